From an optimization exercise on the open Yosys and OpenROAD flow, aimed at small area; shortcuts taken in it are not production practice.
RTL that was checked went through simulation tests only; none was proved equivalent to the original.
Order is by start time. A run may have started before the one above it ended, and the first run may already hold edits.
Some runs may be left out. An edit can pass the tests and still lose a function that they never use.
The RTL of runs 3 and 13 was laid out without a check of its function.
No activity file was given, so power comes from the tool's default toggle rates.

$ cat flow/run.sh
#!/bin/bash
# synth_recipe.tcl (not shown) runs the flow's synth.tcl, then flattens the netlist and writes it again
# the make line also repeats each setting of config.mk as NAME=value (left out here)
make -C /OpenROAD-flow-scripts/flow DESIGN_CONFIG=/design/flow/config.mk WORK_HOME=/design/flow/orfs CLKGATE_MAP_FILE= SYNTH_SCRIPT=/design/flow/synth_recipe.tcl finish
$ cat flow/config.mk
export PLATFORM = sky130hd
export DESIGN_NAME = morse_top
export DESIGN_NICKNAME = morse_top
export VERILOG_FILES = /design/flow/design.v
export SDC_FILE = /design/flow/constraint.sdc
export NUM_CORES = 4
export LEC_CHECK = 0
export CAP_MARGIN = 20
export CORE_MARGIN = 2
export CORE_UTILIZATION = 40
export SLEW_MARGIN = 20
$ cat flow/constraint.sdc
create_clock -name core_clock -period 20.0 [get_ports {clk}]
set_input_delay 4.0000 -clock core_clock [delete_from_list [all_inputs] [get_ports {clk}]]
set_output_delay 4.0000 -clock core_clock [all_outputs]
set_load 0.01 [all_outputs]
$ cat flow/design.v
`timescale 1ns / 1ps
module decoder(
input check,
input rst,       
input en,        
input long_key,  
input short_key,  
input send,  
input back_space, 
input reset, 
output reg[14:0] Y_led,  
output reg error_out_of_length,  
output reg error_character,    
output reg [3:0]cnt_character, 
output reg error_decode,          
output reg [39:0] characters_code, 
output reg [23:0] cnt_character_code 
);
reg [5:0] cnt_code;
reg [2:0] codes_length; 
reg [5:0] index; 
reg decode_complete;
reg [15:0] y_pad;   
reg[3:0] reg_long_key;
reg[3:0] reg_short_key;
reg[3:0] reg_back_space;
reg[3:0] reg_send;
reg[3:0] reg_reset;
always@(posedge check)
if(rst)
begin
    Y_led = 0;
    error_out_of_length = 0;
    error_character = 0;
    cnt_character = 0;
    error_decode = 0;
    characters_code = 0;
    cnt_character_code = 0;
    cnt_code = 0;
    codes_length = 0;
    index = 0;
    decode_complete = 0;
    y_pad = 0;
    reg_long_key = 0;
    reg_short_key = 0;
    reg_back_space = 0;
    reg_send = 0;
    reg_reset = 0;
end
else if(en)
begin  
    if(error_decode)
        error_decode = 0;
    if(long_key) 
    begin
        if(reg_long_key[3] != 1)
        reg_long_key = reg_long_key + 1;   
    end
    if(short_key)
    begin
        if(reg_short_key[3] != 1)
        reg_short_key = reg_short_key + 1;
    end
    if(back_space)
    begin
        if(reg_back_space[3] != 1)
        reg_back_space = reg_back_space + 1;
    end
    if(send)
    begin
        if(reg_send[3] != 1)
        reg_send = reg_send + 1;
    end
    if(reset)
    begin
        if(reg_reset[3] != 1)
        reg_reset = reg_reset + 1;
    end
    if(reg_long_key[3])
    begin
        if(cnt_code <= 13)
        begin
            Y_led[cnt_code] = 1;                       
            Y_led[cnt_code + 1] = 1;
            cnt_code = cnt_code + 3;
            if(cnt_code > 14)
            begin
                cnt_code = 15;
            end            
        end
        else
        cnt_code = 15;
        reg_long_key = 0;
        reg_short_key = 0;
        reg_back_space = 0;
        reg_send = 0;
    end
    else if(reg_short_key[3])
    begin
        if(cnt_code <= 14)
        begin
            Y_led[cnt_code] = 1;    
            cnt_code = cnt_code + 2;
            if(cnt_code > 14)
            cnt_code = 15;
        end
        reg_long_key = 0;
        reg_short_key = 0;
        reg_back_space = 0;
        reg_send = 0;
        reg_reset = 0;
    end
    else if(reg_back_space[3])
    begin             
        if(cnt_code == 15)
        begin
            error_out_of_length = 0;
            if(Y_led[14] && Y_led[13]) 
            begin
                Y_led[14] = 0;
                Y_led[13] = 0;
                cnt_code = 13;
            end
            else if(Y_led[14] && ~Y_led[13])  
            begin
                Y_led[14] = 0;
                cnt_code = 14;
            end
            else if(~Y_led[14] && Y_led[13] && Y_led[12]) 
            begin
                Y_led[13] = 0;
                Y_led[12] = 0;
                cnt_code = 12;
            end
            else if(~Y_led[14] && Y_led[13] && ~Y_led[12]) 
            begin
                Y_led[13] = 0;
                cnt_code = 13;
            end
            else if(~Y_led[14] && ~Y_led[13] && Y_led[12] && ~Y_led[11]) 
            begin
                Y_led[12] = 0;
                cnt_code = 12;
            end
            else if(~Y_led[14] && ~Y_led[13] && Y_led[12] && Y_led[11]) 
            begin
                Y_led[12] = 0;
                Y_led[11] = 0;
                cnt_code = 11;
            end
        end
        else if(cnt_code > 2)
        begin   
            cnt_code = cnt_code - 2; 
            Y_led[cnt_code] = 0;                  
            if(Y_led[cnt_code - 1] == 1)
            begin
                Y_led[cnt_code - 1] = 0;
                cnt_code = cnt_code - 1;
            end
        end
        else
        begin
        Y_led = 0;
        cnt_code = 0;
        end
        reg_long_key = 0;
        reg_short_key = 0;
        reg_back_space = 0;
        reg_send = 0;  
        reg_reset = 0;          
    end
    else if(reg_send[3])
    begin
        codes_length = 0;
        index = 0;
        decode_complete = 1;
        y_pad = {1'b0, Y_led};
        if(cnt_character <= 7)                              
        begin                        
            repeat(6) 
            begin
            if(index <= 14)
            begin
                if(y_pad[index] && y_pad[index + 1])  
                begin
                    if(codes_length < 5)  
                    begin
                        codes_length = codes_length + 1;
                        characters_code[5 * (cnt_character + 1) - codes_length] = 1;  
                    end
                    else
                    decode_complete = 0;
                    index = index + 3; 
                end
                else if(y_pad[index] && ~y_pad[index+1])  
                begin
                    if(codes_length < 5)  
                    begin
                        codes_length = codes_length + 1;
                        characters_code[5 * (cnt_character + 1) - codes_length] = 0;   
                    end
                    else
                    decode_complete = 0;
                    index = index + 2;
                end
                else   
                    index = index + 1;
            end
            end
            case(codes_length)
                4:
                begin
                    case({characters_code[5 * (cnt_character + 1) - 1], characters_code[5 * (cnt_character + 1) - 2], characters_code[5 * (cnt_character + 1) - 3], characters_code[5 * (cnt_character + 1) - 4]})
                        4'b0011: 
                        begin
                        codes_length = 0;
                        decode_complete = 0;
                        end
                        4'b0101: 
                        begin
                        codes_length = 0;
                        decode_complete = 0;
                        end
                        4'b1110: 
                        begin
                        codes_length = 0;
                        decode_complete = 0;
                        end
                        4'b1111:
                        begin
                        codes_length = 0;
                        decode_complete = 0; 
                        end
                        default: codes_length = codes_length;
                    endcase
                end
                5:               
                begin
                    case({characters_code[5 * (cnt_character + 1) - 1], characters_code[5 * (cnt_character + 1) - 2], characters_code[5 * (cnt_character + 1) - 3], characters_code[5 * (cnt_character + 1) - 4], characters_code[5 * (cnt_character + 1) - 5]}) 
                        5'b01111: codes_length = codes_length;
                        5'b00111: codes_length = codes_length;
                        5'b00011: codes_length = codes_length;
                        5'b00001: codes_length = codes_length;
                        5'b00000: codes_length = codes_length;
                        5'b10000: codes_length = codes_length;
                        5'b11000: codes_length = codes_length;
                        5'b11100: codes_length = codes_length;
                        5'b11110: codes_length = codes_length;
                        5'b11111: codes_length = codes_length;
                        default:
                        begin
                            codes_length = 0; 
                            decode_complete = 0;
                        end
                    endcase
                end
                default: 
                begin
                codes_length = codes_length;
                end
            endcase
            if(decode_complete && codes_length != 0)
            begin
                cnt_character = cnt_character + 1;
                error_decode = 0;
            end
            else   
            begin
                codes_length = 0;
                error_decode = 1; 
            end
            case(codes_length)
                1: begin cnt_character_code[3 * cnt_character - 3] = 1'b0; cnt_character_code[3 * cnt_character - 2] = 1'b0; cnt_character_code[3 * cnt_character - 1] = 1'b1; end
                2: begin cnt_character_code[3 * cnt_character - 3] = 1'b0; cnt_character_code[3 * cnt_character - 2] = 1'b1; cnt_character_code[3 * cnt_character - 1] = 1'b0; end
                3: begin cnt_character_code[3 * cnt_character - 3] = 1'b0; cnt_character_code[3 * cnt_character - 2] = 1'b1; cnt_character_code[3 * cnt_character - 1] = 1'b1; end
                4: begin cnt_character_code[3 * cnt_character - 3] = 1'b1; cnt_character_code[3 * cnt_character - 2] = 1'b0; cnt_character_code[3 * cnt_character - 1] = 1'b0; end
                5: begin cnt_character_code[3 * cnt_character - 3] = 1'b1; cnt_character_code[3 * cnt_character - 2] = 1'b0; cnt_character_code[3 * cnt_character - 1] = 1'b1; end 
                default: 
                begin
                characters_code[5 * (cnt_character + 1) - 1] = 1'b0; characters_code[5 * (cnt_character + 1) - 2] = 1'b0;
                characters_code[5 * (cnt_character + 1) - 3] = 1'b0; characters_code[5 * (cnt_character + 1) - 4] = 1'b0; characters_code[5 * (cnt_character + 1) - 5] = 1'b0;
                end
            endcase            
            index = 0;
            codes_length = 0;
            if(cnt_character == 8)
            error_character = 1; 
        end
        else
        error_character = 1;
        Y_led = 0;
        cnt_code = 0;
        error_out_of_length = 0;
        reg_long_key = 0;
        reg_short_key = 0;
        reg_back_space = 0;
        reg_send = 0;
        reg_reset = 0;
    end
    else if(reg_reset[3])
    begin
        cnt_code = 0;
        Y_led = 0;
        error_out_of_length = 0;
        error_character = 0;
        characters_code = 0;
        cnt_character_code = 0;
        cnt_character = 0;
        reg_long_key = 0;
        reg_short_key = 0;
        reg_back_space = 0;
        reg_send = 0;
        reg_reset = 0;
    end
    else
        Y_led = Y_led; 
    if(cnt_code >= 15)
    begin
    cnt_code = 15;
    error_out_of_length = 1;
    end   
end
endmodule
`timescale 1ns / 1ps
module seg_tube(
    input switch,   
    input mode_selection,    
    input clk,  
    input rst,  
    output [7:0] DIG,  
    input [39:0] characters_code,
    input [23:0] cnt_character_code,
    input [3:0] cnt_characters,
    input [63:0] store,
    output [7:0] Y   
  );  
    wire [4:0] character_1;   wire [2:0] length_1;
    wire [4:0] character_2;   wire [2:0] length_2;
    wire [4:0] character_3;   wire [2:0] length_3;
    wire [4:0] character_4;   wire [2:0] length_4;
    wire [4:0] character_5;   wire [2:0] length_5;
    wire [4:0] character_6;   wire [2:0] length_6;
    wire [4:0] character_7;   wire [2:0] length_7;
    wire [4:0] character_8;   wire [2:0] length_8;
    assign character_1 = {characters_code[4],characters_code[3],characters_code[2],characters_code[1],characters_code[0]};
    assign character_2 = {characters_code[9],characters_code[8],characters_code[7],characters_code[6],characters_code[5]};
    assign character_3 = {characters_code[14],characters_code[13],characters_code[12],characters_code[11],characters_code[10]};
    assign character_4 = {characters_code[19],characters_code[18],characters_code[17],characters_code[16],characters_code[15]};
    assign character_5 = {characters_code[24],characters_code[23],characters_code[22],characters_code[21],characters_code[20]};
    assign character_6 = {characters_code[29],characters_code[28],characters_code[27],characters_code[26],characters_code[25]};
    assign character_7 = {characters_code[34],characters_code[33],characters_code[32],characters_code[31],characters_code[30]};
    assign character_8 = {characters_code[39],characters_code[38],characters_code[37],characters_code[36],characters_code[35]};
    assign length_1 = {cnt_character_code[0],cnt_character_code[1],cnt_character_code[2]};
    assign length_2 = {cnt_character_code[3],cnt_character_code[4],cnt_character_code[5]};
    assign length_3 = {cnt_character_code[6],cnt_character_code[7],cnt_character_code[8]};
    assign length_4 = {cnt_character_code[9],cnt_character_code[10],cnt_character_code[11]};
    assign length_5 = {cnt_character_code[12],cnt_character_code[13],cnt_character_code[14]};
    assign length_6 = {cnt_character_code[15],cnt_character_code[16],cnt_character_code[17]};
    assign length_7 = {cnt_character_code[18],cnt_character_code[19],cnt_character_code[20]};
    assign length_8 = {cnt_character_code[21],cnt_character_code[22],cnt_character_code[23]};
    reg [31:0] mode_cnt;
    reg [2:0] scan_cnt;
    parameter period = 200000;  
    reg [6:0] Y_r;
    reg [7:0] DIG_r;
    reg [4:0] mode;
    assign Y = {1'b1,(~Y_r[6:0])};  
    assign DIG = ~DIG_r;
    always@(posedge clk)  
    if(rst)
    begin
            scan_cnt <= 0;
            mode_cnt <= 0;
            mode <= 0;
    end
    else
    begin
            scan_cnt <= scan_cnt + 1;
            if(scan_cnt == 7) scan_cnt <= 0;
            if(!mode_selection)
            begin
                if(mode_cnt == (1200 >> 1) - 1)   
                begin
                    if(mode == 23)
                    begin
                        mode <= 0;
                    end
                    else
                    mode <= mode + 1;
                    mode_cnt <= 0;
                end
                else
                mode_cnt <= mode_cnt + 1;
          end
            else
            begin
                mode_cnt <= 0;
                mode <= 0;
            end
    end 
    always@(*)   
    begin
    case(switch)
    0:
    begin
        case (scan_cnt)
            0: DIG_r = 8'b1000_0000;
            1: DIG_r = 8'b0100_0000;
            2: DIG_r = 8'b0010_0000;
            3: DIG_r = 8'b0001_0000;
            4: DIG_r = 8'b0000_1000;
            5: DIG_r = 8'b0000_0100; 
            6: DIG_r = 8'b0000_0010;
            7: DIG_r = 8'b0000_0001;
            default:DIG_r = 8'b0000_0000;
        endcase
    end
    1:
    begin
       case(scan_cnt) 
            0: DIG_r = 8'b0000_0001;
            1: DIG_r = 8'b0000_0010;
            2: DIG_r = 8'b0000_0100;
            3: DIG_r = 8'b0000_1000;
            4: DIG_r = 8'b0001_0000;
            5: DIG_r = 8'b0010_0000;
            6: DIG_r = 8'b0100_0000;
            7: DIG_r = 8'b1000_0000;
            default:DIG_r = 8'b0000_0000;
        endcase   
    end
    endcase
    end
    always@(*)   
    begin
        case(switch)
        0:   
        begin
          case(mode_selection)
            0:   
            begin
                case(mode)
                        0:    
                        begin
                            case(scan_cnt)
                                0: Y_r = 7'b1101_101;  
                                1: Y_r = 7'b0111_110;  
                                2: Y_r = 7'b1101_101;  
                                3: Y_r = 7'b0000_111;  
                                4: Y_r = 7'b1111_001;  
                                5: Y_r = 7'b0111_001;  
                                6: Y_r = 7'b1110_110;  
                                7: Y_r = 7'b0000_000;
                            endcase
                        end
                        1:    
                        begin
                            case(scan_cnt)
                                0: Y_r = 7'b1101_101;  
                                1: Y_r = 7'b0111_110;  
                                2: Y_r = 7'b1101_101;  
                                3: Y_r = 7'b0000_111;  
                                4: Y_r = 7'b1111_001;  
                                5: Y_r = 7'b0111_001;  
                                6: Y_r = 7'b1110_110;  
                                7: Y_r = 7'b0000_000;
                            endcase
                        end            
                        2:    
                        begin
                            case(scan_cnt)
                                0: Y_r = 7'b0111_001;  
                                1: Y_r = 7'b1101_101;  
                                2: Y_r = 7'b1011_011;  
                                3: Y_r = 7'b0111_111;  
                                4: Y_r = 7'b0100_111;  
                                5: Y_r = 7'b0000_000;
                                6: Y_r = 7'b0000_000;
                                7: Y_r = 7'b0000_000;
                            endcase
                        end 
                        3:    
                        begin
                            case(scan_cnt)
                                0: Y_r = 7'b0111_001;  
                                1: Y_r = 7'b1101_101;  
                                2: Y_r = 7'b1011_011;  
                                3: Y_r = 7'b0111_111;  
                                4: Y_r = 7'b0100_111;  
                                5: Y_r = 7'b0000_000;
                                6: Y_r = 7'b0000_000;
                                7: Y_r = 7'b0000_000;
                            endcase
                        end           
                        4:   
                        begin
                            case(scan_cnt)
                            0: Y_r = 7'b0000_110;  
                            1: Y_r = 7'b1011_011;  
                            2: Y_r = 7'b0111_111;  
                            3: Y_r = 7'b0000_110;  
                            4: Y_r = 7'b1011_011;  
                            5: Y_r = 7'b1101_111;  
                            6: Y_r = 7'b0111_111;  
                            7: Y_r = 7'b1011_011;  
                        endcase            
                        end
                        5:   
                        begin
                            case(scan_cnt)
                            0: Y_r = 7'b0000_110;  
                            1: Y_r = 7'b1011_011;  
                            2: Y_r = 7'b0111_111;  
                            3: Y_r = 7'b0000_110;  
                            4: Y_r = 7'b1011_011;  
                            5: Y_r = 7'b1101_111;  
                            6: Y_r = 7'b0111_111;  
                            7: Y_r = 7'b1011_011;  
                        endcase            
                        end            
                        6:   
                        begin
                            case(scan_cnt)
                            0: Y_r = 7'b0000_110;  
                            1: Y_r = 7'b1011_011;  
                            2: Y_r = 7'b0111_111;  
                            3: Y_r = 7'b0000_110;  
                            4: Y_r = 7'b1011_011;  
                            5: Y_r = 7'b0100_111;  
                            6: Y_r = 7'b0000_110;  
                            7: Y_r = 7'b1101_111;  
                        endcase            
                        end
                        7:   
                        begin
                            case(scan_cnt)
                            0: Y_r = 7'b0000_110;  
                            1: Y_r = 7'b1011_011;  
                            2: Y_r = 7'b0111_111;  
                            3: Y_r = 7'b0000_110;  
                            4: Y_r = 7'b1011_011;  
                            5: Y_r = 7'b0100_111;  
                            6: Y_r = 7'b0000_110;  
                            7: Y_r = 7'b1101_111;  
                        endcase            
                        end            
                        8:   
                        begin
                           case(scan_cnt)
                           0: Y_r = 7'b0000_110;  
                           1: Y_r = 7'b1011_011;  
                           2: Y_r = 7'b0111_111;  
                           3: Y_r = 7'b0000_110;  
                           4: Y_r = 7'b0111_111;  
                           5: Y_r = 7'b1001_111;  
                           6: Y_r = 7'b1001_111;  
                           7: Y_r = 7'b1111_101;  
                        endcase  
                        end
                        9:   
                        begin
                           case(scan_cnt)
                           0: Y_r = 7'b0000_110;  
                           1: Y_r = 7'b1011_011;  
                           2: Y_r = 7'b0111_111;  
                           3: Y_r = 7'b0000_110;  
                           4: Y_r = 7'b0111_111;  
                           5: Y_r = 7'b1001_111;  
                           6: Y_r = 7'b1001_111;  
                           7: Y_r = 7'b1111_101;  
                        endcase  
                        end            
                        10:
                        begin
                            case(scan_cnt)
                                7: Y_r = 7'b1110_110;  
                                default: Y_r = 7'b0000_000;
                            endcase
                        end
                        11:
                        begin
                            case(scan_cnt)
                                6: Y_r = 7'b1110_110;  
                                7: Y_r = 7'b1111_001;  
                                default: Y_r = 7'b0000_000;
                            endcase
                        end
                        12:
                        begin
                            case(scan_cnt)
                                5: Y_r = 7'b1110_110;  
                                6: Y_r = 7'b1111_001;  
                                7: Y_r = 7'b0111_000;  
                                default: Y_r = 7'b0000_000;
                            endcase
                        end
                        13:
                        begin
                            case(scan_cnt)
                                4: Y_r = 7'b1110_110;  
                                5: Y_r = 7'b1111_001;  
                                6: Y_r = 7'b0111_000;  
                                7: Y_r = 7'b0111_000;  
                                default: Y_r = 7'b0000_000;
                            endcase
                        end        
                        14:
                        begin
                            case(scan_cnt)
                                3: Y_r = 7'b1110_110;  
                                4: Y_r = 7'b1111_001;  
                                5: Y_r = 7'b0111_000;  
                                6: Y_r = 7'b0111_000;  
                                7: Y_r = 7'b0111_111;  
                                default: Y_r = 7'b0000_000;
                            endcase
                        end  
                        15:
                        begin
                           case(scan_cnt) 
                            2: Y_r = 7'b1110_110;  
                            3: Y_r = 7'b1111_001;  
                            4: Y_r = 7'b0111_000;  
                            5: Y_r = 7'b0111_000;  
                            6: Y_r = 7'b0111_111;  
                            default: Y_r = 7'b0000_000;
                        endcase                
                        end
                        16:
                        begin
                           case(scan_cnt) 
                            1: Y_r = 7'b1110_110;  
                            2: Y_r = 7'b1111_001;  
                            3: Y_r = 7'b0111_000;  
                            4: Y_r = 7'b0111_000;  
                            5: Y_r = 7'b0111_111;  
                            default: Y_r = 7'b0000_000;
                        endcase
                        end                                                         
                        17:   
                        begin
                           case(scan_cnt)
                           0: Y_r = 7'b1110_110;  
                           1: Y_r = 7'b1111_001;  
                           2: Y_r = 7'b0111_000;  
                           3: Y_r = 7'b0111_000;  
                           4: Y_r = 7'b0111_111;  
                           default: Y_r = 7'b0000_000;
                        endcase  
                        end
                        18:  
                        begin
                           case(scan_cnt)
                           0: Y_r = 7'b1111_001;  
                           1: Y_r = 7'b0111_000;  
                           2: Y_r = 7'b0111_000;  
                           3: Y_r = 7'b0111_111;  
                           default: Y_r = 7'b0000_000;
                        endcase  
                        end 
                        19:
                        begin
                            case(scan_cnt)
                            0: Y_r = 7'b0111_000;  
                            1: Y_r = 7'b0111_000;  
                            2: Y_r = 7'b0111_111;  
                            default: Y_r = 7'b0000_000;
                        endcase
                        end
                        20:
                         begin
                            case(scan_cnt)
                            0: Y_r = 7'b0111_000;  
                            1: Y_r = 7'b0111_111;  
                            default: Y_r = 7'b0000_000;
                        endcase   
                        end
                        21:
                         begin
                            case(scan_cnt)
                            0: Y_r = 7'b0111_111;  
                            default: Y_r = 7'b0000_000;
                        endcase   
                        end
                        default: Y_r = 7'b0000_000;                             
                  endcase
            end
            1:   
            begin
                if(scan_cnt + 1 > cnt_characters)
                begin
                    Y_r = 7'b0000_000;  
                end
                else
                begin
                    case(scan_cnt)
                       0: 
                       begin
                       case(length_1)
                            3'b001: 
                            begin
                                casex(character_1)
                                    5'b0xxxx: Y_r = 7'b1111_001;  
                                    5'b1xxxx: Y_r = 7'b1111_000;  
                                endcase
                            end
                            3'b010: 
                            begin
                                casex(character_1)
                                    5'b00xxx: Y_r = 7'b0001_111;  
                                    5'b01xxx: Y_r = 7'b1110_111;  
                                    5'b10xxx: Y_r = 7'b1010_100;  
                                    5'b11xxx: Y_r = 7'b0110_111;  
                                endcase
                            end
                            3'b011: 
                            begin
                                casex(character_1)
                                    5'b000xx: Y_r = 7'b1001_001;   
                                    5'b001xx: Y_r = 7'b0111_110;   
                                    5'b010xx: Y_r = 7'b0110_001;   
                                    5'b011xx: Y_r = 7'b1111_110;   
                                    5'b100xx: Y_r = 7'b1011_110;   
                                    5'b101xx: Y_r = 7'b1110_101;   
                                    5'b110xx: Y_r = 7'b0111_101;   
                                    5'b111xx: Y_r = 7'b1011_100;   
                                endcase
                            end
                            3'b100: 
                            begin
                                casex(character_1)
                                    5'b0000x: Y_r = 7'b1110_110;  
                                    5'b0001x: Y_r = 7'b0011_100;  
                                    5'b0010x: Y_r = 7'b1110_001;  
                                    5'b0100x: Y_r = 7'b0111_000;  
                                    5'b0110x: Y_r = 7'b1110_011;  
                                    5'b0111x: Y_r = 7'b0001_110;  
                                    5'b1000x: Y_r = 7'b1111_100;  
                                    5'b1001x: Y_r = 7'b1100_100;  
                                    5'b1010x: Y_r = 7'b0111_001;  
                                    5'b1011x: Y_r = 7'b1101_110;  
                                    5'b1100x: Y_r = 7'b1011_010;  
                                    5'b1101x: Y_r = 7'b1100_111;  
                                    default:  Y_r = 7'b0000_000; 
                                endcase
                            end
                            3'b101:
                            begin
                                casex(character_1)      
                                    5'b01111: Y_r = 7'b0000_110;  
                                    5'b00111: Y_r = 7'b1011_011;  
                                    5'b00011: Y_r = 7'b1001_111;  
                                    5'b00001: Y_r = 7'b1100_110;  
                                    5'b00000: Y_r = 7'b1101_101;  
                                    5'b10000: Y_r = 7'b1111_101;  
                                    5'b11000: Y_r = 7'b0100_111;  
                                    5'b11100: Y_r = 7'b1111_111;  
                                    5'b11110: Y_r = 7'b1101_111;  
                                    5'b11111: Y_r = 7'b0111_111;  
                                    default:  Y_r = 7'b0000_000; 
                                endcase
                            end
                            default: Y_r = 7'b0000_000;
                       endcase
                       end
                       1: 
                       begin
                          case(length_2)
                               3'b001: 
                               begin
                                   casex(character_2)
                                       5'b0xxxx: Y_r = 7'b1111_001;  
                                       5'b1xxxx: Y_r = 7'b1111_000;  
                                   endcase
                               end
                               3'b010: 
                               begin
                                   casex(character_2)
                                       5'b00xxx: Y_r = 7'b0001_111;  
                                       5'b01xxx: Y_r = 7'b1110_111;  
                                       5'b10xxx: Y_r = 7'b1010_100;  
                                       5'b11xxx: Y_r = 7'b0110_111;  
                                   endcase
                               end
                               3'b011: 
                               begin
                                   casex(character_2)
                                       5'b000xx: Y_r = 7'b1001_001;   
                                       5'b001xx: Y_r = 7'b0111_110;   
                                       5'b010xx: Y_r = 7'b0110_001;   
                                       5'b011xx: Y_r = 7'b1111_110;   
                                       5'b100xx: Y_r = 7'b1011_110;   
                                       5'b101xx: Y_r = 7'b1110_101;   
                                       5'b110xx: Y_r = 7'b0111_101;   
                                       5'b111xx: Y_r = 7'b1011_100;   
                                   endcase
                               end
                               3'b100: 
                               begin
                                   casex(character_2)
                                       5'b0000x: Y_r = 7'b1110_110;  
                                       5'b0001x: Y_r = 7'b0011_100;  
                                       5'b0010x: Y_r = 7'b1110_001;  
                                       5'b0100x: Y_r = 7'b0111_000;  
                                       5'b0110x: Y_r = 7'b1110_011;  
                                       5'b0111x: Y_r = 7'b0001_110;  
                                       5'b1000x: Y_r = 7'b1111_100;  
                                       5'b1001x: Y_r = 7'b1100_100;  
                                       5'b1010x: Y_r = 7'b0111_001;  
                                       5'b1011x: Y_r = 7'b1101_110;  
                                       5'b1100x: Y_r = 7'b1011_010;  
                                       5'b1101x: Y_r = 7'b1100_111;  
                                       default:  Y_r = 7'b0000_000; 
                                   endcase
                               end
                               3'b101:
                               begin
                                   casex(character_2)      
                                       5'b01111: Y_r = 7'b0000_110;  
                                       5'b00111: Y_r = 7'b1011_011;  
                                       5'b00011: Y_r = 7'b1001_111;  
                                       5'b00001: Y_r = 7'b1100_110;  
                                       5'b00000: Y_r = 7'b1101_101;  
                                       5'b10000: Y_r = 7'b1111_101;  
                                       5'b11000: Y_r = 7'b0100_111;  
                                       5'b11100: Y_r = 7'b1111_111;  
                                       5'b11110: Y_r = 7'b1101_111;  
                                       5'b11111: Y_r = 7'b0111_111;  
                                       default:  Y_r = 7'b0000_000; 
                                   endcase
                               end
                               default: Y_r = 7'b0000_000;
                          endcase
                        end
                       2: 
                       begin
                          case(length_3)
                               3'b001: 
                               begin
                                   casex(character_3)
                                        5'b0xxxx: Y_r = 7'b1111_001;  
                                        5'b1xxxx: Y_r = 7'b1111_000;  
                                   endcase
                               end
                               3'b010: 
                               begin
                                   casex(character_3)
                                       5'b00xxx: Y_r = 7'b0001_111;  
                                       5'b01xxx: Y_r = 7'b1110_111;  
                                       5'b10xxx: Y_r = 7'b1010_100;  
                                       5'b11xxx: Y_r = 7'b0110_111;  
                                   endcase
                               end
                               3'b011: 
                               begin
                                   casex(character_3)
                                       5'b000xx: Y_r = 7'b1001_001;   
                                       5'b001xx: Y_r = 7'b0111_110;   
                                       5'b010xx: Y_r = 7'b0110_001;   
                                       5'b011xx: Y_r = 7'b1111_110;   
                                       5'b100xx: Y_r = 7'b1011_110;   
                                       5'b101xx: Y_r = 7'b1110_101;   
                                       5'b110xx: Y_r = 7'b0111_101;   
                                       5'b111xx: Y_r = 7'b1011_100;   
                                   endcase
                               end
                               3'b100: 
                               begin
                                   casex(character_3)
                                       5'b0000x: Y_r = 7'b1110_110;  
                                       5'b0001x: Y_r = 7'b0011_100;  
                                       5'b0010x: Y_r = 7'b1110_001;  
                                       5'b0100x: Y_r = 7'b0111_000;  
                                       5'b0110x: Y_r = 7'b1110_011;  
                                       5'b0111x: Y_r = 7'b0001_110;  
                                       5'b1000x: Y_r = 7'b1111_100;  
                                       5'b1001x: Y_r = 7'b1100_100;  
                                       5'b1010x: Y_r = 7'b0111_001;  
                                       5'b1011x: Y_r = 7'b1101_110;  
                                       5'b1100x: Y_r = 7'b1011_010;  
                                       5'b1101x: Y_r = 7'b1100_111;  
                                       default:  Y_r = 7'b0000_000; 
                                   endcase
                               end
                               3'b101:
                               begin
                                   casex(character_3)      
                                       5'b01111: Y_r = 7'b0000_110;  
                                       5'b00111: Y_r = 7'b1011_011;  
                                       5'b00011: Y_r = 7'b1001_111;  
                                       5'b00001: Y_r = 7'b1100_110;  
                                       5'b00000: Y_r = 7'b1101_101;  
                                       5'b10000: Y_r = 7'b1111_101;  
                                       5'b11000: Y_r = 7'b0100_111;  
                                       5'b11100: Y_r = 7'b1111_111;  
                                       5'b11110: Y_r = 7'b1101_111;  
                                       5'b11111: Y_r = 7'b0111_111;  
                                       default:  Y_r = 7'b0000_000; 
                                   endcase
                               end
                               default: Y_r = 7'b0000_000;
                          endcase
                       end                
                       3: 
                       begin
                          case(length_4)
                               3'b001: 
                               begin
                                   casex(character_4)
                                        5'b0xxxx: Y_r = 7'b1111_001;  
                                        5'b1xxxx: Y_r = 7'b1111_000;  
                                   endcase
                               end
                               3'b010: 
                               begin
                                   casex(character_4)
                                       5'b00xxx: Y_r = 7'b0001_111;  
                                       5'b01xxx: Y_r = 7'b1110_111;  
                                       5'b10xxx: Y_r = 7'b1010_100;  
                                       5'b11xxx: Y_r = 7'b0110_111;  
                                   endcase
                               end
                               3'b011: 
                               begin
                                   casex(character_4)
                                       5'b000xx: Y_r = 7'b1001_001;   
                                       5'b001xx: Y_r = 7'b0111_110;   
                                       5'b010xx: Y_r = 7'b0110_001;   
                                       5'b011xx: Y_r = 7'b1111_110;   
                                       5'b100xx: Y_r = 7'b1011_110;   
                                       5'b101xx: Y_r = 7'b1110_101;   
                                       5'b110xx: Y_r = 7'b0111_101;   
                                       5'b111xx: Y_r = 7'b1011_100;   
                                   endcase
                               end
                               3'b100: 
                               begin
                                   casex(character_4)
                                       5'b0000x: Y_r = 7'b1110_110;  
                                       5'b0001x: Y_r = 7'b0011_100;  
                                       5'b0010x: Y_r = 7'b1110_001;  
                                       5'b0100x: Y_r = 7'b0111_000;  
                                       5'b0110x: Y_r = 7'b1110_011;  
                                       5'b0111x: Y_r = 7'b0001_110;  
                                       5'b1000x: Y_r = 7'b1111_100;  
                                       5'b1001x: Y_r = 7'b1100_100;  
                                       5'b1010x: Y_r = 7'b0111_001;  
                                       5'b1011x: Y_r = 7'b1101_110;  
                                       5'b1100x: Y_r = 7'b1011_010;  
                                       5'b1101x: Y_r = 7'b1100_111;  
                                       default:  Y_r = 7'b0000_000; 
                                   endcase
                               end
                               3'b101:
                               begin
                                   casex(character_4)      
                                       5'b01111: Y_r = 7'b0000_110;  
                                       5'b00111: Y_r = 7'b1011_011;  
                                       5'b00011: Y_r = 7'b1001_111;  
                                       5'b00001: Y_r = 7'b1100_110;  
                                       5'b00000: Y_r = 7'b1101_101;  
                                       5'b10000: Y_r = 7'b1111_101;  
                                       5'b11000: Y_r = 7'b0100_111;  
                                       5'b11100: Y_r = 7'b1111_111;  
                                       5'b11110: Y_r = 7'b1101_111;  
                                       5'b11111: Y_r = 7'b0111_111;  
                                       default:  Y_r = 7'b0000_000; 
                                   endcase
                               end
                               default: Y_r = 7'b0000_000;
                          endcase
                       end               
                       4: 
                       begin
                          case(length_5)
                               3'b001: 
                               begin
                                   casex(character_5)
                                        5'b0xxxx: Y_r = 7'b1111_001;  
                                        5'b1xxxx: Y_r = 7'b1111_000;  
                                   endcase
                               end
                               3'b010: 
                               begin
                                   casex(character_5)
                                       5'b00xxx: Y_r = 7'b0001_111;  
                                       5'b01xxx: Y_r = 7'b1110_111;  
                                       5'b10xxx: Y_r = 7'b1010_100;  
                                       5'b11xxx: Y_r = 7'b0110_111;  
                                   endcase
                               end
                               3'b011: 
                               begin
                                   casex(character_5)
                                       5'b000xx: Y_r = 7'b1001_001;   
                                       5'b001xx: Y_r = 7'b0111_110;   
                                       5'b010xx: Y_r = 7'b0110_001;   
                                       5'b011xx: Y_r = 7'b1111_110;   
                                       5'b100xx: Y_r = 7'b1011_110;   
                                       5'b101xx: Y_r = 7'b1110_101;   
                                       5'b110xx: Y_r = 7'b0111_101;   
                                       5'b111xx: Y_r = 7'b1011_100;   
                                   endcase
                               end
                               3'b100: 
                               begin
                                   casex(character_5)
                                       5'b0000x: Y_r = 7'b1110_110;  
                                       5'b0001x: Y_r = 7'b0011_100;  
                                       5'b0010x: Y_r = 7'b1110_001;  
                                       5'b0100x: Y_r = 7'b0111_000;  
                                       5'b0110x: Y_r = 7'b1110_011;  
                                       5'b0111x: Y_r = 7'b0001_110;  
                                       5'b1000x: Y_r = 7'b1111_100;  
                                       5'b1001x: Y_r = 7'b1100_100;  
                                       5'b1010x: Y_r = 7'b0111_001;  
                                       5'b1011x: Y_r = 7'b1101_110;  
                                       5'b1100x: Y_r = 7'b1011_010;  
                                       5'b1101x: Y_r = 7'b1100_111;  
                                       default:  Y_r = 7'b0000_000; 
                                   endcase
                               end
                               3'b101:
                               begin
                                   casex(character_5)      
                                       5'b01111: Y_r = 7'b0000_110;  
                                       5'b00111: Y_r = 7'b1011_011;  
                                       5'b00011: Y_r = 7'b1001_111;  
                                       5'b00001: Y_r = 7'b1100_110;  
                                       5'b00000: Y_r = 7'b1101_101;  
                                       5'b10000: Y_r = 7'b1111_101;  
                                       5'b11000: Y_r = 7'b0100_111;  
                                       5'b11100: Y_r = 7'b1111_111;  
                                       5'b11110: Y_r = 7'b1101_111;  
                                       5'b11111: Y_r = 7'b0111_111;  
                                       default:  Y_r = 7'b0000_000; 
                                   endcase
                               end
                               default: Y_r = 7'b0000_000;
                          endcase
                       end               
                       5: 
                       begin
                          case(length_6)
                               3'b001: 
                               begin
                                   casex(character_6)
                                        5'b0xxxx: Y_r = 7'b1111_001;  
                                        5'b1xxxx: Y_r = 7'b1111_000;  
                                   endcase
                               end
                               3'b010: 
                               begin
                                   casex(character_6)
                                       5'b00xxx: Y_r = 7'b0001_111;  
                                       5'b01xxx: Y_r = 7'b1110_111;  
                                       5'b10xxx: Y_r = 7'b1010_100;  
                                       5'b11xxx: Y_r = 7'b0110_111;  
                                   endcase
                               end
                               3'b011: 
                               begin
                                   casex(character_6)
                                       5'b000xx: Y_r = 7'b1001_001;   
                                       5'b001xx: Y_r = 7'b0111_110;   
                                       5'b010xx: Y_r = 7'b0110_001;   
                                       5'b011xx: Y_r = 7'b1111_110;   
                                       5'b100xx: Y_r = 7'b1011_110;   
                                       5'b101xx: Y_r = 7'b1110_101;   
                                       5'b110xx: Y_r = 7'b0111_101;   
                                       5'b111xx: Y_r = 7'b1011_100;   
                                   endcase
                               end
                               3'b100: 
                               begin
                                   casex(character_6)
                                       5'b0000x: Y_r = 7'b1110_110;  
                                       5'b0001x: Y_r = 7'b0011_100;  
                                       5'b0010x: Y_r = 7'b1110_001;  
                                       5'b0100x: Y_r = 7'b0111_000;  
                                       5'b0110x: Y_r = 7'b1110_011;  
                                       5'b0111x: Y_r = 7'b0001_110;  
                                       5'b1000x: Y_r = 7'b1111_100;  
                                       5'b1001x: Y_r = 7'b1100_100;  
                                       5'b1010x: Y_r = 7'b0111_001;  
                                       5'b1011x: Y_r = 7'b1101_110;  
                                       5'b1100x: Y_r = 7'b1011_010;  
                                       5'b1101x: Y_r = 7'b1100_111;  
                                       default:  Y_r = 7'b0000_000; 
                                   endcase
                               end
                               3'b101:
                               begin
                                   casex(character_6)      
                                       5'b01111: Y_r = 7'b0000_110;  
                                       5'b00111: Y_r = 7'b1011_011;  
                                       5'b00011: Y_r = 7'b1001_111;  
                                       5'b00001: Y_r = 7'b1100_110;  
                                       5'b00000: Y_r = 7'b1101_101;  
                                       5'b10000: Y_r = 7'b1111_101;  
                                       5'b11000: Y_r = 7'b0100_111;  
                                       5'b11100: Y_r = 7'b1111_111;  
                                       5'b11110: Y_r = 7'b1101_111;  
                                       5'b11111: Y_r = 7'b0111_111;  
                                       default:  Y_r = 7'b0000_000; 
                                   endcase
                               end
                               default: Y_r = 7'b0000_000;
                          endcase
                       end 
                       6: 
                       begin
                          case(length_7)
                               3'b001: 
                               begin
                                   casex(character_7)
                                        5'b0xxxx: Y_r = 7'b1111_001;  
                                        5'b1xxxx: Y_r = 7'b1111_000;  
                                   endcase
                               end
                               3'b010: 
                               begin
                                   casex(character_7)
                                       5'b00xxx: Y_r = 7'b0001_111;  
                                       5'b01xxx: Y_r = 7'b1110_111;  
                                       5'b10xxx: Y_r = 7'b1010_100;  
                                       5'b11xxx: Y_r = 7'b0110_111;  
                                   endcase
                               end
                               3'b011: 
                               begin
                                   casex(character_7)
                                       5'b000xx: Y_r = 7'b1001_001;   
                                       5'b001xx: Y_r = 7'b0111_110;   
                                       5'b010xx: Y_r = 7'b0110_001;   
                                       5'b011xx: Y_r = 7'b1111_110;   
                                       5'b100xx: Y_r = 7'b1011_110;   
                                       5'b101xx: Y_r = 7'b1110_101;   
                                       5'b110xx: Y_r = 7'b0111_101;   
                                       5'b111xx: Y_r = 7'b1011_100;   
                                   endcase
                               end
                               3'b100: 
                               begin
                                   casex(character_7)
                                       5'b0000x: Y_r = 7'b1110_110;  
                                       5'b0001x: Y_r = 7'b0011_100;  
                                       5'b0010x: Y_r = 7'b1110_001;  
                                       5'b0100x: Y_r = 7'b0111_000;  
                                       5'b0110x: Y_r = 7'b1110_011;  
                                       5'b0111x: Y_r = 7'b0001_110;  
                                       5'b1000x: Y_r = 7'b1111_100;  
                                       5'b1001x: Y_r = 7'b1100_100;  
                                       5'b1010x: Y_r = 7'b0111_001;  
                                       5'b1011x: Y_r = 7'b1101_110;  
                                       5'b1100x: Y_r = 7'b1011_010;  
                                       5'b1101x: Y_r = 7'b1100_111;  
                                       default:  Y_r = 7'b0000_000; 
                                   endcase
                               end
                               3'b101:
                               begin
                                   casex(character_7)      
                                       5'b01111: Y_r = 7'b0000_110;  
                                       5'b00111: Y_r = 7'b1011_011;  
                                       5'b00011: Y_r = 7'b1001_111;  
                                       5'b00001: Y_r = 7'b1100_110;  
                                       5'b00000: Y_r = 7'b1101_101;  
                                       5'b10000: Y_r = 7'b1111_101;  
                                       5'b11000: Y_r = 7'b0100_111;  
                                       5'b11100: Y_r = 7'b1111_111;  
                                       5'b11110: Y_r = 7'b1101_111;  
                                       5'b11111: Y_r = 7'b0111_111;  
                                       default:  Y_r = 7'b0000_000; 
                                   endcase
                               end
                               default: Y_r = 7'b0000_000;
                          endcase
                       end
                       7: 
                       begin
                          case(length_8)
                               3'b001: 
                               begin
                                   casex(character_8)
                                        5'b0xxxx: Y_r = 7'b1111_001;  
                                        5'b1xxxx: Y_r = 7'b1111_000;  
                                   endcase
                               end
                               3'b010: 
                               begin
                                   casex(character_8)
                                       5'b00xxx: Y_r = 7'b0001_111;  
                                       5'b01xxx: Y_r = 7'b1110_111;  
                                       5'b10xxx: Y_r = 7'b1010_100;  
                                       5'b11xxx: Y_r = 7'b0110_111;  
                                   endcase
                               end
                               3'b011: 
                               begin
                                   casex(character_8)
                                       5'b000xx: Y_r = 7'b1001_001;   
                                       5'b001xx: Y_r = 7'b0111_110;   
                                       5'b010xx: Y_r = 7'b0110_001;   
                                       5'b011xx: Y_r = 7'b1111_110;   
                                       5'b100xx: Y_r = 7'b1011_110;   
                                       5'b101xx: Y_r = 7'b1110_101;   
                                       5'b110xx: Y_r = 7'b0111_101;   
                                       5'b111xx: Y_r = 7'b1011_100;   
                                   endcase
                               end
                               3'b100: 
                               begin
                                   casex(character_8)
                                       5'b0000x: Y_r = 7'b1110_110;  
                                       5'b0001x: Y_r = 7'b0011_100;  
                                       5'b0010x: Y_r = 7'b1110_001;  
                                       5'b0100x: Y_r = 7'b0111_000;  
                                       5'b0110x: Y_r = 7'b1110_011;  
                                       5'b0111x: Y_r = 7'b0001_110;  
                                       5'b1000x: Y_r = 7'b1111_100;  
                                       5'b1001x: Y_r = 7'b1100_100;  
                                       5'b1010x: Y_r = 7'b0111_001;  
                                       5'b1011x: Y_r = 7'b1101_110;  
                                       5'b1100x: Y_r = 7'b1011_010;  
                                       5'b1101x: Y_r = 7'b1100_111;  
                                       default:  Y_r = 7'b0000_000; 
                                   endcase
                               end
                               3'b101:
                               begin
                                   casex(character_8)      
                                       5'b01111: Y_r = 7'b0000_110;  
                                       5'b00111: Y_r = 7'b1011_011;  
                                       5'b00011: Y_r = 7'b1001_111;  
                                       5'b00001: Y_r = 7'b1100_110;  
                                       5'b00000: Y_r = 7'b1101_101;  
                                       5'b10000: Y_r = 7'b1111_101;  
                                       5'b11000: Y_r = 7'b0100_111;  
                                       5'b11100: Y_r = 7'b1111_111;  
                                       5'b11110: Y_r = 7'b1101_111;  
                                       5'b11111: Y_r = 7'b0111_111;  
                                       default:  Y_r = 7'b0000_000; 
                                   endcase
                               end
                               default: Y_r = 7'b0000_000;
                          endcase
                       end               
                       default: Y_r = 7'b0000_000;                             
                    endcase
                    end
                end 
            endcase 
          end  
        1:   
        begin
             case(DIG_r)
               8'b10000000:
                   begin
                   Y_r[0] = ~store[0];
                   Y_r[1] = ~store[1];
                   Y_r[2] = ~store[2];
                   Y_r[3] = ~store[3];
                   Y_r[4] = ~store[4];
                   Y_r[5] = ~store[5];
                   Y_r[6] = ~store[6];
                   end
               8'b01000000:
                   begin
                   Y_r[0] = ~store[8];
                   Y_r[1] = ~store[9];
                   Y_r[2] = ~store[10];
                   Y_r[3] = ~store[11];
                   Y_r[4] = ~store[12];
                   Y_r[5] = ~store[13];
                   Y_r[6] = ~store[14];
                   end
               8'b00100000:
                   begin
                   Y_r[0] = ~store[16];
                   Y_r[1] = ~store[17];
                   Y_r[2] = ~store[18];
                   Y_r[3] = ~store[19];
                   Y_r[4] = ~store[20];
                   Y_r[5] = ~store[21];
                   Y_r[6] = ~store[22];
                   end
               8'b00010000:
                   begin
                   Y_r[0] = ~store[24];
                   Y_r[1] = ~store[25];
                   Y_r[2] = ~store[26];
                   Y_r[3] = ~store[27];
                   Y_r[4] = ~store[28];
                   Y_r[5] = ~store[29];
                   Y_r[6] = ~store[30];
                   end
               8'b00001000:
                   begin
                   Y_r[0] = ~store[32];
                   Y_r[1] = ~store[33];
                   Y_r[2] = ~store[34];
                   Y_r[3] = ~store[35];
                   Y_r[4] = ~store[36];
                   Y_r[5] = ~store[37];
                   Y_r[6] = ~store[38];
                   end
               8'b00000100:
                   begin
                   Y_r[0] = ~store[40];
                   Y_r[1] = ~store[41];
                   Y_r[2] = ~store[42];
                   Y_r[3] = ~store[43];
                   Y_r[4] = ~store[44];
                   Y_r[5] = ~store[45];
                   Y_r[6] = ~store[46];
                   end
               8'b00000010:
                   begin
                   Y_r[0] = ~store[48];
                   Y_r[1] = ~store[49];
                   Y_r[2] = ~store[50];
                   Y_r[3] = ~store[51];
                   Y_r[4] = ~store[52];
                   Y_r[5] = ~store[53];
                   Y_r[6] = ~store[54];
                   end
               8'b00000001:
                   begin
                   Y_r[0] = ~store[56];
                   Y_r[1] = ~store[57];
                   Y_r[2] = ~store[58];
                   Y_r[3] = ~store[59];
                   Y_r[4] = ~store[60];
                   Y_r[5] = ~store[61];
                   Y_r[6] = ~store[62];
                   end
               default: Y_r = 7'b0000000;
           endcase
        end
        endcase
    end
endmodule
`timescale 1ns / 1ps
module morse_top(
    input clk,                  
    input rst,                  
    input enable,               
    input EN,                   
    input [63:0] store,         
    input long_key,             
    input short_key,            
    input send_decoder,         
    input back_space_decoder,   
    input reset,                
    output [14:0] Y_led,
    output error_out_of_length,
    output error_character,
    output error_decode,
    output [7:0] seg_bit_selection,
    output [7:0] seg_selection
);
wire [3:0] cnt_character;
wire [39:0] characters_code;
wire [23:0] cnt_character_code;
decoder u_decoder(
    clk,
    rst,
    enable,
    long_key,
    short_key,
    send_decoder,
    back_space_decoder,
    reset,
    Y_led,
    error_out_of_length,
    error_character,
    cnt_character,
    error_decode,
    characters_code,
    cnt_character_code
);
seg_tube u_seg_tube(
    EN,
    enable,
    clk,
    rst,
    seg_bit_selection,
    characters_code,
    cnt_character_code,
    cnt_character,
    store,
    seg_selection
);
endmodule
==> results of run 1 <==
-- cells in the final DEF (no fill, tap or decap), types with 153 or more instances in the layout --
cell     netlist  final
nor2_1       690    684
nand2_1      634    631
a21oi_1      402    401
o21ai_0      305    304
ha_1         262    260
nand3_1      245    245
dfxtp_1      241    235
nor3_1       226    223
inv_1        217    215
buf_4         13    213
mux2i_1      154    153
-- power breakdown --
| part | internal (W) | switching, W |
|---|---|---|
| combinational | 0.0000461 | 0.0000715 |
| clock | 0.000391 | 0.000259 |
| sequential | 0.000490 | 0.00000690 |
-- layer usage --
layer  vias up  track usage [%]  routed length, um
met5         -                0                  0
met4         0             14.7               9020
met3       494             7.23              20400
met2      2698             51.0              76800
met1     22695             47.7              79000
li1      21993                -                  -
-- through the flow --
stage	utilization, %	cells
after floorplan	-	5885
after global placement	43.1	7086
after detailed placement	43.1	7086
after CTS	44.3	7144
after global routing	44.7	7155
final	44.7	7156
-- cell families (layout without fill, tap and decap cells) --
| group | Yosys count | in the layout |
|---|---|---|
| AND/OR/NAND/NOR | 2486 | 2486 |
| multiplexers | 231 | 231 |
| flip-flops | 241 | 241 |
| XOR/XNOR | 234 | 234 |
| buffers and inverters | 619 | 602 |
| adder cells (fa/ha/maj) | 270 | 270 |
| other | 1 | 2 |
| AO/OA/AOI/OAI | 1803 | 1803 |
-- path summary, 6_finish.rpt --
check / from / endpoint / slack [ps]
min reg2reg: u_seg_tube.mode_cnt[0]$_SDFF_PP0_ / u_seg_tube.mode_cnt[0]$_SDFF_PP0_ / 450
max reg2reg: u_decoder.Y_led[1]$_SDFFE_PP0P_ / register / 960
max: u_decoder.Y_led[1]$_SDFFE_PP0P_ / register / 960
min: u_seg_tube.mode_cnt[0]$_SDFF_PP0_ / u_seg_tube.mode_cnt[0]$_SDFF_PP0_ / 450
-- critical path: cells and delay by family (launching register included) --
kind / cells / cell delay (ps)
multiplexers: 4 / 900
adder cells (fa/ha/maj): 8 / 2500
AND/OR/NAND/NOR: 26 / 6290
XOR/XNOR: 5 / 1120
flip-flops: 1 / 490
buffers and inverters: 15 / 2530
AO/OA/AOI/OAI: 19 / 4930
-- layout make-up --
type	count	area [um2]	share of cell area (%)
diodes	1	2.50	0.00568
multi-input cells	5025	33000	74.8
clock inverters	22	349	0.792
well taps	1287	1610	3.65
inverters	232	873	1.98
clock buffers	36	825	1.87
flip-flops and latches	241	4840	11.0
repair buffers	312	2600	5.91
-- what timing repair did --
item	4_1_cts	5_1_grt
endpoints found under the hold margin	0	0
setup endpoints to repair	0	104
hold buffers	0	0
resized for setup	0	50
setup buffers	0	9
==> results.ini, run 1 <==
[clock_tree]
cts_buffer_depth=3
clk_latency_ps=660
clk_pin_slew_ps=70
cts-buffers-inserted=31
htreeDepth=1
clock_sinks=241
root_buffer=clkbuf_16
cts_tree=done

[synthesis]
synth_fa_ha_area_share_pct=8.61
netlist_top_cells_count=690 x nor2_1, 634 x nand2_1, 402 x a21oi_1
postSynth.asyncResetShare_pct=0
synth_seq_area_share_pct=12.1
synth_top_family_by_area=compound AO/OA/AOI/OAI gates
synth-main-ff-cell=dfxtp_1
ys_warn_count=2
synth_compound_area_share_pct=31.2
synthesis.nets=6228
synth-edff-count=0
synth_seq_cells=241
synth_top_cells_by_area=dfxtp_1 12%, ha_1 8.2%, nor2_1 6.5%, nand2_1 6.0%, a21oi_1 5.0%
ys_types=135
avgSynthCellArea_um2=6.79
synthXorXnorAreaFrac_pct=5.23
synth_top_area_cell=dfxtp_1
syn-cell-area_mm2=0.0399
muxShareOfSynthArea_pct=6.50
yosysMostFrequentCell=nor2_1
synth_top_area_share_pct=12.1
synthCells=5885
synth-simple-area-share_pct=30.2

[detailed_routing]
routedWlPerCell_um=25.9
drc_errors=0
antenna_left=0
drt-initial-drc-count=6490
routed_wl_mm=185
vias=47880
dr.pass1.iters=9
viasPerCell=6.69

[critical_path]
worstPathRequired_ps=20440
slowest_stage=o31ai_2
cp-start-kind=register
end_kind=register
cp.arrival_ps=19480
reg2regPathDepth=77
slowest_delay_ps=620
crit_top_cell=buf_4
worstPathMaxFanout=27
worstSetupPathType=reg2reg

[sta]
setup_viol=0
tightest_slew_ps=1140
final.setup.worst_slack_ps=959
hold_slack_ps=446
fin_setup_tns_ps=0
finClkSkew_ps=60.7
max_freq_mhz=52.5
fin_crit_ps=19040
post-route-period-util_pct=95.2
finalMaxSlewViolations=0
timing.slew.headroom_pct=23.7
hold_violations=0

[status]
status=complete, no violations

[cells_and_area]
final_nets=6186
fillCellCount=10313
area_growth_pct=10.4
finish.instance_area_mm2=0.0441
drive_gt1_share_pct=9.03

[place]
gp_congestion=1.07
post-place-ws_ps=289
post_dp_cell_area_mm2=0.0426
portBuffers=97
dpl.hpwl_mm=143

[worst_hold_path]
hp-class=reg2reg
holdPathStages=1

[power_and_ir_drop]
p_leak_nw=15.6
ir_drop_mv=0.0729
power_density_mw_per_mm2=28.7
totalPowerFinal_w=0.00127

[floorplanning]
die_h_um=320
fp.coreArea_mm2=0.0987
die-area_mm2=0.102
start_util_pct=40.5
rows=115
ios=107
fp.dieW_um=320

[global_route]
grt_overflow_total=0
track_usage_pct=34.4
antenna_found_initial=3
grt_pass1_vias=43487
grt_max_degree=54
grt_pass1_wl_mm=275

[flow_run]
maxCapViolCount=0

==> inputs of run 2 (changes only) <==
==> flow/design.v (replaced) <==
`timescale 1ns / 1ps
module decoder(
    input clk,
    input rst,           
    input en,            
    input long_key,
    input short_key,
    input send,
    input back_space,
    input reset,
    input wr,            
    output reg [14:0] Y_led,
    output error_out_of_length,
    output error_character,
    output reg error_decode,
    output reg [3:0] cnt_character,
    output reg [5:0] code,
    output reg pend
);
reg [3:0] cnt_code;
reg [1:0] extra;
reg [2:0] k_long, k_short, k_back, k_send;
reg [3:0] k_reset;
assign error_out_of_length = &cnt_code;
assign error_character = cnt_character[3];
wire h_long  = long_key & (&k_long);
wire h_short = short_key & (&k_short);
wire h_back  = back_space & (&k_back);
wire h_send  = send & (&k_send);
wire h_reset = k_reset[3] | (reset & (&k_reset[2:0]));
wire a_long  = h_long;
wire a_short = ~h_long & h_short;
wire a_back  = ~h_long & ~h_short & h_back;
wire a_send  = ~h_long & ~h_short & ~h_back & h_send;
wire a_reset = ~h_long & ~h_short & ~h_back & ~h_send & h_reset;
wire a_any   = h_long | h_short | h_back | h_send | h_reset;
localparam [63:0] CODE_OK = 64'hd101808b3fd7fffc;
wire code_ok = CODE_OK[code];
wire send_ok = ~cnt_character[3] & (cnt_code != 4'd0) & (extra == 2'd0) & code_ok;
reg [14:0] y_n;
reg [3:0] c_n;
reg push, pop, clr;
integer i;
always @(*) begin
    y_n = Y_led;
    c_n = cnt_code;
    push = 1'b0;
    pop = 1'b0;
    clr = 1'b0;
    if (a_long) begin
        if (cnt_code <= 4'd13) begin
            for (i = 0; i < 15; i = i + 1)
                if (i == cnt_code || i == cnt_code + 1) y_n[i] = 1'b1;
            c_n = (cnt_code >= 4'd12) ? 4'd15 : cnt_code + 4'd3;
            push = 1'b1;
        end else
            c_n = 4'd15;
    end else if (a_short) begin
        if (cnt_code <= 4'd14) begin
            for (i = 0; i < 15; i = i + 1)
                if (i == cnt_code) y_n[i] = 1'b1;
            c_n = (cnt_code >= 4'd13) ? 4'd15 : cnt_code + 4'd2;
            push = 1'b1;
        end
    end else if (a_back) begin
        if (cnt_code == 4'd15) begin
            pop = 1'b1;
            if (Y_led[14] && Y_led[13]) begin
                y_n[14] = 1'b0; y_n[13] = 1'b0; c_n = 4'd13;
            end else if (Y_led[14]) begin
                y_n[14] = 1'b0; c_n = 4'd14;
            end else if (Y_led[13] && Y_led[12]) begin
                y_n[13] = 1'b0; y_n[12] = 1'b0; c_n = 4'd12;
            end else if (Y_led[13]) begin
                y_n[13] = 1'b0; c_n = 4'd13;
            end else if (Y_led[12] && !Y_led[11]) begin
                y_n[12] = 1'b0; c_n = 4'd12;
            end else if (Y_led[12]) begin
                y_n[12] = 1'b0; y_n[11] = 1'b0; c_n = 4'd11;
            end
        end else if (cnt_code > 4'd2) begin
            pop = 1'b1;
            for (i = 0; i < 15; i = i + 1)
                if (i + 2 == cnt_code || i + 3 == cnt_code) y_n[i] = 1'b0;
            c_n = Y_led[cnt_code - 4'd3] ? cnt_code - 4'd3 : cnt_code - 4'd2;
        end else begin
            y_n = 15'd0;
            c_n = 4'd0;
            clr = 1'b1;
        end
    end else if (a_send || a_reset) begin
        y_n = 15'd0;
        c_n = 4'd0;
        clr = ~(a_send & send_ok);
    end
end
always @(posedge clk)
if (rst) begin
    Y_led <= 15'd0;
    cnt_code <= 4'd0;
    cnt_character <= 4'd0;
    error_decode <= 1'b0;
    code <= 6'd1;
    extra <= 2'd0;
    pend <= 1'b0;
    k_long <= 3'd0;
    k_short <= 3'd0;
    k_back <= 3'd0;
    k_send <= 3'd0;
    k_reset <= 4'd0;
end else begin
    if (wr) begin
        pend <= 1'b0;
        code <= 6'd1;
    end
    if (en) begin
        error_decode <= 1'b0;
        Y_led <= y_n;
        cnt_code <= c_n;
        k_long  <= a_any ? 3'd0 : k_long + long_key;
        k_short <= a_any ? 3'd0 : k_short + short_key;
        k_back  <= a_any ? 3'd0 : k_back + back_space;
        k_send  <= a_any ? 3'd0 : k_send + send;
        k_reset <= (a_any & ~a_long) ? 4'd0 : k_reset + (reset & ~k_reset[3]);
        if (clr) begin
            code <= 6'd1;
            extra <= 2'd0;
        end else if (push) begin
            if (pend)
                code <= {5'b00001, a_long};
            else if (code[5] || extra != 2'd0)
                extra <= extra + 2'd1;
            else
                code <= {code[4:0], a_long};
        end else if (pop) begin
            if (extra != 2'd0)
                extra <= extra - 2'd1;
            else
                code <= {1'b0, code[5:1]};
        end
        if (a_send) begin
            if (send_ok) begin
                cnt_character <= cnt_character + 4'd1;
                pend <= 1'b1;
            end else if (!cnt_character[3])
                error_decode <= 1'b1;
        end
        if (a_reset) begin
            cnt_character <= 4'd0;
            pend <= 1'b0;
        end
    end
end
endmodule
`timescale 1ns / 1ps
module seg_tube(
    input switch,               
    input mode_selection,       
    input clk,
    input rst,                  
    output [7:0] DIG,           
    input [5:0] code,           
    input pend,
    input [3:0] cnt_characters,
    input [63:0] store,
    output wr,                  
    output [7:0] Y              
);
reg [2:0] scan_cnt;
reg [4:0] mode;
reg [9:0] mode_cnt;
reg [47:0] ring;
wire [3:0] last = cnt_characters - 4'd1;
assign wr = pend & (scan_cnt == last[2:0]);
wire [5:0] cur = wr ? code : ring[5:0];
always @(posedge clk)
    ring <= {cur, ring[47:6]};
always @(posedge clk)
if (rst) begin
    scan_cnt <= 3'd0;
    mode_cnt <= 10'd0;
    mode <= 5'd0;
end else begin
    scan_cnt <= scan_cnt + 3'd1;
    if (mode_selection) begin
        mode_cnt <= 10'd0;
        mode <= 5'd0;
    end else if (mode_cnt == 10'd599) begin
        mode_cnt <= 10'd0;
        mode <= (mode == 5'd23) ? 5'd0 : mode + 5'd1;
    end else
        mode_cnt <= mode_cnt + 10'd1;
end
localparam [63:0] CH0 = 64'hd1010089244465b4;
localparam [63:0] CH1 = 64'hd100808a38c11ab0;
localparam [63:0] CH2 = 64'hd101800b2b83faf0;
localparam [63:0] CH3 = 64'hd00100891d92db1c;
localparam [63:0] CH4 = 64'h900100801557feec;
localparam [63:0] CH5 = 64'hd10100032f556eac;
localparam [63:0] CH6 = 64'h5001008b3b45b96c;
wire [6:0] ch = {CH6[cur], CH5[cur], CH4[cur], CH3[cur], CH2[cur], CH1[cur], CH0[cur]};
localparam [255:0] WEL0 = 256'h10204091224489020408000f6f6b6b6f6f61f1f3d3d;
localparam [255:0] WEL1 = 256'h102040811224488102040807f7fffffffff1c1c4a4a;
localparam [255:0] WEL2 = 256'h10204081122448810204080fdfdeded6d6d1a1a4f4f;
localparam [255:0] WEL3 = 256'h103070f1e3c78f0e0c08000f6f69696f6f60f0f3737;
localparam [255:0] WEL4 = 256'h103070f1f3e7cf8f0e0c08096961616d6d60d0d7272;
localparam [255:0] WEL5 = 256'h103070f1f3e7cf8f0e0c0809494a4a464641b1b7777;
localparam [255:0] WEL6 = 256'h103060c183060c080e2e29292b2b206065555;
wire [7:0] ws = {mode, scan_cnt};
wire [6:0] wel = {WEL6[ws], WEL5[ws], WEL4[ws], WEL3[ws], WEL2[ws], WEL1[ws], WEL0[ws]};
wire show = {1'b0, scan_cnt} < cnt_characters;
wire [2:0] byte_sel = ~scan_cnt;
reg [6:0] seg;
always @(*)
    if (switch)
        seg = store[{byte_sel, 3'b000} +: 7];
    else if (mode_selection)
        seg = show ? ~ch : 7'b111_1111;
    else
        seg = ~wel;
assign Y = {1'b1, seg};
assign DIG = switch ? ~(8'b0000_0001 << scan_cnt) : ~(8'b1000_0000 >> scan_cnt);
endmodule
`timescale 1ns / 1ps
module morse_top(
    input clk,                  
    input rst,                  
    input enable,               
    input EN,                   
    input [63:0] store,         
    input long_key,             
    input short_key,            
    input send_decoder,         
    input back_space_decoder,   
    input reset,                
    output [14:0] Y_led,
    output error_out_of_length,
    output error_character,
    output error_decode,
    output [7:0] seg_bit_selection,
    output [7:0] seg_selection
);
wire [3:0] cnt_character;
wire [5:0] code;
wire pend, wr;
decoder u_decoder(
    .clk(clk),
    .rst(rst),
    .en(enable),
    .long_key(long_key),
    .short_key(short_key),
    .send(send_decoder),
    .back_space(back_space_decoder),
    .reset(reset),
    .wr(wr),
    .Y_led(Y_led),
    .error_out_of_length(error_out_of_length),
    .error_character(error_character),
    .error_decode(error_decode),
    .cnt_character(cnt_character),
    .code(code),
    .pend(pend)
);
seg_tube u_seg_tube(
    .switch(EN),
    .mode_selection(enable),
    .clk(clk),
    .rst(rst),
    .DIG(seg_bit_selection),
    .code(code),
    .pend(pend),
    .cnt_characters(cnt_character),
    .store(store),
    .wr(wr),
    .Y(seg_selection)
);
endmodule
--- a/flow/config.mk
+++ b/flow/config.mk
@@ -5,6 +5,7 @@
 export SDC_FILE = /design/flow/constraint.sdc
 export NUM_CORES = 4
 export LEC_CHECK = 0
+export ABC_AREA = 1
 export CAP_MARGIN = 20
 export CORE_MARGIN = 2
 export CORE_UTILIZATION = 40
==> run 2 against run 1 <==
Maximum frequency is 76% higher. Setup slack better by 8200 ps. Count of clock-buffer cells in the layout shrank 19. Clock power decreased by 53%. Combinational power is 38% lower. Cell count decreased by 78%. First-iteration DRC count down 85%. Critical path type is now in2out. Largest cell class unchanged.
==> results.ini, run 2 <==
[synthesis]
avgSynthCellArea_um2=6.53  ; was 6.79 um2
ys_warn_count=2  ; unchanged
synth_top_family_by_area=simple AND/OR/NAND/NOR gates  ; was compound AO/OA/AOI/OAI gates
synthCells=1218  ; was 5,885
synth_top_cells_by_area=dfxtp_1 29%, nand2_1 13%, ha_1 7.7%, nor2_1 6.5%, o21ai_0 6.0%  ; was dfxtp_1 12%, ha_1 8.2%, nor2_1 6.5%, nand2_1 6.0%, a21oi_1 5.0%
synth-main-ff-cell=dfxtp_1  ; unchanged
postSynth.asyncResetShare_pct=0  ; unchanged
synthesis.nets=1340  ; was 6,228
synthXorXnorAreaFrac_pct=0.660  ; was 5.23%
synth_seq_area_share_pct=28.9  ; was 12.1%
synth_top_area_share_pct=28.9  ; was 12.1%
netlist_top_cells_count=271 x nand2_1, 137 x nor2_1, 115 x dfxtp_1  ; was 690 x nor2_1, 634 x nand2_1, 402 x a21oi_1
ys_types=53  ; was 135
synth_fa_ha_area_share_pct=7.70  ; was 8.61%
synth-edff-count=0  ; unchanged
yosysMostFrequentCell=nand2_1  ; was nor2_1
syn-cell-area_mm2=0.00796  ; was 0.0399 mm2
synth_top_area_cell=dfxtp_1  ; unchanged
synth-simple-area-share_pct=32.2  ; was 30.2%
synth_compound_area_share_pct=21.2  ; was 31.2%
synth_seq_cells=115  ; was 241
muxShareOfSynthArea_pct=0.377  ; was 6.50%

[floorplanning]
ios=107  ; unchanged
die-area_mm2=0.0210  ; was 0.102 mm2
die_h_um=145  ; was 320 um
start_util_pct=40.9  ; was 40.5%
rows=51  ; was 115
fp.coreArea_mm2=0.0195  ; was 0.0987 mm2
fp.dieW_um=145  ; was 320 um

[sta]
fin_crit_ps=10810  ; was 19,040 ps
finalMaxSlewViolations=0  ; unchanged
finClkSkew_ps=6.68  ; was 60.7 ps
post-route-period-util_pct=54.1  ; was 95.2%
timing.slew.headroom_pct=29.3  ; was 23.7%
hold_violations=0  ; unchanged
fin_setup_tns_ps=0  ; unchanged
tightest_slew_ps=1060  ; was 1140 ps
rsz0062_at_grt=no
max_freq_mhz=92.5  ; was 52.5 MHz
setup_viol=0  ; unchanged
hold_slack_ps=324  ; was 446 ps

[power_and_ir_drop]
power.internal_w=0.000451  ; was 0.000927 W
power_frac_seq_pct=38.3  ; was 39.3%
power_density_mw_per_mm2=63.2  ; was 28.7 mW/mm2
p_sw_share_pct=26.2  ; was 26.7%
p_sw_w=0.000160  ; was 0.000338 W
power_frac_comb_pct=11.9  ; was 9.3%
p_leak_nw=4.15  ; was 15.6 nW
clock_power_share_pct=49.8  ; was 51.4%
ir_drop_mv=0.0564  ; was 0.0729 mV

[detailed_routing]
drc_errors=0  ; unchanged
dr.pass1.iters=6  ; was 9
antenna_left=0  ; unchanged
viasPerCell=5.38  ; was 6.69
drt-initial-drc-count=990  ; was 6,490
routed_wl_mm=24.2  ; was 185 mm
vias=8458  ; was 47,880
routedWlPerCell_um=15.4  ; was 25.9 um

[critical_path]
reg2regPathDepth=10  ; was 77
worstReg2RegStart=u_decoder.k_long[1]$_SDFFE_PP0P_  ; was u_decoder.Y_led[1]$_SDFFE_PP0P_
critPathBufInv=4  ; was 15
end_kind=primary output  ; was register
slowest_stage=clkdlybuf4s50_1  ; was o31ai_2
rr_endpoint=u_decoder.Y_led[9]$_SDFFE_PP0P_
ff2ff_setup_slack_ps=17140  ; was 960 ps
path_cells=clkdlybuf4s50_1 -> clkinv_1 -> nor2_1 -> inv_1 -> a21oi_1 -> nand2_1 -> nand2_1 -> nand2_1 -> clkdlybuf4s50_1
crit_top_cell=nand2_1  ; was buf_4
cp-start-kind=primary input  ; was register
worstSetupPathType=in2out  ; was reg2reg
crit_family=buffers and inverters  ; was simple AND/OR/NAND/NOR gates
slowest_delay_ps=970  ; was 620 ps
worstPathMaxFanout=19  ; was 27
worstPathRequired_ps=16000  ; was 20,440 ps
cp.arrival_ps=6810  ; was 19,480 ps

[cells_and_area]
top_register=u_seg_tube.ring
area_growth_pct=21.6  ; was 10.4%
final_common_cell=nand2_1  ; was nor2_1
final_nets=1415  ; was 6,186
n_antenna_cell=0  ; was 1
drive_gt1_share_pct=5.67  ; was 9.03%
largest_register_ffs=48
layout_common_cells=271 x nand2_1, 136 x nor2_1, 115 x dfxtp_1  ; was 684 x nor2_1, 631 x nand2_1, 401 x a21oi_1
top_regs=u_seg_tube.ring (48), u_decoder.Y_led (15), u_seg_tube.mode_cnt (10)
fillCellCount=1972  ; was 10,313

[clock_tree]
htreeDepth=4  ; was 1
clock_sinks=115  ; was 241
root_buffer=clkbuf_16  ; unchanged
cts_tree=done  ; unchanged
cts_resized=0  ; unchanged
post_cts_buffers=0  ; unchanged
holdBufCountCts=0  ; unchanged
cts-buffers-inserted=17  ; was 31
clk_latency_ps=410  ; was 660 ps
cts_buffer_depth=2  ; was 3
clk_pin_slew_ps=60  ; was 70 ps

[place]
dpl.hpwl_mm=17.6  ; was 143 mm
gp_congestion=0.928  ; was 1.07
portBuffers=97  ; unchanged

[flow_run]
maxCapViolCount=0  ; unchanged

[global_route]
grt_pass1_vias=7324  ; was 43,487
grt_overflow_total=0  ; unchanged
grt_max_degree=45  ; was 54
grt_pass1_wl_mm=38.6  ; was 275 mm
track_usage_pct=22.2  ; was 34.4%
antenna_found_initial=0  ; was 3

[worst_hold_path]
min_to=u_seg_tube.ring[24]$_DFF_P_  ; was u_seg_tube.mode_cnt[0]$_SDFF_PP0_
hp-class=reg2reg  ; unchanged
holdPathStages=0  ; was 1
hp-start=u_seg_tube.ring[30]$_DFF_P_  ; was u_seg_tube.mode_cnt[0]$_SDFF_PP0_

[status]
status=complete, no violations  ; unchanged

run 2: cell count changes in the layout (fill, tap and decap cells not counted), sizes merged, moves of 208 or more:
| cell | before | now |
|---|---|---|
| nor2 | 693 | 142 |
| nand2 | 634 | 284 |
| a21oi | 406 | 88 |
| o21ai | 337 | 102 |
| ha | 262 | 49 |
| buf | 215 | 7 |
run 2: power groups by stage:
stage | logic, W | registers (W) | clock network, W
detailed placement | 0.0000722 | 0.000239 | 0
CTS | 0.0000727 | 0.000234 | 0.000311
floorplan | 0.0000402 | 0.000238 | 0
global route | 0.0000805 | 0.000234 | 0.000321
finish | 0.0000729 | 0.000234 | 0.000305
global placement | 0.0000725 | 0.000239 | 0
run 2: worst max path at each step:
stage | from | end | slack (ps) | depth (start not counted)
final | enable | seg_selection[4] | 9190 | 9
after global routing | enable | seg_selection[4] | 8920 | 9
after CTS | enable | seg_selection[4] | 9200 | 9
after detailed placement | enable | seg_selection[4] | 9190 | 9
after global placement | enable | seg_selection[4] | 9250 | 9
after floorplan | enable | seg_selection[4] | 11010 | 8
run 2: kinds of logic after synthesis:
family | Yosys count
and+or+nand+nor | 588
xor gates and xnor gates | 6
AOI/OAI and AO/OA | 282
other | 1
adders and majority gates | 49
muxes | 3
buffers and inverters | 174
DFF | 115
run 2: worst register-to-register path: cells and delay by family (launching register included):
kind	cells	cell delay [ps]
AOI/OAI and AO/OA	2	270
buffers and inverters	2	680
DFF	1	370
and+or+nand+nor	6	1460
run 2: metrics by stage:
stage | util (%) | instances | cell area [um2] | power, W | setup slack (ps)
2_1_floorplan | - | 1218 | 7960 | 0.000278 | 11010
3_3_place_gp | 46.6 | 1539 | 9080 | 0.000311 | 9250
3_5_place_dp | 46.6 | 1539 | 9080 | 0.000311 | 9190
4_1_cts | 49.7 | 1571 | 9680 | 0.000617 | 9200
5_1_grt | 49.7 | 1571 | 9680 | 0.000636 | 8920
6_report | 49.7 | 1571 | 9680 | 0.000611 | 9190
run 2: per-layer routing:
metal  part of all wire (%)  track usage (%)  vias to the layer above
li1                       -                -                     4301
met4                    1.3             5.98                        0
met3                    6.2             3.43                       28
met2                     45             34.2                      299
met1                     48             32.2                     3830
met5                      0                0                        -
run 2: layout make-up:
type,instances,area [um2],share of cell area [%]
clock buffers,17,425,4.40
multi-input cells,929,4950,51.2
repair buffers,104,1020,10.6
inverters,126,473,4.89
clock inverters,15,173,1.78
flip-flops and latches,115,2300,23.8
well taps,265,332,3.43
==> inputs of run 3 (changes only) <==
--- a/flow/design.v
+++ b/flow/design.v
@@ -10,18 +10,17 @@
     input reset,
     input wr,            
     output reg [14:0] Y_led,
-    output error_out_of_length,
+    output reg error_out_of_length,
     output error_character,
     output reg error_decode,
     output reg [3:0] cnt_character,
     output reg [5:0] code,
     output reg pend
 );
-reg [3:0] cnt_code;
 reg [1:0] extra;
 reg [2:0] k_long, k_short, k_back, k_send;
 reg [3:0] k_reset;
-assign error_out_of_length = &cnt_code;
+wire full = error_out_of_length;
 assign error_character = cnt_character[3];
 wire h_long  = long_key & (&k_long);
 wire h_short = short_key & (&k_short);
@@ -34,70 +33,46 @@
 wire a_send  = ~h_long & ~h_short & ~h_back & h_send;
 wire a_reset = ~h_long & ~h_short & ~h_back & ~h_send & h_reset;
 wire a_any   = h_long | h_short | h_back | h_send | h_reset;
+wire [15:0] z;
+assign z[15] = 1'b1;
+genvar g;
+generate
+    for (g = 0; g < 15; g = g + 1) begin : g_z
+        assign z[g] = z[g + 1] & ~Y_led[g];
+    end
+endgenerate
+wire [14:0] at;
+assign at[0] = z[0];
+assign at[1] = 1'b0;
+generate
+    for (g = 2; g < 15; g = g + 1) begin : g_at
+        assign at[g] = Y_led[g - 2] & z[g - 1];
+    end
+endgenerate
+wire [16:0] last;
+assign last[13:0] = {14{~full}} & at[13:0];
+assign last[14] = full ? (~Y_led[14] & ~Y_led[13]) : at[14];
+assign last[15] = full & ~Y_led[14] & Y_led[13];
+assign last[16] = full & Y_led[14];
+wire empty = ~full & z[0];
 localparam [63:0] CODE_OK = 64'hd101808b3fd7fffc;
 wire code_ok = CODE_OK[code];
-wire send_ok = ~cnt_character[3] & (cnt_code != 4'd0) & (extra == 2'd0) & code_ok;
+wire send_ok = ~cnt_character[3] & ~empty & (extra == 2'd0) & code_ok;
+wire push_long  = a_long & ~full & ~at[14];
+wire push_short = a_short & ~full;
+wire push = push_long | push_short;
+wire pop  = a_back & ~empty;
 reg [14:0] y_n;
-reg [3:0] c_n;
-reg push, pop, clr;
 integer i;
-always @(*) begin
-    y_n = Y_led;
-    c_n = cnt_code;
-    push = 1'b0;
-    pop = 1'b0;
-    clr = 1'b0;
-    if (a_long) begin
-        if (cnt_code <= 4'd13) begin
-            for (i = 0; i < 15; i = i + 1)
-                if (i == cnt_code || i == cnt_code + 1) y_n[i] = 1'b1;
-            c_n = (cnt_code >= 4'd12) ? 4'd15 : cnt_code + 4'd3;
-            push = 1'b1;
-        end else
-            c_n = 4'd15;
-    end else if (a_short) begin
-        if (cnt_code <= 4'd14) begin
-            for (i = 0; i < 15; i = i + 1)
-                if (i == cnt_code) y_n[i] = 1'b1;
-            c_n = (cnt_code >= 4'd13) ? 4'd15 : cnt_code + 4'd2;
-            push = 1'b1;
-        end
-    end else if (a_back) begin
-        if (cnt_code == 4'd15) begin
-            pop = 1'b1;
-            if (Y_led[14] && Y_led[13]) begin
-                y_n[14] = 1'b0; y_n[13] = 1'b0; c_n = 4'd13;
-            end else if (Y_led[14]) begin
-                y_n[14] = 1'b0; c_n = 4'd14;
-            end else if (Y_led[13] && Y_led[12]) begin
-                y_n[13] = 1'b0; y_n[12] = 1'b0; c_n = 4'd12;
-            end else if (Y_led[13]) begin
-                y_n[13] = 1'b0; c_n = 4'd13;
-            end else if (Y_led[12] && !Y_led[11]) begin
-                y_n[12] = 1'b0; c_n = 4'd12;
-            end else if (Y_led[12]) begin
-                y_n[12] = 1'b0; y_n[11] = 1'b0; c_n = 4'd11;
-            end
-        end else if (cnt_code > 4'd2) begin
-            pop = 1'b1;
-            for (i = 0; i < 15; i = i + 1)
-                if (i + 2 == cnt_code || i + 3 == cnt_code) y_n[i] = 1'b0;
-            c_n = Y_led[cnt_code - 4'd3] ? cnt_code - 4'd3 : cnt_code - 4'd2;
-        end else begin
-            y_n = 15'd0;
-            c_n = 4'd0;
-            clr = 1'b1;
-        end
-    end else if (a_send || a_reset) begin
-        y_n = 15'd0;
-        c_n = 4'd0;
-        clr = ~(a_send & send_ok);
-    end
-end
+always @(*)
+    for (i = 0; i < 15; i = i + 1)
+        y_n[i] = (Y_led[i] & ~(a_send | a_reset) & ~(a_back & (last[i + 2] | last[i + 3])))
+               | (push_long & (at[i] | (i > 0 ? at[i - 1] : 1'b0)))
+               | (push_short & at[i]);
 always @(posedge clk)
 if (rst) begin
     Y_led <= 15'd0;
-    cnt_code <= 4'd0;
+    error_out_of_length <= 1'b0;
     cnt_character <= 4'd0;
     error_decode <= 1'b0;
     code <= 6'd1;
@@ -116,13 +91,18 @@
     if (en) begin
         error_decode <= 1'b0;
         Y_led <= y_n;
-        cnt_code <= c_n;
+        if (a_long)
+            error_out_of_length <= full | at[12] | at[13] | at[14];
+        else if (a_short)
+            error_out_of_length <= full | at[13] | at[14];
+        else if (a_any)
+            error_out_of_length <= 1'b0;
         k_long  <= a_any ? 3'd0 : k_long + long_key;
         k_short <= a_any ? 3'd0 : k_short + short_key;
         k_back  <= a_any ? 3'd0 : k_back + back_space;
         k_send  <= a_any ? 3'd0 : k_send + send;
         k_reset <= (a_any & ~a_long) ? 4'd0 : k_reset + (reset & ~k_reset[3]);
-        if (clr) begin
+        if (a_reset || (a_send && !send_ok)) begin
             code <= 6'd1;
             extra <= 2'd0;
         end else if (push) begin
==> flow/flow/run.sh (new file) <==
#!/bin/bash
# The standard layout, with smaller port buffers and a leaner clock tree:
# every port still gets its own buffer (buf_1 instead of clkdlybuf4s50_1),
# and CTS builds from small clock buffers without dummy loads.
set -euo pipefail
cat >> config.mk <<'EOC'
export BUFFER_PORTS_ARGS = -buffer_cell sky130_fd_sc_hd__buf_1
export CTS_ARGS = -sink_clustering_enable -repair_clock_nets -dont_use_dummy_load -buf_list {sky130_fd_sc_hd__clkbuf_2 sky130_fd_sc_hd__clkbuf_4 sky130_fd_sc_hd__clkbuf_8}
EOC
bash standard.sh finish > make_finish.log 2>&1
==> flow/standard.sh (new file) <==
#!/bin/bash
# synth_recipe.tcl (not shown) runs the flow's synth.tcl, then flattens the netlist and writes it again
# the make line also repeats each setting of config.mk as NAME=value (left out here)
make -C /OpenROAD-flow-scripts/flow DESIGN_CONFIG=/design/flow/config.mk WORK_HOME=/design/flow/orfs CLKGATE_MAP_FILE= SYNTH_SCRIPT=/design/flow/synth_recipe.tcl "${@:-finish}"
--- a/flow/config.mk
+++ b/flow/config.mk
@@ -10,3 +10,5 @@
 export CORE_MARGIN = 2
 export CORE_UTILIZATION = 40
 export SLEW_MARGIN = 20
+export BUFFER_PORTS_ARGS = -buffer_cell sky130_fd_sc_hd__buf_1
+export CTS_ARGS = -sink_clustering_enable -repair_clock_nets -dont_use_dummy_load -buf_list {sky130_fd_sc_hd__clkbuf_2 sky130_fd_sc_hd__clkbuf_4 sky130_fd_sc_hd__clkbuf_8}
removed: flow/run.sh
==> run 3 against run 2 <==
Clock power shrank 64%. Total power shrank 33%. Largest power group is now sequential cells. Sequential share of layout area grew 5.5 points. Final area shrank 21%. Still clean. Maximum frequency grew 6.1%. Combinational power shrank 2%. Global-route usage shrank 0.47 points. Sequential power shrank 2%. Clock skew grew 40 ps.
==> results.ini, run 3 <==
[status]
status=complete, no violations  ; unchanged

[cells_and_area]
fillCellCount=1854  ; was 1,972
top_register=u_seg_tube.ring  ; unchanged
area_growth_pct=9.28  ; was 21.6%
largest_register_ffs=48  ; unchanged
top_regs=u_seg_tube.ring (48), u_decoder.Y_led (15), u_seg_tube.mode_cnt (10)  ; unchanged
final_nets=1226  ; was 1,415
drive_gt1_share_pct=3.78  ; was 5.67%
finish.instance_area_mm2=0.00766  ; was 0.00968 mm2
n_antenna_cell=0  ; unchanged
final_util_pct=44.4  ; was 49.7%
final_common_cell=nand2_1  ; unchanged
layout_common_cells=192 x nand2_1, 134 x nor2_1, 118 x o21ai_0  ; was 271 x nand2_1, 136 x nor2_1, 115 x dfxtp_1

[global_route]
grt_pass1_vias=6704  ; was 7,324
grt_max_degree=43  ; was 45
grt_overflow_total=0  ; unchanged
grt_pass1_wl_mm=32.2  ; was 38.6 mm
track_usage_pct=21.7  ; was 22.2%
antenna_found_initial=0  ; unchanged

[floorplanning]
rows=48  ; was 51
start_util_pct=40.7  ; was 40.9%
ios=107  ; unchanged
fp.coreArea_mm2=0.0172  ; was 0.0195 mm2
die_h_um=136  ; was 145 um
fp.dieW_um=136  ; was 145 um
die-area_mm2=0.0186  ; was 0.0210 mm2

[worst_hold_path]
min_to=u_seg_tube.ring[14]$_DFF_P_  ; was u_seg_tube.ring[24]$_DFF_P_
hp-start=u_seg_tube.ring[20]$_DFF_P_  ; was u_seg_tube.ring[30]$_DFF_P_
holdPathStages=0  ; unchanged
hp-class=reg2reg  ; unchanged

[sta]
timing.slew.headroom_pct=44.3  ; was 29.3%
post-route-period-util_pct=51.0  ; was 54.1%
tightest_slew_ps=834  ; was 1060 ps
finClkSkew_ps=47.1  ; was 6.68 ps
hold_slack_ps=320  ; was 324 ps
fin_crit_ps=10190  ; was 10,810 ps
setup_viol=0  ; unchanged
rsz0062_at_grt=no  ; unchanged
finalMaxSlewViolations=0  ; unchanged
hold_violations=0  ; unchanged
fin_setup_tns_ps=0  ; unchanged
max_freq_mhz=98.1  ; was 92.5 MHz

[clock_tree]
clock_sinks=112  ; was 115
cts-buffers-inserted=9  ; was 17
cts_tree=done  ; unchanged
post_cts_buffers=0  ; unchanged
clk_pin_slew_ps=120  ; was 60 ps
root_buffer=clkbuf_8  ; was clkbuf_16
clk_latency_ps=400  ; was 410 ps
cts_resized=0  ; unchanged
cts_buffer_depth=2  ; unchanged
htreeDepth=3  ; was 4
holdBufCountCts=0  ; unchanged

[detailed_routing]
routed_wl_mm=19.8  ; was 24.2 mm
dr.pass1.iters=5  ; was 6
drt-initial-drc-count=564  ; was 990
viasPerCell=5.46  ; was 5.38
antenna_left=0  ; unchanged
routedWlPerCell_um=14.8  ; was 15.4 um
vias=7306  ; was 8,458
drc_errors=0  ; unchanged

[synthesis]
synth_top_area_cell=dfxtp_1  ; unchanged
synth_seq_area_share_pct=32.0  ; was 28.9%
ys_types=52  ; was 53
synthCells=1039  ; was 1,218
synth_top_cells_by_area=dfxtp_1 32%, nand2_1 10%, o21ai_0 8.4%, nor2_1 7.2%, ha_1 7.0%  ; was dfxtp_1 29%, nand2_1 13%, ha_1 7.7%, nor2_1 6.5%, o21ai_0 6.0%
avgSynthCellArea_um2=6.75  ; was 6.53 um2
synth_seq_cells=112  ; was 115
synth-main-ff-cell=dfxtp_1  ; unchanged
syn-cell-area_mm2=0.00701  ; was 0.00796 mm2
postSynth.asyncResetShare_pct=0  ; unchanged
yosysMostFrequentCell=nand2_1  ; unchanged
synth-edff-count=0  ; unchanged
ys_warn_count=3  ; was 2
synthesis.nets=1151  ; was 1,340
synth_top_area_share_pct=32.0  ; was 28.9%
netlist_top_cells_count=192 x nand2_1, 134 x nor2_1, 118 x o21ai_0  ; was 271 x nand2_1, 137 x nor2_1, 115 x dfxtp_1

[critical_path]
rr_endpoint=u_decoder.extra[1]$_SDFFE_PP0P_  ; was u_decoder.Y_led[9]$_SDFFE_PP0P_
slowest_stage=a21oi_1  ; was clkdlybuf4s50_1
ff2ff_setup_slack_ps=17380  ; was 17,140 ps
slowest_delay_ps=660  ; was 970 ps
worstPathMaxFanout=31  ; was 19
startpoint=enable  ; unchanged
worstReg2RegStart=u_decoder.k_long[1]$_SDFFE_PP0P_  ; unchanged
cp-start-kind=primary input  ; unchanged
cp.arrival_ps=6190  ; was 6810 ps
reg2regPathDepth=15  ; was 10
end_kind=primary output  ; unchanged
worstPathRequired_ps=16000  ; about the same
worstSetupPathType=in2out  ; unchanged
path_cells=buf_1 -> buf_4 -> clkinv_1 -> a21oi_1 -> nand3_1 -> nand3_1 -> nand2_1 -> buf_1  ; was clkdlybuf4s50_1 -> clkinv_1 -> nor2_1 -> inv_1 -> a21oi_1 -> nand2_1 -> nand2_1 -> nand2_1 -> clkdlybuf4s50_1

[place]
post_dp_cell_area_mm2=0.00754  ; was 0.00908 mm2
dpl.hpwl_mm=14.4  ; was 17.6 mm
portBuffers=97  ; unchanged
gp_congestion=0.943  ; was 0.928

[power_and_ir_drop]
p_leak_nw=3.20  ; was 4.15 nW
totalPowerFinal_w=0.000410  ; was 0.000611 W
ir_drop_mv=0.0279  ; was 0.0564 mV
power_density_mw_per_mm2=53.5  ; was 63.2 mW/mm2

[flow_run]
maxCapViolCount=0  ; unchanged

-- run 3: cell count changes after synthesis, moves of 8 or more --
cell	delta
nand2_2	-11
ha_1	-10
nand3_1	-26
inv_1	-8
buf_2	-9
o22ai_1	+8
nand4_1	-12
nand2_1	-79
nor3_1	-8
o21ai_0	+23
o211ai_1	+8
a21oi_1	-32
a22oi_1	-10
-- run 3: logic make-up (layout without fill, tap and decap cells) --
family / after synthesis / in the layout / share of synthesized area [%]
and+or+nand+nor: 446 / 446 / 27.1
AOI/OAI and AO/OA: 280 / 280 / 24.4
other: 1 / 1 / 0.0535
DFF: 112 / 112 / 32.0
adders and majority gates: 39 / 39 / 6.96
buffers and inverters: 155 / 228 / 8.71
xor gates and xnor gates: 6 / 6 / 0.750
-- run 3: per-layer routing --
| metal | vias up | share of wire [%] | track usage, % |
|---|---|---|---|
| met1 | 3283 | 46 | 28.0 |
| met4 | 0 | 2.6 | 8.33 |
| li1 | 3697 | - | - |
| met2 | 280 | 45 | 35.6 |
| met5 | - | 0 | 0 |
| met3 | 46 | 6.4 | 4.29 |
-- run 3: through the flow --
stage	setup slack (ps)	instances
after CTS	9830	1337
after floorplan	11210	1039
after global routing	9550	1337
after global placement	9860	1328
final	9810	1337
after detailed placement	9840	1328
-- run 3: worst max path at each step --
| stage | end | slack [ps] |
|---|---|---|
| 2_1_floorplan | seg_selection[1] | 11210 |
| 3_3_place_gp | seg_selection[1] | 9860 |
| 3_5_place_dp | seg_selection[1] | 9840 |
| 4_1_cts | seg_selection[1] | 9830 |
| 5_1_grt | seg_selection[1] | 9550 |
| 6_report | seg_selection[1] | 9810 |
-- run 3: power by group --
| part | leakage (nW) | internal (W) | switching [W] |
|---|---|---|---|
| logic | 2.23 | 0.0000245 | 0.0000471 |
| clock network | 0.0647 | 0.0000406 | 0.0000689 |
| registers | 0.906 | 0.000226 | 0.00000276 |
-- run 3: worst max-delay path, delay by kind of cell --
kind            cells  cell delay [ps]
buf+inv             4             1150
simple gates        3              360
compound gates      1              660
-- run 3: layout make-up --
| type | instances | area, um2 | share of cell area [%] |
|---|---|---|---|
| timing repair buffer | 106 | 432 | 5.64 |
| sequential | 112 | 2240 | 29.3 |
| inverter | 113 | 424 | 5.54 |
| multi-input combinational | 772 | 4160 | 54.3 |
| tap | 225 | 282 | 3.68 |
| clock buffer | 9 | 124 | 1.62 |
==> inputs of run 4 (changes only) <==
--- a/flow/design.v
+++ b/flow/design.v
@@ -147,7 +147,7 @@
     output [7:0] Y              
 );
 reg [2:0] scan_cnt;
-reg [4:0] mode;
+reg [4:0] frame;
 reg [9:0] mode_cnt;
 reg [47:0] ring;
 wire [3:0] last = cnt_characters - 4'd1;
@@ -155,51 +155,80 @@
 wire [5:0] cur = wr ? code : ring[5:0];
 always @(posedge clk)
     ring <= {cur, ring[47:6]};
+wire frame_end = ~mode_cnt[0] & mode_cnt[1] & mode_cnt[3] & ~mode_cnt[4] &
+                 mode_cnt[5] & mode_cnt[6] & ~mode_cnt[7] & ~mode_cnt[9];
 always @(posedge clk)
 if (rst) begin
     scan_cnt <= 3'd0;
     mode_cnt <= 10'd0;
-    mode <= 5'd0;
+    frame <= 5'd16;
 end else begin
     scan_cnt <= scan_cnt + 3'd1;
     if (mode_selection) begin
         mode_cnt <= 10'd0;
-        mode <= 5'd0;
-    end else if (mode_cnt == 10'd599) begin
+        frame <= 5'd16;
+    end else if (frame_end) begin
         mode_cnt <= 10'd0;
-        mode <= (mode == 5'd23) ? 5'd0 : mode + 5'd1;
+        frame <= (frame == 5'd7) ? 5'd16 : frame + 5'd1;
     end else
-        mode_cnt <= mode_cnt + 10'd1;
+        mode_cnt <= {mode_cnt[8:0], ~(mode_cnt[9] ^ mode_cnt[6])};
 end
-localparam [63:0] CH0 = 64'hd1010089244465b4;
-localparam [63:0] CH1 = 64'hd100808a38c11ab0;
-localparam [63:0] CH2 = 64'hd101800b2b83faf0;
-localparam [63:0] CH3 = 64'hd00100891d92db1c;
-localparam [63:0] CH4 = 64'h900100801557feec;
-localparam [63:0] CH5 = 64'hd10100032f556eac;
-localparam [63:0] CH6 = 64'h5001008b3b45b96c;
-wire [6:0] ch = {CH6[cur], CH5[cur], CH4[cur], CH3[cur], CH2[cur], CH1[cur], CH0[cur]};
-localparam [255:0] WEL0 = 256'h10204091224489020408000f6f6b6b6f6f61f1f3d3d;
-localparam [255:0] WEL1 = 256'h102040811224488102040807f7fffffffff1c1c4a4a;
-localparam [255:0] WEL2 = 256'h10204081122448810204080fdfdeded6d6d1a1a4f4f;
-localparam [255:0] WEL3 = 256'h103070f1e3c78f0e0c08000f6f69696f6f60f0f3737;
-localparam [255:0] WEL4 = 256'h103070f1f3e7cf8f0e0c08096961616d6d60d0d7272;
-localparam [255:0] WEL5 = 256'h103070f1f3e7cf8f0e0c0809494a4a464641b1b7777;
-localparam [255:0] WEL6 = 256'h103060c183060c080e2e29292b2b206065555;
-wire [7:0] ws = {mode, scan_cnt};
-wire [6:0] wel = {WEL6[ws], WEL5[ws], WEL4[ws], WEL3[ws], WEL2[ws], WEL1[ws], WEL0[ws]};
+wire [6:0] ch;
+assign ch[0] = (cur[0] & cur[2] & ~cur[3] & ~cur[4]) | (~cur[0] & ~cur[2] & ~cur[4]) | (cur[0] & ~cur[1] & cur[2]) | (~cur[0] & cur[1] & cur[3]) | (~cur[0] & cur[1] & cur[4]) | (cur[4] & cur[5]) | (cur[1] & ~cur[2] & cur[5]) | (~cur[0] & ~cur[1] & ~cur[3] & ~cur[4]);
+assign ch[1] = (cur[0] & cur[2] & ~cur[3]) | (~cur[0] & ~cur[1] & ~cur[2] & ~cur[3] & ~cur[5]) | (cur[1] & cur[2] & cur[4]) | (cur[3] & cur[5]) | (cur[0] & cur[5]) | (cur[2] & cur[3] & cur[4]) | (cur[0] & cur[1] & ~cur[2] & cur[3]) | (~cur[0] & ~cur[1] & cur[2] & ~cur[4]) | (cur[0] & ~cur[1] & ~cur[2] & ~cur[4]);
+assign ch[2] = (cur[0] & cur[3]) | (~cur[2] & cur[5]) | (~cur[1] & ~cur[2] & cur[4]) | (cur[2] & ~cur[4] & ~cur[5]) | (cur[4] & cur[5]) | (cur[0] & cur[4]);
+assign ch[3] = (~cur[0] & ~cur[1] & cur[2]) | (cur[1] & cur[3] & cur[4]) | (cur[0] & cur[1] & ~cur[2]) | (cur[0] & ~cur[3] & cur[4]) | (~cur[0] & ~cur[3] & cur[5]) | (~cur[0] & ~cur[1] & cur[3] & ~cur[5]) | (cur[1] & cur[2] & cur[3] & ~cur[5]) | (cur[2] & ~cur[3] & cur[5]) | (cur[1] & ~cur[2] & ~cur[3] & ~cur[4]) | (cur[0] & ~cur[2] & cur[3] & ~cur[4]);
+assign ch[4] = (~cur[0] & cur[4] & ~cur[5]) | (cur[1] & ~cur[4] & ~cur[5]) | (cur[0] & ~cur[4] & ~cur[5]) | (~cur[2] & ~cur[3] & cur[4]) | (~cur[0] & ~cur[1] & cur[2] & cur[3]) | (cur[2] & ~cur[3] & cur[5]) | (cur[0] & cur[4] & cur[5]);
+assign ch[5] = (cur[0] & ~cur[3] & ~cur[4] & ~cur[5]) | (~cur[0] & cur[1] & cur[3]) | (~cur[1] & cur[5]) | (cur[0] & cur[3] & cur[4]) | (~cur[0] & ~cur[3] & cur[4]) | (cur[1] & ~cur[2] & ~cur[5]) | (cur[0] & ~cur[1] & cur[3]) | (~cur[0] & ~cur[2] & cur[4]);
+assign ch[6] = ~((cur[0] & cur[1] & cur[2] & ~cur[3] & ~cur[5]) | (~cur[2] & cur[3] & cur[5]) | (~cur[0] & cur[1] & cur[3] & ~cur[5]) | (cur[0] & cur[3] & cur[5]) | (~cur[0] & ~cur[1] & cur[2] & ~cur[3]) | (cur[0] & ~cur[3] & cur[4]) | (cur[0] & ~cur[1] & ~cur[2] & ~cur[4] & ~cur[5]));
+wire [3:0] g_static, g_scroll;
+assign g_static[0] = ~((~scan_cnt[0] & frame[1] & ~frame[2]) | (scan_cnt[1] & scan_cnt[2] & frame[3]) | (scan_cnt[0] & scan_cnt[1] & scan_cnt[2] & ~frame[1]) | (scan_cnt[0] & scan_cnt[2] & ~frame[2]) | (~scan_cnt[0] & ~scan_cnt[1] & scan_cnt[2] & ~frame[3]) | (scan_cnt[0] & ~scan_cnt[1] & ~scan_cnt[2] & ~frame[1]) | (scan_cnt[0] & ~scan_cnt[1] & frame[1] & frame[2]));
+assign g_static[1] = (scan_cnt[2] & frame[3]) | (scan_cnt[0] & frame[1] & ~frame[2]) | (scan_cnt[1] & scan_cnt[2] & frame[1] & ~frame[2]) | (~scan_cnt[0] & scan_cnt[1] & ~frame[1] & frame[2]) | (~scan_cnt[0] & scan_cnt[1] & ~scan_cnt[2] & frame[2]) | (~scan_cnt[0] & scan_cnt[1] & ~scan_cnt[2] & ~frame[1]) | (scan_cnt[0] & scan_cnt[1] & ~frame[2] & ~frame[3]) | (~scan_cnt[0] & ~scan_cnt[1] & ~frame[1] & ~frame[2] & ~frame[3]);
+assign g_static[2] = ~((scan_cnt[0] & scan_cnt[1] & ~scan_cnt[2] & ~frame[1] & ~frame[2] & ~frame[3]) | (scan_cnt[0] & ~scan_cnt[1] & scan_cnt[2] & ~frame[1]) | (scan_cnt[1] & scan_cnt[2] & frame[3]) | (~scan_cnt[0] & ~scan_cnt[1] & frame[1] & ~frame[2]) | (scan_cnt[0] & scan_cnt[2] & frame[1] & frame[2]));
+assign g_static[3] = ~((~scan_cnt[1] & scan_cnt[2] & ~frame[1] & ~frame[2] & ~frame[3]) | (~scan_cnt[0] & ~scan_cnt[2] & frame[1]) | (~scan_cnt[2] & frame[3]) | (scan_cnt[0] & scan_cnt[1] & frame[3]) | (scan_cnt[1] & ~scan_cnt[2] & frame[1]) | (~scan_cnt[2] & frame[2]) | (scan_cnt[1] & ~frame[1] & frame[2]) | (~scan_cnt[0] & frame[2]) | (~scan_cnt[0] & ~scan_cnt[1] & frame[3]));
+wire [4:0] k = frame + {2'b00, scan_cnt};
+assign g_scroll[0] = ~((~k[0] & ~k[2]) | (k[1] & k[2]) | (k[3]) | (k[4]));
+assign g_scroll[1] = (~k[0]) | (k[1]) | (k[2]) | (k[3]) | (k[4]);
+assign g_scroll[2] = (k[3]) | (k[4]) | (k[0] & ~k[1]) | (~k[0] & ~k[2]) | (k[1] & k[2]);
+assign g_scroll[3] = (~k[1] & ~k[2]) | (k[1] & k[2]) | (k[3]) | (k[4]);
+wire still = frame[4] & (frame[3:1] < 3'd5);
+wire [3:0] glyph = still ? g_static : g_scroll;
+wire [6:0] wel;
+assign wel[0] = (~glyph[0] & ~glyph[3]) | (~glyph[2] & glyph[3]) | (glyph[0] & glyph[1] & glyph[2]);
+assign wel[1] = (~glyph[1] & glyph[2]) | (glyph[0] & glyph[2] & ~glyph[3]) | (~glyph[2] & glyph[3]);
+assign wel[2] = (~glyph[0] & glyph[1] & ~glyph[2]) | (glyph[0] & glyph[2]) | (~glyph[1] & glyph[3]) | (~glyph[2] & glyph[3]);
+assign wel[3] = ~((~glyph[0] & ~glyph[1] & ~glyph[2] & glyph[3]) | (glyph[0] & ~glyph[1] & glyph[2]) | (glyph[0] & glyph[1] & ~glyph[2] & glyph[3]) | (~glyph[0] & glyph[1] & glyph[2] & glyph[3]));
+assign wel[4] = (glyph[1] & ~glyph[3]) | (~glyph[1] & glyph[2] & glyph[3]) | (~glyph[0] & ~glyph[3]);
+assign wel[5] = (glyph[1] & ~glyph[3]) | (~glyph[1] & glyph[3]) | (~glyph[2] & ~glyph[3]) | (glyph[0] & glyph[2] & glyph[3]);
+assign wel[6] = ~((glyph[0] & ~glyph[3]) | (glyph[0] & glyph[1] & ~glyph[2]) | (~glyph[0] & glyph[2] & glyph[3]) | (~glyph[0] & ~glyph[1] & ~glyph[2]));
+wire [7:0] sel = 8'b1000_0000 >> scan_cnt;
+wire [6:0] st_seg;
+genvar i, j;
+generate
+    for (i = 0; i < 7; i = i + 1) begin : g_store
+        wire [7:0] t;
+        for (j = 0; j < 8; j = j + 1) begin : g_byte
+            assign t[j] = sel[j] & store[8 * j + i];
+        end
+        assign st_seg[i] = |t;
+    end
+endgenerate
 wire show = {1'b0, scan_cnt} < cnt_characters;
-wire [2:0] byte_sel = ~scan_cnt;
 reg [6:0] seg;
 always @(*)
     if (switch)
-        seg = store[{byte_sel, 3'b000} +: 7];
+        seg = st_seg;
     else if (mode_selection)
         seg = show ? ~ch : 7'b111_1111;
     else
         seg = ~wel;
 assign Y = {1'b1, seg};
-assign DIG = switch ? ~(8'b0000_0001 << scan_cnt) : ~(8'b1000_0000 >> scan_cnt);
+genvar d;
+generate
+    for (d = 0; d < 8; d = d + 1) begin : g_dig
+        assign DIG[d] = ~(switch ? sel[7 - d] : sel[d]);
+    end
+endgenerate
 endmodule
 `timescale 1ns / 1ps
 module morse_top(
==> flow/flow/run.sh (replaced) <==
#!/bin/bash
# The standard layout (standard.sh, unchanged synthesis), with smaller port
# buffers and a leaner clock tree: every port still gets its own buffer
# (buf_1 instead of clkdlybuf4s50_1), and CTS builds the tree from small
# clock buffers in small clusters, without dummy loads.
# make's full output goes to make_finish.log; each ORFS step also keeps its
# own log under orfs/logs/.
set -euo pipefail
cat >> config.mk <<'EOC'
export BUFFER_PORTS_ARGS = -buffer_cell sky130_fd_sc_hd__buf_1
export CTS_ARGS = -sink_clustering_enable -repair_clock_nets -dont_use_dummy_load -sink_clustering_size 12 -sink_clustering_max_diameter 60 -buf_list {sky130_fd_sc_hd__clkbuf_4 sky130_fd_sc_hd__clkbuf_8 sky130_fd_sc_hd__clkbuf_16}
EOC
bash standard.sh finish > make_finish.log 2>&1
==> flow/config.mk (replaced) <==
export PLATFORM = sky130hd
export DESIGN_NAME = morse_top
export DESIGN_NICKNAME = morse_top
export VERILOG_FILES = /design/flow/design.v
export SDC_FILE = /design/flow/constraint.sdc
export NUM_CORES = 4
export LEC_CHECK = 0
export ABC_AREA = 1
export CAP_MARGIN = 20
export CORE_MARGIN = 2
export CORE_UTILIZATION = 55
export SLEW_MARGIN = 20
export BUFFER_PORTS_ARGS = -buffer_cell sky130_fd_sc_hd__buf_1
export CTS_ARGS = -sink_clustering_enable -repair_clock_nets -dont_use_dummy_load -sink_clustering_size 12 -sink_clustering_max_diameter 60 -buf_list {sky130_fd_sc_hd__clkbuf_4 sky130_fd_sc_hd__clkbuf_8 sky130_fd_sc_hd__clkbuf_16}
==> run 4 against run 3 <==
Still clean on timing, DRC and antenna. Non-clock buffer count down 7. Sequential share of layout area grew 3.9 points. Final area fell by 12%. Count of clock-buffer cells in the layout is the same. Critical endpoint is now seg_selection[6]. Largest power group unchanged.
==> results.ini, run 4 <==
[synthesis]
synth_top_area_share_pct=36.3  ; was 32.0%
synth-main-ff-cell=dfxtp_1  ; unchanged
synth_compound_area_share_pct=21.6  ; was 24.4%
synth_top_family_by_area=simple AND/OR/NAND/NOR gates  ; unchanged
synth-simple-area-share_pct=26.2  ; was 27.1%
avgSynthCellArea_um2=7.25  ; was 6.75 um2
synthesis.nets=956  ; was 1,151
netlist_top_cells_count=157 x nand2_1, 112 x dfxtp_1, 103 x inv_1  ; was 192 x nand2_1, 134 x nor2_1, 118 x o21ai_0
synthCells=853  ; was 1,039
synth_top_cells_by_area=dfxtp_1 36%, nand2_1 9.5%, inv_1 6.3%, ha_1 5.9%, o21ai_0 5.3%  ; was dfxtp_1 32%, nand2_1 10%, o21ai_0 8.4%, nor2_1 7.2%, ha_1 7.0%
synth_top_area_cell=dfxtp_1  ; unchanged
syn-cell-area_mm2=0.00618  ; was 0.00701 mm2
postSynth.asyncResetShare_pct=0  ; unchanged
synth-edff-count=0  ; unchanged
ys_types=56  ; was 52
muxShareOfSynthArea_pct=0  ; unchanged
ys_warn_count=3  ; unchanged
synth_seq_area_share_pct=36.3  ; was 32.0%
synthXorXnorAreaFrac_pct=1.11  ; was 0.750%
yosysMostFrequentCell=nand2_1  ; unchanged
synth_seq_cells=112  ; unchanged
synth_fa_ha_area_share_pct=6.19  ; was 6.96%

[power_and_ir_drop]
p_sw_w=0.000109  ; was 0.000119 W
p_leak_nw=2.86  ; was 3.20 nW
p_sw_share_pct=27.5  ; was 29.0%
power_frac_seq_pct=58.2  ; was 55.8%
power_density_mw_per_mm2=58.5  ; was 53.5 mW/mm2
ir_drop_mv=0.0610  ; was 0.0279 mV
power.internal_w=0.000287  ; was 0.000291 W
power_frac_comb_pct=14.5  ; was 17.5%
clock_power_share_pct=27.4  ; was 26.7%

[clock_tree]
post_cts_buffers=0  ; unchanged
clk_latency_ps=390  ; was 400 ps
cts_resized=0  ; unchanged
cts_tree=done  ; unchanged
root_buffer=clkbuf_8  ; unchanged
htreeDepth=3  ; unchanged
clock_sinks=112  ; unchanged
holdBufCountCts=0  ; unchanged
clk_pin_slew_ps=100  ; was 120 ps
cts_buffer_depth=2  ; unchanged
cts-buffers-inserted=9  ; unchanged

[detailed_routing]
dr.max_layer_used=met4  ; unchanged
dr_wl_met2_mm=7.86  ; was 8.96 mm
routedWlPerCell_um=15.0  ; was 14.8 um
dr_wl_met3_mm=1.05  ; was 1.26 mm
drt-initial-drc-count=555  ; was 564
wl_met1_mm=6.90  ; was 9.09 mm
antenna_left=0  ; unchanged
vias=6166  ; was 7,306
viasPerCell=5.71  ; was 5.46
dr.pass1.iters=6  ; was 5
drc_errors=0  ; unchanged
routed_wl_mm=16.2  ; was 19.8 mm

[sta]
rsz0062_at_grt=no  ; unchanged
tightest_slew_ps=1020  ; was 834 ps
max_freq_mhz=103  ; was 98.1 MHz
finClkSkew_ps=32.5  ; was 47.1 ps
setup_viol=0  ; unchanged
finalMaxSlewViolations=0  ; unchanged
timing.slew.headroom_pct=31.7  ; was 44.3%
fin_crit_ps=9680  ; was 10,190 ps
fin_setup_tns_ps=0  ; unchanged
post-route-period-util_pct=48.4  ; was 51.0%
hold_violations=0  ; unchanged

[cells_and_area]
drive_gt1_share_pct=4.79  ; was 3.78%
layout_common_cells=157 x nand2_1, 112 x dfxtp_1, 103 x inv_1  ; was 192 x nand2_1, 134 x nor2_1, 118 x o21ai_0
final_common_cell=nand2_1  ; unchanged
finish.instance_area_mm2=0.00677  ; was 0.00766 mm2
n_antenna_cell=0  ; unchanged
top_register=u_seg_tube.ring  ; unchanged
largest_register_ffs=48  ; unchanged
area_growth_pct=9.39  ; was 9.28%
final_nets=1044  ; was 1,226
fillCellCount=1032  ; was 1,854
top_regs=u_seg_tube.ring (48), u_decoder.Y_led (15), u_seg_tube.mode_cnt (10)  ; unchanged
multi_input_area_mm2=0.00341  ; was 0.00416 mm2
regArea_mm2=0.00224  ; unchanged
layout.cells.non_filler=1079  ; was 1,337

[critical_path]
startpoint=enable  ; unchanged
ff2ff_setup_slack_ps=17440  ; was 17,380 ps
worstPathRequired_ps=16000  ; about the same
worstSetupPathType=in2out  ; unchanged
cp.arrival_ps=5680  ; was 6190 ps
end_kind=primary output  ; unchanged
cp-start-kind=primary input  ; unchanged
cp-endpoint=seg_selection[6]  ; was seg_selection[1]
rr_endpoint=u_decoder.Y_led[6]$_SDFFE_PP0P_  ; was u_decoder.extra[1]$_SDFFE_PP0P_
worstPathMaxFanout=33  ; was 31
worstReg2RegStart=u_decoder.k_long[1]$_SDFFE_PP0P_  ; unchanged
reg2regPathDepth=10  ; was 15

[global_route]
grt_max_degree=34  ; was 43
antenna_found_initial=0  ; unchanged
track_usage_pct=26.8  ; was 21.7%
grt_overflow_total=0  ; unchanged
grt_pass1_wl_mm=25.6  ; was 32.2 mm
grt_pass1_vias=5541  ; was 6,704

[place]
portBuffers=97  ; unchanged
post_dp_cell_area_mm2=0.00664  ; was 0.00754 mm2
dpl.hpwl_mm=12.0  ; was 14.4 mm
gp_congestion=0.926  ; was 0.943
placedCellCount=1070  ; was 1,328

[floorplanning]
start_util_pct=56.8  ; was 40.7%
ios=107  ; unchanged
die-area_mm2=0.0121  ; was 0.0186 mm2
rows=38  ; was 48
fp.coreArea_mm2=0.0109  ; was 0.0172 mm2
fp.dieW_um=110  ; was 136 um
die_h_um=110  ; was 136 um

[worst_hold_path]
hp-class=reg2reg  ; unchanged

[status]
status=complete, no violations  ; unchanged

[flow_run]
maxCapViolCount=0  ; unchanged

run 4: cell types whose count changed after synthesis, moves of 8 or more:
cell,before,now
o21ai_0,118,66
nand2_1,192,157
a221oi_1,0,8
a22o_1,1,9
a21oi_1,56,45
clkbuf_1,31,16
ha_1,39,29
nand3_1,60,41
o221ai_1,10,1
nor2_1,134,84
run 4: kinds of logic (layout without fill, tap and decap cells):
kind of cell	Yosys count	count (layout)
and+or+nand+nor	361	361
AOI/OAI and AO/OA	205	205
buffers and inverters	137	223
adders and majority gates	30	30
xor gates and xnor gates	7	7
DFF	112	112
other	1	1
run 4: layout make-up:
class | count | share of cell area (%)
clock buffer | 9 | 1.83
inverter | 115 | 6.45
sequential | 112 | 33.1
tap | 140 | 2.59
multi-input combinational | 604 | 50.4
timing repair buffer | 99 | 5.60
run 4: stage by stage:
step           hold slack (ps)  utilization, %  setup slack [ps]  power (W)
6_report                   333            62.1             10320   0.000396
4_1_cts                    336            62.1             10330   0.000397
2_1_floorplan              310               -             11010   0.000272
3_3_place_gp               310            61.0             10370   0.000289
5_1_grt                    342            62.1             10180   0.000414
3_5_place_dp               312            61.0             10350   0.000291
run 4: power groups by stage:
stage	clock network, W	logic, W	registers, W
floorplan	0	0.0000379	0.000234
global placement	0	0.0000545	0.000235
detailed placement	0	0.0000563	0.000235
CTS	0.000110	0.0000566	0.000230
global route	0.000119	0.0000637	0.000231
finish	0.000108	0.0000573	0.000230
run 4: metal layers:
layer / global-route usage [%] / vias up
li1: - / 3089
met1: 33.2 / 2803
met2: 46.5 / 249
met3: 4.17 / 25
met4: 10.5 / 0
met5: 0 / -
run 4: worst max-delay path: stages:
cell and delay [ps]:
buf_1 70, buf_4 320, inv_1 360, nor2_1 380, nand4_1 150, nand2_1 100
o21ai_1 120, buf_1 170
run 4: worst min path at each step:
stage                             endpoint  slack (ps)                   startpoint  depth (start not counted)
5_1_grt        u_seg_tube.ring[37]$_DFF_P_         340  u_seg_tube.ring[43]$_DFF_P_                          0
3_5_place_dp   u_seg_tube.ring[16]$_DFF_P_         310  u_seg_tube.ring[22]$_DFF_P_                          0
4_1_cts         u_seg_tube.ring[1]$_DFF_P_         340   u_seg_tube.ring[7]$_DFF_P_                          0
2_1_floorplan   u_seg_tube.ring[0]$_DFF_P_         310   u_seg_tube.ring[6]$_DFF_P_                          0
3_3_place_gp   u_seg_tube.ring[18]$_DFF_P_         310  u_seg_tube.ring[24]$_DFF_P_                          0
6_report       u_seg_tube.ring[24]$_DFF_P_         330  u_seg_tube.ring[30]$_DFF_P_                          0
==> inputs of run 5 (changes only) <==
--- a/flow/design.v
+++ b/flow/design.v
@@ -22,17 +22,18 @@
 reg [3:0] k_reset;
 wire full = error_out_of_length;
 assign error_character = cnt_character[3];
+wire run = en & ~rst;
 wire h_long  = long_key & (&k_long);
 wire h_short = short_key & (&k_short);
 wire h_back  = back_space & (&k_back);
 wire h_send  = send & (&k_send);
 wire h_reset = k_reset[3] | (reset & (&k_reset[2:0]));
-wire a_long  = h_long;
-wire a_short = ~h_long & h_short;
-wire a_back  = ~h_long & ~h_short & h_back;
-wire a_send  = ~h_long & ~h_short & ~h_back & h_send;
-wire a_reset = ~h_long & ~h_short & ~h_back & ~h_send & h_reset;
-wire a_any   = h_long | h_short | h_back | h_send | h_reset;
+wire a_long  = run & h_long;
+wire a_short = run & ~h_long & h_short;
+wire a_back  = run & ~h_long & ~h_short & h_back;
+wire a_send  = run & ~h_long & ~h_short & ~h_back & h_send;
+wire a_reset = run & ~h_long & ~h_short & ~h_back & ~h_send & h_reset;
+wire a_any   = run & (h_long | h_short | h_back | h_send | h_reset);
 wire [15:0] z;
 assign z[15] = 1'b1;
 genvar g;
@@ -58,78 +59,63 @@
 localparam [63:0] CODE_OK = 64'hd101808b3fd7fffc;
 wire code_ok = CODE_OK[code];
 wire send_ok = ~cnt_character[3] & ~empty & (extra == 2'd0) & code_ok;
+wire sent = a_send & send_ok;            
+wire wipe = rst | a_reset | (a_send & ~send_ok);   
 wire push_long  = a_long & ~full & ~at[14];
 wire push_short = a_short & ~full;
 wire push = push_long | push_short;
 wire pop  = a_back & ~empty;
+wire clear = rst | a_send | a_reset;     
 reg [14:0] y_n;
 integer i;
 always @(*)
     for (i = 0; i < 15; i = i + 1)
-        y_n[i] = (Y_led[i] & ~(a_send | a_reset) & ~(a_back & (last[i + 2] | last[i + 3])))
+        y_n[i] = (Y_led[i] & ~clear & ~(a_back & (last[i + 2] | last[i + 3])))
                | (push_long & (at[i] | (i > 0 ? at[i - 1] : 1'b0)))
                | (push_short & at[i]);
-always @(posedge clk)
-if (rst) begin
-    Y_led <= 15'd0;
-    error_out_of_length <= 1'b0;
-    cnt_character <= 4'd0;
-    error_decode <= 1'b0;
-    code <= 6'd1;
-    extra <= 2'd0;
-    pend <= 1'b0;
-    k_long <= 3'd0;
-    k_short <= 3'd0;
-    k_back <= 3'd0;
-    k_send <= 3'd0;
-    k_reset <= 4'd0;
-end else begin
-    if (wr) begin
-        pend <= 1'b0;
-        code <= 6'd1;
-    end
-    if (en) begin
-        error_decode <= 1'b0;
-        Y_led <= y_n;
-        if (a_long)
-            error_out_of_length <= full | at[12] | at[13] | at[14];
-        else if (a_short)
-            error_out_of_length <= full | at[13] | at[14];
-        else if (a_any)
-            error_out_of_length <= 1'b0;
-        k_long  <= a_any ? 3'd0 : k_long + long_key;
-        k_short <= a_any ? 3'd0 : k_short + short_key;
-        k_back  <= a_any ? 3'd0 : k_back + back_space;
-        k_send  <= a_any ? 3'd0 : k_send + send;
-        k_reset <= (a_any & ~a_long) ? 4'd0 : k_reset + (reset & ~k_reset[3]);
-        if (a_reset || (a_send && !send_ok)) begin
-            code <= 6'd1;
-            extra <= 2'd0;
-        end else if (push) begin
-            if (pend)
-                code <= {5'b00001, a_long};
-            else if (code[5] || extra != 2'd0)
-                extra <= extra + 2'd1;
-            else
-                code <= {code[4:0], a_long};
-        end else if (pop) begin
-            if (extra != 2'd0)
-                extra <= extra - 2'd1;
-            else
-                code <= {1'b0, code[5:1]};
-        end
-        if (a_send) begin
-            if (send_ok) begin
-                cnt_character <= cnt_character + 4'd1;
-                pend <= 1'b1;
-            end else if (!cnt_character[3])
-                error_decode <= 1'b1;
-        end
-        if (a_reset) begin
-            cnt_character <= 4'd0;
-            pend <= 1'b0;
-        end
-    end
+wire full_n = (a_long & (full | at[12] | at[13] | at[14]))
+            | (a_short & (full | at[13] | at[14]))
+            | (full & ~rst & ~a_any);
+wire more = code[5] | (extra != 2'd0);   
+reg [5:0] code_n;
+reg [1:0] extra_n;
+always @(*) begin
+    code_n = code;
+    extra_n = extra;
+    if (wipe) begin
+        code_n = 6'd1;
+        extra_n = 2'd0;
+    end else if (push) begin
+        if (pend)
+            code_n = {5'b00001, a_long};
+        else if (more)
+            extra_n = extra + 2'd1;
+        else
+            code_n = {code[4:0], a_long};
+    end else if (pop) begin
+        if (extra != 2'd0)
+            extra_n = extra - 2'd1;
+        else
+            code_n = {1'b0, code[5:1]};
+    end else if (wr)
+        code_n = 6'd1;
+end
+wire k_clr  = rst | a_any;
+wire kr_clr = rst | (a_any & ~a_long);
+wire ke = en;
+always @(posedge clk) begin
+    Y_led <= y_n;
+    error_out_of_length <= full_n;
+    code <= code_n;
+    extra <= extra_n;
+    pend <= ~rst & ~a_reset & (sent | (pend & ~wr));
+    cnt_character <= {4{~rst & ~a_reset}} & (cnt_character + {3'd0, sent});
+    error_decode <= ~rst & (en ? (a_send & ~send_ok & ~cnt_character[3]) : error_decode);
+    k_long  <= {3{~k_clr}} & (k_long + {2'd0, long_key & ke});
+    k_short <= {3{~k_clr}} & (k_short + {2'd0, short_key & ke});
+    k_back  <= {3{~k_clr}} & (k_back + {2'd0, back_space & ke});
+    k_send  <= {3{~k_clr}} & (k_send + {2'd0, send & ke});
+    k_reset <= {4{~kr_clr}} & (k_reset + {3'd0, reset & ke & ~k_reset[3]});
 end
 endmodule
 `timescale 1ns / 1ps
==> run 5 against run 4 <==
Sequential cell count did not move. Non-clock buffer count decreased by 2. Worst hold slack got worse by 11 ps. Count of clock-buffer cells in the layout unchanged. Clock skew barely moved. Global-route usage decreased by 1.3 points. Critical path depth down 1. Largest cell class unchanged.
==> results.ini, run 5 <==
[detailed_routing]
vias=5754  ; was 6,166
dr.max_layer_used=met4  ; unchanged
dr_wl_met3_mm=1.15  ; was 1.05 mm
wl_met1_mm=6.72  ; was 6.90 mm
routed_wl_mm=14.7  ; was 16.2 mm
viasPerCell=5.53  ; was 5.71
antenna_left=0  ; unchanged
routedWlPerCell_um=14.1  ; was 15.0 um
drc_errors=0  ; unchanged
dr.pass1.iters=5  ; was 6
dr_wl_met2_mm=6.58  ; was 7.86 mm
drt-initial-drc-count=424  ; was 555

[synthesis]
synth_top_area_share_pct=38.1  ; was 36.3%
synth_top_cells_by_area=dfxtp_1 38%, nand2_1 11%, inv_1 7.5%, nor2_1 6.5%, ha_1 6.4%  ; was dfxtp_1 36%, nand2_1 9.5%, inv_1 6.3%, ha_1 5.9%, o21ai_0 5.3%
muxShareOfSynthArea_pct=0  ; unchanged
postSynth.asyncResetShare_pct=0  ; unchanged
synthXorXnorAreaFrac_pct=2.64  ; was 1.11%
synthCells=816  ; was 853
synth_top_family_by_area=simple AND/OR/NAND/NOR gates  ; unchanged
yosysMostFrequentCell=nand2_1  ; unchanged
synth-edff-count=0  ; unchanged
synth_seq_cells=112  ; unchanged
ys_types=49  ; was 56
synth_seq_area_share_pct=38.1  ; was 36.3%
synth_top_area_cell=dfxtp_1  ; unchanged
synth_compound_area_share_pct=15.5  ; was 21.6%
synth-simple-area-share_pct=27.8  ; was 26.2%
syn-cell-area_mm2=0.00589  ; was 0.00618 mm2
netlist_top_cells_count=173 x nand2_1, 117 x inv_1, 112 x dfxtp_1  ; was 157 x nand2_1, 112 x dfxtp_1, 103 x inv_1
ys_warn_count=3  ; unchanged
synthesis.nets=920  ; was 956
avgSynthCellArea_um2=7.21  ; was 7.25 um2
synth_fa_ha_area_share_pct=6.72  ; was 6.19%
synth-main-ff-cell=dfxtp_1  ; unchanged

[global_route]
antenna_found_initial=0  ; unchanged
grt_pass1_wl_mm=23.7  ; was 25.6 mm
grt_pass1_vias=5227  ; was 5,541
track_usage_pct=25.5  ; was 26.8%
grt_overflow_total=0  ; unchanged
grt_max_degree=22  ; was 34

[cells_and_area]
area_growth_pct=9.95  ; was 9.39%
final_nets=1011  ; was 1,044
fillCellCount=982  ; was 1,032
top_register=u_seg_tube.ring  ; unchanged
finish.instance_area_mm2=0.00647  ; was 0.00677 mm2
largest_register_ffs=48  ; unchanged
top_regs=u_seg_tube.ring (48), u_decoder.Y_led (15), u_seg_tube.mode_cnt (10)  ; unchanged
multi_input_area_mm2=0.00311  ; was 0.00341 mm2
drive_gt1_share_pct=4.31  ; was 4.79%
layout_common_cells=173 x nand2_1, 117 x inv_1, 112 x dfxtp_1  ; was 157 x nand2_1, 112 x dfxtp_1, 103 x inv_1
regArea_mm2=0.00224  ; unchanged
final_common_cell=nand2_1  ; unchanged
n_antenna_cell=0  ; unchanged

[sta]
rsz0062_at_grt=no  ; unchanged
fin_crit_ps=9490  ; was 9680 ps
timing.slew.headroom_pct=31.7  ; about the same
fin_setup_tns_ps=0  ; unchanged
post-route-period-util_pct=47.5  ; was 48.4%
setup_viol=0  ; unchanged
finClkSkew_ps=32.3  ; was 32.5 ps
finalMaxSlewViolations=0  ; unchanged
tightest_slew_ps=1020  ; about the same
hold_violations=0  ; unchanged
max_freq_mhz=105  ; was 103 MHz

[clock_tree]
cts-buffers-inserted=9  ; unchanged
clock_sinks=112  ; unchanged
post_cts_buffers=0  ; unchanged
clk_pin_slew_ps=90  ; was 100 ps
root_buffer=clkbuf_8  ; unchanged
cts_tree=done  ; unchanged
cts_resized=0  ; unchanged
htreeDepth=3  ; unchanged
clk_latency_ps=370  ; was 390 ps
cts_buffer_depth=2  ; unchanged
holdBufCountCts=0  ; unchanged

[critical_path]
ff2ff_setup_slack_ps=17320  ; was 17,440 ps
cp.arrival_ps=5490  ; was 5680 ps
reg2regPathDepth=16  ; was 10
worstPathRequired_ps=16000  ; about the same
end_kind=primary output  ; unchanged
startpoint=enable  ; unchanged
worstReg2RegStart=u_decoder.Y_led[14]$_DFF_P_  ; was u_decoder.k_long[1]$_SDFFE_PP0P_
worstPathMaxFanout=9  ; was 33
cp-start-kind=primary input  ; unchanged
worstSetupPathType=in2out  ; unchanged
rr_endpoint=u_decoder.cnt_character[2]$_DFF_P_  ; was u_decoder.Y_led[6]$_SDFFE_PP0P_

[worst_hold_path]
min_to=u_seg_tube.ring[9]$_DFF_P_  ; was u_seg_tube.ring[24]$_DFF_P_
hp-start=u_seg_tube.ring[15]$_DFF_P_  ; was u_seg_tube.ring[30]$_DFF_P_
hp-class=reg2reg  ; unchanged
holdPathStages=0  ; unchanged

[floorplanning]
rows=37  ; was 38
ios=107  ; unchanged
start_util_pct=56.8  ; about the same
fp.coreArea_mm2=0.0104  ; was 0.0109 mm2
die_h_um=107  ; was 110 um
fp.dieW_um=107  ; was 110 um
die-area_mm2=0.0115  ; was 0.0121 mm2

[place]
gp_congestion=0.915  ; was 0.926
portBuffers=97  ; unchanged
post_dp_cell_area_mm2=0.00634  ; was 0.00664 mm2
dpl.hpwl_mm=11.2  ; was 12.0 mm

[power_and_ir_drop]
totalPowerFinal_w=0.000385  ; was 0.000396 W
p_leak_nw=2.94  ; was 2.86 nW
power_density_mw_per_mm2=59.6  ; was 58.5 mW/mm2
ir_drop_mv=0.0606  ; was 0.0610 mV

[status]
status=complete, no violations  ; unchanged

[flow_run]
maxCapViolCount=0  ; unchanged

-- run 5: power breakdown --
part / switching, W / internal (W) / leakage, nW / total [W]
registers: 0.00000336 / 0.000226 / 0.905 / 0.000230
clock network: 0.0000654 / 0.0000407 / 0.0647 / 0.000106
logic: 0.0000316 / 0.0000180 / 1.97 / 0.0000496
-- run 5: worst max path at each step --
| stage | to | slack (ps) | cells after the start |
|---|---|---|---|
| floorplan | seg_bit_selection[0] | 11180 | 4 |
| global placement | seg_selection[4] | 10500 | 7 |
| detailed placement | seg_selection[4] | 10470 | 7 |
| CTS | seg_selection[4] | 10470 | 7 |
| global route | seg_selection[4] | 10220 | 7 |
| finish | seg_selection[4] | 10510 | 7 |
-- run 5: cell type report --
cell class              count  area share [%]
clock buffers               9            1.91
inverters                 123            7.13
multi-input cells         564            48.0
flip-flops and latches    112            34.6
well taps                 136            2.63
repair buffers             97            5.63
-- run 5: routing by layer --
layer / global-route usage, % / vias up
li1: - / 2862
met1: 33.8 / 2631
met2: 43.0 / 244
met3: 4.48 / 17
met4: 6.41 / 0
met5: 0 / -
-- run 5: kinds of logic after synthesis --
| family | Yosys count |
|---|---|
| other | 1 |
| AND/OR/NAND/NOR | 379 |
| flip-flops | 112 |
| buffers and inverters | 140 |
| adder cells (fa/ha/maj) | 31 |
| AO/OA/AOI/OAI | 137 |
| XOR/XNOR | 16 |
-- run 5: critical path, cell delays in order --
cell	delay [ps]
buf_1	410
inv_2	170
nor2_1	330
o21ai_0	240
nand2_1	110
o21ai_0	80
buf_1	150
-- run 5: through the flow --
stage | instances | hold slack, ps | utilization, % | setup WS (ps)
6_report | 1041 | 323 | 62.4 | 10510
5_1_grt | 1041 | 322 | 62.4 | 10220
4_1_cts | 1041 | 318 | 62.3 | 10470
3_5_place_dp | 1032 | 312 | 61.1 | 10470
3_3_place_gp | 1032 | 310 | 61.1 | 10500
2_1_floorplan | 816 | 310 | - | 11180
==> inputs of run 6 (changes only) <==
==> flow/flow/run.sh (replaced) <==
#!/bin/bash
# Layout flow: the standard flow (standard.sh), with three changes.
#  1. After the standard synthesis, its logic (everything but the flip-flops,
#     which keep their cells and names) is optimised again by ABC with a
#     stronger script (flow/abc.script) and mapped onto the same library;
#     the netlist then goes through the rest of the standard flow.
#  2. Every port still gets its own buffer, a buf_1 instead of clkdlybuf4s50_1.
#  3. CTS builds the tree from small clock buffers in small clusters,
#     without dummy loads.
# Each tool's full output goes to a log here: make_synth.log, resynth.log,
# make_finish.log (ORFS also keeps each step's log under orfs/logs/).
set -euo pipefail
cat >> config.mk <<'EOC'
export BUFFER_PORTS_ARGS = -buffer_cell sky130_fd_sc_hd__buf_1
export CTS_ARGS = -sink_clustering_enable -repair_clock_nets -dont_use_dummy_load -sink_clustering_size 12 -sink_clustering_max_diameter 60 -buf_list {sky130_fd_sc_hd__clkbuf_4 sky130_fd_sc_hd__clkbuf_8 sky130_fd_sc_hd__clkbuf_16}
EOC
bash standard.sh synth > make_synth.log 2>&1

RES=orfs/results/${FLOW_PLATFORM}/morse_top/base
LIB=${FLOW_HOME}/platforms/${FLOW_PLATFORM}/lib/sky130_fd_sc_hd__tt_025C_1v80.lib
YOSYS=yosys
if [[ -x ${FLOW_HOME}/../tools/install/yosys/bin/yosys ]]; then
  YOSYS=${FLOW_HOME}/../tools/install/yosys/bin/yosys
fi
DONT_USE=""
for c in $(sed -n 's/^export DONT_USE_CELLS += *//p; /^ *sky130_fd_sc_hd__/p' ${FLOW_HOME}/platforms/${FLOW_PLATFORM}/config.mk | tr -d '\\'); do
  DONT_USE="$DONT_USE -dont_use $c"
done
cp ${RES}/1_2_yosys.v standard_1_2_yosys.v
${YOSYS} -l resynth.log -p "
read_liberty -ignore_miss_func ${LIB}
blackbox sky130_fd_sc_hd__dfxtp_1
read_verilog standard_1_2_yosys.v
hierarchy -top ${FLOW_TOP}
flatten
opt -purge
techmap
opt -fast -purge
abc -script flow/abc.script -liberty ${LIB} ${DONT_USE}
setundef -zero
splitnets
opt_clean -purge
hilomap -singleton -hicell sky130_fd_sc_hd__conb_1 HI -locell sky130_fd_sc_hd__conb_1 LO
insbuf -buf sky130_fd_sc_hd__buf_4 A X
write_verilog -noattr -nohex -nodec resynth_1_2_yosys.v
tee -o resynth_stat.txt stat -liberty ${LIB}
" > /dev/null
cp resynth_1_2_yosys.v ${RES}/1_2_yosys.v
rm -f ${RES}/1_synth.odb ${RES}/1_synth.sdc
bash standard.sh finish > make_finish.log 2>&1
==> flow/flow/abc.script (new file) <==
strash
&get -n
&deepsyn -T 120
&put
&get -n
&dch -f
&nf -R 1000
&put
topo
dnsize -c
==> run 6 against run 5 <==
Largest power group unchanged. Highest routed layer unchanged. Final area fell by 16%. Still clean on timing, DRC and antenna. Cell count fell by 24%. Core utilization rose by 0.49 points. Area after synthesis fell by 16%. Sequential power barely moved. First-iteration DRC count fell by 23%.
==> results.ini, run 6 <==
[floorplanning]
die_h_um=98.6  ; was 107 um
ios=107  ; unchanged
fp.coreArea_mm2=0.00868  ; was 0.0104 mm2
rows=34  ; was 37
fp.dieW_um=98.6  ; was 107 um
start_util_pct=56.7  ; was 56.8%
die-area_mm2=0.00972  ; was 0.0115 mm2

[sta]
fin_setup_tns_ps=0  ; unchanged
final.setup.worst_slack_ps=10140  ; was 10,510 ps
finClkSkew_ps=51.0  ; was 32.3 ps
hold_violations=0  ; unchanged
max_freq_mhz=101  ; was 105 MHz
tightest_slew_ps=946  ; was 1020 ps
finalMaxSlewViolations=0  ; unchanged
timing.slew.headroom_pct=36.4  ; was 31.7%
setup_viol=0  ; unchanged
fin_crit_ps=9860  ; was 9490 ps
post-route-period-util_pct=49.3  ; was 47.5%
rsz0062_at_grt=no  ; unchanged

[clock_tree]
clock_sinks=112  ; unchanged
holdBufCountCts=0  ; unchanged
cts_tree=done  ; unchanged
clk_latency_ps=370  ; about the same
cts_buffer_depth=2  ; unchanged
cts_resized=0  ; unchanged
post_cts_buffers=0  ; unchanged
root_buffer=clkbuf_8  ; unchanged
clk_pin_slew_ps=90  ; about the same
cts-buffers-inserted=9  ; unchanged
htreeDepth=3  ; unchanged

[status]
status=complete, no violations  ; unchanged

[power_and_ir_drop]
power_density_mw_per_mm2=67.8  ; was 59.6 mW/mm2
p_leak_nw=1.93  ; was 2.94 nW
ir_drop_mv=0.0345  ; was 0.0606 mV

[cells_and_area]
fillCellCount=774  ; was 982
top_register=u_seg_tube.ring  ; unchanged
drive_gt1_share_pct=2.21  ; was 4.31%
area_growth_pct=10.9  ; was 9.95%
final_common_cell=dfxtp_1  ; was nand2_1
final_util_pct=62.9  ; was 62.4%
largest_register_ffs=48  ; unchanged
n_antenna_cell=0  ; unchanged
layout.cells.non_filler=787  ; was 1,041
final_nets=754  ; was 1,011
top_regs=u_seg_tube.ring (48), u_decoder.Y_led (15), u_seg_tube.mode_cnt (10)  ; unchanged
layout_common_cells=112 x dfxtp_1, 97 x buf_1, 71 x nor2_1  ; was 173 x nand2_1, 117 x inv_1, 112 x dfxtp_1

[critical_path]
worstPathRequired_ps=16000  ; about the same
worstSetupPathType=in2out  ; unchanged
worstPathMaxFanout=9  ; unchanged
cp.arrival_ps=5860  ; was 5490 ps
end_kind=primary output  ; unchanged
path_cells=buf_1 -> clkinv_1 -> nor2_1 -> nand3_1 -> a21oi_1 -> a21oi_1 -> a31oi_1 -> nor4_1 -> buf_1  ; was buf_1 -> inv_2 -> nor2_1 -> o21ai_0 -> nand2_1 -> o21ai_0 -> buf_1
slowest_delay_ps=570  ; was 410 ps
slowest_stage=nor2_1  ; was buf_1
cp-start-kind=primary input  ; unchanged

[detailed_routing]
viasPerCell=5.99  ; was 5.53
dr.pass1.iters=5  ; unchanged
drc_errors=0  ; unchanged
routedWlPerCell_um=14.7  ; was 14.1 um
drt-initial-drc-count=326  ; was 424
routed_wl_mm=11.5  ; was 14.7 mm
vias=4713  ; was 5,754
antenna_left=0  ; unchanged

[flow_run]
maxCapViolCount=0  ; unchanged

[synthesis]
syn-cell-area_mm2=0.00492  ; was 0.00589 mm2
synthCells=585  ; was 816
avgSynthCellArea_um2=8.41  ; was 7.21 um2
ys_warn_count=3  ; unchanged
synthesis.nets=658  ; was 920

[global_route]
track_usage_pct=23.5  ; was 25.5%
grt_overflow_total=0  ; unchanged
grt_pass1_wl_mm=19.4  ; was 23.7 mm
grt_max_degree=26  ; was 22
antenna_found_initial=0  ; unchanged
grt_pass1_vias=4408  ; was 5,227

[place]
gp_congestion=0.897  ; was 0.915
placedCellCount=778  ; was 1,032
dpl.hpwl_mm=8.38  ; was 11.2 mm
portBuffers=97  ; unchanged
post-place-ws_ps=10100  ; was 10,470 ps

[worst_hold_path]
hp-class=reg2reg  ; unchanged

[run 6: routing by layer]
layer	share of wire, %	routed length (um)	vias up	track usage (%)
met3	5.7	654	19	3.83
met4	1.3	150	0	8.11
met5	0	0	-	0
met1	46	5320	2150	31.1
li1	-	-	2353	-
met2	47	5410	191	39.4
[run 6: cell type report]
class,instances,area [um2],area share [%]
repair buffers,101,394,7.22
multi-input cells,437,2490,45.6
clock buffers,9,124,2.27
well taps,108,135,2.48
flip-flops and latches,112,2240,41.1
inverters,20,75.1,1.38
[run 6: final timing paths]
path | endpoint | from | cells past startpoint | slack, ps
setup / recovery | seg_selection[0] | EN | 9 | 10140
hold reg to reg | u_seg_tube.ring[35]$_DFF_P_ | u_seg_tube.ring[41]$_DFF_P_ | 0 | 300
hold / removal | u_seg_tube.ring[35]$_DFF_P_ | u_seg_tube.ring[41]$_DFF_P_ | 0 | 300
setup reg to reg | u_decoder.code[1]$_SDFFE_PP0P_ | u_decoder.error_out_of_length$_DFF_P_ | 10 | 16530
[run 6: metrics by stage]
| step | hold slack (ps) | total power, W | cell area (um2) |
|---|---|---|---|
| 6_report | 297 | 0.000370 | 5460 |
| 5_1_grt | 303 | 0.000386 | 5460 |
| 4_1_cts | 303 | 0.000374 | 5450 |
| 3_5_place_dp | 312 | 0.000271 | 5330 |
| 3_3_place_gp | 311 | 0.000270 | 5330 |
| 2_1_floorplan | 310 | 0.000256 | 4920 |
[run 6: worst max-delay path, delay by kind of cell]
| kind | cells | cell delay, ps |
|---|---|---|
| buffers and inverters | 3 | 580 |
| AO/OA/AOI/OAI | 3 | 420 |
| AND/OR/NAND/NOR | 3 | 840 |
[run 6: report_power, final]
| part | switching (W) | leakage, nW | internal (W) |
|---|---|---|---|
| clock | 0.0000633 | 0.0647 | 0.0000406 |
| sequential | 0.00000240 | 0.904 | 0.000225 |
| combinational | 0.0000239 | 0.957 | 0.0000153 |
==> inputs of run 7 (changes only) <==
--- a/flow/flow/run.sh
+++ b/flow/flow/run.sh
@@ -12,7 +12,7 @@
 set -euo pipefail
 cat >> config.mk <<'EOC'
 export BUFFER_PORTS_ARGS = -buffer_cell sky130_fd_sc_hd__buf_1
-export CTS_ARGS = -sink_clustering_enable -repair_clock_nets -dont_use_dummy_load -sink_clustering_size 12 -sink_clustering_max_diameter 60 -buf_list {sky130_fd_sc_hd__clkbuf_4 sky130_fd_sc_hd__clkbuf_8 sky130_fd_sc_hd__clkbuf_16}
+export CTS_ARGS = -sink_clustering_enable -repair_clock_nets -dont_use_dummy_load -sink_clustering_size 8 -sink_clustering_max_diameter 30 -buf_list {sky130_fd_sc_hd__clkbuf_4 sky130_fd_sc_hd__clkbuf_8}
 EOC
 bash standard.sh synth > make_synth.log 2>&1
 
==> flow/config.mk (replaced) <==
export PLATFORM = sky130hd
export DESIGN_NAME = morse_top
export DESIGN_NICKNAME = morse_top
export VERILOG_FILES = /design/flow/design.v
export SDC_FILE = /design/flow/constraint.sdc
export NUM_CORES = 4
export LEC_CHECK = 0
export ABC_AREA = 1
export CAP_MARGIN = 20
export CORE_MARGIN = 2
export CORE_UTILIZATION = 55
export SLEW_MARGIN = 20
export BUFFER_PORTS_ARGS = -buffer_cell sky130_fd_sc_hd__buf_1
export CTS_ARGS = -sink_clustering_enable -repair_clock_nets -dont_use_dummy_load -sink_clustering_size 8 -sink_clustering_max_diameter 30 -buf_list {sky130_fd_sc_hd__clkbuf_4 sky130_fd_sc_hd__clkbuf_8}
==> run 7 against run 6 <==
Die area unchanged. Still clean. Synthesized cell count did not move. First-iteration DRC count did not move. Routed wire length is the same. Setup slack unchanged. Core utilization unchanged. Critical path type unchanged.
==> results.ini, run 7 <==
[cells_and_area]
top_register=u_seg_tube.ring  ; unchanged
layout_common_cells=112 x dfxtp_1, 97 x buf_1, 71 x nor2_1  ; unchanged
multi_input_area_mm2=0.00249  ; unchanged
top_regs=u_seg_tube.ring (48), u_decoder.Y_led (15), u_seg_tube.mode_cnt (10)  ; unchanged
final_common_cell=dfxtp_1  ; unchanged
finish.instance_area_mm2=0.00546  ; unchanged
n_antenna_cell=0  ; unchanged
final_nets=754  ; unchanged
fillCellCount=774  ; unchanged
regArea_mm2=0.00224  ; unchanged
area_growth_pct=10.9  ; unchanged
layout.cells.non_filler=787  ; unchanged
drive_gt1_share_pct=2.21  ; unchanged
largest_register_ffs=48  ; unchanged

[floorplanning]
ios=107  ; unchanged
die_h_um=98.6  ; unchanged
die-area_mm2=0.00972  ; unchanged
rows=34  ; unchanged
fp.coreArea_mm2=0.00868  ; unchanged
fp.dieW_um=98.6  ; unchanged
start_util_pct=56.7  ; unchanged

[clock_tree]
cts_resized=0  ; unchanged
clock_sinks=112  ; unchanged
htreeDepth=3  ; unchanged
clk_latency_ps=370  ; about the same
cts_tree=done  ; unchanged
clk_pin_slew_ps=90  ; about the same
holdBufCountCts=0  ; unchanged
cts_buffer_depth=2  ; unchanged
cts-buffers-inserted=9  ; unchanged
root_buffer=clkbuf_8  ; unchanged
post_cts_buffers=0  ; unchanged

[power_and_ir_drop]
p_leak_nw=1.93  ; unchanged
ir_drop_mv=0.0345  ; unchanged
totalPowerFinal_w=0.000370  ; unchanged
power_density_mw_per_mm2=67.8  ; unchanged

[sta]
hold_slack_ps=297  ; unchanged
tightest_slew_ps=946  ; unchanged
post-route-period-util_pct=49.3  ; unchanged
rsz0062_at_grt=no  ; unchanged
finClkSkew_ps=51.0  ; unchanged
setup_viol=0  ; unchanged
max_freq_mhz=101  ; unchanged
fin_setup_tns_ps=0  ; unchanged
fin_crit_ps=9860  ; unchanged
timing.slew.headroom_pct=36.4  ; unchanged
hold_violations=0  ; unchanged
finalMaxSlewViolations=0  ; unchanged

[synthesis]
synthesis.nets=658  ; unchanged
synthCells=585  ; unchanged
ys_warn_count=3  ; unchanged
syn-cell-area_mm2=0.00492  ; unchanged
avgSynthCellArea_um2=8.41  ; unchanged

[global_route]
grt_pass1_vias=4408  ; unchanged
track_usage_pct=23.5  ; unchanged
grt_pass1_wl_mm=19.4  ; unchanged
antenna_found_initial=0  ; unchanged
grt_overflow_total=0  ; unchanged
grt_max_degree=26  ; unchanged

[worst_hold_path]
hp-start=u_seg_tube.ring[41]$_DFF_P_  ; unchanged
min_to=u_seg_tube.ring[35]$_DFF_P_  ; unchanged
holdPathStages=0  ; unchanged
hp-class=reg2reg  ; unchanged

[critical_path]
crit_family=simple AND/OR/NAND/NOR gates  ; unchanged
rr_endpoint=u_decoder.code[1]$_SDFFE_PP0P_  ; unchanged
cp.depth=9  ; unchanged
ff2ff_setup_slack_ps=16530  ; about the same
path_cells=buf_1 -> clkinv_1 -> nor2_1 -> nand3_1 -> a21oi_1 -> a21oi_1 -> a31oi_1 -> nor4_1 -> buf_1  ; unchanged
critPathBufInv=3  ; unchanged
slowest_stage=nor2_1  ; unchanged
worstSetupPathType=in2out  ; unchanged
cp.arrival_ps=5860  ; about the same
end_kind=primary output  ; unchanged
reg2regPathDepth=10  ; unchanged
worstPathMaxFanout=9  ; unchanged
worstReg2RegStart=u_decoder.error_out_of_length$_DFF_P_  ; unchanged
slowest_delay_ps=570  ; about the same
worstPathRequired_ps=16000  ; about the same
cp-start-kind=primary input  ; unchanged

[detailed_routing]
drc_errors=0  ; unchanged
dr.pass1.iters=5  ; unchanged
routed_wl_mm=11.5  ; unchanged
vias=4713  ; unchanged
antenna_left=0  ; unchanged
drt-initial-drc-count=326  ; unchanged
routedWlPerCell_um=14.7  ; unchanged
viasPerCell=5.99  ; unchanged

[place]
gp_congestion=0.897  ; unchanged
placedCellCount=778  ; unchanged
dpl.hpwl_mm=8.38  ; unchanged
portBuffers=97  ; unchanged
post_dp_cell_area_mm2=0.00533  ; unchanged

[flow_run]
maxCapViolCount=0  ; unchanged

[status]
status=complete, no violations  ; unchanged

[run 7: report_power, final]
group          total [W]  internal (W)  switching [W]  leakage [nW]
sequential      0.000227      0.000225     0.00000240         0.904
combinational  0.0000391     0.0000153      0.0000239         0.957
clock           0.000104     0.0000406      0.0000633        0.0647
total           0.000370      0.000281      0.0000896          1.93
[run 7: per-layer routing]
metal  track usage [%]  vias up  routed length, um
li1                  -     2353                  -
met5                 0        -                  0
met4              8.11        0                150
met1              31.1     2150               5320
met3              3.83       19                654
met2              39.4      191               5410
[run 7: worst max-delay path by stage]
stage	startpoint	to	slack, ps
2_1_floorplan	EN	seg_selection[2]	10990
3_3_place_gp	EN	seg_selection[3]	10170
3_5_place_dp	EN	seg_selection[0]	10100
4_1_cts	EN	seg_selection[0]	10100
5_1_grt	EN	seg_selection[3]	9880
6_report	EN	seg_selection[0]	10140
[run 7: stage by stage]
step                      util, %  worst slack (ps)
after floorplan                 -             10990
after global placement       61.4             10170
after global routing         62.9              9880
after CTS                    62.8             10100
final                        62.9             10140
after detailed placement     61.4             10100
[run 7: worst reg2reg max path, delay by kind of cell, from the launching register on]
family	cells	cell delay (ps)
AND/OR/NAND/NOR	7	2580
flip-flops	1	360
AO/OA/AOI/OAI	3	430
[run 7: final cells by class]
| cell class | instances | share of cell area (%) |
|---|---|---|
| multi-input cells | 437 | 45.6 |
| flip-flops and latches | 112 | 41.1 |
| repair buffers | 101 | 7.22 |
| well taps | 108 | 2.48 |
| clock buffers | 9 | 2.27 |
| inverters | 20 | 1.38 |
==> inputs of run 8 (changes only) <==
--- a/flow/flow/run.sh
+++ b/flow/flow/run.sh
@@ -12,7 +12,7 @@
 set -euo pipefail
 cat >> config.mk <<'EOC'
 export BUFFER_PORTS_ARGS = -buffer_cell sky130_fd_sc_hd__buf_1
-export CTS_ARGS = -sink_clustering_enable -repair_clock_nets -dont_use_dummy_load -sink_clustering_size 8 -sink_clustering_max_diameter 30 -buf_list {sky130_fd_sc_hd__clkbuf_4 sky130_fd_sc_hd__clkbuf_8}
+export CTS_ARGS = -sink_clustering_enable -repair_clock_nets -dont_use_dummy_load -sink_buffer_max_cap_derate 0.6 -buf_list {sky130_fd_sc_hd__clkbuf_8}
 EOC
 bash standard.sh synth > make_synth.log 2>&1
 
--- a/flow/config.mk
+++ b/flow/config.mk
@@ -11,4 +11,4 @@
 export CORE_UTILIZATION = 55
 export SLEW_MARGIN = 20
 export BUFFER_PORTS_ARGS = -buffer_cell sky130_fd_sc_hd__buf_1
-export CTS_ARGS = -sink_clustering_enable -repair_clock_nets -dont_use_dummy_load -sink_clustering_size 8 -sink_clustering_max_diameter 30 -buf_list {sky130_fd_sc_hd__clkbuf_4 sky130_fd_sc_hd__clkbuf_8}
+export CTS_ARGS = -sink_clustering_enable -repair_clock_nets -dont_use_dummy_load -sink_buffer_max_cap_derate 0.6 -buf_list {sky130_fd_sc_hd__clkbuf_8}
==> run 8 against run 7 <==
Count of clock-buffer cells in the layout unchanged. Total power unchanged. Clock power about the same. Global-route usage unchanged. First-iteration DRC count unchanged. Critical endpoint unchanged.
==> results.ini, run 8 <==
[status]
status=complete, no violations  ; unchanged

[critical_path]
worstSetupPathType=in2out  ; unchanged
ff2ff_setup_slack_ps=16530  ; about the same
reg2regPathDepth=10  ; unchanged
startpoint=EN  ; unchanged
cp-start-kind=primary input  ; unchanged
worstPathRequired_ps=16000  ; about the same
slowest_delay_ps=570  ; about the same
cp-endpoint=seg_selection[0]  ; unchanged
worstPathMaxFanout=9  ; unchanged
path_cells=buf_1 -> clkinv_1 -> nor2_1 -> nand3_1 -> a21oi_1 -> a21oi_1 -> a31oi_1 -> nor4_1 -> buf_1  ; unchanged
critPathBufInv=3  ; unchanged
rr_endpoint=u_decoder.code[1]$_SDFFE_PP0P_  ; unchanged
crit_family=simple AND/OR/NAND/NOR gates  ; unchanged
end_kind=primary output  ; unchanged
worstReg2RegStart=u_decoder.error_out_of_length$_DFF_P_  ; unchanged
cp.arrival_ps=5860  ; about the same
slowest_stage=nor2_1  ; unchanged
cp.depth=9  ; unchanged

[place]
post_dp_cell_area_mm2=0.00533  ; unchanged
gp_congestion=0.897  ; unchanged
dpl.hpwl_mm=8.38  ; unchanged
portBuffers=97  ; unchanged

[sta]
setup_viol=0  ; unchanged
fin_setup_tns_ps=0  ; unchanged
finalMaxSlewViolations=0  ; unchanged
fin_crit_ps=9860  ; unchanged
timing.slew.headroom_pct=36.4  ; unchanged
hold_violations=0  ; unchanged
finClkSkew_ps=51.0  ; unchanged
tightest_slew_ps=946  ; unchanged
hold_slack_ps=297  ; unchanged
max_freq_mhz=101  ; unchanged
post-route-period-util_pct=49.3  ; unchanged
rsz0062_at_grt=no  ; unchanged

[clock_tree]
cts_resized=0  ; unchanged
cts_tree=done  ; unchanged
cts-buffers-inserted=9  ; unchanged
htreeDepth=3  ; unchanged
cts_buffer_depth=2  ; unchanged
clk_latency_ps=370  ; about the same
clock_sinks=112  ; unchanged
post_cts_buffers=0  ; unchanged
clk_pin_slew_ps=90  ; about the same
root_buffer=clkbuf_8  ; unchanged
holdBufCountCts=0  ; unchanged

[cells_and_area]
final_util_pct=62.9  ; unchanged
final_nets=754  ; unchanged
top_register=u_seg_tube.ring  ; unchanged
drive_gt1_share_pct=2.21  ; unchanged
n_antenna_cell=0  ; unchanged
area_growth_pct=10.9  ; unchanged
layout_common_cells=112 x dfxtp_1, 97 x buf_1, 71 x nor2_1  ; unchanged
finish.instance_area_mm2=0.00546  ; unchanged
largest_register_ffs=48  ; unchanged
final_common_cell=dfxtp_1  ; unchanged
top_regs=u_seg_tube.ring (48), u_decoder.Y_led (15), u_seg_tube.mode_cnt (10)  ; unchanged

[synthesis]
ys_warn_count=3  ; unchanged
synthesis.nets=658  ; unchanged
avgSynthCellArea_um2=8.41  ; unchanged
synthCells=585  ; unchanged
syn-cell-area_mm2=0.00492  ; unchanged

[floorplanning]
die-area_mm2=0.00972  ; unchanged
start_util_pct=56.7  ; unchanged
die_h_um=98.6  ; unchanged
rows=34  ; unchanged
ios=107  ; unchanged
fp.dieW_um=98.6  ; unchanged
fp.coreArea_mm2=0.00868  ; unchanged

[global_route]
grt_pass1_vias=4408  ; unchanged
grt_max_degree=26  ; unchanged
antenna_found_initial=0  ; unchanged
grt_pass1_wl_mm=19.4  ; unchanged
grt_overflow_total=0  ; unchanged
track_usage_pct=23.5  ; unchanged

[detailed_routing]
antenna_left=0  ; unchanged
routedWlPerCell_um=14.7  ; unchanged
vias=4713  ; unchanged
dr.pass1.iters=5  ; unchanged
viasPerCell=5.99  ; unchanged
routed_wl_mm=11.5  ; unchanged
drc_errors=0  ; unchanged
drt-initial-drc-count=326  ; unchanged

[power_and_ir_drop]
p_leak_nw=1.93  ; unchanged
ir_drop_mv=0.0345  ; unchanged
power_density_mw_per_mm2=67.8  ; unchanged

[flow_run]
maxCapViolCount=0  ; unchanged

[worst_hold_path]
holdPathStages=0  ; unchanged
hp-class=reg2reg  ; unchanged

[run 8: how the worst min path moves through the flow]
stage	startpoint	end	slack (ps)
final	u_seg_tube.ring[41]$_DFF_P_	u_seg_tube.ring[35]$_DFF_P_	300
after CTS	u_seg_tube.ring[41]$_DFF_P_	u_seg_tube.ring[35]$_DFF_P_	300
after global routing	u_seg_tube.ring[41]$_DFF_P_	u_seg_tube.ring[35]$_DFF_P_	300
after global placement	u_seg_tube.ring[43]$_DFF_P_	u_seg_tube.ring[37]$_DFF_P_	310
after floorplan	u_seg_tube.ring[6]$_DFF_P_	u_seg_tube.ring[0]$_DFF_P_	310
after detailed placement	u_seg_tube.ring[26]$_DFF_P_	u_seg_tube.ring[20]$_DFF_P_	310
[run 8: where the power goes]
| part | leakage (nW) | internal, W | switching (W) |
|---|---|---|---|
| clock network | 0.0647 | 0.0000406 | 0.0000633 |
| registers | 0.904 | 0.000225 | 0.00000240 |
| logic | 0.957 | 0.0000153 | 0.0000239 |
[run 8: area by class of cell]
| type | instances | area, um2 |
|---|---|---|
| Multi-Input combinational cell | 437 | 2490 |
| Tap cell | 108 | 135 |
| Fill cell | 774 | 3220 |
| Timing Repair Buffer | 101 | 394 |
| Clock buffer | 9 | 124 |
| Sequential cell | 112 | 2240 |
| Inverter | 20 | 75.1 |
[run 8: routing by layer]
layer	GRT usage, %	share of wire (%)	up-vias
met4	8.11	1.3	0
met5	0	0	-
met2	39.4	47	191
met1	31.1	46	2150
met3	3.83	5.7	19
li1	-	-	2353
[run 8: metrics by stage]
stage               power [W]  setup slack [ps]  cells
floorplan            0.000256             10990    585
global placement     0.000270             10170    778
detailed placement   0.000271             10100    778
CTS                  0.000374             10100    787
global route         0.000386              9880    787
finish               0.000370             10140    787
==> inputs of run 9 (changes only) <==
==> flow/flow/run.sh (replaced) <==
#!/bin/bash
# Layout flow: the standard flow (standard.sh), with three changes.
#  1. After the standard synthesis, its logic (everything but the flip-flops,
#     which keep their cells and names) is optimised again by ABC and mapped
#     onto the same library.  Four ABC runs (flow/abc_N.script: the same
#     script with different random seeds for &deepsyn) go in parallel, and the
#     netlist with the smallest cell area goes on through the rest of the
#     standard flow.
#  2. Every port still gets its own buffer, a buf_1 instead of clkdlybuf4s50_1.
#  3. CTS builds the tree from small clock buffers, without dummy loads.
# Each tool's full output goes to a log here: make_synth.log, resynth_N.log,
# make_finish.log (ORFS also keeps each step's log under orfs/logs/).
set -euo pipefail
cat >> config.mk <<'EOC'
export BUFFER_PORTS_ARGS = -buffer_cell sky130_fd_sc_hd__buf_1
export CTS_ARGS = -sink_clustering_enable -repair_clock_nets -dont_use_dummy_load -sink_clustering_size 12 -sink_clustering_max_diameter 60 -buf_list {sky130_fd_sc_hd__clkbuf_4 sky130_fd_sc_hd__clkbuf_8 sky130_fd_sc_hd__clkbuf_16}
EOC
bash standard.sh synth > make_synth.log 2>&1

RES=orfs/results/${FLOW_PLATFORM}/morse_top/base
LIB=${FLOW_HOME}/platforms/${FLOW_PLATFORM}/lib/sky130_fd_sc_hd__tt_025C_1v80.lib
YOSYS=yosys
if [[ -x ${FLOW_HOME}/../tools/install/yosys/bin/yosys ]]; then
  YOSYS=${FLOW_HOME}/../tools/install/yosys/bin/yosys
fi
DONT_USE=""
for c in $(sed -n 's/^export DONT_USE_CELLS += *//p; /^ *sky130_fd_sc_hd__/p' ${FLOW_HOME}/platforms/${FLOW_PLATFORM}/config.mk | tr -d '\\'); do
  DONT_USE="$DONT_USE -dont_use $c"
done
cp ${RES}/1_2_yosys.v standard_1_2_yosys.v

resynth() {
  ${YOSYS} -l resynth_$1.log -p "
read_liberty -ignore_miss_func ${LIB}
blackbox sky130_fd_sc_hd__dfxtp_1
read_verilog standard_1_2_yosys.v
hierarchy -top ${FLOW_TOP}
flatten
opt -purge
techmap
opt -fast -purge
abc -script flow/abc_$1.script -liberty ${LIB} ${DONT_USE}
setundef -zero
splitnets
opt_clean -purge
hilomap -singleton -hicell sky130_fd_sc_hd__conb_1 HI -locell sky130_fd_sc_hd__conb_1 LO
insbuf -buf sky130_fd_sc_hd__buf_4 A X
write_verilog -noattr -nohex -nodec resynth_$1.v
tee -o resynth_stat_$1.txt stat -liberty ${LIB}
" > /dev/null
}
for n in 0 1 2 3; do resynth $n & done
wait
best=""
best_area=""
for n in 0 1 2 3; do
  a=$(sed -n 's/.*Chip area for module.*: *//p' resynth_stat_$n.txt | head -1)
  echo "resynth $n: $a" >> resynth_choice.txt
  if [[ -n "$a" ]] && { [[ -z "$best" ]] || awk -v a="$a" -v b="$best_area" 'BEGIN{exit !(a < b)}'; }; then
    best=$n
    best_area=$a
  fi
done
echo "chosen: $best ($best_area)" >> resynth_choice.txt
cp resynth_${best}.v ${RES}/1_2_yosys.v
rm -f ${RES}/1_synth.odb ${RES}/1_synth.sdc
bash standard.sh finish > make_finish.log 2>&1
==> flow/flow/abc_0.script (new file) <==
strash
&get -n
&deepsyn -T 150 -S 0
&put
&get -n
&dch -f
&nf -R 1000
&put
topo
dnsize -c
==> flow/flow/abc_1.script (new file) <==
strash
&get -n
&deepsyn -T 150 -S 1
&put
&get -n
&dch -f
&nf -R 1000
&put
topo
dnsize -c
==> flow/flow/abc_2.script (new file) <==
strash
&get -n
&deepsyn -T 150 -S 2
&put
&get -n
&dch -f
&nf -R 1000
&put
topo
dnsize -c
==> flow/flow/abc_3.script (new file) <==
strash
&get -n
&deepsyn -T 150 -S 3
&put
&get -n
&dch -f
&nf -R 1000
&put
topo
dnsize -c
--- a/flow/config.mk
+++ b/flow/config.mk
@@ -11,4 +11,4 @@
 export CORE_UTILIZATION = 55
 export SLEW_MARGIN = 20
 export BUFFER_PORTS_ARGS = -buffer_cell sky130_fd_sc_hd__buf_1
-export CTS_ARGS = -sink_clustering_enable -repair_clock_nets -dont_use_dummy_load -sink_buffer_max_cap_derate 0.6 -buf_list {sky130_fd_sc_hd__clkbuf_8}
+export CTS_ARGS = -sink_clustering_enable -repair_clock_nets -dont_use_dummy_load -sink_clustering_size 12 -sink_clustering_max_diameter 60 -buf_list {sky130_fd_sc_hd__clkbuf_4 sky130_fd_sc_hd__clkbuf_8 sky130_fd_sc_hd__clkbuf_16}
removed: flow/flow/abc.script
==> run 9 against run 8 <==
Still clean on timing, DRC and antenna. Die area did not move. Sequential share of layout area did not move. First-iteration DRC count did not move. Largest cell class unchanged. Largest power group unchanged.
==> results.ini, run 9 <==
[status]
status=complete, no violations  ; unchanged

[global_route]
grt_overflow_total=0  ; unchanged
track_usage_pct=23.5  ; unchanged
grt_pass1_wl_mm=19.4  ; unchanged
grt_max_degree=26  ; unchanged
grt_pass1_vias=4408  ; unchanged
antenna_found_initial=0  ; unchanged

[cells_and_area]
n_antenna_cell=0  ; unchanged
final_common_cell=dfxtp_1  ; unchanged
area_growth_pct=10.9  ; unchanged
largest_register_ffs=48  ; unchanged
top_regs=u_seg_tube.ring (48), u_decoder.Y_led (15), u_seg_tube.mode_cnt (10)  ; unchanged
drive_gt1_share_pct=2.21  ; unchanged
final_nets=754  ; unchanged
top_register=u_seg_tube.ring  ; unchanged
finish.instance_area_mm2=0.00546  ; unchanged
fillCellCount=774  ; unchanged
layout_common_cells=112 x dfxtp_1, 97 x buf_1, 71 x nor2_1  ; unchanged

[power_and_ir_drop]
power_density_mw_per_mm2=67.8  ; unchanged
p_leak_nw=1.93  ; unchanged
ir_drop_mv=0.0345  ; unchanged

[floorplanning]
rows=34  ; unchanged
die-area_mm2=0.00972  ; unchanged
fp.dieW_um=98.6  ; unchanged
fp.coreArea_mm2=0.00868  ; unchanged
die_h_um=98.6  ; unchanged
ios=107  ; unchanged
start_util_pct=56.7  ; unchanged

[sta]
post-route-period-util_pct=49.3  ; unchanged
rsz0062_at_grt=no  ; unchanged
timing.slew.headroom_pct=36.4  ; unchanged
fin_crit_ps=9860  ; unchanged
final.setup.worst_slack_ps=10140  ; unchanged
max_freq_mhz=101  ; unchanged
finClkSkew_ps=51.0  ; unchanged
setup_viol=0  ; unchanged
hold_violations=0  ; unchanged
tightest_slew_ps=946  ; unchanged
finalMaxSlewViolations=0  ; unchanged
fin_setup_tns_ps=0  ; unchanged

[clock_tree]
htreeDepth=3  ; unchanged
clock_sinks=112  ; unchanged
post_cts_buffers=0  ; unchanged
holdBufCountCts=0  ; unchanged
clk_pin_slew_ps=90  ; about the same
clk_latency_ps=370  ; about the same
cts_tree=done  ; unchanged
cts_resized=0  ; unchanged
cts_buffer_depth=2  ; unchanged
root_buffer=clkbuf_8  ; unchanged
cts-buffers-inserted=9  ; unchanged

[flow_run]
maxCapViolCount=0  ; unchanged

[critical_path]
path_cells=buf_1 -> clkinv_1 -> nor2_1 -> nand3_1 -> a21oi_1 -> a21oi_1 -> a31oi_1 -> nor4_1 -> buf_1  ; unchanged
worstSetupPathType=in2out  ; unchanged
crit_family=simple AND/OR/NAND/NOR gates  ; unchanged
critPathBufInv=3  ; unchanged
cp-start-kind=primary input  ; unchanged
ff2ff_setup_slack_ps=16530  ; about the same
worstPathRequired_ps=16000  ; about the same
slowest_stage=nor2_1  ; unchanged
slowest_delay_ps=570  ; about the same
worstPathMaxFanout=9  ; unchanged
end_kind=primary output  ; unchanged
cp.arrival_ps=5860  ; about the same

[worst_hold_path]
hp-class=reg2reg  ; unchanged

[detailed_routing]
drc_errors=0  ; unchanged
antenna_left=0  ; unchanged
routed_wl_mm=11.5  ; unchanged
viasPerCell=5.99  ; unchanged
routedWlPerCell_um=14.7  ; unchanged
vias=4713  ; unchanged
dr.pass1.iters=5  ; unchanged
drt-initial-drc-count=326  ; unchanged

[synthesis]
syn-cell-area_mm2=0.00492  ; unchanged
synthesis.nets=658  ; unchanged
avgSynthCellArea_um2=8.41  ; unchanged
synthCells=585  ; unchanged
ys_warn_count=3  ; unchanged

[place]
post_dp_cell_area_mm2=0.00533  ; unchanged
dpl.hpwl_mm=8.38  ; unchanged
portBuffers=97  ; unchanged
gp_congestion=0.897  ; unchanged
post-place-ws_ps=10100  ; unchanged

[run 9: worst register-to-register path: cells and delay by family, from the launching register on]
family | cells | cell delay, ps
flops | 1 | 360
compound gates | 3 | 430
simple gates | 7 | 2580
[run 9: worst paths after layout]
path	start	cells after the start	to
hold reg to reg	u_seg_tube.ring[41]$_DFF_P_	0	u_seg_tube.ring[35]$_DFF_P_
setup reg to reg	u_decoder.error_out_of_length$_DFF_P_	10	u_decoder.code[1]$_SDFFE_PP0P_
hold / removal	u_seg_tube.ring[41]$_DFF_P_	0	u_seg_tube.ring[35]$_DFF_P_
setup / recovery	EN	9	seg_selection[0]
[run 9: final cells by class]
cell class | instances | area [um2] | share of cell area, %
inverter | 20 | 75.1 | 1.38
multi-input combinational | 437 | 2490 | 45.6
sequential | 112 | 2240 | 41.1
tap | 108 | 135 | 2.48
clock buffer | 9 | 124 | 2.27
timing repair buffer | 101 | 394 | 7.22
[run 9: routing by layer]
metal	global-route usage [%]	wire length, um	up-vias
met3	3.83	654	19
met4	8.11	150	0
li1	-	-	2353
met2	39.4	5410	191
met5	0	0	-
met1	31.1	5320	2150
[run 9: through the flow]
stage          power, W  std cells  utilization (%)  hold slack [ps]
2_1_floorplan  0.000256        585                -              310
3_3_place_gp   0.000270        778             61.4              311
3_5_place_dp   0.000271        778             61.4              312
4_1_cts        0.000374        787             62.8              303
5_1_grt        0.000386        787             62.9              303
6_report       0.000370        787             62.9              297
[run 9: power breakdown]
group | internal, W | switching (W) | leakage (nW)
clock | 0.0000406 | 0.0000633 | 0.0647
combinational | 0.0000153 | 0.0000239 | 0.957
sequential | 0.000225 | 0.00000240 | 0.904
==> inputs of run 10 (changes only) <==
==> flow/flow/run.sh (replaced) <==
#!/bin/bash
# Layout flow: the standard flow (standard.sh), with three changes.
#  1. Synthesis: the standard synthesis runs first.  Then its logic is made
#     again four ways, each keeping the standard synthesis's flip-flops (same
#     names, same cells):
#       std_deep0  the standard netlist's logic re-optimised by ABC
#                  (flow/abc_deep0.script),
#       rtl_deep0, rtl_deep2, rtl_nf
#                  design.v synthesised by Yosys as the standard synthesis
#                  does (synth -flatten -nofsm -noshare, registers renamed
#                  after their wires), its logic mapped by ABC with
#                  flow/abc_deep0.script, abc_deep2.script or abc_nf.script.
#     A candidate whose flip-flop names differ from the standard netlist's is
#     dropped; of the rest, the netlist with the smallest cell area goes on
#     through the rest of the standard flow (resynth_choice.txt says which).
#  2. Every port still gets its own buffer, a buf_1 instead of clkdlybuf4s50_1.
#  3. CTS builds the tree from small clock buffers, without dummy loads.
# Each tool's full output goes to a log here: make_synth.log, <candidate>.log,
# make_finish.log (ORFS also keeps each step's log under orfs/logs/).
set -euo pipefail
cat >> config.mk <<'EOC'
export BUFFER_PORTS_ARGS = -buffer_cell sky130_fd_sc_hd__buf_1
export CTS_ARGS = -sink_clustering_enable -repair_clock_nets -dont_use_dummy_load -sink_clustering_size 12 -sink_clustering_max_diameter 60 -buf_list {sky130_fd_sc_hd__clkbuf_4 sky130_fd_sc_hd__clkbuf_8 sky130_fd_sc_hd__clkbuf_16}
EOC
bash standard.sh synth > make_synth.log 2>&1

RES=orfs/results/${FLOW_PLATFORM}/morse_top/base
LIB=${FLOW_HOME}/platforms/${FLOW_PLATFORM}/lib/sky130_fd_sc_hd__tt_025C_1v80.lib
YOSYS=yosys
if [[ -x ${FLOW_HOME}/../tools/install/yosys/bin/yosys ]]; then
  YOSYS=${FLOW_HOME}/../tools/install/yosys/bin/yosys
fi
DONT_USE=""
for c in $(sed -n 's/^export DONT_USE_CELLS += *//p; /^ *sky130_fd_sc_hd__/p' ${FLOW_HOME}/platforms/${FLOW_PLATFORM}/config.mk | tr -d '\\'); do
  DONT_USE="$DONT_USE -dont_use $c"
done
cp ${RES}/1_2_yosys.v standard_1_2_yosys.v
FINISH="setundef -zero
splitnets
opt_clean -purge
hilomap -singleton -hicell sky130_fd_sc_hd__conb_1 HI -locell sky130_fd_sc_hd__conb_1 LO
insbuf -buf sky130_fd_sc_hd__buf_4 A X
rename -hide w:*\$func\$*
write_verilog -noattr -nohex -nodec"

# $1 candidate name, $2 ABC script
from_standard() {
  ${YOSYS} -l $1.log -p "
read_liberty -ignore_miss_func ${LIB}
blackbox sky130_fd_sc_hd__dfxtp_1
read_verilog standard_1_2_yosys.v
hierarchy -top ${FLOW_TOP}
flatten
opt -purge
techmap
opt -fast -purge
abc -script $2 -liberty ${LIB} ${DONT_USE}
${FINISH} $1.v
tee -o $1_stat.txt stat -liberty ${LIB}
" > /dev/null || true
}
from_rtl() {
  ${YOSYS} -l $1.log -p "
read_verilog -sv ${FLOW_DESIGN}
hierarchy -top ${FLOW_TOP}
synth -top ${FLOW_TOP} -flatten -nofsm -noshare
rename -wire
opt_clean -purge
dfflibmap -liberty ${LIB} ${DONT_USE}
abc -script $2 -liberty ${LIB} ${DONT_USE}
${FINISH} $1.v
tee -o $1_stat.txt stat -liberty ${LIB}
" > /dev/null || true
}
from_standard std_deep0 flow/abc_deep0.script &
from_rtl rtl_deep0 flow/abc_deep0.script &
from_rtl rtl_deep2 flow/abc_deep2.script &
from_rtl rtl_nf flow/abc_nf.script &
wait

flops() { grep -E '^ *sky130_fd_sc_hd__df' "$1" | awk '{print $1, $2}' | sort; }
flops standard_1_2_yosys.v > flops_standard.txt
best=""
best_area=""
for c in std_deep0 rtl_deep0 rtl_deep2 rtl_nf; do
  a=""
  if [[ -f $c.v && -f ${c}_stat.txt ]]; then
    a=$(sed -n 's/.*Chip area for module.*: *//p' ${c}_stat.txt | head -1)
    flops $c.v > flops_$c.txt
    if ! cmp -s flops_standard.txt flops_$c.txt; then
      echo "$c: flip-flops differ from the standard synthesis, dropped" >> resynth_choice.txt
      continue
    fi
  fi
  echo "$c: ${a:-failed}" >> resynth_choice.txt
  if [[ -n "$a" ]] && { [[ -z "$best" ]] || awk -v a="$a" -v b="$best_area" 'BEGIN{exit !(a < b)}'; }; then
    best=$c
    best_area=$a
  fi
done
if [[ -n "$best" ]]; then
  echo "chosen: $best ($best_area)" >> resynth_choice.txt
  cp $best.v ${RES}/1_2_yosys.v
  rm -f ${RES}/1_synth.odb ${RES}/1_synth.sdc
else
  echo "chosen: standard synthesis" >> resynth_choice.txt
fi
bash standard.sh finish > make_finish.log 2>&1
==> flow/flow/abc_deep0.script (new file) <==
strash
&get -n
&deepsyn -T 150
&put
&get -n
&dch -f
&nf -R 1000
&put
topo
dnsize -c
==> flow/flow/abc_deep2.script (new file) <==
strash
&get -n
&deepsyn -T 150 -S 2
&put
&get -n
&dch -f
&nf -R 1000
&put
topo
dnsize -c
==> flow/flow/abc_nf.script (new file) <==
strash
dc2
balance
 rewrite
 refactor
 balance
 rewrite
 rewrite -z
 balance
 refactor -z
 rewrite -z
 balance
&get -n
&dch -f
&nf -R 1000
&put
topo
dnsize -c
removed: flow/flow/abc_0.script
removed: flow/flow/abc_1.script
removed: flow/flow/abc_2.script
removed: flow/flow/abc_3.script
==> run 10 against run 9 <==
Still clean. Die area fell by 1.3%. Area after synthesis fell by 1.3%. Final area is 1.1% higher. Worst hold slack better by 9.1 ps. Sequential share of layout area decreased by 0.43 points. Synthesized cell count grew 1.0%. Core utilization is 0.98 points higher. Non-clock buffer count grew 2. Clock skew barely moved. Count of clock-buffer cells in the layout unchanged. Global-route usage up 0.77 points. Sequential cell count unchanged. Critical path type unchanged. Largest power group unchanged. Highest routed layer unchanged.
==> results.ini, run 10 <==
[detailed_routing]
routedWlPerCell_um=14.2  ; was 14.7 um
vias=4818  ; was 4,713
drc_errors=0  ; unchanged
drt-initial-drc-count=377  ; was 326
viasPerCell=5.95  ; was 5.99
routed_wl_mm=11.5  ; about the same
dr.pass1.iters=7  ; was 5
antenna_left=0  ; unchanged

[critical_path]
crit_top_cell=o21ai_0
path_cells=buf_1 -> buf_4 -> nor2_1 -> o21ai_0 -> nor2_1 -> o21ai_0 -> nand2_1 -> o21ai_0 -> nand2b_1 -> o21ai_0 -> buf_1  ; was buf_1 -> clkinv_1 -> nor2_1 -> nand3_1 -> a21oi_1 -> a21oi_1 -> a31oi_1 -> nor4_1 -> buf_1
slowest_delay_ps=220  ; was 570 ps
worstPathRequired_ps=16000  ; about the same
cp.arrival_ps=5670  ; was 5860 ps
worstPathMaxFanout=18  ; was 9
critPathBufInv=3  ; unchanged
rr_endpoint=u_decoder.code[2]$_SDFFE_PP0P_  ; was u_decoder.code[1]$_SDFFE_PP0P_
reg2regPathDepth=10  ; unchanged
crit_family=simple AND/OR/NAND/NOR gates  ; unchanged
worstSetupPathType=in2out  ; unchanged
end_kind=primary output  ; unchanged
worstReg2RegStart=u_decoder.k_long[0]$_DFF_P_  ; was u_decoder.error_out_of_length$_DFF_P_
cp-start-kind=primary input  ; unchanged
ff2ff_setup_slack_ps=15930  ; was 16,530 ps
slowest_stage=nor2_1  ; unchanged

[worst_hold_path]
hp-start=u_seg_tube.ring[11]$_DFF_P_  ; was u_seg_tube.ring[41]$_DFF_P_
min_to=u_seg_tube.ring[5]$_DFF_P_  ; was u_seg_tube.ring[35]$_DFF_P_
hp-class=reg2reg  ; unchanged
holdPathStages=0  ; unchanged

[synthesis]
syn-cell-area_mm2=0.00485  ; was 0.00492 mm2
ys_warn_count=3  ; unchanged
synthCells=591  ; was 585
avgSynthCellArea_um2=8.21  ; was 8.41 um2
synthesis.nets=664  ; was 658

[cells_and_area]
drive_gt1_share_pct=2.14  ; was 2.21%
final_nets=777  ; was 754
area_growth_pct=13.6  ; was 10.9%
multi_input_area_mm2=0.00253  ; was 0.00249 mm2
finish.instance_area_mm2=0.00552  ; was 0.00546 mm2
largest_register_ffs=48  ; unchanged
regArea_mm2=0.00224  ; unchanged
final_common_cell=dfxtp_1  ; unchanged
top_register=u_seg_tube.ring  ; unchanged
top_regs=u_seg_tube.ring (48), u_decoder.Y_led (15), u_seg_tube.mode_cnt (10)  ; unchanged
fillCellCount=792  ; was 774
layout_common_cells=112 x dfxtp_1, 97 x buf_1, 80 x nor2_1  ; was 112 x dfxtp_1, 97 x buf_1, 71 x nor2_1
n_antenna_cell=0  ; unchanged

[floorplanning]
start_util_pct=56.2  ; was 56.7%
ios=107  ; unchanged
fp.coreArea_mm2=0.00864  ; was 0.00868 mm2
die_h_um=98.0  ; was 98.6 um
rows=34  ; unchanged
die-area_mm2=0.00959  ; was 0.00972 mm2
fp.dieW_um=98.0  ; was 98.6 um

[global_route]
grt_pass1_vias=4412  ; was 4,408
grt_max_degree=25  ; was 26
grt_pass1_wl_mm=19.8  ; was 19.4 mm
track_usage_pct=24.3  ; was 23.5%
antenna_found_initial=0  ; unchanged
grt_overflow_total=0  ; unchanged

[power_and_ir_drop]
p_leak_nw=1.98  ; was 1.93 nW
ir_drop_mv=0.0377  ; was 0.0345 mV
totalPowerFinal_w=0.000374  ; was 0.000370 W
power_density_mw_per_mm2=67.9  ; was 67.8 mW/mm2

[sta]
tightest_slew_ps=946  ; about the same
timing.slew.headroom_pct=36.7  ; was 36.4%
final.setup.worst_slack_ps=10330  ; was 10,140 ps
post-route-period-util_pct=48.3  ; was 49.3%
setup_viol=0  ; unchanged
fin_crit_ps=9670  ; was 9860 ps
max_freq_mhz=103  ; was 101 MHz
finClkSkew_ps=50.7  ; was 51.0 ps
finalMaxSlewViolations=0  ; unchanged
fin_setup_tns_ps=0  ; unchanged
hold_violations=0  ; unchanged
rsz0062_at_grt=no  ; unchanged

[clock_tree]
cts-buffers-inserted=9  ; unchanged
htreeDepth=3  ; unchanged
clk_pin_slew_ps=120  ; was 90 ps
holdBufCountCts=0  ; unchanged
cts_buffer_depth=2  ; unchanged
cts_resized=0  ; unchanged
post_cts_buffers=0  ; unchanged
cts_tree=done  ; unchanged
clock_sinks=112  ; unchanged
clk_latency_ps=370  ; about the same
root_buffer=clkbuf_8  ; unchanged

[place]
dpl.hpwl_mm=8.38  ; about the same
post_dp_cell_area_mm2=0.00539  ; was 0.00533 mm2
gp_congestion=0.885  ; was 0.897
post-place-ws_ps=10340  ; was 10,100 ps
portBuffers=97  ; unchanged

[status]
status=complete, no violations  ; unchanged

[flow_run]
maxCapViolCount=0  ; unchanged

-- run 10: how the worst max path moves through the flow --
stage	start	to	depth (start not counted)	slack (ps)
after detailed placement	enable	seg_selection[3]	11	10340
after global routing	enable	seg_selection[3]	11	10050
after global placement	enable	seg_selection[3]	11	10360
after floorplan	enable	seg_selection[3]	8	10830
after CTS	enable	seg_selection[3]	11	10310
final	enable	seg_selection[3]	11	10330
-- run 10: worst register-to-register path: stages (launching register included) --
cell and delay (ps):
dfxtp_1 360, nand4_1 180, or3b_1 430, a211oi_1 690, nor2_1 260, o21a_1 250, or3_1 410, a211oi_1 700
nor3_1 210, a222oi_1 340, clkinv_1 100
-- run 10: stage by stage --
stage / util [%] / hold slack [ps] / cells
floorplan: - / 310 / 591
global placement: 62.4 / 311 / 801
detailed placement: 62.4 / 312 / 801
CTS: 63.9 / 307 / 810
global route: 63.9 / 309 / 810
finish: 63.9 / 307 / 810
-- run 10: layer usage --
metal,global-route usage (%),routed length [um]
met2,40.8,5430
met5,0,0
met3,4.44,645
met1,32.9,5370
met4,5.34,85
-- run 10: area by class of cell --
| class | count | share of cell area [%] |
|---|---|---|
| inverter | 20 | 1.36 |
| multi-input combinational | 458 | 45.9 |
| sequential | 112 | 40.7 |
| tap | 108 | 2.45 |
| timing repair buffer | 103 | 7.42 |
| clock buffer | 9 | 2.25 |
-- run 10: report_power, final --
group | internal [W] | switching [W]
combinational | 0.0000161 | 0.0000256
sequential | 0.000225 | 0.00000322
clock | 0.0000407 | 0.0000636
total | 0.000282 | 0.0000925
==> inputs of run 11 (changes only) <==
--- a/flow/design.v
+++ b/flow/design.v
@@ -50,11 +50,6 @@
         assign at[g] = Y_led[g - 2] & z[g - 1];
     end
 endgenerate
-wire [16:0] last;
-assign last[13:0] = {14{~full}} & at[13:0];
-assign last[14] = full ? (~Y_led[14] & ~Y_led[13]) : at[14];
-assign last[15] = full & ~Y_led[14] & Y_led[13];
-assign last[16] = full & Y_led[14];
 wire empty = ~full & z[0];
 localparam [63:0] CODE_OK = 64'hd101808b3fd7fffc;
 wire code_ok = CODE_OK[code];
@@ -70,11 +65,11 @@
 integer i;
 always @(*)
     for (i = 0; i < 15; i = i + 1)
-        y_n[i] = (Y_led[i] & ~clear & ~(a_back & (last[i + 2] | last[i + 3])))
+        y_n[i] = (Y_led[i] & ~clear & ~(a_back & z[i < 14 ? i + 2 : 15]))
                | (push_long & (at[i] | (i > 0 ? at[i - 1] : 1'b0)))
                | (push_short & at[i]);
-wire full_n = (a_long & (full | at[12] | at[13] | at[14]))
-            | (a_short & (full | at[13] | at[14]))
+wire full_n = (a_long & (full | ~z[10]))
+            | (a_short & (full | ~z[11]))
             | (full & ~rst & ~a_any);
 wire more = code[5] | (extra != 2'd0);   
 reg [5:0] code_n;
@@ -168,25 +163,25 @@
 assign ch[5] = (cur[0] & ~cur[3] & ~cur[4] & ~cur[5]) | (~cur[0] & cur[1] & cur[3]) | (~cur[1] & cur[5]) | (cur[0] & cur[3] & cur[4]) | (~cur[0] & ~cur[3] & cur[4]) | (cur[1] & ~cur[2] & ~cur[5]) | (cur[0] & ~cur[1] & cur[3]) | (~cur[0] & ~cur[2] & cur[4]);
 assign ch[6] = ~((cur[0] & cur[1] & cur[2] & ~cur[3] & ~cur[5]) | (~cur[2] & cur[3] & cur[5]) | (~cur[0] & cur[1] & cur[3] & ~cur[5]) | (cur[0] & cur[3] & cur[5]) | (~cur[0] & ~cur[1] & cur[2] & ~cur[3]) | (cur[0] & ~cur[3] & cur[4]) | (cur[0] & ~cur[1] & ~cur[2] & ~cur[4] & ~cur[5]));
 wire [3:0] g_static, g_scroll;
-assign g_static[0] = ~((~scan_cnt[0] & frame[1] & ~frame[2]) | (scan_cnt[1] & scan_cnt[2] & frame[3]) | (scan_cnt[0] & scan_cnt[1] & scan_cnt[2] & ~frame[1]) | (scan_cnt[0] & scan_cnt[2] & ~frame[2]) | (~scan_cnt[0] & ~scan_cnt[1] & scan_cnt[2] & ~frame[3]) | (scan_cnt[0] & ~scan_cnt[1] & ~scan_cnt[2] & ~frame[1]) | (scan_cnt[0] & ~scan_cnt[1] & frame[1] & frame[2]));
-assign g_static[1] = (scan_cnt[2] & frame[3]) | (scan_cnt[0] & frame[1] & ~frame[2]) | (scan_cnt[1] & scan_cnt[2] & frame[1] & ~frame[2]) | (~scan_cnt[0] & scan_cnt[1] & ~frame[1] & frame[2]) | (~scan_cnt[0] & scan_cnt[1] & ~scan_cnt[2] & frame[2]) | (~scan_cnt[0] & scan_cnt[1] & ~scan_cnt[2] & ~frame[1]) | (scan_cnt[0] & scan_cnt[1] & ~frame[2] & ~frame[3]) | (~scan_cnt[0] & ~scan_cnt[1] & ~frame[1] & ~frame[2] & ~frame[3]);
-assign g_static[2] = ~((scan_cnt[0] & scan_cnt[1] & ~scan_cnt[2] & ~frame[1] & ~frame[2] & ~frame[3]) | (scan_cnt[0] & ~scan_cnt[1] & scan_cnt[2] & ~frame[1]) | (scan_cnt[1] & scan_cnt[2] & frame[3]) | (~scan_cnt[0] & ~scan_cnt[1] & frame[1] & ~frame[2]) | (scan_cnt[0] & scan_cnt[2] & frame[1] & frame[2]));
-assign g_static[3] = ~((~scan_cnt[1] & scan_cnt[2] & ~frame[1] & ~frame[2] & ~frame[3]) | (~scan_cnt[0] & ~scan_cnt[2] & frame[1]) | (~scan_cnt[2] & frame[3]) | (scan_cnt[0] & scan_cnt[1] & frame[3]) | (scan_cnt[1] & ~scan_cnt[2] & frame[1]) | (~scan_cnt[2] & frame[2]) | (scan_cnt[1] & ~frame[1] & frame[2]) | (~scan_cnt[0] & frame[2]) | (~scan_cnt[0] & ~scan_cnt[1] & frame[3]));
+assign g_static[0] = (~scan_cnt[0] & ~scan_cnt[2] & ~frame[1] & ~frame[2] & ~frame[3]) | (~scan_cnt[0] & scan_cnt[1] & ~frame[1]) | (scan_cnt[0] & ~scan_cnt[1] & frame[3]) | (~scan_cnt[0] & ~scan_cnt[1] & scan_cnt[2] & frame[1]) | (scan_cnt[0] & ~scan_cnt[1] & frame[2]) | (~scan_cnt[0] & scan_cnt[1] & ~scan_cnt[2]) | (scan_cnt[0] & scan_cnt[2] & frame[2]) | (scan_cnt[0] & ~scan_cnt[2] & frame[1] & ~frame[2]) | (~scan_cnt[0] & scan_cnt[2] & frame[3]) | (scan_cnt[2] & ~frame[1] & frame[2]);
+assign g_static[1] = (~scan_cnt[0] & scan_cnt[2] & ~frame[1]) | (scan_cnt[0] & scan_cnt[2] & frame[1] & ~frame[2]) | (~scan_cnt[2] & frame[2]) | (~scan_cnt[2] & frame[3]) | (~scan_cnt[1] & frame[3]) | (~scan_cnt[0] & frame[2]) | (scan_cnt[1] & frame[1] & ~frame[2]) | (scan_cnt[1] & scan_cnt[2] & ~frame[1] & ~frame[3]);
+assign g_static[2] = ~((~scan_cnt[2] & ~frame[1] & ~frame[2] & ~frame[3]) | (scan_cnt[0] & ~scan_cnt[1] & ~scan_cnt[2]) | (~scan_cnt[0] & ~frame[1] & ~frame[2] & ~frame[3]) | (~scan_cnt[0] & ~scan_cnt[1] & scan_cnt[2] & frame[2]) | (scan_cnt[0] & scan_cnt[1] & scan_cnt[2] & ~frame[1] & frame[2]) | (~scan_cnt[0] & scan_cnt[1] & ~scan_cnt[2] & frame[1] & ~frame[2]));
+assign g_static[3] = (~scan_cnt[0] & ~scan_cnt[2] & ~frame[2] & ~frame[3]) | (~scan_cnt[1] & ~frame[1] & ~frame[3]) | (~scan_cnt[1] & ~scan_cnt[2]) | (scan_cnt[0] & ~scan_cnt[2] & frame[3]) | (~scan_cnt[0] & scan_cnt[1] & scan_cnt[2] & frame[3]) | (scan_cnt[0] & scan_cnt[1] & frame[2]) | (~scan_cnt[0] & scan_cnt[2] & frame[1] & frame[2]) | (scan_cnt[0] & ~scan_cnt[1] & frame[3]);
 wire [4:0] k = frame + {2'b00, scan_cnt};
-assign g_scroll[0] = ~((~k[0] & ~k[2]) | (k[1] & k[2]) | (k[3]) | (k[4]));
-assign g_scroll[1] = (~k[0]) | (k[1]) | (k[2]) | (k[3]) | (k[4]);
-assign g_scroll[2] = (k[3]) | (k[4]) | (k[0] & ~k[1]) | (~k[0] & ~k[2]) | (k[1] & k[2]);
-assign g_scroll[3] = (~k[1] & ~k[2]) | (k[1] & k[2]) | (k[3]) | (k[4]);
+assign g_scroll[0] = (k[0] & ~k[1] & ~k[3] & ~k[4]);
+assign g_scroll[1] = 1'b1;
+assign g_scroll[2] = (~k[0] & ~k[1] & ~k[2]) | (k[0] & k[2]) | (k[1] & k[2]) | (k[3]) | (k[4]);
+assign g_scroll[3] = (~k[0] & k[1] & ~k[2] & ~k[3] & ~k[4]);
 wire still = frame[4] & (frame[3:1] < 3'd5);
 wire [3:0] glyph = still ? g_static : g_scroll;
 wire [6:0] wel;
-assign wel[0] = (~glyph[0] & ~glyph[3]) | (~glyph[2] & glyph[3]) | (glyph[0] & glyph[1] & glyph[2]);
-assign wel[1] = (~glyph[1] & glyph[2]) | (glyph[0] & glyph[2] & ~glyph[3]) | (~glyph[2] & glyph[3]);
-assign wel[2] = (~glyph[0] & glyph[1] & ~glyph[2]) | (glyph[0] & glyph[2]) | (~glyph[1] & glyph[3]) | (~glyph[2] & glyph[3]);
-assign wel[3] = ~((~glyph[0] & ~glyph[1] & ~glyph[2] & glyph[3]) | (glyph[0] & ~glyph[1] & glyph[2]) | (glyph[0] & glyph[1] & ~glyph[2] & glyph[3]) | (~glyph[0] & glyph[1] & glyph[2] & glyph[3]));
-assign wel[4] = (glyph[1] & ~glyph[3]) | (~glyph[1] & glyph[2] & glyph[3]) | (~glyph[0] & ~glyph[3]);
-assign wel[5] = (glyph[1] & ~glyph[3]) | (~glyph[1] & glyph[3]) | (~glyph[2] & ~glyph[3]) | (glyph[0] & glyph[2] & glyph[3]);
-assign wel[6] = ~((glyph[0] & ~glyph[3]) | (glyph[0] & glyph[1] & ~glyph[2]) | (~glyph[0] & glyph[2] & glyph[3]) | (~glyph[0] & ~glyph[1] & ~glyph[2]));
+assign wel[0] = ~((~glyph[0] & ~glyph[1] & ~glyph[2] & glyph[3]) | (~glyph[0] & glyph[1] & glyph[2]) | (glyph[1] & ~glyph[2] & ~glyph[3]));
+assign wel[1] = (~glyph[0] & ~glyph[1] & ~glyph[2]) | (glyph[0] & glyph[1]) | (glyph[0] & glyph[2]) | (glyph[1] & glyph[2] & glyph[3]);
+assign wel[2] = ~((~glyph[0] & glyph[1] & ~glyph[3]) | (glyph[1] & ~glyph[2] & glyph[3]) | (~glyph[0] & ~glyph[1] & glyph[2] & glyph[3]));
+assign wel[3] = ~((~glyph[1] & ~glyph[2] & ~glyph[3]) | (glyph[0] & ~glyph[2] & ~glyph[3]) | (glyph[0] & ~glyph[1] & ~glyph[3]) | (~glyph[0] & glyph[1] & glyph[2]));
+assign wel[4] = (glyph[1] & ~glyph[2]) | (~glyph[0] & ~glyph[1] & glyph[2]) | (glyph[0] & glyph[1] & ~glyph[3]) | (~glyph[0] & ~glyph[1] & glyph[3]);
+assign wel[5] = (~glyph[1] & glyph[2]) | (glyph[0] & ~glyph[3]) | (~glyph[1] & glyph[3]) | (~glyph[0] & glyph[1] & ~glyph[2]);
+assign wel[6] = (glyph[0] & ~glyph[2]) | (glyph[1] & ~glyph[2] & glyph[3]) | (~glyph[0] & ~glyph[1] & glyph[2] & ~glyph[3]) | (glyph[0] & glyph[3]);
 wire [7:0] sel = 8'b1000_0000 >> scan_cnt;
 wire [6:0] st_seg;
 genvar i, j;
--- a/flow/flow/run.sh
+++ b/flow/flow/run.sh
@@ -11,7 +11,8 @@
 #                  after their wires), its logic mapped by ABC with
 #                  flow/abc_deep0.script, abc_deep2.script or abc_nf.script.
 #     A candidate whose flip-flop names differ from the standard netlist's is
-#     dropped; of the rest, the netlist with the smallest cell area goes on
+#     dropped; of the rest, the netlist with the smallest cell area (not
+#     counting plain buffers, which the layout flow removes) goes on
 #     through the rest of the standard flow (resynth_choice.txt says which).
 #  2. Every port still gets its own buffer, a buf_1 instead of clkdlybuf4s50_1.
 #  3. CTS builds the tree from small clock buffers, without dummy loads.
@@ -85,7 +86,8 @@
 for c in std_deep0 rtl_deep0 rtl_deep2 rtl_nf; do
   a=""
   if [[ -f $c.v && -f ${c}_stat.txt ]]; then
-    a=$(sed -n 's/.*Chip area for module.*: *//p' ${c}_stat.txt | head -1)
+    # cell area less plain buffers, which the layout flow removes again
+    a=$(awk '/Chip area for module/ {t = $NF} /sky130_fd_sc_hd__buf_[0-9]+$/ {b += $2} END {if (t != "") printf "%.4f", t - b}' ${c}_stat.txt)
     flops $c.v > flops_$c.txt
     if ! cmp -s flops_standard.txt flops_$c.txt; then
       echo "$c: flip-flops differ from the standard synthesis, dropped" >> resynth_choice.txt
==> run 11 against run 10 <==
Non-clock buffer count fell by 4. Register-to-register slack improved by 430 ps. Core utilization fell by 1.2 points. Maximum frequency rose by 0.50%. Highest routed layer unchanged.
==> results.ini, run 11 <==
[critical_path]
crit_family=compound AO/OA/AOI/OAI gates  ; was simple AND/OR/NAND/NOR gates
end_kind=primary output  ; unchanged
cp.arrival_ps=5620  ; was 5670 ps
crit_top_cell=buf_1  ; was o21ai_0
slowest_stage=buf_1  ; was nor2_1
slowest_delay_ps=360  ; was 220 ps
worstPathMaxFanout=9  ; was 18
worstSetupPathType=in2out  ; unchanged
cp-start-kind=primary input  ; unchanged
path_cells=buf_1 -> nand2_1 -> a221o_1 -> a221oi_1 -> a21oi_1 -> a31oi_1 -> nor4_1 -> buf_1  ; was buf_1 -> buf_4 -> nor2_1 -> o21ai_0 -> nor2_1 -> o21ai_0 -> nand2_1 -> o21ai_0 -> nand2b_1 -> o21ai_0 -> buf_1
worstPathRequired_ps=16000  ; about the same
critPathBufInv=2  ; was 3

[cells_and_area]
final_nets=759  ; was 777
top_regs=u_seg_tube.ring (48), u_decoder.Y_led (15), u_seg_tube.mode_cnt (10)  ; unchanged
n_antenna_cell=0  ; unchanged
area_growth_pct=10.6  ; was 13.6%
largest_register_ffs=48  ; unchanged
layout_common_cells=112 x dfxtp_1, 97 x buf_1, 70 x nand2_1  ; was 112 x dfxtp_1, 97 x buf_1, 80 x nor2_1
final_common_cell=dfxtp_1  ; unchanged
finish.instance_area_mm2=0.00544  ; was 0.00552 mm2
top_register=u_seg_tube.ring  ; unchanged
drive_gt1_share_pct=1.75  ; was 2.14%

[sta]
hold_violations=0  ; unchanged
timing.slew.headroom_pct=35.0  ; was 36.7%
fin_crit_ps=9620  ; was 9670 ps
finalMaxSlewViolations=0  ; unchanged
rsz0062_at_grt=no  ; unchanged
post-route-period-util_pct=48.1  ; was 48.3%
max_freq_mhz=104  ; was 103 MHz
fin_setup_tns_ps=0  ; unchanged
tightest_slew_ps=972  ; was 946 ps
final.setup.worst_slack_ps=10380  ; was 10,330 ps
finClkSkew_ps=47.0  ; was 50.7 ps
setup_viol=0  ; unchanged

[clock_tree]
cts_resized=0  ; unchanged
clk_latency_ps=370  ; about the same
cts_buffer_depth=2  ; unchanged
clk_pin_slew_ps=120  ; about the same
cts-buffers-inserted=9  ; unchanged
clock_sinks=112  ; unchanged
root_buffer=clkbuf_8  ; unchanged
htreeDepth=3  ; unchanged
cts_tree=done  ; unchanged
holdBufCountCts=0  ; unchanged
post_cts_buffers=0  ; unchanged

[global_route]
grt_overflow_total=0  ; unchanged
grt_max_degree=25  ; unchanged
track_usage_pct=22.9  ; was 24.3%
antenna_found_initial=0  ; unchanged
grt_pass1_vias=4236  ; was 4,412
grt_pass1_wl_mm=18.9  ; was 19.8 mm

[place]
dpl.hpwl_mm=8.27  ; was 8.38 mm
gp_congestion=0.885  ; about the same
post-place-ws_ps=10410  ; was 10,340 ps
portBuffers=97  ; unchanged
post_dp_cell_area_mm2=0.00531  ; was 0.00539 mm2

[status]
status=complete, no violations  ; unchanged

[detailed_routing]
dr.pass1.iters=5  ; was 7
antenna_left=0  ; unchanged
vias=4700  ; was 4,818
viasPerCell=5.93  ; was 5.95
routed_wl_mm=11.2  ; was 11.5 mm
routedWlPerCell_um=14.2  ; about the same
drt-initial-drc-count=305  ; was 377
drc_errors=0  ; unchanged

[power_and_ir_drop]
p_leak_nw=1.98  ; about the same
ir_drop_mv=0.0446  ; was 0.0377 mV
power_density_mw_per_mm2=69.7  ; was 67.9 mW/mm2

[synthesis]
syn-cell-area_mm2=0.00492  ; was 0.00485 mm2
synthesis.nets=665  ; was 664
ys_warn_count=2  ; was 3
avgSynthCellArea_um2=8.30  ; was 8.21 um2
synthCells=592  ; was 591

[floorplanning]
fp.coreArea_mm2=0.00868  ; was 0.00864 mm2
die-area_mm2=0.00971  ; was 0.00959 mm2
fp.dieW_um=98.5  ; was 98.0 um
rows=34  ; unchanged
die_h_um=98.5  ; was 98.0 um
start_util_pct=56.6  ; was 56.2%
ios=107  ; unchanged

[flow_run]
maxCapViolCount=0  ; unchanged

[worst_hold_path]
hp-class=reg2reg  ; unchanged

[run 11: metrics by stage]
| stage | std cells | power [W] | util [%] | hold slack, ps |
|---|---|---|---|---|
| 4_1_cts | 792 | 0.000382 | 62.6 | 267 |
| 3_5_place_dp | 783 | 0.000278 | 61.2 | 312 |
| 5_1_grt | 792 | 0.000396 | 62.6 | 267 |
| 3_3_place_gp | 783 | 0.000277 | 61.2 | 310 |
| 2_1_floorplan | 592 | 0.000262 | - | 310 |
| 6_report | 792 | 0.000379 | 62.6 | 273 |
[run 11: layout make-up]
class                           count  area [um2]
Inverter                           17        63.8
Sequential cell                   112        2240
Clock buffer                        9         124
Multi-Input combinational cell    447        2490
Timing Repair Buffer               99         379
Tap cell                          108         135
Fill cell                         809        3240
[run 11: power by group]
| part | internal [W] | leakage (nW) | switching (W) |
|---|---|---|---|
| combinational | 0.0000176 | 1.01 | 0.0000281 |
| sequential | 0.000225 | 0.904 | 0.00000348 |
| clock | 0.0000407 | 0.0647 | 0.0000645 |
[run 11: routing by layer]
| metal | routed length [um] | track usage (%) |
|---|---|---|
| met1 | 5180 | 30.9 |
| met2 | 5300 | 38.8 |
| met3 | 676 | 4.61 |
| met4 | 100 | 4.00 |
| met5 | 0 | 0 |
[run 11: final timing paths]
path                                    start                             end  slack (ps)  cells past startpoint
setup reg to reg  u_decoder.k_long[0]$_DFF_P_  u_decoder.code[0]$_SDFFE_PP1P_       16360                     13
hold reg to reg   u_seg_tube.ring[24]$_DFF_P_     u_seg_tube.ring[18]$_DFF_P_         270                      0
setup / recovery                           EN                seg_selection[3]       10380                      8
hold / removal    u_seg_tube.ring[24]$_DFF_P_     u_seg_tube.ring[18]$_DFF_P_         270                      0
==> inputs of run 12 (changes only) <==
--- a/flow/config.mk
+++ b/flow/config.mk
@@ -8,7 +8,7 @@
 export ABC_AREA = 1
 export CAP_MARGIN = 20
 export CORE_MARGIN = 2
-export CORE_UTILIZATION = 55
+export CORE_UTILIZATION = 70
 export SLEW_MARGIN = 20
 export BUFFER_PORTS_ARGS = -buffer_cell sky130_fd_sc_hd__buf_1
 export CTS_ARGS = -sink_clustering_enable -repair_clock_nets -dont_use_dummy_load -sink_clustering_size 12 -sink_clustering_max_diameter 60 -buf_list {sky130_fd_sc_hd__clkbuf_4 sky130_fd_sc_hd__clkbuf_8 sky130_fd_sc_hd__clkbuf_16}
==> run 12 against run 11 <==
Register-to-register slack worse by 90 ps. Worst hold slack gained 33 ps. Core utilization grew 17 points. Critical path depth grew 3. Setup slack improved by 6.6 ps. Count of clock-buffer cells in the layout is the same. Die area is 21% lower. Largest cell class unchanged. Still clean. Clock power hardly changed. Sequential power is essentially flat. Total power about the same. Critical path type unchanged. Non-clock buffer count unchanged.
==> results.ini, run 12 <==
[synthesis]
syn-cell-area_mm2=0.00492  ; unchanged
synthesis.nets=665  ; unchanged
avgSynthCellArea_um2=8.30  ; unchanged
ys_warn_count=2  ; unchanged
synthCells=592  ; unchanged

[place]
portBuffers=97  ; unchanged
gp_congestion=0.896  ; was 0.885
dpl.hpwl_mm=8.84  ; was 8.27 mm

[critical_path]
ff2ff_setup_slack_ps=16270  ; was 16,360 ps
worstSetupPathType=in2out  ; unchanged
cp-start-kind=primary input  ; unchanged
end_kind=primary output  ; unchanged
worstPathRequired_ps=16000  ; about the same
cp.arrival_ps=5610  ; was 5620 ps
worstPathMaxFanout=9  ; unchanged

[floorplanning]
die_h_um=87.8  ; was 98.5 um
rows=30  ; was 34
ios=107  ; unchanged
fp.dieW_um=87.8  ; was 98.5 um
fp.coreArea_mm2=0.00679  ; was 0.00868 mm2
start_util_pct=72.4  ; was 56.6%
die-area_mm2=0.00771  ; was 0.00971 mm2

[cells_and_area]
top_register=u_seg_tube.ring  ; unchanged
drive_gt1_share_pct=1.61  ; was 1.75%
final_common_cell=dfxtp_1  ; unchanged
n_antenna_cell=0  ; unchanged
layout_common_cells=112 x dfxtp_1, 97 x buf_1, 70 x nand2_1  ; unchanged
area_growth_pct=10.2  ; was 10.6%
top_regs=u_seg_tube.ring (48), u_decoder.Y_led (15), u_seg_tube.mode_cnt (10)  ; unchanged
final_nets=759  ; unchanged
largest_register_ffs=48  ; unchanged

[status]
status=complete, no violations  ; unchanged

[sta]
tightest_slew_ps=1050  ; was 972 ps
setup_viol=0  ; unchanged
finClkSkew_ps=47.4  ; was 47.0 ps
fin_crit_ps=9610  ; was 9620 ps
fin_setup_tns_ps=0  ; unchanged
rsz0062_at_grt=no  ; unchanged
hold_slack_ps=306  ; was 273 ps
post-route-period-util_pct=48.1  ; about the same
max_freq_mhz=104  ; about the same
hold_violations=0  ; unchanged
timing.slew.headroom_pct=29.6  ; was 35.0%
finalMaxSlewViolations=0  ; unchanged

[clock_tree]
cts_resized=0  ; unchanged
root_buffer=clkbuf_8  ; unchanged
clk_latency_ps=380  ; was 370 ps
holdBufCountCts=0  ; unchanged
cts-buffers-inserted=9  ; unchanged
post_cts_buffers=0  ; unchanged
cts_tree=done  ; unchanged
clock_sinks=112  ; unchanged
htreeDepth=3  ; unchanged
cts_buffer_depth=2  ; unchanged
clk_pin_slew_ps=120  ; about the same

[detailed_routing]
vias=4913  ; was 4,700
drc_errors=0  ; unchanged
dr.pass1.iters=6  ; was 5
routed_wl_mm=12.1  ; was 11.2 mm
viasPerCell=6.30  ; was 5.93
drt-initial-drc-count=348  ; was 305
antenna_left=0  ; unchanged
routedWlPerCell_um=15.5  ; was 14.2 um

[global_route]
grt_pass1_wl_mm=19.5  ; was 18.9 mm
met2_usage_pct=56.1  ; was 38.8%
grt_pass1_vias=4462  ; was 4,236
grt_use_met3_pct=6.31  ; was 4.61%
antenna_found_initial=0  ; unchanged
met1_usage_pct=37.6  ; was 30.9%
grt_max_degree=24  ; was 25
grt_overflow_total=0  ; unchanged
top_usage_layer=met2  ; unchanged
track_usage_pct=31.4  ; was 22.9%

[power_and_ir_drop]
power_density_mw_per_mm2=70.0  ; was 69.7 mW/mm2
ir_drop_mv=0.0575  ; was 0.0446 mV
p_leak_nw=1.98  ; about the same

[flow_run]
maxCapViolCount=0  ; unchanged

[worst_hold_path]
hp-class=reg2reg  ; unchanged

## run 12: cell type report
| type | count | area, um2 |
|---|---|---|
| multi-input cells | 447 | 2490 |
| flip-flops and latches | 112 | 2240 |
| fillers | 478 | 1380 |
| repair buffers | 99 | 379 |
| clock buffers | 9 | 124 |
| well taps | 96 | 120 |
| inverters | 17 | 63.8 |
## run 12: report_power, final
| part | internal [W] | switching [W] | total [W] |
|---|---|---|---|
| Sequential | 0.000225 | 0.00000361 | 0.000228 |
| Clock | 0.0000407 | 0.0000643 | 0.000105 |
| Combinational | 0.0000176 | 0.0000283 | 0.0000459 |
## run 12: final timing paths
check	from	cells after the start	end
setup reg to reg	u_seg_tube.scan_cnt[1]$_SDFF_PP0_	7	u_seg_tube.ring[45]$_DFF_P_
hold / removal	u_seg_tube.ring[37]$_DFF_P_	0	u_seg_tube.ring[31]$_DFF_P_
hold reg to reg	u_seg_tube.ring[37]$_DFF_P_	0	u_seg_tube.ring[31]$_DFF_P_
setup / recovery	EN	11	seg_selection[4]
## run 12: metal layers
metal	routed length (um)	part of all wire, %	vias to the layer above
met1	4890	40	2237
li1	-	-	2354
met4	274	2.3	0
met3	887	7.3	45
met2	6050	50	277
met5	0	0	-
## run 12: per-stage QoR
stage               instances  util [%]  setup WS, ps  area (um2)  total power, W
CTS                       780      79.8         10420        5420        0.000380
floorplan                 592         -         10970        4920        0.000262
finish                    780      79.8         10390        5420        0.000379
detailed placement        771      77.9         10420        5300        0.000278
global route              780      79.8         10070        5420        0.000395
global placement          771      77.9         10440        5300        0.000277
## run 12: critical path, stage by stage
cell     delay [ps]
buf_1           330
nand2_1         250
a21oi_1         190
nand2_1          80
a21oi_1         120
a21oi_1          60
o21ai_0         210
a21oi_1          70
o41ai_1          80
a21oi_1          80
buf_1           150
==> inputs of run 13 (changes only) <==
--- a/flow/design.v
+++ b/flow/design.v
@@ -17,7 +17,6 @@
     output reg [5:0] code,
     output reg pend
 );
-reg [1:0] extra;
 reg [2:0] k_long, k_short, k_back, k_send;
 reg [3:0] k_reset;
 wire full = error_out_of_length;
@@ -53,7 +52,10 @@
 wire empty = ~full & z[0];
 localparam [63:0] CODE_OK = 64'hd101808b3fd7fffc;
 wire code_ok = CODE_OK[code];
-wire send_ok = ~cnt_character[3] & ~empty & (extra == 2'd0) & code_ok;
+wire [2:0] longs = {2'd0, code[0]} + {2'd0, code[1]} + {2'd0, code[2]} + {2'd0, code[3]} + {2'd0, code[4]};
+wire [15:0] y_pad = {1'b0, Y_led};
+wire six = code[5] & y_pad[4'd10 + {1'b0, longs}];
+wire send_ok = ~cnt_character[3] & ~empty & ~six & code_ok;
 wire sent = a_send & send_ok;            
 wire wipe = rst | a_reset | (a_send & ~send_ok);   
 wire push_long  = a_long & ~full & ~at[14];
@@ -71,26 +73,18 @@
 wire full_n = (a_long & (full | ~z[10]))
             | (a_short & (full | ~z[11]))
             | (full & ~rst & ~a_any);
-wire more = code[5] | (extra != 2'd0);   
 reg [5:0] code_n;
-reg [1:0] extra_n;
 always @(*) begin
     code_n = code;
-    extra_n = extra;
-    if (wipe) begin
+    if (wipe)
         code_n = 6'd1;
-        extra_n = 2'd0;
-    end else if (push) begin
+    else if (push) begin
         if (pend)
             code_n = {5'b00001, a_long};
-        else if (more)
-            extra_n = extra + 2'd1;
-        else
+        else if (!code[5])
             code_n = {code[4:0], a_long};
     end else if (pop) begin
-        if (extra != 2'd0)
-            extra_n = extra - 2'd1;
-        else
+        if (!six)
             code_n = {1'b0, code[5:1]};
     end else if (wr)
         code_n = 6'd1;
@@ -102,7 +96,6 @@
     Y_led <= y_n;
     error_out_of_length <= full_n;
     code <= code_n;
-    extra <= extra_n;
     pend <= ~rst & ~a_reset & (sent | (pend & ~wr));
     cnt_character <= {4{~rst & ~a_reset}} & (cnt_character + {3'd0, sent});
     error_decode <= ~rst & (en ? (a_send & ~send_ok & ~cnt_character[3]) : error_decode);
--- a/flow/config.mk
+++ b/flow/config.mk
@@ -8,7 +8,7 @@
 export ABC_AREA = 1
 export CAP_MARGIN = 20
 export CORE_MARGIN = 2
-export CORE_UTILIZATION = 70
+export CORE_UTILIZATION = 55
 export SLEW_MARGIN = 20
 export BUFFER_PORTS_ARGS = -buffer_cell sky130_fd_sc_hd__buf_1
 export CTS_ARGS = -sink_clustering_enable -repair_clock_nets -dont_use_dummy_load -sink_clustering_size 12 -sink_clustering_max_diameter 60 -buf_list {sky130_fd_sc_hd__clkbuf_4 sky130_fd_sc_hd__clkbuf_8 sky130_fd_sc_hd__clkbuf_16}
==> run 13 against run 12 <==
Still clean. Cell count is 3.3% higher. Critical path depth rose by 3. Maximum frequency fell by 5.1%. Core utilization decreased by 16 points. Combinational power barely moved. Routed wire length shrank 2.3%. Synthesized cell count down 0.84%. Worst hold slack gained 12 ps. Sequential share of layout area decreased by 1.2 points. Clock power hardly changed. First-iteration DRC count fell by 35%. Die area increased by 24%. Critical path type unchanged. Largest cell class unchanged. Largest power group unchanged.
==> results.ini, run 13 <==
[clock_tree]
htreeDepth=3  ; unchanged
cts_tree=done  ; unchanged
clk_pin_slew_ps=110  ; was 120 ps
holdBufCountCts=0  ; unchanged
cts_resized=0  ; unchanged
root_buffer=clkbuf_8  ; unchanged
clk_latency_ps=370  ; was 380 ps
cts-buffers-inserted=9  ; unchanged
clock_sinks=110  ; was 112
post_cts_buffers=0  ; unchanged
cts_buffer_depth=2  ; unchanged

[flow_run]
maxCapViolCount=0  ; unchanged

[power_and_ir_drop]
ir_drop_mv=0.0420  ; was 0.0575 mV
p_sw_w=0.0000939  ; was 0.0000963 W
power.internal_w=0.000279  ; was 0.000283 W
clock_power_share_pct=27.8  ; was 27.7%
power_density_mw_per_mm2=67.9  ; was 70.0 mW/mm2
power_frac_comb_pct=12.4  ; was 12.1%
power_frac_seq_pct=59.8  ; was 60.2%
p_leak_nw=2.01  ; was 1.98 nW
p_sw_share_pct=25.2  ; was 25.4%

[detailed_routing]
dr_wl_met2_mm=5.66  ; was 6.05 mm
drt-initial-drc-count=226  ; was 348
routed_wl_mm=11.8  ; was 12.1 mm
routedWlPerCell_um=14.7  ; was 15.5 um
vias=4792  ; was 4,913
dr.max_layer_used=met4  ; unchanged
dr.pass1.iters=6  ; unchanged
dr_wl_met3_um=698  ; was 887 um
antenna_left=0  ; unchanged
viasPerCell=5.95  ; was 6.30
wl_met1_mm=5.30  ; was 4.89 mm
drc_errors=0  ; unchanged

[global_route]
grt_max_degree=25  ; was 24
grt_overflow_total=0  ; unchanged
antenna_found_initial=0  ; unchanged
grt_pass1_vias=4359  ; was 4,462
track_usage_pct=24.6  ; was 31.4%
grt_pass1_wl_mm=19.8  ; was 19.5 mm

[place]
dpl.hpwl_mm=8.72  ; was 8.84 mm
gp_congestion=0.877  ; was 0.896
post-place-ws_ps=9900  ; was 10,420 ps
placedCellCount=797  ; was 771
portBuffers=97  ; unchanged

[sta]
finalMaxSlewViolations=0  ; unchanged
fin_setup_tns_ps=0  ; unchanged
timing.slew.headroom_pct=39.0  ; was 29.6%
fin_crit_ps=10130  ; was 9610 ps
setup_viol=0  ; unchanged
rsz0062_at_grt=no  ; unchanged
hold_violations=0  ; unchanged
finClkSkew_ps=39.4  ; was 47.4 ps
final.setup.worst_slack_ps=9870  ; was 10,390 ps
max_freq_mhz=98.7  ; was 104 MHz
hold_slack_ps=318  ; was 306 ps
tightest_slew_ps=890  ; was 1050 ps
post-route-period-util_pct=50.7  ; was 48.1%

[cells_and_area]
largest_register_ffs=48  ; unchanged
drive_gt1_share_pct=2.15  ; was 1.61%
regArea_mm2=0.00220  ; was 0.00224 mm2
final_common_cell=dfxtp_1  ; unchanged
layout.cells.non_filler=806  ; was 780
multi_input_area_mm2=0.00255  ; was 0.00249 mm2
n_antenna_cell=0  ; unchanged
layout_common_cells=110 x dfxtp_1, 97 x buf_1, 74 x nor2_1  ; was 112 x dfxtp_1, 97 x buf_1, 70 x nand2_1
area_growth_pct=13.7  ; was 10.2%
final_nets=773  ; was 759
fillCellCount=756  ; was 478
top_regs=u_seg_tube.ring (48), u_decoder.Y_led (15), u_seg_tube.mode_cnt (10)  ; unchanged
top_register=u_seg_tube.ring  ; unchanged

[critical_path]
end_kind=primary output  ; unchanged
worstPathMaxFanout=9  ; unchanged
cp-start-kind=primary input  ; unchanged
cp.arrival_ps=6130  ; was 5610 ps
path_cells=buf_1 -> nor2_1 -> nand3_1 -> a2111oi_1 -> buf_4 -> nor3_1 -> nand2_1 -> nand2_1 -> a21oi_1 -> a21oi_1 -> a21oi_1 -> nand2_1 -> a21oi_1 -> buf_1  ; was buf_1 -> nand2_1 -> a21oi_1 -> nand2_1 -> a21oi_1 -> a21oi_1 -> o21ai_0 -> a21oi_1 -> o41ai_1 -> a21oi_1 -> buf_1
worstSetupPathType=in2out  ; unchanged
worstPathRequired_ps=16000  ; about the same
slowest_stage=a2111oi_1  ; was buf_1
crit_top_cell=a21oi_1  ; unchanged
crit_family=compound AO/OA/AOI/OAI gates  ; unchanged
critPathBufInv=3  ; was 2
slowest_delay_ps=270  ; was 330 ps

[floorplanning]
start_util_pct=56.1  ; was 72.4%
die-area_mm2=0.00954  ; was 0.00771 mm2
fp.dieW_um=97.7  ; was 87.8 um
fp.coreArea_mm2=0.00859  ; was 0.00679 mm2
rows=34  ; was 30
die_h_um=97.7  ; was 87.8 um
ios=107  ; unchanged

[status]
status=complete, no violations  ; unchanged

[synthesis]
synthCells=587  ; was 592
synthesis.nets=660  ; was 665
avgSynthCellArea_um2=8.22  ; was 8.30 um2
syn-cell-area_mm2=0.00482  ; was 0.00492 mm2
ys_warn_count=2  ; unchanged

[worst_hold_path]
hp-class=reg2reg  ; unchanged

-- run 13: metal layers --
| layer | vias to the layer above | track usage (%) |
|---|---|---|
| met1 | 2201 | 31.3 |
| met3 | 16 | 4.10 |
| met2 | 191 | 42.7 |
| met5 | - | 0 |
| met4 | 0 | 7.59 |
| li1 | 2384 | - |
-- run 13: worst paths after layout --
kind	depth (start not counted)	slack (ps)	endpoint	startpoint
setup reg to reg	13	16210	u_decoder.code[3]$_SDFFE_PP0P_	u_decoder.Y_led[14]$_DFF_P_
hold / removal	0	320	u_seg_tube.ring[22]$_DFF_P_	u_seg_tube.ring[28]$_DFF_P_
hold reg to reg	0	320	u_seg_tube.ring[22]$_DFF_P_	u_seg_tube.ring[28]$_DFF_P_
setup / recovery	14	9870	seg_selection[6]	EN
-- run 13: final cells by class --
class,instances,area share (%)
Clock buffer,9,2.26
Inverter,17,1.16
Multi-Input combinational cell,459,46.5
Sequential cell,110,40.1
Tap cell,108,2.46
Timing Repair Buffer,103,7.46
-- run 13: stage by stage --
| step | power (W) | area, um2 | util, % |
|---|---|---|---|
| 3_5_place_dp | 0.000273 | 5360 | 62.4 |
| 3_3_place_gp | 0.000273 | 5360 | 62.4 |
| 5_1_grt | 0.000391 | 5490 | 63.8 |
| 4_1_cts | 0.000376 | 5490 | 63.8 |
| 6_report | 0.000372 | 5490 | 63.8 |
| 2_1_floorplan | 0.000256 | 4820 | - |
-- run 13: power by group through the flow --
stage                     Clock [W]  Combinational [W]  Sequential [W]
final                      0.000104          0.0000461        0.000223
after global routing       0.000116          0.0000516        0.000223
after CTS                  0.000108          0.0000460        0.000223
after detailed placement          0          0.0000457        0.000228
after global placement            0          0.0000449        0.000228
after floorplan                   0          0.0000278        0.000228
==> inputs of run 14 (changes only) <==
--- a/flow/design.v
+++ b/flow/design.v
@@ -17,6 +17,7 @@
     output reg [5:0] code,
     output reg pend
 );
+reg [1:0] extra;
 reg [2:0] k_long, k_short, k_back, k_send;
 reg [3:0] k_reset;
 wire full = error_out_of_length;
@@ -52,10 +53,7 @@
 wire empty = ~full & z[0];
 localparam [63:0] CODE_OK = 64'hd101808b3fd7fffc;
 wire code_ok = CODE_OK[code];
-wire [2:0] longs = {2'd0, code[0]} + {2'd0, code[1]} + {2'd0, code[2]} + {2'd0, code[3]} + {2'd0, code[4]};
-wire [15:0] y_pad = {1'b0, Y_led};
-wire six = code[5] & y_pad[4'd10 + {1'b0, longs}];
-wire send_ok = ~cnt_character[3] & ~empty & ~six & code_ok;
+wire send_ok = ~cnt_character[3] & ~empty & (extra == 2'd0) & code_ok;
 wire sent = a_send & send_ok;            
 wire wipe = rst | a_reset | (a_send & ~send_ok);   
 wire push_long  = a_long & ~full & ~at[14];
@@ -73,18 +71,26 @@
 wire full_n = (a_long & (full | ~z[10]))
             | (a_short & (full | ~z[11]))
             | (full & ~rst & ~a_any);
+wire more = code[5] | (extra != 2'd0);   
 reg [5:0] code_n;
+reg [1:0] extra_n;
 always @(*) begin
     code_n = code;
-    if (wipe)
+    extra_n = extra;
+    if (wipe) begin
         code_n = 6'd1;
-    else if (push) begin
+        extra_n = 2'd0;
+    end else if (push) begin
         if (pend)
             code_n = {5'b00001, a_long};
-        else if (!code[5])
+        else if (more)
+            extra_n = extra + 2'd1;
+        else
             code_n = {code[4:0], a_long};
     end else if (pop) begin
-        if (!six)
+        if (extra != 2'd0)
+            extra_n = extra - 2'd1;
+        else
             code_n = {1'b0, code[5:1]};
     end else if (wr)
         code_n = 6'd1;
@@ -96,6 +102,7 @@
     Y_led <= y_n;
     error_out_of_length <= full_n;
     code <= code_n;
+    extra <= extra_n;
     pend <= ~rst & ~a_reset & (sent | (pend & ~wr));
     cnt_character <= {4{~rst & ~a_reset}} & (cnt_character + {3'd0, sent});
     error_decode <= ~rst & (en ? (a_send & ~send_ok & ~cnt_character[3]) : error_decode);
--- a/flow/flow/run.sh
+++ b/flow/flow/run.sh
@@ -21,7 +21,7 @@
 set -euo pipefail
 cat >> config.mk <<'EOC'
 export BUFFER_PORTS_ARGS = -buffer_cell sky130_fd_sc_hd__buf_1
-export CTS_ARGS = -sink_clustering_enable -repair_clock_nets -dont_use_dummy_load -sink_clustering_size 12 -sink_clustering_max_diameter 60 -buf_list {sky130_fd_sc_hd__clkbuf_4 sky130_fd_sc_hd__clkbuf_8 sky130_fd_sc_hd__clkbuf_16}
+export CTS_ARGS = -repair_clock_nets -dont_use_dummy_load -buf_list {sky130_fd_sc_hd__clkbuf_4 sky130_fd_sc_hd__clkbuf_8 sky130_fd_sc_hd__clkbuf_16}
 EOC
 bash standard.sh synth > make_synth.log 2>&1
 
==> flow/config.mk (replaced) <==
export PLATFORM = sky130hd
export DESIGN_NAME = morse_top
export DESIGN_NICKNAME = morse_top
export VERILOG_FILES = /design/flow/design.v
export SDC_FILE = /design/flow/constraint.sdc
export NUM_CORES = 4
export LEC_CHECK = 0
export ABC_AREA = 1
export CAP_MARGIN = 20
export CORE_MARGIN = 2
export CORE_UTILIZATION = 55
export SLEW_MARGIN = 20
export BUFFER_PORTS_ARGS = -buffer_cell sky130_fd_sc_hd__buf_1
export CTS_ARGS = -repair_clock_nets -dont_use_dummy_load -buf_list {sky130_fd_sc_hd__clkbuf_4 sky130_fd_sc_hd__clkbuf_8 sky130_fd_sc_hd__clkbuf_16}
==> run 14 against run 13 <==
Still clean. Synthesized cell count up 0.85%. Worst hold slack got worse by 45 ps. Cell count decreased by 1.7%. Via count decreased by 1.9%. Largest cell class unchanged.
==> results.ini, run 14 <==
[clock_tree]
cts_buffer_depth=2  ; unchanged
clk_pin_slew_ps=120  ; was 110 ps
post_cts_buffers=0  ; unchanged
cts-buffers-inserted=9  ; unchanged
clk_latency_ps=370  ; about the same
holdBufCountCts=0  ; unchanged
cts_resized=0  ; unchanged
htreeDepth=3  ; unchanged
root_buffer=clkbuf_8  ; unchanged
clock_sinks=112  ; was 110
cts_tree=done  ; unchanged

[critical_path]
cp.arrival_ps=5620  ; was 6130 ps
worstPathMaxFanout=9  ; unchanged
worstSetupPathType=in2out  ; unchanged
end_kind=primary output  ; unchanged
cp-start-kind=primary input  ; unchanged
worstPathRequired_ps=16000  ; about the same

[cells_and_area]
final_common_cell=dfxtp_1  ; unchanged
largest_register_ffs=48  ; unchanged
n_antenna_cell=0  ; unchanged
top_regs=u_seg_tube.ring (48), u_decoder.Y_led (15), u_seg_tube.mode_cnt (10)  ; unchanged
area_growth_pct=10.6  ; was 13.7%
top_register=u_seg_tube.ring  ; unchanged
fillCellCount=809  ; was 756
final_nets=759  ; was 773
final_util_pct=62.6  ; was 63.8%
layout_common_cells=112 x dfxtp_1, 97 x buf_1, 70 x nand2_1  ; was 110 x dfxtp_1, 97 x buf_1, 74 x nor2_1
drive_gt1_share_pct=1.75  ; was 2.15%

[global_route]
grt_pass1_wl_mm=18.9  ; was 19.8 mm
antenna_found_initial=0  ; unchanged
met1_usage_pct=30.9  ; was 31.3%
grt_use_met3_pct=4.61  ; was 4.10%
met2_usage_pct=38.8  ; was 42.7%
top_usage_layer=met2  ; unchanged
grt_overflow_total=0  ; unchanged
grt_pass1_vias=4236  ; was 4,359
grt_max_degree=25  ; unchanged
track_usage_pct=22.9  ; was 24.6%

[floorplanning]
die_h_um=98.5  ; was 97.7 um
start_util_pct=56.6  ; was 56.1%
fp.dieW_um=98.5  ; was 97.7 um
fp.coreArea_mm2=0.00868  ; was 0.00859 mm2
die-area_mm2=0.00971  ; was 0.00954 mm2
ios=107  ; unchanged
rows=34  ; unchanged

[power_and_ir_drop]
ir_drop_mv=0.0446  ; was 0.0420 mV
power_density_mw_per_mm2=69.7  ; was 67.9 mW/mm2
p_leak_nw=1.98  ; was 2.01 nW

[worst_hold_path]
hp-class=reg2reg  ; unchanged

[sta]
timing.slew.headroom_pct=35.0  ; was 39.0%
post-route-period-util_pct=48.1  ; was 50.7%
setup_viol=0  ; unchanged
tightest_slew_ps=972  ; was 890 ps
rsz0062_at_grt=no  ; unchanged
finalMaxSlewViolations=0  ; unchanged
max_freq_mhz=104  ; was 98.7 MHz
hold_violations=0  ; unchanged
fin_crit_ps=9620  ; was 10,130 ps
fin_setup_tns_ps=0  ; unchanged
finClkSkew_ps=47.0  ; was 39.4 ps

[detailed_routing]
drt-initial-drc-count=305  ; was 226
routedWlPerCell_um=14.2  ; was 14.7 um
antenna_left=0  ; unchanged
dr.pass1.iters=5  ; was 6
routed_wl_mm=11.2  ; was 11.8 mm
drc_errors=0  ; unchanged
vias=4700  ; was 4,792
viasPerCell=5.93  ; was 5.95

[place]
dpl.hpwl_mm=8.27  ; was 8.72 mm
gp_congestion=0.885  ; was 0.877
portBuffers=97  ; unchanged

[synthesis]
syn-cell-area_mm2=0.00492  ; was 0.00482 mm2
avgSynthCellArea_um2=8.30  ; was 8.22 um2
synthCells=592  ; was 587
ys_warn_count=2  ; unchanged
synthesis.nets=665  ; was 660

[flow_run]
maxCapViolCount=0  ; unchanged

[status]
status=complete, no violations  ; unchanged

==> run 14: path summary, 6_finish.rpt <==
kind | start | end | slack, ps | cells after the start
setup / recovery | EN | seg_selection[3] | 10380 | 8
hold / removal | u_seg_tube.ring[24]$_DFF_P_ | u_seg_tube.ring[18]$_DFF_P_ | 270 | 0
setup reg to reg | u_decoder.k_long[0]$_DFF_P_ | u_decoder.code[0]$_SDFFE_PP1P_ | 16360 | 13
hold reg to reg | u_seg_tube.ring[24]$_DFF_P_ | u_seg_tube.ring[18]$_DFF_P_ | 270 | 0
==> run 14: layout make-up <==
cell class                 count  area, um2  share of cell area [%]
inverter                      17       63.8                    1.17
multi-input combinational    447       2490                    45.8
timing repair buffer          99        379                    6.97
sequential                   112       2240                    41.2
tap                          108        135                    2.49
clock buffer                   9        124                    2.28
==> run 14: layer usage <==
metal / up-vias / part of all wire [%]
met3: 13 / 6.0
met1: 2180 / 46
li1: 2341 / -
met4: 0 / 0.89
met5: - / 0
met2: 166 / 47
==> run 14: power breakdown <==
part | internal, W | switching, W | leakage, nW
clock network | 0.0000407 | 0.0000645 | 0.0647
registers | 0.000225 | 0.00000348 | 0.904
logic | 0.0000176 | 0.0000281 | 1.01
total | 0.000283 | 0.0000960 | 1.98
==> run 14: critical path, stage by stage <==
cell and delay [ps]:
buf_1 360, nand2_1 260, a221o_1 350, a221oi_1 210, a21oi_1 60, a31oi_1 170
nor4_1 70, buf_1 140
==> run 14: stage by stage <==
stage | hold WS, ps | instances | total power [W] | area (um2) | worst slack [ps]
2_1_floorplan | 310 | 592 | 0.000262 | 4920 | 10970
3_3_place_gp | 310 | 783 | 0.000277 | 5310 | 10430
3_5_place_dp | 312 | 783 | 0.000278 | 5310 | 10410
4_1_cts | 267 | 792 | 0.000382 | 5430 | 10410
5_1_grt | 267 | 792 | 0.000396 | 5440 | 10190
6_report | 273 | 792 | 0.000379 | 5440 | 10380

==> port drivers added, routing unchanged <==
How much do the figures lean on ideal ports? The routed layouts below were timed once more, with nothing changed but the port constraints.
Step 1 sets driving cells, clkbuf_16 on the clock port and buf_2 on the other inputs (assumed; they add their load-dependent delay and slew).
Step 2 adds t to the input delays and takes it off the output delays; t is the mean of the earliest and latest rising clock arrival at the registers after step 1. Input paths then give back, and output paths get back, about the clock's delay inside the block.
Three values: ideal ports, drivers, drivers and shift; two values: the first two.
| run | t (ns) | slack for setup (ns) | worst register clock-pin slew, ns |
|---|---|---|---|
| run 1 | 0.702 | 0.959 / 0.959 / 0.959 | 0.07 / 0.07 |
| run 2 | 0.456 | 9.186 / 9.164 / 9.164 | 0.06 / 0.06 |
| run 3 | 0.414 | 9.808 / 9.786 / 9.786 | 0.12 / 0.12 |
| run 4 | 0.409 | 10.317 / 10.294 / 10.294 | 0.10 / 0.10 |
| run 5 | 0.385 | 10.508 / 10.486 / 10.486 | 0.11 / 0.11 |
| run 6 | 0.376 | 10.145 / 10.119 / 10.119 | 0.12 / 0.12 |
| run 7 | 0.376 | 10.145 / 10.119 / 10.119 | 0.12 / 0.12 |
| run 8 | 0.376 | 10.145 / 10.119 / 10.119 | 0.12 / 0.12 |
| run 9 | 0.376 | 10.145 / 10.119 / 10.119 | 0.12 / 0.12 |
| run 10 | 0.373 | 10.332 / 10.313 / 10.313 | 0.12 / 0.12 |
| run 11 | 0.382 | 10.381 / 10.354 / 10.354 | 0.12 / 0.12 |
| run 12 | 0.384 | 10.387 / 10.355 / 10.355 | 0.12 / 0.12 |
| run 13 | 0.382 | 9.869 / 9.849 / 9.849 | 0.11 / 0.11 |
| run 14 | 0.382 | 10.381 / 10.354 / 10.354 | 0.12 / 0.12 |
After both steps every run listed still meets setup and hold. The setup slack of run 12, which loses most, moves by -0.032 ns with the drivers and by -0.032 ns with both steps.
